Source: an optimization exercise on an open RTL-to-GDS flow (aim: small area). Production flows keep margins and buffers that such runs may drop. Function was checked by simulation only, so behaviour that the tests miss may differ from the original. The runs stand in the order in which they began. Some may have run side by side, so a run need not build on the results above it, and the first need not be the original design. Some runs may be left out. An edit can pass the tests and still lose a function that they never use. No activity file was given, so power comes from the tool's default toggle rates.

==> flow/design.v <==
module mrfm_dsp
  (input clock,
   input reset,
   input enable,
   input serial_strobe,
   input [6:0] serial_addr,
   input [31:0] serial_data,
   input [11:0] rx_a_a,
   input [11:0] rx_b_a,
   output [15:0] adc_out,
   output [15:0] filt_out,
   output strobe_out);
   reg        k0nz, k1nz;
   reg [7:0]  rate_0, rate_1;
   reg [4:0]  shift;           
   wire       wr_decim = serial_strobe & (serial_addr == 7'd64);
   wire       wr_coeff = serial_strobe & (serial_addr == 7'd67);
   wire       wr_shift = serial_strobe & (serial_addr == 7'd68);
   wire       wr_k0    = serial_strobe & (serial_addr == 7'd75);
   wire       wr_k1    = serial_strobe & (serial_addr == 7'd76);
   always @(posedge clock)
     if (reset) begin
        k0nz <= 1'b0;
        k1nz <= 1'b0;
        rate_0 <= 8'd0;
        rate_1 <= 8'd0;
        shift <= 5'd0;
     end else begin
        if (wr_k0) k0nz <= |serial_data;
        if (wr_k1) k1nz <= |serial_data;
        if (wr_decim) begin
           rate_0 <= serial_data[7:0];
           rate_1 <= serial_data[15:8];
        end
        if (wr_shift)
          shift <= (serial_data[7:0] > 8'd22) ? 5'd0 : serial_data[4:0];
     end
   wire [16:0] sum_extend = (k0nz ? {rx_a_a[11], rx_a_a, 4'b0} : 17'd0)
                          + (k1nz ? {rx_b_a[11], rx_b_a, 4'b0} : 17'd0);
   wire        in_range = sum_extend[16] == sum_extend[15];
   reg [15:0]  adc0;
   always @(posedge clock)
     adc0 <= in_range ? sum_extend[15:0] : {sum_extend[16], {15{~sum_extend[16]}}};
   assign adc_out = adc0;
   reg [7:0]  cnt0, cnt1;
   wire       strobe_0 = (cnt0 == 8'd0) & enable;
   wire       strobe_1 = (cnt1 == 8'd0) & enable & strobe_0;
   assign strobe_out = strobe_1;
   always @(posedge clock)
     if (reset | ~enable)
       cnt0 <= 8'd0;
     else if (cnt0 == 8'd0)
       cnt0 <= rate_0;
     else
       cnt0 <= cnt0 - 8'd1;
   always @(posedge clock)
     if (reset | ~enable)
       cnt1 <= 8'd0;
     else if (strobe_0)
       if (cnt1 == 8'd0)
         cnt1 <= rate_1;
       else
         cnt1 <= cnt1 - 8'd1;
   reg [3:0]  phase;
   always @(posedge clock)
     if (reset | strobe_1)
       phase <= 4'd0;
     else if (phase != 4'd15)
       phase <= phase + 4'd1;
   reg [23:0] c1, c2, c3, c4, c5, c7, c8, c9, c10, c11;
   wire [23:0] cdata = reset ? 24'd0 : serial_data[23:0];
   wire [3:0]  caddr = serial_data[27:24];
   always @(posedge clock) begin
      if (reset | (wr_coeff & (caddr == 4'd1)))  c1  <= cdata;
      if (reset | (wr_coeff & (caddr == 4'd2)))  c2  <= cdata;
      if (reset | (wr_coeff & (caddr == 4'd3)))  c3  <= cdata;
      if (reset | (wr_coeff & (caddr == 4'd4)))  c4  <= cdata;
      if (reset | (wr_coeff & (caddr == 4'd5)))  c5  <= cdata;
      if (reset | (wr_coeff & (caddr == 4'd7)))  c7  <= cdata;
      if (reset | (wr_coeff & (caddr == 4'd8)))  c8  <= cdata;
      if (reset | (wr_coeff & (caddr == 4'd9)))  c9  <= cdata;
      if (reset | (wr_coeff & (caddr == 4'd10))) c10 <= cdata;
      if (reset | (wr_coeff & (caddr == 4'd11))) c11 <= cdata;
   end
   reg [23:0] cread;
   always @*
     case (phase)
       4'd0:  cread = c1;
       4'd1:  cread = c2;
       4'd2:  cread = c3;
       4'd3:  cread = c4;
       4'd4:  cread = c5;
       4'd6:  cread = c7;
       4'd7:  cread = c8;
       4'd8:  cread = c9;
       4'd9:  cread = c10;
       4'd10: cread = c11;
       default: cread = 24'd0;
     endcase
   reg [23:0] cq1, cq2;
   always @(posedge clock) begin
      cq1 <= cread;
      cq2 <= cq1;
   end
   reg [15:0] x1, x2;            
   reg [23:0] y1a, y1b;          
   reg [23:0] y2a, y2b;          
   reg [49:0] acc;
   wire [23:0] scaled;
   always @(posedge clock)
     if (reset) begin
        x1 <= 16'd0; x2 <= 16'd0;
     end else if (phase == 4'd0) begin
        x1 <= adc0; x2 <= x1;
     end
   always @(posedge clock)
     if (reset) begin
        y1a <= 24'd0; y1b <= 24'd0;
     end else if (phase == 4'd8) begin
        y1a <= scaled; y1b <= y1a;
     end
   always @(posedge clock)
     if (reset) begin
        y2a <= 24'd0; y2b <= 24'd0;
     end else if (phase == 4'd14) begin
        y2a <= scaled; y2b <= y2a;
     end
   assign filt_out = y2a[23:8];
   reg [23:0] opa;
   always @*
     case (phase)
       4'd0, 4'd1:        opa = {x2, 8'd0};
       4'd2:              opa = {x1, 8'd0};
       4'd3, 4'd8, 4'd9:  opa = y1b;
       4'd4, 4'd10:       opa = y1a;
       4'd11:             opa = y2b;
       4'd12:             opa = y2a;
       default:           opa = 24'd0;
     endcase
   wire [23:0] opb = phase[3] ? cq2 : cread;
   wire signed [23:0] sopa = opa;
   wire signed [23:0] sopb = opb;
   wire signed [46:0] product = sopa * sopb;
   wire        clear = (phase == 4'd0) | (phase == 4'd8);
   always @(posedge clock)
     acc <= (clear ? 50'd0 : acc) + {{3{product[46]}}, product};
   wire [21:0] below;            
   genvar      gi;
   generate
      for (gi = 0; gi < 22; gi = gi + 1) begin : g_therm
         assign below[gi] = (shift > gi);
      end
   endgenerate
   wire        neg = acc[49];
   wire        sticky = |(acc[21:0] & below);
   wire [25:0] diff = acc[48:23] ^ {26{neg}};
   wire        over = |(diff[21:0] & ~below) | |diff[25:22];
   wire [45:0] shifted = acc[45:0] >> shift;
   wire [23:0] rounded = shifted[23:0] + {23'd0, neg & sticky};
   assign scaled = over ? {neg, {23{~neg}}} : rounded;
endmodule  
==> flow/run.sh <==
#!/bin/bash
# synth_recipe.tcl (not shown) runs the flow's synth.tcl, then flattens the netlist and writes it again
# the make line also repeats each setting of config.mk as NAME=value (left out here)
make -C /OpenROAD-flow-scripts/flow DESIGN_CONFIG=/design/flow/config.mk WORK_HOME=/design/flow/orfs CLKGATE_MAP_FILE= SYNTH_SCRIPT=/design/flow/synth_recipe.tcl finish
==> flow/config.mk <==
export PLATFORM = sky130hd
export DESIGN_NAME = mrfm_dsp
export DESIGN_NICKNAME = mrfm_dsp
export VERILOG_FILES = /design/flow/design.v
export SDC_FILE = /design/flow/constraint.sdc
export NUM_CORES = 4
export LEC_CHECK = 0
export CAP_MARGIN = 20
export CORE_MARGIN = 2
export CORE_UTILIZATION = 40
export SLEW_MARGIN = 20
==> flow/constraint.sdc <==
create_clock -name core_clock -period 10.0 [get_ports {clock}]
set_input_delay 2.0000 -clock core_clock [delete_from_list [all_inputs] [get_ports {clock}]]
set_output_delay 2.0000 -clock core_clock [all_outputs]
set_load 0.01 [all_outputs]
==> results.toml, run 1 <==
[outcome]
status = "complete, but fails checks"
violations = "setup timing"

[min_path]
hold_depth = 0
min_path_type = "reg -> reg"

[synthesis]
synth-seq-cells = 516
yosysWarnings = 1
syn_nets = 5561
synth_cell_types = 90
yosysTopAreaCell = "fa_1"
ys.flop_type = "dfxtp_1"
synth_common_cells = "inv_1 (698), nand2_1 (627), fa_1 (601)"
syn_area_um2 = 46100
avgSynthCellArea_um2 = 9.82
seq_area_frac_synth = 0.276
synth_most_common_cell = "inv_1"
yosysTopAreaCellShare = 0.261
synth_area_leaders = "fa_1 (26%), edfxtp_1 (16%), dfxtp_1 (12%)"
synthArstFlopShare = 0
synth_edf_count = 240
synthCells = 4690

[clock_network]
ctsLongestPathBuffers = 3
postCtsHoldBufs = 0
htree_levels = 2
insertion_delay_ns = 0.66
clock_sinks = 516
numCtsBuffers = 51
clockRootBuffer = "clkbuf_16"
clkTransAtPathRegs_ns = 0.07
cts_tree = "yes"

[critical_path]
path_max_fanout = 9
reg2reg_depth = 42
required_ns = 10.58
cp-endpoint = "acc[38]$_DFF_P_"
crit_path_start_kind = "flip-flop"
max_stage_delay_ns = 0.52
cp_slowest_cell = "fa_1"
arrival_ns = 10.73
rr_startpoint = "phase[0]$_SDFFE_PP0P_"
startpoint = "phase[0]$_SDFFE_PP0P_"
endpoint_kind = "flip-flop"
reg2reg_to = "acc[38]$_DFF_P_"
worstSetupPathType = "reg -> reg"
r2r_setup_slack_ns = -0.15
path_common_cell = "fa_1"

[floorplan]
die_h_um = 343
ios = 100
core_um2 = 114000
row_count = 124
die_area_um2 = 118000
die_w_um = 343
initial_core_util = 0.403

[timing]
timing.hold.ws_ns = 0.309
final_hold_viol_count = 0
maxSlewViolCount = 0
finClkSkew_ns = 0.0546
fin_setup_tns_ns = -0.423
worst_slew_pin_slew_ns = 0.991
max_freq_mhz = 98.5
timing.final.crit_period_ns = 10.15
slew_headroom = 0.337
post-route-period-util = 1.02
final-setup-viol-count = 3
setup_slack_ns = -0.151
rsz0062_at_grt = "true"

[power_and_ir_drop]
clock_power_share = 0.191
power_density_nw_per_um2 = 190
switching_power_mw = 4.30
ir_worst_vdd_mv = 0.150
swShare = 0.403
power_leakage_nw = 24.9
comb_power_share = 0.552
seqPwrFrac = 0.258
p_int_mw = 6.38

[routing]
vias = 35748
wl_per_cell_um = 20.9
remaining_drc_errors = 0
viasPerCell = 5.31
antenna_left = 0
first_iter_violations = 2995
drt-total-wl_um = 141000
dr.pass1.iters = 6

[finish]
drive_gt1_frac = 0.201
areaGrowthSynthToFinish_pct = 22.1
final_area_um2 = 56200
largest_reg_flops = 50
fin_util = 0.492
regMostFlops = "acc"
nNetsFinal = 6053

[place]
hpwl_um = 109000
routabilityCongestion = 0.906
place_area_um2 = 52500
portBuffers = 99
place_ws_ns = -0.569

[flow_run]
cap_violations = 0

[global_route]
grt_pass1_wl_um = 218000
grt_pass1_vias = 36380
grt_use_total = 0.242
overflow = 0
antenna_found_initial = 3
grt_max_degree = 107
[layout by cell type, fill, tap and decap left out, types with 71 or more instances in the layout]
cell / count
nand2_1: 615
xnor2_1: 98
fa_1: 578
clkdlybuf4s50_1: 98
mux4_2: 71
and2_1: 105
dfxtp_1: 270
buf_4: 510
inv_1: 670
ha_1: 185
a21oi_1: 178
a22oi_1: 87
nor2_1: 295
edfxtp_1: 240
[power by group through the flow]
| stage | logic (mW) | clock network [mW] | registers, mW |
|---|---|---|---|
| 3_5_place_dp | 5.08 | 0 | 2.78 |
| 2_1_floorplan | 2.87 | 0 | 2.66 |
| 4_1_cts | 5.56 | 2.06 | 2.74 |
| 6_report | 5.89 | 2.04 | 2.75 |
| 3_3_place_gp | 5.10 | 0 | 2.77 |
| 5_1_grt | 6.33 | 2.14 | 2.77 |
[worst min path at each step]
stage                          from               to  slack, ns
floorplan            cq1[0]$_DFF_P_   cq2[0]$_DFF_P_       0.31
global placement    cq1[21]$_DFF_P_  cq2[21]$_DFF_P_       0.31
detailed placement  cq1[21]$_DFF_P_  cq2[21]$_DFF_P_       0.31
CTS                 cq1[21]$_DFF_P_  cq2[21]$_DFF_P_       0.31
global route        cq1[22]$_DFF_P_  cq2[22]$_DFF_P_       0.33
finish              cq1[21]$_DFF_P_  cq2[21]$_DFF_P_       0.31
[timing repair]
action                     4_1_cts  5_1_grt
buffers inserted                48       37
cloned                           3        1
setup endpoints to repair       17       20
pin swaps                       90      111
gates resized for setup        174      136
[layout make-up]
type / instances / area [µm²]
fill: 10352 / 58100
multi-input combinational: 3205 / 30600
sequential: 516 / 12700
timing repair buffer: 708 / 6520
inverter: 700 / 2630
tap: 1512 / 1890
clock buffer: 72 / 1550
clock inverter: 23 / 255
antenna: 1 / 2.50
[cell families (layout without fill, tap and decap cells)]
| logic type | Yosys count | count (layout) | synth area share |
|---|---|---|---|
| buffers and inverters | 969 | 1503 | 0.0825 |
| muxes | 154 | 154 | 0.0536 |
| other | 0 | 1 | 0 |
| AOI/OAI and AO/OA | 697 | 697 | 0.104 |
| DFF | 516 | 516 | 0.276 |
| and+or+nand+nor | 1402 | 1402 | 0.139 |
| adders and majority gates | 805 | 805 | 0.317 |
| xor gates and xnor gates | 147 | 147 | 0.0282 |
[through the flow]
step / instances / power [mW]
floorplan: 4690 / 5.53
global placement: 6556 / 7.87
detailed placement: 6556 / 7.86
CTS: 6701 / 10.4
global route: 6737 / 11.2
finish: 6737 / 10.7
[critical path: cells and delay by family (launching register included)]
kind,cells,cell delay [ns]
buffers and inverters,9,0.90
xor gates and xnor gates,2,0.30
AOI/OAI and AO/OA,15,3.16
muxes,1,0.33
and+or+nand+nor,5,0.97
DFF,1,0.39
adders and majority gates,10,4.09
[metal layers]
| metal | share of wire | vias to the layer above | GRT usage | routed length (µm) |
|---|---|---|---|---|
| met5 | 0.00023 | - | 0 | 32 |
| met4 | 0.030 | 4 | 0.0711 | 4200 |
| met3 | 0.085 | 198 | 0.0536 | 12000 |
| met2 | 0.45 | 1285 | 0.380 | 63800 |
| met1 | 0.43 | 17879 | 0.335 | 60600 |
| li1 | - | 16382 | - | - |
==> run 2, diff against run 1 <==
--- a/flow/design.v
+++ b/flow/design.v
@@ -1,2 +1,333 @@
+module mac_fa(input a, input b, input c, output s, output co);
+   assign s = a ^ b ^ c;
+   assign co = (a & b) | (a & c) | (b & c);
+endmodule
+module mac_ha(input a, input b, output s, output co);
+   assign s = a ^ b;
+   assign co = a & b;
+endmodule
+module mac(input [23:0] a, input [23:0] b, input [49:0] accin, output [49:0] sum);
+   wire [24:0] bb = {b, 1'b0};
+   wire [11:0] one, two, neg;
+   wire [24:0] pp [0:11];
+   genvar i, j;
+   generate for (i = 0; i < 12; i = i + 1) begin : g_enc
+      assign neg[i] = bb[2*i+2];
+      assign one[i] = bb[2*i+1] ^ bb[2*i];
+      assign two[i] = (bb[2*i+2] & ~bb[2*i+1] & ~bb[2*i]) | (~bb[2*i+2] & bb[2*i+1] & bb[2*i]);
+      assign pp[i][0] = (one[i] & a[0]) ^ neg[i];
+      for (j = 1; j < 24; j = j + 1) begin : g_pp
+         assign pp[i][j] = ((one[i] & a[j]) | (two[i] & a[j-1])) ^ neg[i];
+      end
+      assign pp[i][24] = ~(((one[i] & a[23]) | (two[i] & a[23])) ^ neg[i]);
+   end endgenerate
+   wire wrap = (a == 24'h800000) & (b == 24'h800000);
+   wire hs1, hc2; mac_ha u_hs1(.a(pp[0][22]), .b(pp[1][20]), .s(hs1), .co(hc2));
+   wire hs3, hc4; mac_ha u_hs3(.a(pp[0][23]), .b(pp[1][21]), .s(hs3), .co(hc4));
+   wire hs5, hc6; mac_ha u_hs5(.a(pp[0][24]), .b(pp[1][22]), .s(hs5), .co(hc6));
+   wire hs7, hc8; mac_ha u_hs7(.a(pp[0][14]), .b(pp[1][12]), .s(hs7), .co(hc8));
+   wire hs9, hc10; mac_ha u_hs9(.a(pp[0][15]), .b(pp[1][13]), .s(hs9), .co(hc10));
+   wire fs11, fc12; mac_fa u_fs11(.a(pp[0][16]), .b(pp[1][14]), .c(pp[2][12]), .s(fs11), .co(fc12));
+   wire hs13, hc14; mac_ha u_hs13(.a(pp[3][10]), .b(pp[4][8]), .s(hs13), .co(hc14));
+   wire fs15, fc16; mac_fa u_fs15(.a(pp[0][17]), .b(pp[1][15]), .c(pp[2][13]), .s(fs15), .co(fc16));
+   wire hs17, hc18; mac_ha u_hs17(.a(pp[3][11]), .b(pp[4][9]), .s(hs17), .co(hc18));
+   wire fs19, fc20; mac_fa u_fs19(.a(pp[0][18]), .b(pp[1][16]), .c(pp[2][14]), .s(fs19), .co(fc20));
+   wire fs21, fc22; mac_fa u_fs21(.a(pp[3][12]), .b(pp[4][10]), .c(pp[5][8]), .s(fs21), .co(fc22));
+   wire hs23, hc24; mac_ha u_hs23(.a(pp[6][6]), .b(pp[7][4]), .s(hs23), .co(hc24));
+   wire fs25, fc26; mac_fa u_fs25(.a(pp[0][19]), .b(pp[1][17]), .c(pp[2][15]), .s(fs25), .co(fc26));
+   wire fs27, fc28; mac_fa u_fs27(.a(pp[3][13]), .b(pp[4][11]), .c(pp[5][9]), .s(fs27), .co(fc28));
+   wire hs29, hc30; mac_ha u_hs29(.a(pp[6][7]), .b(pp[7][5]), .s(hs29), .co(hc30));
+   wire fs31, fc32; mac_fa u_fs31(.a(pp[0][20]), .b(pp[1][18]), .c(pp[2][16]), .s(fs31), .co(fc32));
+   wire fs33, fc34; mac_fa u_fs33(.a(pp[3][14]), .b(pp[4][12]), .c(pp[5][10]), .s(fs33), .co(fc34));
+   wire fs35, fc36; mac_fa u_fs35(.a(pp[6][8]), .b(pp[7][6]), .c(pp[8][4]), .s(fs35), .co(fc36));
+   wire hs37, hc38; mac_ha u_hs37(.a(pp[9][2]), .b(pp[10][0]), .s(hs37), .co(hc38));
+   wire fs39, fc40; mac_fa u_fs39(.a(pp[0][21]), .b(pp[1][19]), .c(pp[2][17]), .s(fs39), .co(fc40));
+   wire fs41, fc42; mac_fa u_fs41(.a(pp[3][15]), .b(pp[4][13]), .c(pp[5][11]), .s(fs41), .co(fc42));
+   wire fs43, fc44; mac_fa u_fs43(.a(pp[6][9]), .b(pp[7][7]), .c(pp[8][5]), .s(fs43), .co(fc44));
+   wire hs45, hc46; mac_ha u_hs45(.a(pp[9][3]), .b(pp[10][1]), .s(hs45), .co(hc46));
+   wire fs47, fc48; mac_fa u_fs47(.a(hs1), .b(pp[2][18]), .c(pp[3][16]), .s(fs47), .co(fc48));
+   wire fs49, fc50; mac_fa u_fs49(.a(pp[4][14]), .b(pp[5][12]), .c(pp[6][10]), .s(fs49), .co(fc50));
+   wire fs51, fc52; mac_fa u_fs51(.a(pp[7][8]), .b(pp[8][6]), .c(pp[9][4]), .s(fs51), .co(fc52));
+   wire fs53, fc54; mac_fa u_fs53(.a(pp[10][2]), .b(pp[11][0]), .c(neg[11]), .s(fs53), .co(fc54));
+   wire fs55, fc56; mac_fa u_fs55(.a(hc2), .b(hs3), .c(pp[2][19]), .s(fs55), .co(fc56));
+   wire fs57, fc58; mac_fa u_fs57(.a(pp[3][17]), .b(pp[4][15]), .c(pp[5][13]), .s(fs57), .co(fc58));
+   wire fs59, fc60; mac_fa u_fs59(.a(pp[6][11]), .b(pp[7][9]), .c(pp[8][7]), .s(fs59), .co(fc60));
+   wire fs61, fc62; mac_fa u_fs61(.a(pp[9][5]), .b(pp[10][3]), .c(pp[11][1]), .s(fs61), .co(fc62));
+   wire fs63, fc64; mac_fa u_fs63(.a(hc4), .b(hs5), .c(pp[2][20]), .s(fs63), .co(fc64));
+   wire fs65, fc66; mac_fa u_fs65(.a(pp[3][18]), .b(pp[4][16]), .c(pp[5][14]), .s(fs65), .co(fc66));
+   wire fs67, fc68; mac_fa u_fs67(.a(pp[6][12]), .b(pp[7][10]), .c(pp[8][8]), .s(fs67), .co(fc68));
+   wire fs69, fc70; mac_fa u_fs69(.a(pp[9][6]), .b(pp[10][4]), .c(pp[11][2]), .s(fs69), .co(fc70));
+   wire fs71, fc72; mac_fa u_fs71(.a(hc6), .b(pp[1][23]), .c(pp[2][21]), .s(fs71), .co(fc72));
+   wire fs73, fc74; mac_fa u_fs73(.a(pp[3][19]), .b(pp[4][17]), .c(pp[5][15]), .s(fs73), .co(fc74));
+   wire fs75, fc76; mac_fa u_fs75(.a(pp[6][13]), .b(pp[7][11]), .c(pp[8][9]), .s(fs75), .co(fc76));
+   wire fs77, fc78; mac_fa u_fs77(.a(pp[9][7]), .b(pp[10][5]), .c(pp[11][3]), .s(fs77), .co(fc78));
+   wire fs79, fc80; mac_fa u_fs79(.a(pp[1][24]), .b(pp[2][22]), .c(pp[3][20]), .s(fs79), .co(fc80));
+   wire fs81, fc82; mac_fa u_fs81(.a(pp[4][18]), .b(pp[5][16]), .c(pp[6][14]), .s(fs81), .co(fc82));
+   wire fs83, fc84; mac_fa u_fs83(.a(pp[7][12]), .b(pp[8][10]), .c(pp[9][8]), .s(fs83), .co(fc84));
+   wire hs85, hc86; mac_ha u_hs85(.a(pp[10][6]), .b(pp[11][4]), .s(hs85), .co(hc86));
+   wire fs87, fc88; mac_fa u_fs87(.a(pp[2][23]), .b(pp[3][21]), .c(pp[4][19]), .s(fs87), .co(fc88));
+   wire fs89, fc90; mac_fa u_fs89(.a(pp[5][17]), .b(pp[6][15]), .c(pp[7][13]), .s(fs89), .co(fc90));
+   wire fs91, fc92; mac_fa u_fs91(.a(pp[8][11]), .b(pp[9][9]), .c(pp[10][7]), .s(fs91), .co(fc92));
+   wire fs93, fc94; mac_fa u_fs93(.a(pp[2][24]), .b(pp[3][22]), .c(pp[4][20]), .s(fs93), .co(fc94));
+   wire fs95, fc96; mac_fa u_fs95(.a(pp[5][18]), .b(pp[6][16]), .c(pp[7][14]), .s(fs95), .co(fc96));
+   wire hs97, hc98; mac_ha u_hs97(.a(pp[8][12]), .b(pp[9][10]), .s(hs97), .co(hc98));
+   wire fs99, fc100; mac_fa u_fs99(.a(pp[3][23]), .b(pp[4][21]), .c(pp[5][19]), .s(fs99), .co(fc100));
+   wire fs101, fc102; mac_fa u_fs101(.a(pp[6][17]), .b(pp[7][15]), .c(pp[8][13]), .s(fs101), .co(fc102));
+   wire fs103, fc104; mac_fa u_fs103(.a(pp[3][24]), .b(pp[4][22]), .c(pp[5][20]), .s(fs103), .co(fc104));
+   wire hs105, hc106; mac_ha u_hs105(.a(pp[6][18]), .b(pp[7][16]), .s(hs105), .co(hc106));
+   wire fs107, fc108; mac_fa u_fs107(.a(pp[4][23]), .b(pp[5][21]), .c(pp[6][19]), .s(fs107), .co(fc108));
+   wire hs109, hc110; mac_ha u_hs109(.a(pp[4][24]), .b(pp[5][22]), .s(hs109), .co(hc110));
+   wire hs111, hc112; mac_ha u_hs111(.a(pp[0][8]), .b(pp[1][6]), .s(hs111), .co(hc112));
+   wire hs113, hc114; mac_ha u_hs113(.a(pp[0][9]), .b(pp[1][7]), .s(hs113), .co(hc114));
+   wire fs115, fc116; mac_fa u_fs115(.a(pp[0][10]), .b(pp[1][8]), .c(pp[2][6]), .s(fs115), .co(fc116));
+   wire hs117, hc118; mac_ha u_hs117(.a(pp[3][4]), .b(pp[4][2]), .s(hs117), .co(hc118));
+   wire fs119, fc120; mac_fa u_fs119(.a(pp[0][11]), .b(pp[1][9]), .c(pp[2][7]), .s(fs119), .co(fc120));
+   wire hs121, hc122; mac_ha u_hs121(.a(pp[3][5]), .b(pp[4][3]), .s(hs121), .co(hc122));
+   wire fs123, fc124; mac_fa u_fs123(.a(pp[0][12]), .b(pp[1][10]), .c(pp[2][8]), .s(fs123), .co(fc124));
+   wire fs125, fc126; mac_fa u_fs125(.a(pp[3][6]), .b(pp[4][4]), .c(pp[5][2]), .s(fs125), .co(fc126));
+   wire hs127, hc128; mac_ha u_hs127(.a(pp[6][0]), .b(neg[6]), .s(hs127), .co(hc128));
+   wire fs129, fc130; mac_fa u_fs129(.a(pp[0][13]), .b(pp[1][11]), .c(pp[2][9]), .s(fs129), .co(fc130));
+   wire fs131, fc132; mac_fa u_fs131(.a(pp[3][7]), .b(pp[4][5]), .c(pp[5][3]), .s(fs131), .co(fc132));
+   wire hs133, hc134; mac_ha u_hs133(.a(pp[6][1]), .b(accin[13]), .s(hs133), .co(hc134));
+   wire fs135, fc136; mac_fa u_fs135(.a(hs7), .b(pp[2][10]), .c(pp[3][8]), .s(fs135), .co(fc136));
+   wire fs137, fc138; mac_fa u_fs137(.a(pp[4][6]), .b(pp[5][4]), .c(pp[6][2]), .s(fs137), .co(fc138));
+   wire fs139, fc140; mac_fa u_fs139(.a(pp[7][0]), .b(neg[7]), .c(accin[14]), .s(fs139), .co(fc140));
+   wire fs141, fc142; mac_fa u_fs141(.a(hc8), .b(hs9), .c(pp[2][11]), .s(fs141), .co(fc142));
+   wire fs143, fc144; mac_fa u_fs143(.a(pp[3][9]), .b(pp[4][7]), .c(pp[5][5]), .s(fs143), .co(fc144));
+   wire fs145, fc146; mac_fa u_fs145(.a(pp[6][3]), .b(pp[7][1]), .c(accin[15]), .s(fs145), .co(fc146));
+   wire fs147, fc148; mac_fa u_fs147(.a(hc10), .b(fs11), .c(hs13), .s(fs147), .co(fc148));
+   wire fs149, fc150; mac_fa u_fs149(.a(pp[5][6]), .b(pp[6][4]), .c(pp[7][2]), .s(fs149), .co(fc150));
+   wire fs151, fc152; mac_fa u_fs151(.a(pp[8][0]), .b(neg[8]), .c(accin[16]), .s(fs151), .co(fc152));
+   wire fs153, fc154; mac_fa u_fs153(.a(fc12), .b(hc14), .c(fs15), .s(fs153), .co(fc154));
+   wire fs155, fc156; mac_fa u_fs155(.a(hs17), .b(pp[5][7]), .c(pp[6][5]), .s(fs155), .co(fc156));
+   wire fs157, fc158; mac_fa u_fs157(.a(pp[7][3]), .b(pp[8][1]), .c(accin[17]), .s(fs157), .co(fc158));
+   wire fs159, fc160; mac_fa u_fs159(.a(fc16), .b(hc18), .c(fs19), .s(fs159), .co(fc160));
+   wire fs161, fc162; mac_fa u_fs161(.a(fs21), .b(hs23), .c(pp[8][2]), .s(fs161), .co(fc162));
+   wire fs163, fc164; mac_fa u_fs163(.a(pp[9][0]), .b(neg[9]), .c(accin[18]), .s(fs163), .co(fc164));
+   wire fs165, fc166; mac_fa u_fs165(.a(fc20), .b(fc22), .c(hc24), .s(fs165), .co(fc166));
+   wire fs167, fc168; mac_fa u_fs167(.a(fs25), .b(fs27), .c(hs29), .s(fs167), .co(fc168));
+   wire fs169, fc170; mac_fa u_fs169(.a(pp[8][3]), .b(pp[9][1]), .c(accin[19]), .s(fs169), .co(fc170));
+   wire fs171, fc172; mac_fa u_fs171(.a(fc26), .b(fc28), .c(hc30), .s(fs171), .co(fc172));
+   wire fs173, fc174; mac_fa u_fs173(.a(fs31), .b(fs33), .c(fs35), .s(fs173), .co(fc174));
+   wire fs175, fc176; mac_fa u_fs175(.a(hs37), .b(neg[10]), .c(accin[20]), .s(fs175), .co(fc176));
+   wire fs177, fc178; mac_fa u_fs177(.a(fc32), .b(fc34), .c(fc36), .s(fs177), .co(fc178));
+   wire fs179, fc180; mac_fa u_fs179(.a(hc38), .b(fs39), .c(fs41), .s(fs179), .co(fc180));
+   wire fs181, fc182; mac_fa u_fs181(.a(fs43), .b(hs45), .c(accin[21]), .s(fs181), .co(fc182));
+   wire fs183, fc184; mac_fa u_fs183(.a(fc40), .b(fc42), .c(fc44), .s(fs183), .co(fc184));
+   wire fs185, fc186; mac_fa u_fs185(.a(hc46), .b(fs47), .c(fs49), .s(fs185), .co(fc186));
+   wire fs187, fc188; mac_fa u_fs187(.a(fs51), .b(fs53), .c(accin[22]), .s(fs187), .co(fc188));
+   wire fs189, fc190; mac_fa u_fs189(.a(fc48), .b(fc50), .c(fc52), .s(fs189), .co(fc190));
+   wire fs191, fc192; mac_fa u_fs191(.a(fc54), .b(fs55), .c(fs57), .s(fs191), .co(fc192));
+   wire fs193, fc194; mac_fa u_fs193(.a(fs59), .b(fs61), .c(accin[23]), .s(fs193), .co(fc194));
+   wire fs195, fc196; mac_fa u_fs195(.a(fc56), .b(fc58), .c(fc60), .s(fs195), .co(fc196));
+   wire fs197, fc198; mac_fa u_fs197(.a(fc62), .b(fs63), .c(fs65), .s(fs197), .co(fc198));
+   wire fs199, fc200; mac_fa u_fs199(.a(fs67), .b(fs69), .c(accin[24]), .s(fs199), .co(fc200));
+   wire fs201, fc202; mac_fa u_fs201(.a(fc64), .b(fc66), .c(fc68), .s(fs201), .co(fc202));
+   wire fs203, fc204; mac_fa u_fs203(.a(fc70), .b(fs71), .c(fs73), .s(fs203), .co(fc204));
+   wire fs205, fc206; mac_fa u_fs205(.a(fs75), .b(fs77), .c(accin[25]), .s(fs205), .co(fc206));
+   wire fs207, fc208; mac_fa u_fs207(.a(fc72), .b(fc74), .c(fc76), .s(fs207), .co(fc208));
+   wire fs209, fc210; mac_fa u_fs209(.a(fc78), .b(fs79), .c(fs81), .s(fs209), .co(fc210));
+   wire fs211, fc212; mac_fa u_fs211(.a(fs83), .b(hs85), .c(accin[26]), .s(fs211), .co(fc212));
+   wire fs213, fc214; mac_fa u_fs213(.a(fc80), .b(fc82), .c(fc84), .s(fs213), .co(fc214));
+   wire fs215, fc216; mac_fa u_fs215(.a(hc86), .b(fs87), .c(fs89), .s(fs215), .co(fc216));
+   wire fs217, fc218; mac_fa u_fs217(.a(fs91), .b(pp[11][5]), .c(accin[27]), .s(fs217), .co(fc218));
+   wire fs219, fc220; mac_fa u_fs219(.a(fc88), .b(fc90), .c(fc92), .s(fs219), .co(fc220));
+   wire fs221, fc222; mac_fa u_fs221(.a(fs93), .b(fs95), .c(hs97), .s(fs221), .co(fc222));
+   wire fs223, fc224; mac_fa u_fs223(.a(pp[10][8]), .b(pp[11][6]), .c(accin[28]), .s(fs223), .co(fc224));
+   wire fs225, fc226; mac_fa u_fs225(.a(fc94), .b(fc96), .c(hc98), .s(fs225), .co(fc226));
+   wire fs227, fc228; mac_fa u_fs227(.a(fs99), .b(fs101), .c(pp[9][11]), .s(fs227), .co(fc228));
+   wire fs229, fc230; mac_fa u_fs229(.a(pp[10][9]), .b(pp[11][7]), .c(accin[29]), .s(fs229), .co(fc230));
+   wire fs231, fc232; mac_fa u_fs231(.a(fc100), .b(fc102), .c(fs103), .s(fs231), .co(fc232));
+   wire fs233, fc234; mac_fa u_fs233(.a(hs105), .b(pp[8][14]), .c(pp[9][12]), .s(fs233), .co(fc234));
+   wire fs235, fc236; mac_fa u_fs235(.a(pp[10][10]), .b(pp[11][8]), .c(accin[30]), .s(fs235), .co(fc236));
+   wire fs237, fc238; mac_fa u_fs237(.a(fc104), .b(hc106), .c(fs107), .s(fs237), .co(fc238));
+   wire fs239, fc240; mac_fa u_fs239(.a(pp[7][17]), .b(pp[8][15]), .c(pp[9][13]), .s(fs239), .co(fc240));
+   wire fs241, fc242; mac_fa u_fs241(.a(pp[10][11]), .b(pp[11][9]), .c(accin[31]), .s(fs241), .co(fc242));
+   wire fs243, fc244; mac_fa u_fs243(.a(fc108), .b(hs109), .c(pp[6][20]), .s(fs243), .co(fc244));
+   wire fs245, fc246; mac_fa u_fs245(.a(pp[7][18]), .b(pp[8][16]), .c(pp[9][14]), .s(fs245), .co(fc246));
+   wire fs247, fc248; mac_fa u_fs247(.a(pp[10][12]), .b(pp[11][10]), .c(accin[32]), .s(fs247), .co(fc248));
+   wire fs249, fc250; mac_fa u_fs249(.a(hc110), .b(pp[5][23]), .c(pp[6][21]), .s(fs249), .co(fc250));
+   wire fs251, fc252; mac_fa u_fs251(.a(pp[7][19]), .b(pp[8][17]), .c(pp[9][15]), .s(fs251), .co(fc252));
+   wire fs253, fc254; mac_fa u_fs253(.a(pp[10][13]), .b(pp[11][11]), .c(accin[33]), .s(fs253), .co(fc254));
+   wire fs255, fc256; mac_fa u_fs255(.a(pp[5][24]), .b(pp[6][22]), .c(pp[7][20]), .s(fs255), .co(fc256));
+   wire fs257, fc258; mac_fa u_fs257(.a(pp[8][18]), .b(pp[9][16]), .c(pp[10][14]), .s(fs257), .co(fc258));
+   wire hs259, hc260; mac_ha u_hs259(.a(pp[11][12]), .b(accin[34]), .s(hs259), .co(hc260));
+   wire fs261, fc262; mac_fa u_fs261(.a(pp[6][23]), .b(pp[7][21]), .c(pp[8][19]), .s(fs261), .co(fc262));
+   wire fs263, fc264; mac_fa u_fs263(.a(pp[9][17]), .b(pp[10][15]), .c(pp[11][13]), .s(fs263), .co(fc264));
+   wire fs265, fc266; mac_fa u_fs265(.a(pp[6][24]), .b(pp[7][22]), .c(pp[8][20]), .s(fs265), .co(fc266));
+   wire hs267, hc268; mac_ha u_hs267(.a(pp[9][18]), .b(pp[10][16]), .s(hs267), .co(hc268));
+   wire fs269, fc270; mac_fa u_fs269(.a(pp[7][23]), .b(pp[8][21]), .c(pp[9][19]), .s(fs269), .co(fc270));
+   wire hs271, hc272; mac_ha u_hs271(.a(pp[7][24]), .b(pp[8][22]), .s(hs271), .co(hc272));
+   wire hs273, hc274; mac_ha u_hs273(.a(pp[0][4]), .b(pp[1][2]), .s(hs273), .co(hc274));
+   wire hs275, hc276; mac_ha u_hs275(.a(pp[0][5]), .b(pp[1][3]), .s(hs275), .co(hc276));
+   wire fs277, fc278; mac_fa u_fs277(.a(pp[0][6]), .b(pp[1][4]), .c(pp[2][2]), .s(fs277), .co(fc278));
+   wire hs279, hc280; mac_ha u_hs279(.a(pp[3][0]), .b(neg[3]), .s(hs279), .co(hc280));
+   wire fs281, fc282; mac_fa u_fs281(.a(pp[0][7]), .b(pp[1][5]), .c(pp[2][3]), .s(fs281), .co(fc282));
+   wire hs283, hc284; mac_ha u_hs283(.a(pp[3][1]), .b(accin[7]), .s(hs283), .co(hc284));
+   wire fs285, fc286; mac_fa u_fs285(.a(hs111), .b(pp[2][4]), .c(pp[3][2]), .s(fs285), .co(fc286));
+   wire fs287, fc288; mac_fa u_fs287(.a(pp[4][0]), .b(neg[4]), .c(accin[8]), .s(fs287), .co(fc288));
+   wire fs289, fc290; mac_fa u_fs289(.a(hc112), .b(hs113), .c(pp[2][5]), .s(fs289), .co(fc290));
+   wire fs291, fc292; mac_fa u_fs291(.a(pp[3][3]), .b(pp[4][1]), .c(accin[9]), .s(fs291), .co(fc292));
+   wire fs293, fc294; mac_fa u_fs293(.a(hc114), .b(fs115), .c(hs117), .s(fs293), .co(fc294));
+   wire fs295, fc296; mac_fa u_fs295(.a(pp[5][0]), .b(neg[5]), .c(accin[10]), .s(fs295), .co(fc296));
+   wire fs297, fc298; mac_fa u_fs297(.a(fc116), .b(hc118), .c(fs119), .s(fs297), .co(fc298));
+   wire fs299, fc300; mac_fa u_fs299(.a(hs121), .b(pp[5][1]), .c(accin[11]), .s(fs299), .co(fc300));
+   wire fs301, fc302; mac_fa u_fs301(.a(fc120), .b(hc122), .c(fs123), .s(fs301), .co(fc302));
+   wire fs303, fc304; mac_fa u_fs303(.a(fs125), .b(hs127), .c(accin[12]), .s(fs303), .co(fc304));
+   wire fs305, fc306; mac_fa u_fs305(.a(fc124), .b(fc126), .c(hc128), .s(fs305), .co(fc306));
+   wire fs307, fc308; mac_fa u_fs307(.a(fs129), .b(fs131), .c(hs133), .s(fs307), .co(fc308));
+   wire fs309, fc310; mac_fa u_fs309(.a(fc130), .b(fc132), .c(hc134), .s(fs309), .co(fc310));
+   wire fs311, fc312; mac_fa u_fs311(.a(fs135), .b(fs137), .c(fs139), .s(fs311), .co(fc312));
+   wire fs313, fc314; mac_fa u_fs313(.a(fc136), .b(fc138), .c(fc140), .s(fs313), .co(fc314));
+   wire fs315, fc316; mac_fa u_fs315(.a(fs141), .b(fs143), .c(fs145), .s(fs315), .co(fc316));
+   wire fs317, fc318; mac_fa u_fs317(.a(fc142), .b(fc144), .c(fc146), .s(fs317), .co(fc318));
+   wire fs319, fc320; mac_fa u_fs319(.a(fs147), .b(fs149), .c(fs151), .s(fs319), .co(fc320));
+   wire fs321, fc322; mac_fa u_fs321(.a(fc148), .b(fc150), .c(fc152), .s(fs321), .co(fc322));
+   wire fs323, fc324; mac_fa u_fs323(.a(fs153), .b(fs155), .c(fs157), .s(fs323), .co(fc324));
+   wire fs325, fc326; mac_fa u_fs325(.a(fc154), .b(fc156), .c(fc158), .s(fs325), .co(fc326));
+   wire fs327, fc328; mac_fa u_fs327(.a(fs159), .b(fs161), .c(fs163), .s(fs327), .co(fc328));
+   wire fs329, fc330; mac_fa u_fs329(.a(fc160), .b(fc162), .c(fc164), .s(fs329), .co(fc330));
+   wire fs331, fc332; mac_fa u_fs331(.a(fs165), .b(fs167), .c(fs169), .s(fs331), .co(fc332));
+   wire fs333, fc334; mac_fa u_fs333(.a(fc166), .b(fc168), .c(fc170), .s(fs333), .co(fc334));
+   wire fs335, fc336; mac_fa u_fs335(.a(fs171), .b(fs173), .c(fs175), .s(fs335), .co(fc336));
+   wire fs337, fc338; mac_fa u_fs337(.a(fc172), .b(fc174), .c(fc176), .s(fs337), .co(fc338));
+   wire fs339, fc340; mac_fa u_fs339(.a(fs177), .b(fs179), .c(fs181), .s(fs339), .co(fc340));
+   wire fs341, fc342; mac_fa u_fs341(.a(fc178), .b(fc180), .c(fc182), .s(fs341), .co(fc342));
+   wire fs343, fc344; mac_fa u_fs343(.a(fs183), .b(fs185), .c(fs187), .s(fs343), .co(fc344));
+   wire fs345, fc346; mac_fa u_fs345(.a(fc184), .b(fc186), .c(fc188), .s(fs345), .co(fc346));
+   wire fs347, fc348; mac_fa u_fs347(.a(fs189), .b(fs191), .c(fs193), .s(fs347), .co(fc348));
+   wire fs349, fc350; mac_fa u_fs349(.a(fc190), .b(fc192), .c(fc194), .s(fs349), .co(fc350));
+   wire fs351, fc352; mac_fa u_fs351(.a(fs195), .b(fs197), .c(fs199), .s(fs351), .co(fc352));
+   wire fs353, fc354; mac_fa u_fs353(.a(fc196), .b(fc198), .c(fc200), .s(fs353), .co(fc354));
+   wire fs355, fc356; mac_fa u_fs355(.a(fs201), .b(fs203), .c(fs205), .s(fs355), .co(fc356));
+   wire fs357, fc358; mac_fa u_fs357(.a(fc202), .b(fc204), .c(fc206), .s(fs357), .co(fc358));
+   wire fs359, fc360; mac_fa u_fs359(.a(fs207), .b(fs209), .c(fs211), .s(fs359), .co(fc360));
+   wire fs361, fc362; mac_fa u_fs361(.a(fc208), .b(fc210), .c(fc212), .s(fs361), .co(fc362));
+   wire fs363, fc364; mac_fa u_fs363(.a(fs213), .b(fs215), .c(fs217), .s(fs363), .co(fc364));
+   wire fs365, fc366; mac_fa u_fs365(.a(fc214), .b(fc216), .c(fc218), .s(fs365), .co(fc366));
+   wire fs367, fc368; mac_fa u_fs367(.a(fs219), .b(fs221), .c(fs223), .s(fs367), .co(fc368));
+   wire fs369, fc370; mac_fa u_fs369(.a(fc220), .b(fc222), .c(fc224), .s(fs369), .co(fc370));
+   wire fs371, fc372; mac_fa u_fs371(.a(fs225), .b(fs227), .c(fs229), .s(fs371), .co(fc372));
+   wire fs373, fc374; mac_fa u_fs373(.a(fc226), .b(fc228), .c(fc230), .s(fs373), .co(fc374));
+   wire fs375, fc376; mac_fa u_fs375(.a(fs231), .b(fs233), .c(fs235), .s(fs375), .co(fc376));
+   wire fs377, fc378; mac_fa u_fs377(.a(fc232), .b(fc234), .c(fc236), .s(fs377), .co(fc378));
+   wire fs379, fc380; mac_fa u_fs379(.a(fs237), .b(fs239), .c(fs241), .s(fs379), .co(fc380));
+   wire fs381, fc382; mac_fa u_fs381(.a(fc238), .b(fc240), .c(fc242), .s(fs381), .co(fc382));
+   wire fs383, fc384; mac_fa u_fs383(.a(fs243), .b(fs245), .c(fs247), .s(fs383), .co(fc384));
+   wire fs385, fc386; mac_fa u_fs385(.a(fc244), .b(fc246), .c(fc248), .s(fs385), .co(fc386));
+   wire fs387, fc388; mac_fa u_fs387(.a(fs249), .b(fs251), .c(fs253), .s(fs387), .co(fc388));
+   wire fs389, fc390; mac_fa u_fs389(.a(fc250), .b(fc252), .c(fc254), .s(fs389), .co(fc390));
+   wire fs391, fc392; mac_fa u_fs391(.a(fs255), .b(fs257), .c(hs259), .s(fs391), .co(fc392));
+   wire fs393, fc394; mac_fa u_fs393(.a(fc256), .b(fc258), .c(hc260), .s(fs393), .co(fc394));
+   wire fs395, fc396; mac_fa u_fs395(.a(fs261), .b(fs263), .c(accin[35]), .s(fs395), .co(fc396));
+   wire fs397, fc398; mac_fa u_fs397(.a(fc262), .b(fc264), .c(fs265), .s(fs397), .co(fc398));
+   wire fs399, fc400; mac_fa u_fs399(.a(hs267), .b(pp[11][14]), .c(accin[36]), .s(fs399), .co(fc400));
+   wire fs401, fc402; mac_fa u_fs401(.a(fc266), .b(hc268), .c(fs269), .s(fs401), .co(fc402));
+   wire fs403, fc404; mac_fa u_fs403(.a(pp[10][17]), .b(pp[11][15]), .c(accin[37]), .s(fs403), .co(fc404));
+   wire fs405, fc406; mac_fa u_fs405(.a(fc270), .b(hs271), .c(pp[9][20]), .s(fs405), .co(fc406));
+   wire fs407, fc408; mac_fa u_fs407(.a(pp[10][18]), .b(pp[11][16]), .c(accin[38]), .s(fs407), .co(fc408));
+   wire fs409, fc410; mac_fa u_fs409(.a(hc272), .b(pp[8][23]), .c(pp[9][21]), .s(fs409), .co(fc410));
+   wire fs411, fc412; mac_fa u_fs411(.a(pp[10][19]), .b(pp[11][17]), .c(accin[39]), .s(fs411), .co(fc412));
+   wire fs413, fc414; mac_fa u_fs413(.a(pp[8][24]), .b(pp[9][22]), .c(pp[10][20]), .s(fs413), .co(fc414));
+   wire hs415, hc416; mac_ha u_hs415(.a(pp[11][18]), .b(accin[40]), .s(hs415), .co(hc416));
+   wire fs417, fc418; mac_fa u_fs417(.a(pp[9][23]), .b(pp[10][21]), .c(pp[11][19]), .s(fs417), .co(fc418));
+   wire hs419, hc420; mac_ha u_hs419(.a(pp[9][24]), .b(pp[10][22]), .s(hs419), .co(hc420));
+   wire hs421, hc422; mac_ha u_hs421(.a(pp[0][2]), .b(pp[1][0]), .s(hs421), .co(hc422));
+   wire hs423, hc424; mac_ha u_hs423(.a(pp[0][3]), .b(pp[1][1]), .s(hs423), .co(hc424));
+   wire fs425, fc426; mac_fa u_fs425(.a(hs273), .b(pp[2][0]), .c(neg[2]), .s(fs425), .co(fc426));
+   wire fs427, fc428; mac_fa u_fs427(.a(hc274), .b(hs275), .c(pp[2][1]), .s(fs427), .co(fc428));
+   wire fs429, fc430; mac_fa u_fs429(.a(hc276), .b(fs277), .c(hs279), .s(fs429), .co(fc430));
+   wire fs431, fc432; mac_fa u_fs431(.a(fc278), .b(hc280), .c(fs281), .s(fs431), .co(fc432));
+   wire fs433, fc434; mac_fa u_fs433(.a(fc282), .b(hc284), .c(fs285), .s(fs433), .co(fc434));
+   wire fs435, fc436; mac_fa u_fs435(.a(fc286), .b(fc288), .c(fs289), .s(fs435), .co(fc436));
+   wire fs437, fc438; mac_fa u_fs437(.a(fc290), .b(fc292), .c(fs293), .s(fs437), .co(fc438));
+   wire fs439, fc440; mac_fa u_fs439(.a(fc294), .b(fc296), .c(fs297), .s(fs439), .co(fc440));
+   wire fs441, fc442; mac_fa u_fs441(.a(fc298), .b(fc300), .c(fs301), .s(fs441), .co(fc442));
+   wire fs443, fc444; mac_fa u_fs443(.a(fc302), .b(fc304), .c(fs305), .s(fs443), .co(fc444));
+   wire fs445, fc446; mac_fa u_fs445(.a(fc306), .b(fc308), .c(fs309), .s(fs445), .co(fc446));
+   wire fs447, fc448; mac_fa u_fs447(.a(fc310), .b(fc312), .c(fs313), .s(fs447), .co(fc448));
+   wire fs449, fc450; mac_fa u_fs449(.a(fc314), .b(fc316), .c(fs317), .s(fs449), .co(fc450));
+   wire fs451, fc452; mac_fa u_fs451(.a(fc318), .b(fc320), .c(fs321), .s(fs451), .co(fc452));
+   wire fs453, fc454; mac_fa u_fs453(.a(fc322), .b(fc324), .c(fs325), .s(fs453), .co(fc454));
+   wire fs455, fc456; mac_fa u_fs455(.a(fc326), .b(fc328), .c(fs329), .s(fs455), .co(fc456));
+   wire fs457, fc458; mac_fa u_fs457(.a(fc330), .b(fc332), .c(fs333), .s(fs457), .co(fc458));
+   wire fs459, fc460; mac_fa u_fs459(.a(fc334), .b(fc336), .c(fs337), .s(fs459), .co(fc460));
+   wire fs461, fc462; mac_fa u_fs461(.a(fc338), .b(fc340), .c(fs341), .s(fs461), .co(fc462));
+   wire fs463, fc464; mac_fa u_fs463(.a(fc342), .b(fc344), .c(fs345), .s(fs463), .co(fc464));
+   wire fs465, fc466; mac_fa u_fs465(.a(fc346), .b(fc348), .c(fs349), .s(fs465), .co(fc466));
+   wire fs467, fc468; mac_fa u_fs467(.a(fc350), .b(fc352), .c(fs353), .s(fs467), .co(fc468));
+   wire fs469, fc470; mac_fa u_fs469(.a(fc354), .b(fc356), .c(fs357), .s(fs469), .co(fc470));
+   wire fs471, fc472; mac_fa u_fs471(.a(fc358), .b(fc360), .c(fs361), .s(fs471), .co(fc472));
+   wire fs473, fc474; mac_fa u_fs473(.a(fc362), .b(fc364), .c(fs365), .s(fs473), .co(fc474));
+   wire fs475, fc476; mac_fa u_fs475(.a(fc366), .b(fc368), .c(fs369), .s(fs475), .co(fc476));
+   wire fs477, fc478; mac_fa u_fs477(.a(fc370), .b(fc372), .c(fs373), .s(fs477), .co(fc478));
+   wire fs479, fc480; mac_fa u_fs479(.a(fc374), .b(fc376), .c(fs377), .s(fs479), .co(fc480));
+   wire fs481, fc482; mac_fa u_fs481(.a(fc378), .b(fc380), .c(fs381), .s(fs481), .co(fc482));
+   wire fs483, fc484; mac_fa u_fs483(.a(fc382), .b(fc384), .c(fs385), .s(fs483), .co(fc484));
+   wire fs485, fc486; mac_fa u_fs485(.a(fc386), .b(fc388), .c(fs389), .s(fs485), .co(fc486));
+   wire fs487, fc488; mac_fa u_fs487(.a(fc390), .b(fc392), .c(fs393), .s(fs487), .co(fc488));
+   wire fs489, fc490; mac_fa u_fs489(.a(fc394), .b(fc396), .c(fs397), .s(fs489), .co(fc490));
+   wire fs491, fc492; mac_fa u_fs491(.a(fc398), .b(fc400), .c(fs401), .s(fs491), .co(fc492));
+   wire fs493, fc494; mac_fa u_fs493(.a(fc402), .b(fc404), .c(fs405), .s(fs493), .co(fc494));
+   wire fs495, fc496; mac_fa u_fs495(.a(fc406), .b(fc408), .c(fs409), .s(fs495), .co(fc496));
+   wire fs497, fc498; mac_fa u_fs497(.a(fc410), .b(fc412), .c(fs413), .s(fs497), .co(fc498));
+   wire fs499, fc500; mac_fa u_fs499(.a(fc414), .b(hc416), .c(fs417), .s(fs499), .co(fc500));
+   wire fs501, fc502; mac_fa u_fs501(.a(fc418), .b(hs419), .c(pp[11][20]), .s(fs501), .co(fc502));
+   wire fs503, fc504; mac_fa u_fs503(.a(hc420), .b(pp[10][23]), .c(pp[11][21]), .s(fs503), .co(fc504));
+   wire hs505, hc506; mac_ha u_hs505(.a(pp[10][24]), .b(pp[11][22]), .s(hs505), .co(hc506));
+   wire hs507, hc508; mac_ha u_hs507(.a(pp[0][0]), .b(neg[0]), .s(hs507), .co(hc508));
+   wire hs509, hc510; mac_ha u_hs509(.a(pp[0][1]), .b(accin[1]), .s(hs509), .co(hc510));
+   wire fs511, fc512; mac_fa u_fs511(.a(hs421), .b(neg[1]), .c(accin[2]), .s(fs511), .co(fc512));
+   wire fs513, fc514; mac_fa u_fs513(.a(hc422), .b(hs423), .c(accin[3]), .s(fs513), .co(fc514));
+   wire fs515, fc516; mac_fa u_fs515(.a(hc424), .b(fs425), .c(accin[4]), .s(fs515), .co(fc516));
+   wire fs517, fc518; mac_fa u_fs517(.a(fc426), .b(fs427), .c(accin[5]), .s(fs517), .co(fc518));
+   wire fs519, fc520; mac_fa u_fs519(.a(fc428), .b(fs429), .c(accin[6]), .s(fs519), .co(fc520));
+   wire fs521, fc522; mac_fa u_fs521(.a(fc430), .b(fs431), .c(hs283), .s(fs521), .co(fc522));
+   wire fs523, fc524; mac_fa u_fs523(.a(fc432), .b(fs433), .c(fs287), .s(fs523), .co(fc524));
+   wire fs525, fc526; mac_fa u_fs525(.a(fc434), .b(fs435), .c(fs291), .s(fs525), .co(fc526));
+   wire fs527, fc528; mac_fa u_fs527(.a(fc436), .b(fs437), .c(fs295), .s(fs527), .co(fc528));
+   wire fs529, fc530; mac_fa u_fs529(.a(fc438), .b(fs439), .c(fs299), .s(fs529), .co(fc530));
+   wire fs531, fc532; mac_fa u_fs531(.a(fc440), .b(fs441), .c(fs303), .s(fs531), .co(fc532));
+   wire fs533, fc534; mac_fa u_fs533(.a(fc442), .b(fs443), .c(fs307), .s(fs533), .co(fc534));
+   wire fs535, fc536; mac_fa u_fs535(.a(fc444), .b(fs445), .c(fs311), .s(fs535), .co(fc536));
+   wire fs537, fc538; mac_fa u_fs537(.a(fc446), .b(fs447), .c(fs315), .s(fs537), .co(fc538));
+   wire fs539, fc540; mac_fa u_fs539(.a(fc448), .b(fs449), .c(fs319), .s(fs539), .co(fc540));
+   wire fs541, fc542; mac_fa u_fs541(.a(fc450), .b(fs451), .c(fs323), .s(fs541), .co(fc542));
+   wire fs543, fc544; mac_fa u_fs543(.a(fc452), .b(fs453), .c(fs327), .s(fs543), .co(fc544));
+   wire fs545, fc546; mac_fa u_fs545(.a(fc454), .b(fs455), .c(fs331), .s(fs545), .co(fc546));
+   wire fs547, fc548; mac_fa u_fs547(.a(fc456), .b(fs457), .c(fs335), .s(fs547), .co(fc548));
+   wire fs549, fc550; mac_fa u_fs549(.a(fc458), .b(fs459), .c(fs339), .s(fs549), .co(fc550));
+   wire fs551, fc552; mac_fa u_fs551(.a(fc460), .b(fs461), .c(fs343), .s(fs551), .co(fc552));
+   wire fs553, fc554; mac_fa u_fs553(.a(fc462), .b(fs463), .c(fs347), .s(fs553), .co(fc554));
+   wire fs555, fc556; mac_fa u_fs555(.a(fc464), .b(fs465), .c(fs351), .s(fs555), .co(fc556));
+   wire fs557, fc558; mac_fa u_fs557(.a(fc466), .b(fs467), .c(fs355), .s(fs557), .co(fc558));
+   wire fs559, fc560; mac_fa u_fs559(.a(fc468), .b(fs469), .c(fs359), .s(fs559), .co(fc560));
+   wire fs561, fc562; mac_fa u_fs561(.a(fc470), .b(fs471), .c(fs363), .s(fs561), .co(fc562));
+   wire fs563, fc564; mac_fa u_fs563(.a(fc472), .b(fs473), .c(fs367), .s(fs563), .co(fc564));
+   wire fs565, fc566; mac_fa u_fs565(.a(fc474), .b(fs475), .c(fs371), .s(fs565), .co(fc566));
+   wire fs567, fc568; mac_fa u_fs567(.a(fc476), .b(fs477), .c(fs375), .s(fs567), .co(fc568));
+   wire fs569, fc570; mac_fa u_fs569(.a(fc478), .b(fs479), .c(fs379), .s(fs569), .co(fc570));
+   wire fs571, fc572; mac_fa u_fs571(.a(fc480), .b(fs481), .c(fs383), .s(fs571), .co(fc572));
+   wire fs573, fc574; mac_fa u_fs573(.a(fc482), .b(fs483), .c(fs387), .s(fs573), .co(fc574));
+   wire fs575, fc576; mac_fa u_fs575(.a(fc484), .b(fs485), .c(fs391), .s(fs575), .co(fc576));
+   wire fs577, fc578; mac_fa u_fs577(.a(fc486), .b(fs487), .c(fs395), .s(fs577), .co(fc578));
+   wire fs579, fc580; mac_fa u_fs579(.a(fc488), .b(fs489), .c(fs399), .s(fs579), .co(fc580));
+   wire fs581, fc582; mac_fa u_fs581(.a(fc490), .b(fs491), .c(fs403), .s(fs581), .co(fc582));
+   wire fs583, fc584; mac_fa u_fs583(.a(fc492), .b(fs493), .c(fs407), .s(fs583), .co(fc584));
+   wire fs585, fc586; mac_fa u_fs585(.a(fc494), .b(fs495), .c(fs411), .s(fs585), .co(fc586));
+   wire fs587, fc588; mac_fa u_fs587(.a(fc496), .b(fs497), .c(hs415), .s(fs587), .co(fc588));
+   wire fs589, fc590; mac_fa u_fs589(.a(fc498), .b(fs499), .c(accin[41]), .s(fs589), .co(fc590));
+   wire fs591, fc592; mac_fa u_fs591(.a(fc500), .b(fs501), .c(accin[42]), .s(fs591), .co(fc592));
+   wire fs593, fc594; mac_fa u_fs593(.a(fc502), .b(fs503), .c(accin[43]), .s(fs593), .co(fc594));
+   wire fs595, fc596; mac_fa u_fs595(.a(fc504), .b(hs505), .c(accin[44]), .s(fs595), .co(fc596));
+   wire fs597, fc598; mac_fa u_fs597(.a(hc506), .b(pp[11][23]), .c(accin[45]), .s(fs597), .co(fc598));
+   wire hs599, hc600; mac_ha u_hs599(.a(pp[11][24]), .b(accin[46]), .s(hs599), .co(hc600));
+   wire hs601, hc602; mac_ha u_hs601(.a(accin[47]), .b(wrap), .s(hs601), .co(hc602));
+   wire hs603, hc604; mac_ha u_hs603(.a(accin[48]), .b(wrap), .s(hs603), .co(hc604));
+   wire hs605, hc606; mac_ha u_hs605(.a(accin[49]), .b(wrap), .s(hs605), .co(hc606));
+   wire [49:0] ra = {hc604, hc602, hc600, fc598, fc596, fc594, fc592, fc590, fc588, fc586, fc584, fc582, fc580, fc578, fc576, fc574, fc572, fc570, fc568, fc566, fc564, fc562, fc560, fc558, fc556, fc554, fc552, fc550, fc548, fc546, fc544, fc542, fc540, fc538, fc536, fc534, fc532, fc530, fc528, fc526, fc524, fc522, fc520, fc518, fc516, fc514, fc512, hc510, hc508, hs507};
+   wire [49:0] rb = {hs605, hs603, hs601, hs599, fs597, fs595, fs593, fs591, fs589, fs587, fs585, fs583, fs581, fs579, fs577, fs575, fs573, fs571, fs569, fs567, fs565, fs563, fs561, fs559, fs557, fs555, fs553, fs551, fs549, fs547, fs545, fs543, fs541, fs539, fs537, fs535, fs533, fs531, fs529, fs527, fs525, fs523, fs521, fs519, fs517, fs515, fs513, fs511, hs509, accin[0]};
+   assign sum = ra + rb;
+endmodule
 module mrfm_dsp
   (input clock,
@@ -98,10 +429,8 @@
        default: cread = 24'd0;
      endcase
-   reg [23:0] cq1, cq2;
-   always @(posedge clock) begin
-      cq1 <= cread;
-      cq2 <= cq1;
-   end
-   reg [15:0] x1, x2;            
+   reg [23:0] cq;
+   always @(posedge clock)
+     cq <= cread;
+   reg [15:0] x0, x1, x2;        
    reg [23:0] y1a, y1b;          
    reg [23:0] y2a, y2b;          
@@ -109,20 +438,18 @@
    wire [23:0] scaled;
    always @(posedge clock)
-     if (reset) begin
-        x1 <= 16'd0; x2 <= 16'd0;
-     end else if (phase == 4'd0) begin
-        x1 <= adc0; x2 <= x1;
+     if (reset | (phase == 4'd0)) begin
+        x0 <= reset ? 16'd0 : adc0;
+        x1 <= reset ? 16'd0 : x0;
+        x2 <= reset ? 16'd0 : x1;
      end
    always @(posedge clock)
-     if (reset) begin
-        y1a <= 24'd0; y1b <= 24'd0;
-     end else if (phase == 4'd8) begin
-        y1a <= scaled; y1b <= y1a;
+     if (reset | (phase == 4'd7)) begin
+        y1a <= reset ? 24'd0 : scaled;
+        y1b <= reset ? 24'd0 : y1a;
      end
    always @(posedge clock)
-     if (reset) begin
-        y2a <= 24'd0; y2b <= 24'd0;
-     end else if (phase == 4'd14) begin
-        y2a <= scaled; y2b <= y2a;
+     if (reset | (phase == 4'd14)) begin
+        y2a <= reset ? 24'd0 : scaled;
+        y2b <= reset ? 24'd0 : y2a;
      end
    assign filt_out = y2a[23:8];
@@ -130,24 +457,27 @@
    always @*
      case (phase)
-       4'd0, 4'd1:        opa = {x2, 8'd0};
+       4'd1:              opa = {x2, 8'd0};
        4'd2:              opa = {x1, 8'd0};
-       4'd3, 4'd8, 4'd9:  opa = y1b;
-       4'd4, 4'd10:       opa = y1a;
-       4'd11:             opa = y2b;
-       4'd12:             opa = y2a;
+       4'd3:              opa = {x0, 8'd0};
+       4'd4, 4'd7, 4'd8:  opa = y1b;
+       4'd5, 4'd9:        opa = y1a;
+       4'd10:             opa = y2b;
+       4'd11:             opa = y2a;
        default:           opa = 24'd0;
      endcase
-   wire [23:0] opb = phase[3] ? cq2 : cread;
-   wire signed [23:0] sopa = opa;
-   wire signed [23:0] sopb = opb;
-   wire signed [46:0] product = sopa * sopb;
-   wire        clear = (phase == 4'd0) | (phase == 4'd8);
+   wire [49:0] sum;
+   wire [49:0] accin = (phase == 4'd1) ? 50'h2000002000000 :
+                       (phase == 4'd7) ? 50'h1aaaaad000000 : acc;
+   mac u_mac(.a(opa), .b(cq), .accin(accin), .sum(sum));
    always @(posedge clock)
-     acc <= (clear ? 50'd0 : acc) + {{3{product[46]}}, product};
+     acc <= sum;
+   wire [4:0]  shift_now = (wr_shift & (phase == 4'd7))
+                           ? ((serial_data[7:0] > 8'd22) ? 5'd0 : serial_data[4:0])
+                           : shift;
    wire [21:0] below;            
    genvar      gi;
    generate
       for (gi = 0; gi < 22; gi = gi + 1) begin : g_therm
-         assign below[gi] = (shift > gi);
+         assign below[gi] = (shift_now > gi);
       end
    endgenerate
@@ -156,5 +486,5 @@
    wire [25:0] diff = acc[48:23] ^ {26{neg}};
    wire        over = |(diff[21:0] & ~below) | |diff[25:22];
-   wire [45:0] shifted = acc[45:0] >> shift;
+   wire [45:0] shifted = acc[45:0] >> shift_now;
    wire [23:0] rounded = shifted[23:0] + {23'd0, neg & sticky};
    assign scaled = over ? {neg, {23{~neg}}} : rounded;
--- a/flow/config.mk
+++ b/flow/config.mk
@@ -6,4 +6,5 @@
 export NUM_CORES = 4
 export LEC_CHECK = 0
+export ABC_AREA = 1
 export CAP_MARGIN = 20
 export CORE_MARGIN = 2
==> results.toml, run 2 <==
[outcome]
status = "complete, no violations"

[clock_network]
cts_tree = "yes"
insertion_delay_ns = 0.68
htree_levels = 2
postCtsHoldBufs = 0
clock_sinks = 505
numCtsBuffers = 55
ctsResizeCount = 0
clkTransAtPathRegs_ns = 0.06
post_cts.repair.setup_buffers = 0
clockRootBuffer = "clkbuf_16"
ctsLongestPathBuffers = 3

[synthesis]
ys.flop_type = "edfxtp_1"
synth_most_common_cell = "inv_1"
synthAdderAreaFrac = 0.168
synth_edf_count = 375
seq_area_frac_synth = 0.355
muxShareOfSynthArea = 0.000256
synth_area_leaders = "edfxtp_1 (29%), fa_1 (13%), inv_1 (7.2%)"
synth_cell_types = 59
synthCells = 4562
synth-seq-cells = 505
synth-compound-area-share = 0.125
synthArstFlopShare = 0
syn_nets = 4997
yosysTopAreaCellShare = 0.288
synth_top_family_by_area = "adder cells"
syn_area_um2 = 39000
synth-xor-area-share = 0.0801
yosys.area_share.simple = 0.164
yosysWarnings = 2
yosysTopAreaCell = "edfxtp_1"
synth_common_cells = "inv_1 (751), nand2_1 (610), nand3_1 (389)"
avgSynthCellArea_um2 = 8.56

[place]
portBuffers = 99
routabilityCongestion = 0.961
hpwl_um = 92600

[global_route]
grt_use_total = 0.258
grt_pass1_vias = 31957
overflow = 0
grt_max_degree = 89
antenna_found_initial = 1
grt_pass1_wl_um = 196000

[timing]
maxSlewViolCount = 0
final-setup-viol-count = 0
post-route-period-util = 0.876
fin_setup_tns_ns = 0
worst_slew_pin_slew_ns = 1.22
timing.final.crit_period_ns = 8.76
max_freq_mhz = 114
finClkSkew_ns = 0.0351
slew_headroom = 0.186
final_hold_viol_count = 0
rsz0062_at_grt = "false"

[floorplan]
row_count = 114
die_area_um2 = 100000
core_um2 = 96700
initial_core_util = 0.404
die_h_um = 316
die_w_um = 316
ios = 100

[finish]
drive_gt1_frac = 0.0588
areaGrowthSynthToFinish_pct = 10.1
diodes = 0
nNetsFinal = 4960
layout_commonest_cell = "inv_1"
regMostFlops = "acc"
mostFrequentLayoutCells = "inv_1 (748), nand2_1 (607), nand3_1 (389)"
largest_reg_flops = 50

[critical_path]
r2r_setup_slack_ns = 1.24
path_buf_inv = 6
arrival_ns = 9.33
path_common_cell = "fa_1"
crit_path_start_kind = "flip-flop"
cp_top_family = "adder cells"
cp_slowest_cell = "a21oi_1"
worstSetupPathType = "reg -> reg"
max_stage_delay_ns = 0.57
path_max_fanout = 29
endpoint_kind = "flip-flop"
required_ns = 10.57

[min_path]
min_path_type = "reg -> reg"

[routing]
dr.pass1.iters = 8
vias = 32850
remaining_drc_errors = 0
drt-total-wl_um = 130000
first_iter_violations = 3662
viasPerCell = 5.62
wl_per_cell_um = 22.2
antenna_left = 0

[flow_run]
cap_violations = 0
## run 2: cell type report
| type | instances | area (µm²) |
|---|---|---|
| Clock buffer | 66 | 1510 |
| Multi-Input combinational cell | 2998 | 21000 |
| Clock inverter | 37 | 379 |
| Tap cell | 1276 | 1600 |
| Timing Repair Buffer | 190 | 1670 |
| Fill cell | 9596 | 53700 |
| Inverter | 775 | 2910 |
| Sequential cell | 505 | 13900 |
## run 2: final timing paths
kind,start,cells past startpoint,end
setup / recovery,phase[2]$_SDFFE_PP0P_,28,acc[48]$_DFF_P_
setup reg to reg,phase[2]$_SDFFE_PP0P_,28,acc[48]$_DFF_P_
hold / removal,cnt0[0]$_SDFF_PP0_,1,cnt0[0]$_SDFF_PP0_
hold reg to reg,cnt0[0]$_SDFF_PP0_,1,cnt0[0]$_SDFF_PP0_
## run 2: through the flow
step / cell area (µm²) / hold WS, ns / worst slack, ns / utilization / std cells
after global routing: 43000 / 0.462 / 0.775 / 0.444 / 5847
final: 43000 / 0.435 / 1.24 / 0.444 / 5847
after CTS: 43000 / 0.433 / 1.40 / 0.444 / 5847
after global placement: 41100 / 0.423 / 1.49 / 0.425 / 5744
after floorplan: 39000 / 0.405 / 2.73 / - / 4562
after detailed placement: 41100 / 0.424 / 1.39 / 0.425 / 5744
## run 2: layer usage
metal / track usage / vias to the layer above / part of all wire
met5: 0 / - / 0
met4: 0.105 / 0 / 0.046
met3: 0.0485 / 320 / 0.090
met2: 0.414 / 1612 / 0.46
met1: 0.343 / 15865 / 0.41
li1: - / 15053 / -
## run 2: worst reg2reg max path: cells and delay by family (launching register included)
| family | cells | cell delay, ns |
|---|---|---|
| compound gates | 8 | 2.27 |
| xor+xnor | 2 | 0.34 |
| fa+ha+maj | 7 | 3.14 |
| buf+inv | 6 | 1.35 |
| flops | 1 | 0.56 |
| simple gates | 5 | 1.01 |
## run 2: kinds of logic (layout without fill, tap and decap cells)
family / after synthesis / in the layout
fa+ha+maj: 368 / 368
mux: 1 / 1
simple gates: 1460 / 1460
xor+xnor: 357 / 357
flops: 505 / 505
compound gates: 812 / 812
buf+inv: 1059 / 1068
Power of run 2 is left out: the tool's default activity adds up to more than one toggle a clock period on the data nets, which glitch-free logic cannot reach.
==> run 3, diff against run 2 <==
--- a/flow/design.v
+++ b/flow/design.v
@@ -437,33 +437,40 @@
    reg [49:0] acc;
    wire [23:0] scaled;
+   reg         v1, v2;
    always @(posedge clock)
-     if (reset | (phase == 4'd0)) begin
-        x0 <= reset ? 16'd0 : adc0;
-        x1 <= reset ? 16'd0 : x0;
-        x2 <= reset ? 16'd0 : x1;
+     if (reset) begin
+        v1 <= 1'b0;
+        v2 <= 1'b0;
+     end else if (phase == 4'd14) begin
+        v1 <= 1'b1;
+        v2 <= v1;
      end
    always @(posedge clock)
-     if (reset | (phase == 4'd7)) begin
-        y1a <= reset ? 24'd0 : scaled;
-        y1b <= reset ? 24'd0 : y1a;
+     if (phase == 4'd0) begin
+        x0 <= adc0;
+        x1 <= x0;
+        x2 <= x1;
      end
    always @(posedge clock)
-     if (reset | (phase == 4'd14)) begin
-        y2a <= reset ? 24'd0 : scaled;
-        y2b <= reset ? 24'd0 : y2a;
+     if (phase == 4'd7) begin
+        y1a <= scaled;
+        y1b <= y1a;
      end
-   assign filt_out = y2a[23:8];
-   reg [23:0] opa;
-   always @*
-     case (phase)
-       4'd1:              opa = {x2, 8'd0};
-       4'd2:              opa = {x1, 8'd0};
-       4'd3:              opa = {x0, 8'd0};
-       4'd4, 4'd7, 4'd8:  opa = y1b;
-       4'd5, 4'd9:        opa = y1a;
-       4'd10:             opa = y2b;
-       4'd11:             opa = y2a;
-       default:           opa = 24'd0;
-     endcase
+   always @(posedge clock)
+     if (phase == 4'd14) begin
+        y2a <= scaled;
+        y2b <= y2a;
+     end
+   assign filt_out = y2a[23:8] & {16{v1}};
+   wire        s_x2  = (phase == 4'd1) & v2;
+   wire        s_x1  = (phase == 4'd2) & v1;
+   wire        s_x0  = (phase == 4'd3);
+   wire        s_y1b = ((phase == 4'd4) | (phase == 4'd7)) & v2 | (phase == 4'd8) & v1;
+   wire        s_y1a = (phase == 4'd5) & v1 | (phase == 4'd9);
+   wire        s_y2b = (phase == 4'd10) & v2;
+   wire        s_y2a = (phase == 4'd11) & v1;
+   wire [23:0] opa = ({24{s_x2}} & {x2, 8'd0}) | ({24{s_x1}} & {x1, 8'd0}) | ({24{s_x0}} & {x0, 8'd0})
+                   | ({24{s_y1b}} & y1b) | ({24{s_y1a}} & y1a)
+                   | ({24{s_y2b}} & y2b) | ({24{s_y2a}} & y2a);
    wire [49:0] sum;
    wire [49:0] accin = (phase == 4'd1) ? 50'h2000002000000 :
==> results.toml, run 3 <==
[outcome]
status = "complete, no violations"

[global_route]
grt_use_total = 0.266
grt-busiest-layer = "met2"
overflow = 0
use_met2 = 0.424
antenna_found_initial = 1
use_met1 = 0.362
grt_pass1_vias = 32242
grt_max_degree = 64
grt_pass1_wl_um = 201000
gr-usage-met3 = 0.0452

[finish]
nNetsFinal = 4910
layout_commonest_cell = "nand2_1"
largest_reg_flops = 50
areaGrowthSynthToFinish_pct = 10.7
drive_gt1_frac = 0.0560
mostFrequentLayoutCells = "nand2_1 (749), inv_1 (624), nand3_1 (434)"
fillCellCount = 9445
diodes = 0
regMostFlops = "acc"

[timing]
max_freq_mhz = 118
finClkSkew_ns = 0.0531
worst_slew_pin_slew_ns = 1.20
final_hold_viol_count = 0
maxSlewViolCount = 0
post-route-period-util = 0.846
final-setup-viol-count = 0
slew_headroom = 0.199
rsz0062_at_grt = "false"
fin_setup_tns_ns = 0
timing.final.crit_period_ns = 8.46

[clock_network]
htree_levels = 2
ctsLongestPathBuffers = 3
ctsResizeCount = 0
insertion_delay_ns = 0.65
clkTransAtPathRegs_ns = 0.06
post_cts.repair.setup_buffers = 0
postCtsHoldBufs = 0
clockRootBuffer = "clkbuf_16"
numCtsBuffers = 52
cts_tree = "yes"
clock_sinks = 507

[critical_path]
required_ns = 10.51
max_stage_delay_ns = 0.70
arrival_ns = 8.97
endpoint_kind = "flip-flop"
rr_startpoint = "phase[2]$_SDFFE_PP0P_"
crit_path_start_kind = "flip-flop"
path_common_cell = "nand2_1"
path_max_fanout = 25
startpoint = "phase[2]$_SDFFE_PP0P_"
cp_slowest_cell = "nor2_4"
worstSetupPathType = "reg -> reg"

[routing]
drt-total-wl_um = 133000
vias = 32969
viasPerCell = 5.69
remaining_drc_errors = 0
wl_per_cell_um = 22.9
first_iter_violations = 3869
antenna_left = 0
dr.pass1.iters = 7

[synthesis]
synth_common_cells = "nand2_1 (749), inv_1 (624), nand3_1 (434)"
synth-seq-cells = 507
synth_most_common_cell = "nand2_1"
synthArstFlopShare = 0
syn_area_um2 = 38700
syn_nets = 4917
avgSynthCellArea_um2 = 8.63
synth_edf_count = 375
synthCells = 4482
synth_area_leaders = "edfxtp_1 (29%), fa_1 (13%), xor2_1 (7.7%)"
seq_area_frac_synth = 0.359
synth_cell_types = 50
ys.flop_type = "edfxtp_1"
yosysTopAreaCellShare = 0.291
yosysTopAreaCell = "edfxtp_1"
yosysWarnings = 2

[place]
portBuffers = 99
hpwl_um = 96400
routabilityCongestion = 1.00

[floorplan]
core_um2 = 96300
die_h_um = 315
die_w_um = 315
die_area_um2 = 99200
ios = 100
initial_core_util = 0.402
row_count = 114

[min_path]
min_path_type = "reg -> reg"
hold_start = "adc0[4]$_DFF_P_"

[flow_run]
cap_violations = 0
==> run 3: cell count changes in the layout (fill, tap and decap cells not counted), moves of 8 or more <==
cell and delta:
nor2_1 -77, nand4_1 +21, a31oi_1 +8, xor2_1 +22, o211ai_1 -13, nor3_1 -11, a32o_1 +25, nand3_1 +45
inv_1 -124, a21oi_1 -8, o221ai_1 -8, nand2_1 +142, o21ai_0 -29, o22ai_1 -31
==> run 3: layer usage <==
layer	share of wire	vias to the layer above	wire length, µm
met5	0	-	0
met4	0.039	0	5240
met3	0.086	313	11400
met2	0.46	1574	60500
met1	0.42	16071	55800
li1	-	15011	-
==> run 3: cells by family after synthesis <==
kind of cell | synth area share
buf+inv | 0.0907
mux | 0.000259
xor+xnor | 0.0854
fa+ha+maj | 0.169
flops | 0.359
compound gates | 0.121
simple gates | 0.174
==> run 3: critical path: cells and delay by family, from the launching register on <==
family	cells	cell delay (ns)
AOI/OAI and AO/OA	6	1.28
xor gates and xnor gates	2	0.32
adders and majority gates	6	2.52
buffers and inverters	6	1.11
DFF	1	0.54
and+or+nand+nor	12	2.54
==> run 3: per-stage QoR <==
| stage | setup WS [ns] | hold WS [ns] | cell area, µm² | cells | util |
|---|---|---|---|---|---|
| after floorplan | 3.08 | 0.405 | 38700 | 4482 | - |
| after global placement | 1.69 | 0.422 | 41100 | 5697 | 0.427 |
| after detailed placement | 1.63 | 0.422 | 41100 | 5697 | 0.427 |
| after CTS | 1.59 | 0.436 | 42800 | 5795 | 0.445 |
| after global routing | 0.927 | 0.456 | 42800 | 5795 | 0.445 |
| final | 1.54 | 0.433 | 42800 | 5795 | 0.445 |
==> run 3: final cells by class <==
class / count / area, µm² / share of cell area
multi-input cells: 3066 / 21400 / 0.501
flip-flops and latches: 507 / 13900 / 0.325
inverters: 652 / 2450 / 0.0572
repair buffers: 196 / 1720 / 0.0402
well taps: 1276 / 1600 / 0.0373
clock buffers: 68 / 1430 / 0.0334
clock inverters: 30 / 272 / 0.00634
==> run 3: final timing paths <==
path | slack (ns) | end | depth (start not counted)
min | 0.43 | x0[4]$_DFFE_PN_ | 0
max reg2reg | 1.54 | acc[44]$_DFF_P_ | 32
min reg2reg | 0.43 | x0[4]$_DFFE_PN_ | 0
max | 1.54 | acc[44]$_DFF_P_ | 32
Power of run 3 is left out for the same reason.
==> run 4, diff against run 3 <==
--- a/flow/config.mk
+++ b/flow/config.mk
@@ -9,4 +9,5 @@
 export CAP_MARGIN = 20
 export CORE_MARGIN = 2
-export CORE_UTILIZATION = 40
+export CORE_UTILIZATION = 65
+export CTS_BUF_LIST = sky130_fd_sc_hd__clkbuf_4 sky130_fd_sc_hd__clkbuf_8
 export SLEW_MARGIN = 20
==> results.toml, run 4 <==
[global_route]
grt_max_degree = 75
overflow = 0
antenna_found_initial = 4
grt_pass1_vias = 32578
grt_pass1_wl_um = 190000
grt_use_total = 0.415

[floorplan]
core_um2 = 58900
initial_core_util = 0.657
row_count = 89
die_h_um = 248
die_area_um2 = 61500
ios = 100
die_w_um = 248

[timing]
max_freq_mhz = 119
post-route-period-util = 0.837
rsz0062_at_grt = "false"
finClkSkew_ns = 0.0706
maxSlewViolCount = 0
final-setup-viol-count = 0
timing.final.crit_period_ns = 8.37
worst_slew_pin_slew_ns = 1.27
slew_headroom = 0.153
final_hold_viol_count = 0
fin_setup_tns_ns = 0

[synthesis]
synth_cell_types = 50
synthCells = 4482
yosysWarnings = 2
ys.flop_type = "edfxtp_1"
synth_area_leaders = "edfxtp_1 (29%), fa_1 (13%), xor2_1 (7.7%)"
synthArstFlopShare = 0
avgSynthCellArea_um2 = 8.63
yosysTopAreaCell = "edfxtp_1"
synth-seq-cells = 507
syn_area_um2 = 38700
yosysTopAreaCellShare = 0.291
synth_edf_count = 375
syn_nets = 4917
synth_common_cells = "nand2_1 (749), inv_1 (624), nand3_1 (434)"
synth_most_common_cell = "nand2_1"
seq_area_frac_synth = 0.359

[critical_path]
path_max_fanout = 16
arrival_ns = 9.01
cp_top_family = "adder cells"
cp_slowest_cell = "ha_1"
reg2reg_to = "acc[42]$_DFF_P_"
endpoint_kind = "flip-flop"
crit_path_start_kind = "flip-flop"
max_stage_delay_ns = 0.67
rr_startpoint = "phase[1]$_SDFFE_PP0P_"
path_buf_inv = 7
reg2reg_depth = 34
path_common_cell = "nand2_1"
r2r_setup_slack_ns = 1.63
required_ns = 10.64
worstSetupPathType = "reg -> reg"

[clock_network]
clkTransAtPathRegs_ns = 0.06
clockRootBuffer = "clkbuf_8"
ctsLongestPathBuffers = 3
ctsResizeCount = 0
cts_tree = "yes"
clock_sinks = 507
post_cts.repair.setup_buffers = 0
insertion_delay_ns = 0.72
numCtsBuffers = 82
htree_levels = 3
postCtsHoldBufs = 0

[routing]
remaining_drc_errors = 0
vias = 33514
antenna_left = 0
drt-total-wl_um = 126000
wl_per_cell_um = 23.6
viasPerCell = 6.28
dr.pass1.iters = 8
first_iter_violations = 4116

[min_path]
hold_depth = 0
hold_start = "y2a[1]$_DFFE_PN_"
min_path_type = "reg -> reg"
min_to = "y2b[1]$_DFFE_PN_"

[finish]
nNetsFinal = 4931
layout_commonest_cell = "nand2_1"
fillCellCount = 4638
largest_reg_flops = 50
area.sequential_um2 = 13900
mostFrequentLayoutCells = "nand2_1 (749), inv_1 (624), nand3_1 (434)"
drive_gt1_frac = 0.0671
regMostFlops = "acc"
areaGrowthSynthToFinish_pct = 9.08
multi_input_area_um2 = 21400

[outcome]
status = "complete, no violations"

[place]
hpwl_um = 87700
routabilityCongestion = 1.05
portBuffers = 99

[flow_run]
cap_violations = 0
==> run 4: cell types whose count changed in the layout (fill, tap and decap cells not counted), moves of 9 or more <==
| cell | delta |
|---|---|
| clkbuf_8 | +84 |
| clkbuf_16 | -52 |
| clkbuf_4 | +30 |
| buf_4 | -10 |
| clkbuf_1 | -9 |
==> run 4: layout make-up <==
type | instances | share of cell area
well taps | 773 | 0.0229
multi-input cells | 3066 | 0.508
diodes | 2 | 0.000119
repair buffers | 187 | 0.0393
flip-flops and latches | 507 | 0.330
clock inverters | 29 | 0.00724
inverters | 652 | 0.0581
clock buffers | 121 | 0.0350
==> run 4: stage by stage <==
step	util	hold WS, ns	cells	instance area (µm²)	setup WS, ns
2_1_floorplan	-	0.405	4482	38700	3.08
3_3_place_gp	0.685	0.417	5184	40400	1.84
3_5_place_dp	0.686	0.417	5184	40400	1.73
4_1_cts	0.716	0.401	5334	42200	1.72
5_1_grt	0.716	0.440	5337	42200	1.17
6_report	0.716	0.403	5337	42200	1.63
==> run 4: how the worst max path moves through the flow <==
stage	cells past startpoint	slack [ns]	from	endpoint
after global placement	29	1.84	phase[3]$_SDFFE_PP0P_	acc[41]$_DFF_P_
after CTS	29	1.72	phase[3]$_SDFFE_PP0P_	acc[41]$_DFF_P_
after detailed placement	29	1.73	phase[3]$_SDFFE_PP0P_	acc[41]$_DFF_P_
final	34	1.63	phase[1]$_SDFFE_PP0P_	acc[42]$_DFF_P_
after floorplan	32	3.08	phase[1]$_SDFFE_PP0P_	acc[41]$_DFF_P_
after global routing	33	1.17	phase[1]$_SDFFE_PP0P_	acc[44]$_DFF_P_
==> run 4: kinds of logic after synthesis <==
family / count (synthesis) / share of synthesized area
AOI/OAI and AO/OA: 760 / 0.121
xor gates and xnor gates: 377 / 0.0854
adders and majority gates: 368 / 0.169
buffers and inverters: 909 / 0.0907
DFF: 507 / 0.359
muxes: 1 / 0.000259
and+or+nand+nor: 1560 / 0.174
==> run 4: routing by layer <==
| layer | wire [µm] | GRT usage | up-vias |
|---|---|---|---|
| li1 | - | - | 15077 |
| met1 | 47100 | 0.537 | 15730 |
| met4 | 7840 | 0.234 | 4 |
| met3 | 15400 | 0.117 | 485 |
| met5 | 24 | 0 | - |
| met2 | 55700 | 0.629 | 2218 |
Power of run 4 is left out for the same reason.
==> run 5, diff against run 4 <==
==> flow/design.v (replaced) <==
module mac_fa(input a, input b, input c, output s, output co);
   assign s = a ^ b ^ c;
   assign co = (a & b) | (a & c) | (b & c);
endmodule
module mac_ha(input a, input b, output s, output co);
   assign s = a ^ b;
   assign co = a & b;
endmodule
module mrfm_dsp
  (input clock,
   input reset,
   input enable,
   input serial_strobe,
   input [6:0] serial_addr,
   input [31:0] serial_data,
   input [11:0] rx_a_a,
   input [11:0] rx_b_a,
   output [15:0] adc_out,
   output [15:0] filt_out,
   output strobe_out);
   reg        k0nz, k1nz;
   reg [7:0]  rate_0, rate_1;
   reg [4:0]  shift;           
   wire       wr_decim = serial_strobe & (serial_addr == 7'd64);
   wire       wr_coeff = serial_strobe & (serial_addr == 7'd67);
   wire       wr_shift = serial_strobe & (serial_addr == 7'd68);
   wire       wr_k0    = serial_strobe & (serial_addr == 7'd75);
   wire       wr_k1    = serial_strobe & (serial_addr == 7'd76);
   always @(posedge clock)
     if (reset) begin
        k0nz <= 1'b0;
        k1nz <= 1'b0;
        rate_0 <= 8'd0;
        rate_1 <= 8'd0;
        shift <= 5'd0;
     end else begin
        if (wr_k0) k0nz <= |serial_data;
        if (wr_k1) k1nz <= |serial_data;
        if (wr_decim) begin
           rate_0 <= serial_data[7:0];
           rate_1 <= serial_data[15:8];
        end
        if (wr_shift)
          shift <= (serial_data[7:0] > 8'd22) ? 5'd0 : serial_data[4:0];
     end
   wire [12:0] sa = k0nz ? {rx_a_a[11], rx_a_a} : 13'd0;
   wire [12:0] sb = k1nz ? {rx_b_a[11], rx_b_a} : 13'd0;
   wire [12:0] ssum, scar;
   mac_ha u_sum0(.a(sa[0]), .b(sb[0]), .s(ssum[0]), .co(scar[0]));
   genvar      si;
   generate
      for (si = 1; si < 13; si = si + 1) begin : g_sum
         mac_fa u_sum(.a(sa[si]), .b(sb[si]), .c(scar[si-1]), .s(ssum[si]), .co(scar[si]));
      end
   endgenerate
   wire [16:0] sum_extend = {ssum, 4'b0};
   wire        in_range = sum_extend[16] == sum_extend[15];
   reg [15:0]  adc0;
   always @(posedge clock)
     adc0 <= in_range ? sum_extend[15:0] : {sum_extend[16], {15{~sum_extend[16]}}};
   assign adc_out = adc0;
   reg [7:0]  cnt0, cnt1;
   wire       strobe_0 = (cnt0 == 8'd0) & enable;
   wire       strobe_1 = (cnt1 == 8'd0) & enable & strobe_0;
   assign strobe_out = strobe_1;
   wire [7:0] dec0, dec1;
   wire [8:0] bor0, bor1;
   assign bor0[0] = 1'b1;
   assign bor1[0] = 1'b1;
   genvar     ci;
   generate
      for (ci = 0; ci < 8; ci = ci + 1) begin : g_dec
         assign dec0[ci] = cnt0[ci] ^ bor0[ci];
         assign dec1[ci] = cnt1[ci] ^ bor1[ci];
         assign bor0[ci+1] = bor0[ci] & ~cnt0[ci];
         assign bor1[ci+1] = bor1[ci] & ~cnt1[ci];
      end
   endgenerate
   always @(posedge clock)
     if (reset | ~enable)
       cnt0 <= 8'd0;
     else if (cnt0 == 8'd0)
       cnt0 <= rate_0;
     else
       cnt0 <= dec0;
   always @(posedge clock)
     if (reset | ~enable)
       cnt1 <= 8'd0;
     else if (strobe_0)
       if (cnt1 == 8'd0)
         cnt1 <= rate_1;
       else
         cnt1 <= dec1;
   reg [3:0]  phase;
   always @(posedge clock)
     if (reset | strobe_1)
       phase <= 4'd0;
     else if (phase != 4'd15)
       phase <= {phase[3] ^ (&phase[2:0]), phase[2] ^ (&phase[1:0]), phase[1] ^ phase[0], ~phase[0]};
   reg [23:0] c1, c2, c3, c4, c5, c7, c8, c9, c10, c11;
   wire [23:0] cdata = reset ? 24'd0 : serial_data[23:0];
   wire [3:0]  caddr = serial_data[27:24];
   always @(posedge clock) begin
      if (reset | (wr_coeff & (caddr == 4'd1)))  c1  <= cdata;
      if (reset | (wr_coeff & (caddr == 4'd2)))  c2  <= cdata;
      if (reset | (wr_coeff & (caddr == 4'd3)))  c3  <= cdata;
      if (reset | (wr_coeff & (caddr == 4'd4)))  c4  <= cdata;
      if (reset | (wr_coeff & (caddr == 4'd5)))  c5  <= cdata;
      if (reset | (wr_coeff & (caddr == 4'd7)))  c7  <= cdata;
      if (reset | (wr_coeff & (caddr == 4'd8)))  c8  <= cdata;
      if (reset | (wr_coeff & (caddr == 4'd9)))  c9  <= cdata;
      if (reset | (wr_coeff & (caddr == 4'd10))) c10 <= cdata;
      if (reset | (wr_coeff & (caddr == 4'd11))) c11 <= cdata;
   end
   reg [23:0] cread;
   always @*
     case (phase)
       4'd0:  cread = c1;
       4'd1:  cread = c2;
       4'd2:  cread = c3;
       4'd3:  cread = c4;
       4'd4:  cread = c5;
       4'd6:  cread = c7;
       4'd7:  cread = c8;
       4'd8:  cread = c9;
       4'd9:  cread = c10;
       4'd10: cread = c11;
       default: cread = 24'd0;
     endcase
   reg [23:0] cq;
   always @(posedge clock)
     cq <= cread;
   reg [15:0] x0, x1, x2;        
   reg [23:0] y1a, y1b;          
   reg [23:0] y2a, y2b;          
   reg [49:0] acc;
   wire [23:0] scaled;
   reg         v1, v2;
   always @(posedge clock)
     if (reset) begin
        v1 <= 1'b0;
        v2 <= 1'b0;
     end else if (phase == 4'd14) begin
        v1 <= 1'b1;
        v2 <= v1;
     end
   always @(posedge clock)
     if (phase == 4'd0) begin
        x0 <= adc0;
        x1 <= x0;
        x2 <= x1;
     end
   always @(posedge clock)
     if (phase == 4'd7) begin
        y1a <= scaled;
        y1b <= y1a;
     end
   always @(posedge clock)
     if (phase == 4'd14) begin
        y2a <= scaled;
        y2b <= y2a;
     end
   assign filt_out = y2a[23:8] & {16{v1}};
   wire        s_x2  = (phase == 4'd1) & v2;
   wire        s_x1  = (phase == 4'd2) & v1;
   wire        s_x0  = (phase == 4'd3);
   wire        s_y1b = ((phase == 4'd4) | (phase == 4'd7)) & v2 | (phase == 4'd8) & v1;
   wire        s_y1a = (phase == 4'd5) & v1 | (phase == 4'd9);
   wire        s_y2b = (phase == 4'd10) & v2;
   wire        s_y2a = (phase == 4'd11) & v1;
   wire [23:0] opa = ({24{s_x2}} & {x2, 8'd0}) | ({24{s_x1}} & {x1, 8'd0}) | ({24{s_x0}} & {x0, 8'd0})
                   | ({24{s_y1b}} & y1b) | ({24{s_y1a}} & y1a)
                   | ({24{s_y2b}} & y2b) | ({24{s_y2a}} & y2a);
   wire [49:0] sum;
   wire [49:0] accin = (phase == 4'd1) ? 50'h2000002000000 :
                       (phase == 4'd7) ? 50'h1aaaaad000000 : acc;
   wire [24:0] m_bb = {cq, 1'b0};
   wire [11:0] m_one, m_two, m_neg;
   wire [24:0] m_pp [0:11];
   genvar      m_i, m_j;
   generate for (m_i = 0; m_i < 12; m_i = m_i + 1) begin : g_booth
      assign m_neg[m_i] = m_bb[2*m_i+2];
      assign m_one[m_i] = m_bb[2*m_i+1] ^ m_bb[2*m_i];
      assign m_two[m_i] = (m_bb[2*m_i+2] & ~m_bb[2*m_i+1] & ~m_bb[2*m_i])
                        | (~m_bb[2*m_i+2] & m_bb[2*m_i+1] & m_bb[2*m_i]);
      assign m_pp[m_i][0] = (m_one[m_i] & opa[0]) ^ m_neg[m_i];
      for (m_j = 1; m_j < 24; m_j = m_j + 1) begin : g_pp
         assign m_pp[m_i][m_j] = ((m_one[m_i] & opa[m_j]) | (m_two[m_i] & opa[m_j-1])) ^ m_neg[m_i];
      end
      assign m_pp[m_i][24] = ~((m_one[m_i] | m_two[m_i]) & opa[23] ^ m_neg[m_i]);
   end endgenerate
   wire        m_wrap = (opa == 24'h800000) & (cq == 24'h800000);
   wire m_s1, m_c1; mac_ha m_h1(.a(m_pp[0][22]), .b(m_pp[1][20]), .s(m_s1), .co(m_c1));
   wire m_s2, m_c2; mac_ha m_h2(.a(m_pp[0][23]), .b(m_pp[1][21]), .s(m_s2), .co(m_c2));
   wire m_s3, m_c3; mac_ha m_h3(.a(m_pp[0][24]), .b(m_pp[1][22]), .s(m_s3), .co(m_c3));
   wire m_s4, m_c4; mac_ha m_h4(.a(m_pp[0][14]), .b(m_pp[1][12]), .s(m_s4), .co(m_c4));
   wire m_s5, m_c5; mac_ha m_h5(.a(m_pp[0][15]), .b(m_pp[1][13]), .s(m_s5), .co(m_c5));
   wire m_s6, m_c6; mac_fa m_f6(.a(m_pp[0][16]), .b(m_pp[1][14]), .c(m_pp[2][12]), .s(m_s6), .co(m_c6));
   wire m_s7, m_c7; mac_ha m_h7(.a(m_pp[3][10]), .b(m_pp[4][8]), .s(m_s7), .co(m_c7));
   wire m_s8, m_c8; mac_fa m_f8(.a(m_pp[0][17]), .b(m_pp[1][15]), .c(m_pp[2][13]), .s(m_s8), .co(m_c8));
   wire m_s9, m_c9; mac_ha m_h9(.a(m_pp[3][11]), .b(m_pp[4][9]), .s(m_s9), .co(m_c9));
   wire m_s10, m_c10; mac_fa m_f10(.a(m_pp[0][18]), .b(m_pp[1][16]), .c(m_pp[2][14]), .s(m_s10), .co(m_c10));
   wire m_s11, m_c11; mac_fa m_f11(.a(m_pp[3][12]), .b(m_pp[4][10]), .c(m_pp[5][8]), .s(m_s11), .co(m_c11));
   wire m_s12, m_c12; mac_ha m_h12(.a(m_pp[6][6]), .b(m_pp[7][4]), .s(m_s12), .co(m_c12));
   wire m_s13, m_c13; mac_fa m_f13(.a(m_pp[0][19]), .b(m_pp[1][17]), .c(m_pp[2][15]), .s(m_s13), .co(m_c13));
   wire m_s14, m_c14; mac_fa m_f14(.a(m_pp[3][13]), .b(m_pp[4][11]), .c(m_pp[5][9]), .s(m_s14), .co(m_c14));
   wire m_s15, m_c15; mac_ha m_h15(.a(m_pp[6][7]), .b(m_pp[7][5]), .s(m_s15), .co(m_c15));
   wire m_s16, m_c16; mac_fa m_f16(.a(m_pp[0][20]), .b(m_pp[1][18]), .c(m_pp[2][16]), .s(m_s16), .co(m_c16));
   wire m_s17, m_c17; mac_fa m_f17(.a(m_pp[3][14]), .b(m_pp[4][12]), .c(m_pp[5][10]), .s(m_s17), .co(m_c17));
   wire m_s18, m_c18; mac_fa m_f18(.a(m_pp[6][8]), .b(m_pp[7][6]), .c(m_pp[8][4]), .s(m_s18), .co(m_c18));
   wire m_s19, m_c19; mac_ha m_h19(.a(m_pp[9][2]), .b(m_pp[10][0]), .s(m_s19), .co(m_c19));
   wire m_s20, m_c20; mac_fa m_f20(.a(m_pp[0][21]), .b(m_pp[1][19]), .c(m_pp[2][17]), .s(m_s20), .co(m_c20));
   wire m_s21, m_c21; mac_fa m_f21(.a(m_pp[3][15]), .b(m_pp[4][13]), .c(m_pp[5][11]), .s(m_s21), .co(m_c21));
   wire m_s22, m_c22; mac_fa m_f22(.a(m_pp[6][9]), .b(m_pp[7][7]), .c(m_pp[8][5]), .s(m_s22), .co(m_c22));
   wire m_s23, m_c23; mac_ha m_h23(.a(m_pp[9][3]), .b(m_pp[10][1]), .s(m_s23), .co(m_c23));
   wire m_s24, m_c24; mac_fa m_f24(.a(m_s1), .b(m_pp[2][18]), .c(m_pp[3][16]), .s(m_s24), .co(m_c24));
   wire m_s25, m_c25; mac_fa m_f25(.a(m_pp[4][14]), .b(m_pp[5][12]), .c(m_pp[6][10]), .s(m_s25), .co(m_c25));
   wire m_s26, m_c26; mac_fa m_f26(.a(m_pp[7][8]), .b(m_pp[8][6]), .c(m_pp[9][4]), .s(m_s26), .co(m_c26));
   wire m_s27, m_c27; mac_fa m_f27(.a(m_pp[10][2]), .b(m_pp[11][0]), .c(m_neg[11]), .s(m_s27), .co(m_c27));
   wire m_s28, m_c28; mac_fa m_f28(.a(m_c1), .b(m_s2), .c(m_pp[2][19]), .s(m_s28), .co(m_c28));
   wire m_s29, m_c29; mac_fa m_f29(.a(m_pp[3][17]), .b(m_pp[4][15]), .c(m_pp[5][13]), .s(m_s29), .co(m_c29));
   wire m_s30, m_c30; mac_fa m_f30(.a(m_pp[6][11]), .b(m_pp[7][9]), .c(m_pp[8][7]), .s(m_s30), .co(m_c30));
   wire m_s31, m_c31; mac_fa m_f31(.a(m_pp[9][5]), .b(m_pp[10][3]), .c(m_pp[11][1]), .s(m_s31), .co(m_c31));
   wire m_s32, m_c32; mac_fa m_f32(.a(m_c2), .b(m_s3), .c(m_pp[2][20]), .s(m_s32), .co(m_c32));
   wire m_s33, m_c33; mac_fa m_f33(.a(m_pp[3][18]), .b(m_pp[4][16]), .c(m_pp[5][14]), .s(m_s33), .co(m_c33));
   wire m_s34, m_c34; mac_fa m_f34(.a(m_pp[6][12]), .b(m_pp[7][10]), .c(m_pp[8][8]), .s(m_s34), .co(m_c34));
   wire m_s35, m_c35; mac_fa m_f35(.a(m_pp[9][6]), .b(m_pp[10][4]), .c(m_pp[11][2]), .s(m_s35), .co(m_c35));
   wire m_s36, m_c36; mac_fa m_f36(.a(m_c3), .b(m_pp[1][23]), .c(m_pp[2][21]), .s(m_s36), .co(m_c36));
   wire m_s37, m_c37; mac_fa m_f37(.a(m_pp[3][19]), .b(m_pp[4][17]), .c(m_pp[5][15]), .s(m_s37), .co(m_c37));
   wire m_s38, m_c38; mac_fa m_f38(.a(m_pp[6][13]), .b(m_pp[7][11]), .c(m_pp[8][9]), .s(m_s38), .co(m_c38));
   wire m_s39, m_c39; mac_fa m_f39(.a(m_pp[9][7]), .b(m_pp[10][5]), .c(m_pp[11][3]), .s(m_s39), .co(m_c39));
   wire m_s40, m_c40; mac_fa m_f40(.a(m_pp[1][24]), .b(m_pp[2][22]), .c(m_pp[3][20]), .s(m_s40), .co(m_c40));
   wire m_s41, m_c41; mac_fa m_f41(.a(m_pp[4][18]), .b(m_pp[5][16]), .c(m_pp[6][14]), .s(m_s41), .co(m_c41));
   wire m_s42, m_c42; mac_fa m_f42(.a(m_pp[7][12]), .b(m_pp[8][10]), .c(m_pp[9][8]), .s(m_s42), .co(m_c42));
   wire m_s43, m_c43; mac_ha m_h43(.a(m_pp[10][6]), .b(m_pp[11][4]), .s(m_s43), .co(m_c43));
   wire m_s44, m_c44; mac_fa m_f44(.a(m_pp[2][23]), .b(m_pp[3][21]), .c(m_pp[4][19]), .s(m_s44), .co(m_c44));
   wire m_s45, m_c45; mac_fa m_f45(.a(m_pp[5][17]), .b(m_pp[6][15]), .c(m_pp[7][13]), .s(m_s45), .co(m_c45));
   wire m_s46, m_c46; mac_fa m_f46(.a(m_pp[8][11]), .b(m_pp[9][9]), .c(m_pp[10][7]), .s(m_s46), .co(m_c46));
   wire m_s47, m_c47; mac_fa m_f47(.a(m_pp[2][24]), .b(m_pp[3][22]), .c(m_pp[4][20]), .s(m_s47), .co(m_c47));
   wire m_s48, m_c48; mac_fa m_f48(.a(m_pp[5][18]), .b(m_pp[6][16]), .c(m_pp[7][14]), .s(m_s48), .co(m_c48));
   wire m_s49, m_c49; mac_ha m_h49(.a(m_pp[8][12]), .b(m_pp[9][10]), .s(m_s49), .co(m_c49));
   wire m_s50, m_c50; mac_fa m_f50(.a(m_pp[3][23]), .b(m_pp[4][21]), .c(m_pp[5][19]), .s(m_s50), .co(m_c50));
   wire m_s51, m_c51; mac_fa m_f51(.a(m_pp[6][17]), .b(m_pp[7][15]), .c(m_pp[8][13]), .s(m_s51), .co(m_c51));
   wire m_s52, m_c52; mac_fa m_f52(.a(m_pp[3][24]), .b(m_pp[4][22]), .c(m_pp[5][20]), .s(m_s52), .co(m_c52));
   wire m_s53, m_c53; mac_ha m_h53(.a(m_pp[6][18]), .b(m_pp[7][16]), .s(m_s53), .co(m_c53));
   wire m_s54, m_c54; mac_fa m_f54(.a(m_pp[4][23]), .b(m_pp[5][21]), .c(m_pp[6][19]), .s(m_s54), .co(m_c54));
   wire m_s55, m_c55; mac_ha m_h55(.a(m_pp[4][24]), .b(m_pp[5][22]), .s(m_s55), .co(m_c55));
   wire m_s56, m_c56; mac_ha m_h56(.a(m_pp[0][8]), .b(m_pp[1][6]), .s(m_s56), .co(m_c56));
   wire m_s57, m_c57; mac_ha m_h57(.a(m_pp[0][9]), .b(m_pp[1][7]), .s(m_s57), .co(m_c57));
   wire m_s58, m_c58; mac_fa m_f58(.a(m_pp[0][10]), .b(m_pp[1][8]), .c(m_pp[2][6]), .s(m_s58), .co(m_c58));
   wire m_s59, m_c59; mac_ha m_h59(.a(m_pp[3][4]), .b(m_pp[4][2]), .s(m_s59), .co(m_c59));
   wire m_s60, m_c60; mac_fa m_f60(.a(m_pp[0][11]), .b(m_pp[1][9]), .c(m_pp[2][7]), .s(m_s60), .co(m_c60));
   wire m_s61, m_c61; mac_ha m_h61(.a(m_pp[3][5]), .b(m_pp[4][3]), .s(m_s61), .co(m_c61));
   wire m_s62, m_c62; mac_fa m_f62(.a(m_pp[0][12]), .b(m_pp[1][10]), .c(m_pp[2][8]), .s(m_s62), .co(m_c62));
   wire m_s63, m_c63; mac_fa m_f63(.a(m_pp[3][6]), .b(m_pp[4][4]), .c(m_pp[5][2]), .s(m_s63), .co(m_c63));
   wire m_s64, m_c64; mac_ha m_h64(.a(m_pp[6][0]), .b(m_neg[6]), .s(m_s64), .co(m_c64));
   wire m_s65, m_c65; mac_fa m_f65(.a(m_pp[0][13]), .b(m_pp[1][11]), .c(m_pp[2][9]), .s(m_s65), .co(m_c65));
   wire m_s66, m_c66; mac_fa m_f66(.a(m_pp[3][7]), .b(m_pp[4][5]), .c(m_pp[5][3]), .s(m_s66), .co(m_c66));
   wire m_s67, m_c67; mac_ha m_h67(.a(m_pp[6][1]), .b(accin[13]), .s(m_s67), .co(m_c67));
   wire m_s68, m_c68; mac_fa m_f68(.a(m_s4), .b(m_pp[2][10]), .c(m_pp[3][8]), .s(m_s68), .co(m_c68));
   wire m_s69, m_c69; mac_fa m_f69(.a(m_pp[4][6]), .b(m_pp[5][4]), .c(m_pp[6][2]), .s(m_s69), .co(m_c69));
   wire m_s70, m_c70; mac_fa m_f70(.a(m_pp[7][0]), .b(m_neg[7]), .c(accin[14]), .s(m_s70), .co(m_c70));
   wire m_s71, m_c71; mac_fa m_f71(.a(m_c4), .b(m_s5), .c(m_pp[2][11]), .s(m_s71), .co(m_c71));
   wire m_s72, m_c72; mac_fa m_f72(.a(m_pp[3][9]), .b(m_pp[4][7]), .c(m_pp[5][5]), .s(m_s72), .co(m_c72));
   wire m_s73, m_c73; mac_fa m_f73(.a(m_pp[6][3]), .b(m_pp[7][1]), .c(accin[15]), .s(m_s73), .co(m_c73));
   wire m_s74, m_c74; mac_fa m_f74(.a(m_c5), .b(m_s6), .c(m_s7), .s(m_s74), .co(m_c74));
   wire m_s75, m_c75; mac_fa m_f75(.a(m_pp[5][6]), .b(m_pp[6][4]), .c(m_pp[7][2]), .s(m_s75), .co(m_c75));
   wire m_s76, m_c76; mac_fa m_f76(.a(m_pp[8][0]), .b(m_neg[8]), .c(accin[16]), .s(m_s76), .co(m_c76));
   wire m_s77, m_c77; mac_fa m_f77(.a(m_c6), .b(m_c7), .c(m_s8), .s(m_s77), .co(m_c77));
   wire m_s78, m_c78; mac_fa m_f78(.a(m_s9), .b(m_pp[5][7]), .c(m_pp[6][5]), .s(m_s78), .co(m_c78));
   wire m_s79, m_c79; mac_fa m_f79(.a(m_pp[7][3]), .b(m_pp[8][1]), .c(accin[17]), .s(m_s79), .co(m_c79));
   wire m_s80, m_c80; mac_fa m_f80(.a(m_c8), .b(m_c9), .c(m_s10), .s(m_s80), .co(m_c80));
   wire m_s81, m_c81; mac_fa m_f81(.a(m_s11), .b(m_s12), .c(m_pp[8][2]), .s(m_s81), .co(m_c81));
   wire m_s82, m_c82; mac_fa m_f82(.a(m_pp[9][0]), .b(m_neg[9]), .c(accin[18]), .s(m_s82), .co(m_c82));
   wire m_s83, m_c83; mac_fa m_f83(.a(m_c10), .b(m_c11), .c(m_c12), .s(m_s83), .co(m_c83));
   wire m_s84, m_c84; mac_fa m_f84(.a(m_s13), .b(m_s14), .c(m_s15), .s(m_s84), .co(m_c84));
   wire m_s85, m_c85; mac_fa m_f85(.a(m_pp[8][3]), .b(m_pp[9][1]), .c(accin[19]), .s(m_s85), .co(m_c85));
   wire m_s86, m_c86; mac_fa m_f86(.a(m_c13), .b(m_c14), .c(m_c15), .s(m_s86), .co(m_c86));
   wire m_s87, m_c87; mac_fa m_f87(.a(m_s16), .b(m_s17), .c(m_s18), .s(m_s87), .co(m_c87));
   wire m_s88, m_c88; mac_fa m_f88(.a(m_s19), .b(m_neg[10]), .c(accin[20]), .s(m_s88), .co(m_c88));
   wire m_s89, m_c89; mac_fa m_f89(.a(m_c16), .b(m_c17), .c(m_c18), .s(m_s89), .co(m_c89));
   wire m_s90, m_c90; mac_fa m_f90(.a(m_c19), .b(m_s20), .c(m_s21), .s(m_s90), .co(m_c90));
   wire m_s91, m_c91; mac_fa m_f91(.a(m_s22), .b(m_s23), .c(accin[21]), .s(m_s91), .co(m_c91));
   wire m_s92, m_c92; mac_fa m_f92(.a(m_c20), .b(m_c21), .c(m_c22), .s(m_s92), .co(m_c92));
   wire m_s93, m_c93; mac_fa m_f93(.a(m_c23), .b(m_s24), .c(m_s25), .s(m_s93), .co(m_c93));
   wire m_s94, m_c94; mac_fa m_f94(.a(m_s26), .b(m_s27), .c(accin[22]), .s(m_s94), .co(m_c94));
   wire m_s95, m_c95; mac_fa m_f95(.a(m_c24), .b(m_c25), .c(m_c26), .s(m_s95), .co(m_c95));
   wire m_s96, m_c96; mac_fa m_f96(.a(m_c27), .b(m_s28), .c(m_s29), .s(m_s96), .co(m_c96));
   wire m_s97, m_c97; mac_fa m_f97(.a(m_s30), .b(m_s31), .c(accin[23]), .s(m_s97), .co(m_c97));
   wire m_s98, m_c98; mac_fa m_f98(.a(m_c28), .b(m_c29), .c(m_c30), .s(m_s98), .co(m_c98));
   wire m_s99, m_c99; mac_fa m_f99(.a(m_c31), .b(m_s32), .c(m_s33), .s(m_s99), .co(m_c99));
   wire m_s100, m_c100; mac_fa m_f100(.a(m_s34), .b(m_s35), .c(accin[24]), .s(m_s100), .co(m_c100));
   wire m_s101, m_c101; mac_fa m_f101(.a(m_c32), .b(m_c33), .c(m_c34), .s(m_s101), .co(m_c101));
   wire m_s102, m_c102; mac_fa m_f102(.a(m_c35), .b(m_s36), .c(m_s37), .s(m_s102), .co(m_c102));
   wire m_s103, m_c103; mac_fa m_f103(.a(m_s38), .b(m_s39), .c(accin[25]), .s(m_s103), .co(m_c103));
   wire m_s104, m_c104; mac_fa m_f104(.a(m_c36), .b(m_c37), .c(m_c38), .s(m_s104), .co(m_c104));
   wire m_s105, m_c105; mac_fa m_f105(.a(m_c39), .b(m_s40), .c(m_s41), .s(m_s105), .co(m_c105));
   wire m_s106, m_c106; mac_fa m_f106(.a(m_s42), .b(m_s43), .c(accin[26]), .s(m_s106), .co(m_c106));
   wire m_s107, m_c107; mac_fa m_f107(.a(m_c40), .b(m_c41), .c(m_c42), .s(m_s107), .co(m_c107));
   wire m_s108, m_c108; mac_fa m_f108(.a(m_c43), .b(m_s44), .c(m_s45), .s(m_s108), .co(m_c108));
   wire m_s109, m_c109; mac_fa m_f109(.a(m_s46), .b(m_pp[11][5]), .c(accin[27]), .s(m_s109), .co(m_c109));
   wire m_s110, m_c110; mac_fa m_f110(.a(m_c44), .b(m_c45), .c(m_c46), .s(m_s110), .co(m_c110));
   wire m_s111, m_c111; mac_fa m_f111(.a(m_s47), .b(m_s48), .c(m_s49), .s(m_s111), .co(m_c111));
   wire m_s112, m_c112; mac_fa m_f112(.a(m_pp[10][8]), .b(m_pp[11][6]), .c(accin[28]), .s(m_s112), .co(m_c112));
   wire m_s113, m_c113; mac_fa m_f113(.a(m_c47), .b(m_c48), .c(m_c49), .s(m_s113), .co(m_c113));
   wire m_s114, m_c114; mac_fa m_f114(.a(m_s50), .b(m_s51), .c(m_pp[9][11]), .s(m_s114), .co(m_c114));
   wire m_s115, m_c115; mac_fa m_f115(.a(m_pp[10][9]), .b(m_pp[11][7]), .c(accin[29]), .s(m_s115), .co(m_c115));
   wire m_s116, m_c116; mac_fa m_f116(.a(m_c50), .b(m_c51), .c(m_s52), .s(m_s116), .co(m_c116));
   wire m_s117, m_c117; mac_fa m_f117(.a(m_s53), .b(m_pp[8][14]), .c(m_pp[9][12]), .s(m_s117), .co(m_c117));
   wire m_s118, m_c118; mac_fa m_f118(.a(m_pp[10][10]), .b(m_pp[11][8]), .c(accin[30]), .s(m_s118), .co(m_c118));
   wire m_s119, m_c119; mac_fa m_f119(.a(m_c52), .b(m_c53), .c(m_s54), .s(m_s119), .co(m_c119));
   wire m_s120, m_c120; mac_fa m_f120(.a(m_pp[7][17]), .b(m_pp[8][15]), .c(m_pp[9][13]), .s(m_s120), .co(m_c120));
   wire m_s121, m_c121; mac_fa m_f121(.a(m_pp[10][11]), .b(m_pp[11][9]), .c(accin[31]), .s(m_s121), .co(m_c121));
   wire m_s122, m_c122; mac_fa m_f122(.a(m_c54), .b(m_s55), .c(m_pp[6][20]), .s(m_s122), .co(m_c122));
   wire m_s123, m_c123; mac_fa m_f123(.a(m_pp[7][18]), .b(m_pp[8][16]), .c(m_pp[9][14]), .s(m_s123), .co(m_c123));
   wire m_s124, m_c124; mac_fa m_f124(.a(m_pp[10][12]), .b(m_pp[11][10]), .c(accin[32]), .s(m_s124), .co(m_c124));
   wire m_s125, m_c125; mac_fa m_f125(.a(m_c55), .b(m_pp[5][23]), .c(m_pp[6][21]), .s(m_s125), .co(m_c125));
   wire m_s126, m_c126; mac_fa m_f126(.a(m_pp[7][19]), .b(m_pp[8][17]), .c(m_pp[9][15]), .s(m_s126), .co(m_c126));
   wire m_s127, m_c127; mac_fa m_f127(.a(m_pp[10][13]), .b(m_pp[11][11]), .c(accin[33]), .s(m_s127), .co(m_c127));
   wire m_s128, m_c128; mac_fa m_f128(.a(m_pp[5][24]), .b(m_pp[6][22]), .c(m_pp[7][20]), .s(m_s128), .co(m_c128));
   wire m_s129, m_c129; mac_fa m_f129(.a(m_pp[8][18]), .b(m_pp[9][16]), .c(m_pp[10][14]), .s(m_s129), .co(m_c129));
   wire m_s130, m_c130; mac_ha m_h130(.a(m_pp[11][12]), .b(accin[34]), .s(m_s130), .co(m_c130));
   wire m_s131, m_c131; mac_fa m_f131(.a(m_pp[6][23]), .b(m_pp[7][21]), .c(m_pp[8][19]), .s(m_s131), .co(m_c131));
   wire m_s132, m_c132; mac_fa m_f132(.a(m_pp[9][17]), .b(m_pp[10][15]), .c(m_pp[11][13]), .s(m_s132), .co(m_c132));
   wire m_s133, m_c133; mac_fa m_f133(.a(m_pp[6][24]), .b(m_pp[7][22]), .c(m_pp[8][20]), .s(m_s133), .co(m_c133));
   wire m_s134, m_c134; mac_ha m_h134(.a(m_pp[9][18]), .b(m_pp[10][16]), .s(m_s134), .co(m_c134));
   wire m_s135, m_c135; mac_fa m_f135(.a(m_pp[7][23]), .b(m_pp[8][21]), .c(m_pp[9][19]), .s(m_s135), .co(m_c135));
   wire m_s136, m_c136; mac_ha m_h136(.a(m_pp[7][24]), .b(m_pp[8][22]), .s(m_s136), .co(m_c136));
   wire m_s137, m_c137; mac_ha m_h137(.a(m_pp[0][4]), .b(m_pp[1][2]), .s(m_s137), .co(m_c137));
   wire m_s138, m_c138; mac_ha m_h138(.a(m_pp[0][5]), .b(m_pp[1][3]), .s(m_s138), .co(m_c138));
   wire m_s139, m_c139; mac_fa m_f139(.a(m_pp[0][6]), .b(m_pp[1][4]), .c(m_pp[2][2]), .s(m_s139), .co(m_c139));
   wire m_s140, m_c140; mac_ha m_h140(.a(m_pp[3][0]), .b(m_neg[3]), .s(m_s140), .co(m_c140));
   wire m_s141, m_c141; mac_fa m_f141(.a(m_pp[0][7]), .b(m_pp[1][5]), .c(m_pp[2][3]), .s(m_s141), .co(m_c141));
   wire m_s142, m_c142; mac_ha m_h142(.a(m_pp[3][1]), .b(accin[7]), .s(m_s142), .co(m_c142));
   wire m_s143, m_c143; mac_fa m_f143(.a(m_s56), .b(m_pp[2][4]), .c(m_pp[3][2]), .s(m_s143), .co(m_c143));
   wire m_s144, m_c144; mac_fa m_f144(.a(m_pp[4][0]), .b(m_neg[4]), .c(accin[8]), .s(m_s144), .co(m_c144));
   wire m_s145, m_c145; mac_fa m_f145(.a(m_c56), .b(m_s57), .c(m_pp[2][5]), .s(m_s145), .co(m_c145));
   wire m_s146, m_c146; mac_fa m_f146(.a(m_pp[3][3]), .b(m_pp[4][1]), .c(accin[9]), .s(m_s146), .co(m_c146));
   wire m_s147, m_c147; mac_fa m_f147(.a(m_c57), .b(m_s58), .c(m_s59), .s(m_s147), .co(m_c147));
   wire m_s148, m_c148; mac_fa m_f148(.a(m_pp[5][0]), .b(m_neg[5]), .c(accin[10]), .s(m_s148), .co(m_c148));
   wire m_s149, m_c149; mac_fa m_f149(.a(m_c58), .b(m_c59), .c(m_s60), .s(m_s149), .co(m_c149));
   wire m_s150, m_c150; mac_fa m_f150(.a(m_s61), .b(m_pp[5][1]), .c(accin[11]), .s(m_s150), .co(m_c150));
   wire m_s151, m_c151; mac_fa m_f151(.a(m_c60), .b(m_c61), .c(m_s62), .s(m_s151), .co(m_c151));
   wire m_s152, m_c152; mac_fa m_f152(.a(m_s63), .b(m_s64), .c(accin[12]), .s(m_s152), .co(m_c152));
   wire m_s153, m_c153; mac_fa m_f153(.a(m_c62), .b(m_c63), .c(m_c64), .s(m_s153), .co(m_c153));
   wire m_s154, m_c154; mac_fa m_f154(.a(m_s65), .b(m_s66), .c(m_s67), .s(m_s154), .co(m_c154));
   wire m_s155, m_c155; mac_fa m_f155(.a(m_c65), .b(m_c66), .c(m_c67), .s(m_s155), .co(m_c155));
   wire m_s156, m_c156; mac_fa m_f156(.a(m_s68), .b(m_s69), .c(m_s70), .s(m_s156), .co(m_c156));
   wire m_s157, m_c157; mac_fa m_f157(.a(m_c68), .b(m_c69), .c(m_c70), .s(m_s157), .co(m_c157));
   wire m_s158, m_c158; mac_fa m_f158(.a(m_s71), .b(m_s72), .c(m_s73), .s(m_s158), .co(m_c158));
   wire m_s159, m_c159; mac_fa m_f159(.a(m_c71), .b(m_c72), .c(m_c73), .s(m_s159), .co(m_c159));
   wire m_s160, m_c160; mac_fa m_f160(.a(m_s74), .b(m_s75), .c(m_s76), .s(m_s160), .co(m_c160));
   wire m_s161, m_c161; mac_fa m_f161(.a(m_c74), .b(m_c75), .c(m_c76), .s(m_s161), .co(m_c161));
   wire m_s162, m_c162; mac_fa m_f162(.a(m_s77), .b(m_s78), .c(m_s79), .s(m_s162), .co(m_c162));
   wire m_s163, m_c163; mac_fa m_f163(.a(m_c77), .b(m_c78), .c(m_c79), .s(m_s163), .co(m_c163));
   wire m_s164, m_c164; mac_fa m_f164(.a(m_s80), .b(m_s81), .c(m_s82), .s(m_s164), .co(m_c164));
   wire m_s165, m_c165; mac_fa m_f165(.a(m_c80), .b(m_c81), .c(m_c82), .s(m_s165), .co(m_c165));
   wire m_s166, m_c166; mac_fa m_f166(.a(m_s83), .b(m_s84), .c(m_s85), .s(m_s166), .co(m_c166));
   wire m_s167, m_c167; mac_fa m_f167(.a(m_c83), .b(m_c84), .c(m_c85), .s(m_s167), .co(m_c167));
   wire m_s168, m_c168; mac_fa m_f168(.a(m_s86), .b(m_s87), .c(m_s88), .s(m_s168), .co(m_c168));
   wire m_s169, m_c169; mac_fa m_f169(.a(m_c86), .b(m_c87), .c(m_c88), .s(m_s169), .co(m_c169));
   wire m_s170, m_c170; mac_fa m_f170(.a(m_s89), .b(m_s90), .c(m_s91), .s(m_s170), .co(m_c170));
   wire m_s171, m_c171; mac_fa m_f171(.a(m_c89), .b(m_c90), .c(m_c91), .s(m_s171), .co(m_c171));
   wire m_s172, m_c172; mac_fa m_f172(.a(m_s92), .b(m_s93), .c(m_s94), .s(m_s172), .co(m_c172));
   wire m_s173, m_c173; mac_fa m_f173(.a(m_c92), .b(m_c93), .c(m_c94), .s(m_s173), .co(m_c173));
   wire m_s174, m_c174; mac_fa m_f174(.a(m_s95), .b(m_s96), .c(m_s97), .s(m_s174), .co(m_c174));
   wire m_s175, m_c175; mac_fa m_f175(.a(m_c95), .b(m_c96), .c(m_c97), .s(m_s175), .co(m_c175));
   wire m_s176, m_c176; mac_fa m_f176(.a(m_s98), .b(m_s99), .c(m_s100), .s(m_s176), .co(m_c176));
   wire m_s177, m_c177; mac_fa m_f177(.a(m_c98), .b(m_c99), .c(m_c100), .s(m_s177), .co(m_c177));
   wire m_s178, m_c178; mac_fa m_f178(.a(m_s101), .b(m_s102), .c(m_s103), .s(m_s178), .co(m_c178));
   wire m_s179, m_c179; mac_fa m_f179(.a(m_c101), .b(m_c102), .c(m_c103), .s(m_s179), .co(m_c179));
   wire m_s180, m_c180; mac_fa m_f180(.a(m_s104), .b(m_s105), .c(m_s106), .s(m_s180), .co(m_c180));
   wire m_s181, m_c181; mac_fa m_f181(.a(m_c104), .b(m_c105), .c(m_c106), .s(m_s181), .co(m_c181));
   wire m_s182, m_c182; mac_fa m_f182(.a(m_s107), .b(m_s108), .c(m_s109), .s(m_s182), .co(m_c182));
   wire m_s183, m_c183; mac_fa m_f183(.a(m_c107), .b(m_c108), .c(m_c109), .s(m_s183), .co(m_c183));
   wire m_s184, m_c184; mac_fa m_f184(.a(m_s110), .b(m_s111), .c(m_s112), .s(m_s184), .co(m_c184));
   wire m_s185, m_c185; mac_fa m_f185(.a(m_c110), .b(m_c111), .c(m_c112), .s(m_s185), .co(m_c185));
   wire m_s186, m_c186; mac_fa m_f186(.a(m_s113), .b(m_s114), .c(m_s115), .s(m_s186), .co(m_c186));
   wire m_s187, m_c187; mac_fa m_f187(.a(m_c113), .b(m_c114), .c(m_c115), .s(m_s187), .co(m_c187));
   wire m_s188, m_c188; mac_fa m_f188(.a(m_s116), .b(m_s117), .c(m_s118), .s(m_s188), .co(m_c188));
   wire m_s189, m_c189; mac_fa m_f189(.a(m_c116), .b(m_c117), .c(m_c118), .s(m_s189), .co(m_c189));
   wire m_s190, m_c190; mac_fa m_f190(.a(m_s119), .b(m_s120), .c(m_s121), .s(m_s190), .co(m_c190));
   wire m_s191, m_c191; mac_fa m_f191(.a(m_c119), .b(m_c120), .c(m_c121), .s(m_s191), .co(m_c191));
   wire m_s192, m_c192; mac_fa m_f192(.a(m_s122), .b(m_s123), .c(m_s124), .s(m_s192), .co(m_c192));
   wire m_s193, m_c193; mac_fa m_f193(.a(m_c122), .b(m_c123), .c(m_c124), .s(m_s193), .co(m_c193));
   wire m_s194, m_c194; mac_fa m_f194(.a(m_s125), .b(m_s126), .c(m_s127), .s(m_s194), .co(m_c194));
   wire m_s195, m_c195; mac_fa m_f195(.a(m_c125), .b(m_c126), .c(m_c127), .s(m_s195), .co(m_c195));
   wire m_s196, m_c196; mac_fa m_f196(.a(m_s128), .b(m_s129), .c(m_s130), .s(m_s196), .co(m_c196));
   wire m_s197, m_c197; mac_fa m_f197(.a(m_c128), .b(m_c129), .c(m_c130), .s(m_s197), .co(m_c197));
   wire m_s198, m_c198; mac_fa m_f198(.a(m_s131), .b(m_s132), .c(accin[35]), .s(m_s198), .co(m_c198));
   wire m_s199, m_c199; mac_fa m_f199(.a(m_c131), .b(m_c132), .c(m_s133), .s(m_s199), .co(m_c199));
   wire m_s200, m_c200; mac_fa m_f200(.a(m_s134), .b(m_pp[11][14]), .c(accin[36]), .s(m_s200), .co(m_c200));
   wire m_s201, m_c201; mac_fa m_f201(.a(m_c133), .b(m_c134), .c(m_s135), .s(m_s201), .co(m_c201));
   wire m_s202, m_c202; mac_fa m_f202(.a(m_pp[10][17]), .b(m_pp[11][15]), .c(accin[37]), .s(m_s202), .co(m_c202));
   wire m_s203, m_c203; mac_fa m_f203(.a(m_c135), .b(m_s136), .c(m_pp[9][20]), .s(m_s203), .co(m_c203));
   wire m_s204, m_c204; mac_fa m_f204(.a(m_pp[10][18]), .b(m_pp[11][16]), .c(accin[38]), .s(m_s204), .co(m_c204));
   wire m_s205, m_c205; mac_fa m_f205(.a(m_c136), .b(m_pp[8][23]), .c(m_pp[9][21]), .s(m_s205), .co(m_c205));
   wire m_s206, m_c206; mac_fa m_f206(.a(m_pp[10][19]), .b(m_pp[11][17]), .c(accin[39]), .s(m_s206), .co(m_c206));
   wire m_s207, m_c207; mac_fa m_f207(.a(m_pp[8][24]), .b(m_pp[9][22]), .c(m_pp[10][20]), .s(m_s207), .co(m_c207));
   wire m_s208, m_c208; mac_ha m_h208(.a(m_pp[11][18]), .b(accin[40]), .s(m_s208), .co(m_c208));
   wire m_s209, m_c209; mac_fa m_f209(.a(m_pp[9][23]), .b(m_pp[10][21]), .c(m_pp[11][19]), .s(m_s209), .co(m_c209));
   wire m_s210, m_c210; mac_ha m_h210(.a(m_pp[9][24]), .b(m_pp[10][22]), .s(m_s210), .co(m_c210));
   wire m_s211, m_c211; mac_ha m_h211(.a(m_pp[0][2]), .b(m_pp[1][0]), .s(m_s211), .co(m_c211));
   wire m_s212, m_c212; mac_ha m_h212(.a(m_pp[0][3]), .b(m_pp[1][1]), .s(m_s212), .co(m_c212));
   wire m_s213, m_c213; mac_fa m_f213(.a(m_s137), .b(m_pp[2][0]), .c(m_neg[2]), .s(m_s213), .co(m_c213));
   wire m_s214, m_c214; mac_fa m_f214(.a(m_c137), .b(m_s138), .c(m_pp[2][1]), .s(m_s214), .co(m_c214));
   wire m_s215, m_c215; mac_fa m_f215(.a(m_c138), .b(m_s139), .c(m_s140), .s(m_s215), .co(m_c215));
   wire m_s216, m_c216; mac_fa m_f216(.a(m_c139), .b(m_c140), .c(m_s141), .s(m_s216), .co(m_c216));
   wire m_s217, m_c217; mac_fa m_f217(.a(m_c141), .b(m_c142), .c(m_s143), .s(m_s217), .co(m_c217));
   wire m_s218, m_c218; mac_fa m_f218(.a(m_c143), .b(m_c144), .c(m_s145), .s(m_s218), .co(m_c218));
   wire m_s219, m_c219; mac_fa m_f219(.a(m_c145), .b(m_c146), .c(m_s147), .s(m_s219), .co(m_c219));
   wire m_s220, m_c220; mac_fa m_f220(.a(m_c147), .b(m_c148), .c(m_s149), .s(m_s220), .co(m_c220));
   wire m_s221, m_c221; mac_fa m_f221(.a(m_c149), .b(m_c150), .c(m_s151), .s(m_s221), .co(m_c221));
   wire m_s222, m_c222; mac_fa m_f222(.a(m_c151), .b(m_c152), .c(m_s153), .s(m_s222), .co(m_c222));
   wire m_s223, m_c223; mac_fa m_f223(.a(m_c153), .b(m_c154), .c(m_s155), .s(m_s223), .co(m_c223));
   wire m_s224, m_c224; mac_fa m_f224(.a(m_c155), .b(m_c156), .c(m_s157), .s(m_s224), .co(m_c224));
   wire m_s225, m_c225; mac_fa m_f225(.a(m_c157), .b(m_c158), .c(m_s159), .s(m_s225), .co(m_c225));
   wire m_s226, m_c226; mac_fa m_f226(.a(m_c159), .b(m_c160), .c(m_s161), .s(m_s226), .co(m_c226));
   wire m_s227, m_c227; mac_fa m_f227(.a(m_c161), .b(m_c162), .c(m_s163), .s(m_s227), .co(m_c227));
   wire m_s228, m_c228; mac_fa m_f228(.a(m_c163), .b(m_c164), .c(m_s165), .s(m_s228), .co(m_c228));
   wire m_s229, m_c229; mac_fa m_f229(.a(m_c165), .b(m_c166), .c(m_s167), .s(m_s229), .co(m_c229));
   wire m_s230, m_c230; mac_fa m_f230(.a(m_c167), .b(m_c168), .c(m_s169), .s(m_s230), .co(m_c230));
   wire m_s231, m_c231; mac_fa m_f231(.a(m_c169), .b(m_c170), .c(m_s171), .s(m_s231), .co(m_c231));
   wire m_s232, m_c232; mac_fa m_f232(.a(m_c171), .b(m_c172), .c(m_s173), .s(m_s232), .co(m_c232));
   wire m_s233, m_c233; mac_fa m_f233(.a(m_c173), .b(m_c174), .c(m_s175), .s(m_s233), .co(m_c233));
   wire m_s234, m_c234; mac_fa m_f234(.a(m_c175), .b(m_c176), .c(m_s177), .s(m_s234), .co(m_c234));
   wire m_s235, m_c235; mac_fa m_f235(.a(m_c177), .b(m_c178), .c(m_s179), .s(m_s235), .co(m_c235));
   wire m_s236, m_c236; mac_fa m_f236(.a(m_c179), .b(m_c180), .c(m_s181), .s(m_s236), .co(m_c236));
   wire m_s237, m_c237; mac_fa m_f237(.a(m_c181), .b(m_c182), .c(m_s183), .s(m_s237), .co(m_c237));
   wire m_s238, m_c238; mac_fa m_f238(.a(m_c183), .b(m_c184), .c(m_s185), .s(m_s238), .co(m_c238));
   wire m_s239, m_c239; mac_fa m_f239(.a(m_c185), .b(m_c186), .c(m_s187), .s(m_s239), .co(m_c239));
   wire m_s240, m_c240; mac_fa m_f240(.a(m_c187), .b(m_c188), .c(m_s189), .s(m_s240), .co(m_c240));
   wire m_s241, m_c241; mac_fa m_f241(.a(m_c189), .b(m_c190), .c(m_s191), .s(m_s241), .co(m_c241));
   wire m_s242, m_c242; mac_fa m_f242(.a(m_c191), .b(m_c192), .c(m_s193), .s(m_s242), .co(m_c242));
   wire m_s243, m_c243; mac_fa m_f243(.a(m_c193), .b(m_c194), .c(m_s195), .s(m_s243), .co(m_c243));
   wire m_s244, m_c244; mac_fa m_f244(.a(m_c195), .b(m_c196), .c(m_s197), .s(m_s244), .co(m_c244));
   wire m_s245, m_c245; mac_fa m_f245(.a(m_c197), .b(m_c198), .c(m_s199), .s(m_s245), .co(m_c245));
   wire m_s246, m_c246; mac_fa m_f246(.a(m_c199), .b(m_c200), .c(m_s201), .s(m_s246), .co(m_c246));
   wire m_s247, m_c247; mac_fa m_f247(.a(m_c201), .b(m_c202), .c(m_s203), .s(m_s247), .co(m_c247));
   wire m_s248, m_c248; mac_fa m_f248(.a(m_c203), .b(m_c204), .c(m_s205), .s(m_s248), .co(m_c248));
   wire m_s249, m_c249; mac_fa m_f249(.a(m_c205), .b(m_c206), .c(m_s207), .s(m_s249), .co(m_c249));
   wire m_s250, m_c250; mac_fa m_f250(.a(m_c207), .b(m_c208), .c(m_s209), .s(m_s250), .co(m_c250));
   wire m_s251, m_c251; mac_fa m_f251(.a(m_c209), .b(m_s210), .c(m_pp[11][20]), .s(m_s251), .co(m_c251));
   wire m_s252, m_c252; mac_fa m_f252(.a(m_c210), .b(m_pp[10][23]), .c(m_pp[11][21]), .s(m_s252), .co(m_c252));
   wire m_s253, m_c253; mac_ha m_h253(.a(m_pp[10][24]), .b(m_pp[11][22]), .s(m_s253), .co(m_c253));
   wire m_s254, m_c254; mac_ha m_h254(.a(m_pp[0][0]), .b(m_neg[0]), .s(m_s254), .co(m_c254));
   wire m_s255, m_c255; mac_ha m_h255(.a(m_pp[0][1]), .b(accin[1]), .s(m_s255), .co(m_c255));
   wire m_s256, m_c256; mac_fa m_f256(.a(m_s211), .b(m_neg[1]), .c(accin[2]), .s(m_s256), .co(m_c256));
   wire m_s257, m_c257; mac_fa m_f257(.a(m_c211), .b(m_s212), .c(accin[3]), .s(m_s257), .co(m_c257));
   wire m_s258, m_c258; mac_fa m_f258(.a(m_c212), .b(m_s213), .c(accin[4]), .s(m_s258), .co(m_c258));
   wire m_s259, m_c259; mac_fa m_f259(.a(m_c213), .b(m_s214), .c(accin[5]), .s(m_s259), .co(m_c259));
   wire m_s260, m_c260; mac_fa m_f260(.a(m_c214), .b(m_s215), .c(accin[6]), .s(m_s260), .co(m_c260));
   wire m_s261, m_c261; mac_fa m_f261(.a(m_c215), .b(m_s216), .c(m_s142), .s(m_s261), .co(m_c261));
   wire m_s262, m_c262; mac_fa m_f262(.a(m_c216), .b(m_s217), .c(m_s144), .s(m_s262), .co(m_c262));
   wire m_s263, m_c263; mac_fa m_f263(.a(m_c217), .b(m_s218), .c(m_s146), .s(m_s263), .co(m_c263));
   wire m_s264, m_c264; mac_fa m_f264(.a(m_c218), .b(m_s219), .c(m_s148), .s(m_s264), .co(m_c264));
   wire m_s265, m_c265; mac_fa m_f265(.a(m_c219), .b(m_s220), .c(m_s150), .s(m_s265), .co(m_c265));
   wire m_s266, m_c266; mac_fa m_f266(.a(m_c220), .b(m_s221), .c(m_s152), .s(m_s266), .co(m_c266));
   wire m_s267, m_c267; mac_fa m_f267(.a(m_c221), .b(m_s222), .c(m_s154), .s(m_s267), .co(m_c267));
   wire m_s268, m_c268; mac_fa m_f268(.a(m_c222), .b(m_s223), .c(m_s156), .s(m_s268), .co(m_c268));
   wire m_s269, m_c269; mac_fa m_f269(.a(m_c223), .b(m_s224), .c(m_s158), .s(m_s269), .co(m_c269));
   wire m_s270, m_c270; mac_fa m_f270(.a(m_c224), .b(m_s225), .c(m_s160), .s(m_s270), .co(m_c270));
   wire m_s271, m_c271; mac_fa m_f271(.a(m_c225), .b(m_s226), .c(m_s162), .s(m_s271), .co(m_c271));
   wire m_s272, m_c272; mac_fa m_f272(.a(m_c226), .b(m_s227), .c(m_s164), .s(m_s272), .co(m_c272));
   wire m_s273, m_c273; mac_fa m_f273(.a(m_c227), .b(m_s228), .c(m_s166), .s(m_s273), .co(m_c273));
   wire m_s274, m_c274; mac_fa m_f274(.a(m_c228), .b(m_s229), .c(m_s168), .s(m_s274), .co(m_c274));
   wire m_s275, m_c275; mac_fa m_f275(.a(m_c229), .b(m_s230), .c(m_s170), .s(m_s275), .co(m_c275));
   wire m_s276, m_c276; mac_fa m_f276(.a(m_c230), .b(m_s231), .c(m_s172), .s(m_s276), .co(m_c276));
   wire m_s277, m_c277; mac_fa m_f277(.a(m_c231), .b(m_s232), .c(m_s174), .s(m_s277), .co(m_c277));
   wire m_s278, m_c278; mac_fa m_f278(.a(m_c232), .b(m_s233), .c(m_s176), .s(m_s278), .co(m_c278));
   wire m_s279, m_c279; mac_fa m_f279(.a(m_c233), .b(m_s234), .c(m_s178), .s(m_s279), .co(m_c279));
   wire m_s280, m_c280; mac_fa m_f280(.a(m_c234), .b(m_s235), .c(m_s180), .s(m_s280), .co(m_c280));
   wire m_s281, m_c281; mac_fa m_f281(.a(m_c235), .b(m_s236), .c(m_s182), .s(m_s281), .co(m_c281));
   wire m_s282, m_c282; mac_fa m_f282(.a(m_c236), .b(m_s237), .c(m_s184), .s(m_s282), .co(m_c282));
   wire m_s283, m_c283; mac_fa m_f283(.a(m_c237), .b(m_s238), .c(m_s186), .s(m_s283), .co(m_c283));
   wire m_s284, m_c284; mac_fa m_f284(.a(m_c238), .b(m_s239), .c(m_s188), .s(m_s284), .co(m_c284));
   wire m_s285, m_c285; mac_fa m_f285(.a(m_c239), .b(m_s240), .c(m_s190), .s(m_s285), .co(m_c285));
   wire m_s286, m_c286; mac_fa m_f286(.a(m_c240), .b(m_s241), .c(m_s192), .s(m_s286), .co(m_c286));
   wire m_s287, m_c287; mac_fa m_f287(.a(m_c241), .b(m_s242), .c(m_s194), .s(m_s287), .co(m_c287));
   wire m_s288, m_c288; mac_fa m_f288(.a(m_c242), .b(m_s243), .c(m_s196), .s(m_s288), .co(m_c288));
   wire m_s289, m_c289; mac_fa m_f289(.a(m_c243), .b(m_s244), .c(m_s198), .s(m_s289), .co(m_c289));
   wire m_s290, m_c290; mac_fa m_f290(.a(m_c244), .b(m_s245), .c(m_s200), .s(m_s290), .co(m_c290));
   wire m_s291, m_c291; mac_fa m_f291(.a(m_c245), .b(m_s246), .c(m_s202), .s(m_s291), .co(m_c291));
   wire m_s292, m_c292; mac_fa m_f292(.a(m_c246), .b(m_s247), .c(m_s204), .s(m_s292), .co(m_c292));
   wire m_s293, m_c293; mac_fa m_f293(.a(m_c247), .b(m_s248), .c(m_s206), .s(m_s293), .co(m_c293));
   wire m_s294, m_c294; mac_fa m_f294(.a(m_c248), .b(m_s249), .c(m_s208), .s(m_s294), .co(m_c294));
   wire m_s295, m_c295; mac_fa m_f295(.a(m_c249), .b(m_s250), .c(accin[41]), .s(m_s295), .co(m_c295));
   wire m_s296, m_c296; mac_fa m_f296(.a(m_c250), .b(m_s251), .c(accin[42]), .s(m_s296), .co(m_c296));
   wire m_s297, m_c297; mac_fa m_f297(.a(m_c251), .b(m_s252), .c(accin[43]), .s(m_s297), .co(m_c297));
   wire m_s298, m_c298; mac_fa m_f298(.a(m_c252), .b(m_s253), .c(accin[44]), .s(m_s298), .co(m_c298));
   wire m_s299, m_c299; mac_fa m_f299(.a(m_c253), .b(m_pp[11][23]), .c(accin[45]), .s(m_s299), .co(m_c299));
   wire m_s300, m_c300; mac_ha m_h300(.a(m_pp[11][24]), .b(accin[46]), .s(m_s300), .co(m_c300));
   wire m_s301, m_c301; mac_ha m_h301(.a(accin[47]), .b(m_wrap), .s(m_s301), .co(m_c301));
   wire m_s302, m_c302; mac_ha m_h302(.a(accin[48]), .b(m_wrap), .s(m_s302), .co(m_c302));
   wire m_s303, m_c303; mac_ha m_h303(.a(accin[49]), .b(m_wrap), .s(m_s303), .co(m_c303));
   wire m_s304, m_c304; mac_ha m_h304(.a(m_s254), .b(accin[0]), .s(m_s304), .co(m_c304));
   wire m_s305, m_c305; mac_ha m_h305(.a(m_c254), .b(m_s255), .s(m_s305), .co(m_c305));
   wire m_s306, m_c306; mac_ha m_h306(.a(m_c255), .b(m_s256), .s(m_s306), .co(m_c306));
   wire m_s307, m_c307; mac_ha m_h307(.a(m_c256), .b(m_s257), .s(m_s307), .co(m_c307));
   wire m_s308, m_c308; mac_ha m_h308(.a(m_c257), .b(m_s258), .s(m_s308), .co(m_c308));
   wire m_s309, m_c309; mac_ha m_h309(.a(m_c258), .b(m_s259), .s(m_s309), .co(m_c309));
   wire m_s310, m_c310; mac_ha m_h310(.a(m_c259), .b(m_s260), .s(m_s310), .co(m_c310));
   wire m_s311, m_c311; mac_ha m_h311(.a(m_c260), .b(m_s261), .s(m_s311), .co(m_c311));
   wire m_s312, m_c312; mac_ha m_h312(.a(m_c261), .b(m_s262), .s(m_s312), .co(m_c312));
   wire m_s313, m_c313; mac_ha m_h313(.a(m_c262), .b(m_s263), .s(m_s313), .co(m_c313));
   wire m_s314, m_c314; mac_ha m_h314(.a(m_c263), .b(m_s264), .s(m_s314), .co(m_c314));
   wire m_s315, m_c315; mac_ha m_h315(.a(m_c264), .b(m_s265), .s(m_s315), .co(m_c315));
   wire m_s316, m_c316; mac_ha m_h316(.a(m_c265), .b(m_s266), .s(m_s316), .co(m_c316));
   wire m_s317, m_c317; mac_ha m_h317(.a(m_c266), .b(m_s267), .s(m_s317), .co(m_c317));
   wire m_s318, m_c318; mac_ha m_h318(.a(m_c267), .b(m_s268), .s(m_s318), .co(m_c318));
   wire m_s319, m_c319; mac_ha m_h319(.a(m_c268), .b(m_s269), .s(m_s319), .co(m_c319));
   wire m_s320, m_c320; mac_ha m_h320(.a(m_c269), .b(m_s270), .s(m_s320), .co(m_c320));
   wire m_s321, m_c321; mac_ha m_h321(.a(m_c270), .b(m_s271), .s(m_s321), .co(m_c321));
   wire m_s322, m_c322; mac_ha m_h322(.a(m_c271), .b(m_s272), .s(m_s322), .co(m_c322));
   wire m_s323, m_c323; mac_ha m_h323(.a(m_c272), .b(m_s273), .s(m_s323), .co(m_c323));
   wire m_s324, m_c324; mac_ha m_h324(.a(m_c273), .b(m_s274), .s(m_s324), .co(m_c324));
   wire m_s325, m_c325; mac_ha m_h325(.a(m_c274), .b(m_s275), .s(m_s325), .co(m_c325));
   wire m_s326, m_c326; mac_ha m_h326(.a(m_c275), .b(m_s276), .s(m_s326), .co(m_c326));
   wire m_s327, m_c327; mac_ha m_h327(.a(m_c276), .b(m_s277), .s(m_s327), .co(m_c327));
   wire m_s328, m_c328; mac_ha m_h328(.a(m_c277), .b(m_s278), .s(m_s328), .co(m_c328));
   wire m_s329, m_c329; mac_ha m_h329(.a(m_c278), .b(m_s279), .s(m_s329), .co(m_c329));
   wire m_s330, m_c330; mac_ha m_h330(.a(m_c279), .b(m_s280), .s(m_s330), .co(m_c330));
   wire m_s331, m_c331; mac_ha m_h331(.a(m_c280), .b(m_s281), .s(m_s331), .co(m_c331));
   wire m_s332, m_c332; mac_ha m_h332(.a(m_c281), .b(m_s282), .s(m_s332), .co(m_c332));
   wire m_s333, m_c333; mac_ha m_h333(.a(m_c282), .b(m_s283), .s(m_s333), .co(m_c333));
   wire m_s334, m_c334; mac_ha m_h334(.a(m_c283), .b(m_s284), .s(m_s334), .co(m_c334));
   wire m_s335, m_c335; mac_ha m_h335(.a(m_c284), .b(m_s285), .s(m_s335), .co(m_c335));
   wire m_s336, m_c336; mac_ha m_h336(.a(m_c285), .b(m_s286), .s(m_s336), .co(m_c336));
   wire m_s337, m_c337; mac_ha m_h337(.a(m_c286), .b(m_s287), .s(m_s337), .co(m_c337));
   wire m_s338, m_c338; mac_ha m_h338(.a(m_c287), .b(m_s288), .s(m_s338), .co(m_c338));
   wire m_s339, m_c339; mac_ha m_h339(.a(m_c288), .b(m_s289), .s(m_s339), .co(m_c339));
   wire m_s340, m_c340; mac_ha m_h340(.a(m_c289), .b(m_s290), .s(m_s340), .co(m_c340));
   wire m_s341, m_c341; mac_ha m_h341(.a(m_c290), .b(m_s291), .s(m_s341), .co(m_c341));
   wire m_s342, m_c342; mac_ha m_h342(.a(m_c291), .b(m_s292), .s(m_s342), .co(m_c342));
   wire m_s343, m_c343; mac_ha m_h343(.a(m_c292), .b(m_s293), .s(m_s343), .co(m_c343));
   wire m_s344, m_c344; mac_ha m_h344(.a(m_c293), .b(m_s294), .s(m_s344), .co(m_c344));
   wire m_s345, m_c345; mac_ha m_h345(.a(m_c294), .b(m_s295), .s(m_s345), .co(m_c345));
   wire m_s346, m_c346; mac_ha m_h346(.a(m_c295), .b(m_s296), .s(m_s346), .co(m_c346));
   wire m_s347, m_c347; mac_ha m_h347(.a(m_c296), .b(m_s297), .s(m_s347), .co(m_c347));
   wire m_s348, m_c348; mac_ha m_h348(.a(m_c297), .b(m_s298), .s(m_s348), .co(m_c348));
   wire m_s349, m_c349; mac_ha m_h349(.a(m_c298), .b(m_s299), .s(m_s349), .co(m_c349));
   wire m_s350, m_c350; mac_ha m_h350(.a(m_c299), .b(m_s300), .s(m_s350), .co(m_c350));
   wire m_s351, m_c351; mac_ha m_h351(.a(m_c300), .b(m_s301), .s(m_s351), .co(m_c351));
   wire m_s352, m_c352; mac_ha m_h352(.a(m_c301), .b(m_s302), .s(m_s352), .co(m_c352));
   wire m_s353, m_c353; mac_ha m_h353(.a(m_c302), .b(m_s303), .s(m_s353), .co(m_c353));
   wire m_g354 = m_c305 | m_s305 & m_c304;
   wire m_g355 = m_c307 | m_s307 & m_c306;
   wire m_p355 = m_s307 & m_s306;
   wire m_g356 = m_c309 | m_s309 & m_c308;
   wire m_p356 = m_s309 & m_s308;
   wire m_g357 = m_c311 | m_s311 & m_c310;
   wire m_p357 = m_s311 & m_s310;
   wire m_g358 = m_c313 | m_s313 & m_c312;
   wire m_p358 = m_s313 & m_s312;
   wire m_g359 = m_c315 | m_s315 & m_c314;
   wire m_p359 = m_s315 & m_s314;
   wire m_g360 = m_c317 | m_s317 & m_c316;
   wire m_p360 = m_s317 & m_s316;
   wire m_g361 = m_c319 | m_s319 & m_c318;
   wire m_p361 = m_s319 & m_s318;
   wire m_g362 = m_c321 | m_s321 & m_c320;
   wire m_p362 = m_s321 & m_s320;
   wire m_g363 = m_c323 | m_s323 & m_c322;
   wire m_p363 = m_s323 & m_s322;
   wire m_g364 = m_c325 | m_s325 & m_c324;
   wire m_p364 = m_s325 & m_s324;
   wire m_g365 = m_c327 | m_s327 & m_c326;
   wire m_p365 = m_s327 & m_s326;
   wire m_g366 = m_c329 | m_s329 & m_c328;
   wire m_p366 = m_s329 & m_s328;
   wire m_g367 = m_c331 | m_s331 & m_c330;
   wire m_p367 = m_s331 & m_s330;
   wire m_g368 = m_c333 | m_s333 & m_c332;
   wire m_p368 = m_s333 & m_s332;
   wire m_g369 = m_c335 | m_s335 & m_c334;
   wire m_p369 = m_s335 & m_s334;
   wire m_g370 = m_c337 | m_s337 & m_c336;
   wire m_p370 = m_s337 & m_s336;
   wire m_g371 = m_c339 | m_s339 & m_c338;
   wire m_p371 = m_s339 & m_s338;
   wire m_g372 = m_c341 | m_s341 & m_c340;
   wire m_p372 = m_s341 & m_s340;
   wire m_g373 = m_c343 | m_s343 & m_c342;
   wire m_p373 = m_s343 & m_s342;
   wire m_g374 = m_c345 | m_s345 & m_c344;
   wire m_p374 = m_s345 & m_s344;
   wire m_g375 = m_c347 | m_s347 & m_c346;
   wire m_p375 = m_s347 & m_s346;
   wire m_g376 = m_c349 | m_s349 & m_c348;
   wire m_p376 = m_s349 & m_s348;
   wire m_g377 = m_c351 | m_s351 & m_c350;
   wire m_p377 = m_s351 & m_s350;
   wire m_g378 = m_c353 | m_s353 & m_c352;
   wire m_p378 = m_s353 & m_s352;
   wire m_g379 = m_g355 | m_p355 & m_g354;
   wire m_g380 = m_g357 | m_p357 & m_g356;
   wire m_p380 = m_p357 & m_p356;
   wire m_g381 = m_g359 | m_p359 & m_g358;
   wire m_p381 = m_p359 & m_p358;
   wire m_g382 = m_g361 | m_p361 & m_g360;
   wire m_p382 = m_p361 & m_p360;
   wire m_g383 = m_g363 | m_p363 & m_g362;
   wire m_p383 = m_p363 & m_p362;
   wire m_g384 = m_g365 | m_p365 & m_g364;
   wire m_p384 = m_p365 & m_p364;
   wire m_g385 = m_g367 | m_p367 & m_g366;
   wire m_p385 = m_p367 & m_p366;
   wire m_g386 = m_g369 | m_p369 & m_g368;
   wire m_p386 = m_p369 & m_p368;
   wire m_g387 = m_g371 | m_p371 & m_g370;
   wire m_p387 = m_p371 & m_p370;
   wire m_g388 = m_g373 | m_p373 & m_g372;
   wire m_p388 = m_p373 & m_p372;
   wire m_g389 = m_g375 | m_p375 & m_g374;
   wire m_p389 = m_p375 & m_p374;
   wire m_g390 = m_g377 | m_p377 & m_g376;
   wire m_p390 = m_p377 & m_p376;
   wire m_g391 = m_g380 | m_p380 & m_g379;
   wire m_g392 = m_g382 | m_p382 & m_g381;
   wire m_p392 = m_p382 & m_p381;
   wire m_g393 = m_g384 | m_p384 & m_g383;
   wire m_p393 = m_p384 & m_p383;
   wire m_g394 = m_g386 | m_p386 & m_g385;
   wire m_p394 = m_p386 & m_p385;
   wire m_g395 = m_g388 | m_p388 & m_g387;
   wire m_p395 = m_p388 & m_p387;
   wire m_g396 = m_g390 | m_p390 & m_g389;
   wire m_p396 = m_p390 & m_p389;
   wire m_g397 = m_g392 | m_p392 & m_g391;
   wire m_g398 = m_g394 | m_p394 & m_g393;
   wire m_p398 = m_p394 & m_p393;
   wire m_g399 = m_g396 | m_p396 & m_g395;
   wire m_p399 = m_p396 & m_p395;
   wire m_g400 = m_g398 | m_p398 & m_g397;
   wire m_g401 = m_g399 | m_p399 & m_g400;
   wire m_g402 = m_g393 | m_p393 & m_g397;
   wire m_g403 = m_g395 | m_p395 & m_g400;
   wire m_g404 = m_g381 | m_p381 & m_g391;
   wire m_g405 = m_g383 | m_p383 & m_g397;
   wire m_g406 = m_g385 | m_p385 & m_g402;
   wire m_g407 = m_g387 | m_p387 & m_g400;
   wire m_g408 = m_g389 | m_p389 & m_g403;
   wire m_g409 = m_g356 | m_p356 & m_g379;
   wire m_g410 = m_g358 | m_p358 & m_g391;
   wire m_g411 = m_g360 | m_p360 & m_g404;
   wire m_g412 = m_g362 | m_p362 & m_g397;
   wire m_g413 = m_g364 | m_p364 & m_g405;
   wire m_g414 = m_g366 | m_p366 & m_g402;
   wire m_g415 = m_g368 | m_p368 & m_g406;
   wire m_g416 = m_g370 | m_p370 & m_g400;
   wire m_g417 = m_g372 | m_p372 & m_g407;
   wire m_g418 = m_g374 | m_p374 & m_g403;
   wire m_g419 = m_g376 | m_p376 & m_g408;
   wire m_g420 = m_g378 | m_p378 & m_g401;
   wire m_g421 = m_c306 | m_s306 & m_g354;
   wire m_g422 = m_c308 | m_s308 & m_g379;
   wire m_g423 = m_c310 | m_s310 & m_g409;
   wire m_g424 = m_c312 | m_s312 & m_g391;
   wire m_g425 = m_c314 | m_s314 & m_g410;
   wire m_g426 = m_c316 | m_s316 & m_g404;
   wire m_g427 = m_c318 | m_s318 & m_g411;
   wire m_g428 = m_c320 | m_s320 & m_g397;
   wire m_g429 = m_c322 | m_s322 & m_g412;
   wire m_g430 = m_c324 | m_s324 & m_g405;
   wire m_g431 = m_c326 | m_s326 & m_g413;
   wire m_g432 = m_c328 | m_s328 & m_g402;
   wire m_g433 = m_c330 | m_s330 & m_g414;
   wire m_g434 = m_c332 | m_s332 & m_g406;
   wire m_g435 = m_c334 | m_s334 & m_g415;
   wire m_g436 = m_c336 | m_s336 & m_g400;
   wire m_g437 = m_c338 | m_s338 & m_g416;
   wire m_g438 = m_c340 | m_s340 & m_g407;
   wire m_g439 = m_c342 | m_s342 & m_g417;
   wire m_g440 = m_c344 | m_s344 & m_g403;
   wire m_g441 = m_c346 | m_s346 & m_g418;
   wire m_g442 = m_c348 | m_s348 & m_g408;
   wire m_g443 = m_c350 | m_s350 & m_g419;
   wire m_g444 = m_c352 | m_s352 & m_g401;
   assign sum = {(m_s353 ^ m_g444), (m_s352 ^ m_g401), (m_s351 ^ m_g443), (m_s350 ^ m_g419), (m_s349 ^ m_g442), (m_s348 ^ m_g408), (m_s347 ^ m_g441), (m_s346 ^ m_g418), (m_s345 ^ m_g440), (m_s344 ^ m_g403), (m_s343 ^ m_g439), (m_s342 ^ m_g417), (m_s341 ^ m_g438), (m_s340 ^ m_g407), (m_s339 ^ m_g437), (m_s338 ^ m_g416), (m_s337 ^ m_g436), (m_s336 ^ m_g400), (m_s335 ^ m_g435), (m_s334 ^ m_g415), (m_s333 ^ m_g434), (m_s332 ^ m_g406), (m_s331 ^ m_g433), (m_s330 ^ m_g414), (m_s329 ^ m_g432), (m_s328 ^ m_g402), (m_s327 ^ m_g431), (m_s326 ^ m_g413), (m_s325 ^ m_g430), (m_s324 ^ m_g405), (m_s323 ^ m_g429), (m_s322 ^ m_g412), (m_s321 ^ m_g428), (m_s320 ^ m_g397), (m_s319 ^ m_g427), (m_s318 ^ m_g411), (m_s317 ^ m_g426), (m_s316 ^ m_g404), (m_s315 ^ m_g425), (m_s314 ^ m_g410), (m_s313 ^ m_g424), (m_s312 ^ m_g391), (m_s311 ^ m_g423), (m_s310 ^ m_g409), (m_s309 ^ m_g422), (m_s308 ^ m_g379), (m_s307 ^ m_g421), (m_s306 ^ m_g354), (m_s305 ^ m_c304), (m_s304)};
   always @(posedge clock)
     acc <= sum;
   wire [4:0]  shift_now = (wr_shift & (phase == 4'd7))
                           ? ((serial_data[7:0] > 8'd22) ? 5'd0 : serial_data[4:0])
                           : shift;
   wire [21:0] below;            
   genvar      gi;
   generate
      for (gi = 0; gi < 22; gi = gi + 1) begin : g_therm
         assign below[gi] = (shift_now > gi);
      end
   endgenerate
   wire        neg = acc[49];
   wire        sticky = |(acc[21:0] & below);
   wire [25:0] diff = acc[48:23] ^ {26{neg}};
   wire        over = |(diff[21:0] & ~below) | |diff[25:22];
   wire [45:0] shifted = acc[45:0] >> shift_now;
   wire [24:0] rcarry;
   assign rcarry[0] = neg & sticky;
   genvar      ri;
   generate
      for (ri = 0; ri < 24; ri = ri + 1) begin : g_round
         assign rcarry[ri+1] = rcarry[ri] & shifted[ri];
      end
   endgenerate
   wire [23:0] rounded = shifted[23:0] ^ rcarry[23:0];
   assign scaled = over ? {neg, {23{~neg}}} : rounded;
endmodule  
--- a/flow/config.mk
+++ b/flow/config.mk
@@ -9,5 +9,8 @@
 export CAP_MARGIN = 20
 export CORE_MARGIN = 2
-export CORE_UTILIZATION = 65
-export CTS_BUF_LIST = sky130_fd_sc_hd__clkbuf_4 sky130_fd_sc_hd__clkbuf_8
+export CORE_UTILIZATION = 50
+export CTS_CLUSTER_DIAMETER = 90
+export CTS_CLUSTER_SIZE = 22
 export SLEW_MARGIN = 20
+export SYNTH_HIERARCHICAL = 1
+export SYNTH_MINIMUM_KEEP_SIZE = 0
==> results.toml, run 5 <==
[global_route]
grt_pass1_vias = 28402
antenna_found_initial = 1
grt_pass1_wl_um = 177000
overflow = 0
grt_max_degree = 52
grt_use_total = 0.319

[synthesis]
synth_edf_count = 375
avgSynthCellArea_um2 = 9.86
synth_common_cells = "nand2_1 (652), edfxtp_1 (375), xor2_1 (315)"
syn_nets = 4104
syn_area_um2 = 35500
synth_area_leaders = "edfxtp_1 (32%), fa_1 (16%), xor2_1 (7.8%)"
synth_most_common_cell = "nand2_1"
yosysTopAreaCellShare = 0.317
ys.flop_type = "edfxtp_1"
synthArstFlopShare = 0
synth-seq-cells = 507
seq_area_frac_synth = 0.391
yosysWarnings = 7
synthCells = 3604
yosysTopAreaCell = "edfxtp_1"
synth_cell_types = 59

[finish]
largest_reg_flops = 50
mostFrequentLayoutCells = "nand2_1 (652), edfxtp_1 (375), xor2_1 (315)"
drive_gt1_frac = 0.0620
nNetsFinal = 4106
layout_commonest_cell = "nand2_1"
regMostFlops = "acc"
areaGrowthSynthToFinish_pct = 8.84

[routing]
antenna_left = 0
wl_per_cell_um = 25.8
dr.pass1.iters = 6
first_iter_violations = 2956
viasPerCell = 6.07
remaining_drc_errors = 0
vias = 27771
drt-total-wl_um = 118000

[timing]
final-setup-viol-count = 0
post-route-period-util = 0.910
fin_setup_tns_ns = 0
timing.final.crit_period_ns = 9.10
slew_headroom = 0.215
rsz0062_at_grt = "false"
final_hold_viol_count = 0
worst_slew_pin_slew_ns = 1.18
max_freq_mhz = 110
maxSlewViolCount = 0
finClkSkew_ns = 0.0349

[min_path]
min_path_type = "reg -> reg"
hold_start = "adc0[5]$_DFF_P_"
min_to = "x0[5]$_DFFE_PN_"
hold_depth = 0

[clock_network]
numCtsBuffers = 31
clock_sinks = 507
clkTransAtPathRegs_ns = 0.09
ctsLongestPathBuffers = 3
clockRootBuffer = "clkbuf_16"
htree_levels = 1
cts_tree = "yes"
ctsResizeCount = 0
postCtsHoldBufs = 0
post_cts.repair.setup_buffers = 0
insertion_delay_ns = 0.66

[floorplan]
ios = 100
die_h_um = 271
core_um2 = 70100
die_w_um = 271
initial_core_util = 0.507
row_count = 97
die_area_um2 = 73200

[critical_path]
reg2reg_to = "acc[49]$_DFF_P_"
reg2reg_depth = 35
rr_startpoint = "phase[0]$_SDFFE_PP0P_"
crit_path_start_kind = "input port"
required_ns = 10.41
arrival_ns = 9.51
path_max_fanout = 20
r2r_setup_slack_ns = 1.44
worstSetupPathType = "in -> reg"
cp_top_family = "adder cells"
path_buf_inv = 4
endpoint_kind = "flip-flop"
max_stage_delay_ns = 0.40
cp_slowest_cell = "clkdlybuf4s50_1"
path_common_cell = "ha_1"

[flow_run]
cap_violations = 0

[place]
routabilityCongestion = 0.967
portBuffers = 99
hpwl_um = 82900

[outcome]
status = "complete, no violations"
## run 5: changes by cell type in the layout (fill, tap and decap cells not counted), sizes merged, moves of 21 or more
| cell | before | now |
|---|---|---|
| a21oi | 143 | 87 |
| a32o | 25 | 0 |
| clkinv | 26 | 4 |
| a31oi | 26 | 4 |
| clkbuf | 121 | 48 |
| xor2 | 340 | 315 |
| nand3 | 437 | 114 |
| inv | 649 | 294 |
| nor2 | 260 | 202 |
| ha | 109 | 157 |
| nand2 | 751 | 658 |
| o21ai | 195 | 216 |
| a22o | 5 | 53 |
## run 5: cells by family after synthesis
| kind of cell | synth area share |
|---|---|
| buffers and inverters | 0.0583 |
| and+or+nand+nor | 0.125 |
| DFF | 0.391 |
| xor gates and xnor gates | 0.0840 |
| muxes | 0.00197 |
| adders and majority gates | 0.211 |
| AOI/OAI and AO/OA | 0.129 |
## run 5: how the worst max path moves through the flow
stage / end / cells past startpoint / start
after floorplan: y1a[23]$_DFFE_PP_ / 43 / serial_addr[5]
after global placement: y2a[23]$_DFFE_PN_ / 43 / serial_addr[5]
after detailed placement: y2a[23]$_DFFE_PN_ / 43 / serial_addr[5]
after CTS: y1a[23]$_DFFE_PP_ / 43 / serial_addr[5]
after global routing: y2a[23]$_DFFE_PN_ / 41 / serial_addr[5]
final: y1a[23]$_DFFE_PP_ / 43 / serial_addr[5]
## run 5: routing by layer
metal	vias to the layer above	GRT usage	part of all wire
li1	12384	-	-
met1	13763	0.431	0.41
met2	1361	0.516	0.46
met3	263	0.0454	0.079
met4	0	0.137	0.051
met5	-	0	0
## run 5: cell type report
cell class                      count  area [µm²]
Antenna cell                        1        2.50
Clock buffer                       48         840
Clock inverter                     10         141
Fill cell                        6254       31500
Inverter                          289        1090
Multi-Input combinational cell   2574       19700
Sequential cell                   507       13900
Tap cell                          940        1180
Timing Repair Buffer              203        1780
## run 5: per-module statistics from Yosys (local to each module, per instance)
module | times used | flip-flops and latches | area, µm² | cells inside
mrfm_dsp | 1 | 507 | 28900 | 3238
mac_ha | 90 | 0 | 12.5 | 1
mac_fa | 276 | 0 | 20.0 | 1
## run 5: per-stage QoR
stage                     hold WS [ns]   util  instance area, µm²  setup WS (ns)  instances
after floorplan                  0.426      -               35500           1.70       3604
after CTS                        0.448  0.551               38700          0.976       4570
after global placement           0.424  0.537               37700          0.314       4512
final                            0.446  0.551               38700          0.901       4572
after detailed placement         0.422  0.537               37700          0.303       4512
after global routing             0.458  0.551               38700          0.487       4572
Power of run 5 is left out for the same reason.
==> run 6, diff against run 5 <==
--- a/flow/config.mk
+++ b/flow/config.mk
@@ -7,10 +7,10 @@
 export LEC_CHECK = 0
 export ABC_AREA = 1
-export CAP_MARGIN = 20
+export CAP_MARGIN = 0
 export CORE_MARGIN = 2
 export CORE_UTILIZATION = 50
 export CTS_CLUSTER_DIAMETER = 90
 export CTS_CLUSTER_SIZE = 22
-export SLEW_MARGIN = 20
+export SLEW_MARGIN = 0
 export SYNTH_HIERARCHICAL = 1
 export SYNTH_MINIMUM_KEEP_SIZE = 0
==> results.toml, run 6 <==
[synthesis]
syn_area_um2 = 35500
synth-compound-area-share = 0.129
synth_common_cells = "nand2_1 (652), edfxtp_1 (375), xor2_1 (315)"
syn_nets = 4104
seq_area_frac_synth = 0.391
yosysTopAreaCell = "edfxtp_1"
synth_area_leaders = "edfxtp_1 (32%), fa_1 (16%), xor2_1 (7.8%)"
synth_cell_types = 59
avgSynthCellArea_um2 = 9.86
yosysWarnings = 7
synthCells = 3604
synth-xor-area-share = 0.0840
ys.flop_type = "edfxtp_1"
yosys.area_share.simple = 0.125
synth-seq-cells = 507
muxShareOfSynthArea = 0.00197
synth_edf_count = 375
synthAdderAreaFrac = 0.211
synth_most_common_cell = "nand2_1"
yosysTopAreaCellShare = 0.317
synth_top_family_by_area = "adder cells"
synthArstFlopShare = 0

[routing]
remaining_drc_errors = 0
vias = 27817
dr.pass1.iters = 6
wl_per_cell_um = 25.8
antenna_left = 0
drt-total-wl_um = 118000
viasPerCell = 6.09
first_iter_violations = 2910

[finish]
final_area_um2 = 38700
drive_gt1_frac = 0.0617
area.sequential_um2 = 13900
areaGrowthSynthToFinish_pct = 8.81
multi_input_area_um2 = 19700
regMostFlops = "acc"
fillCellCount = 6254
layout_commonest_cell = "nand2_1"
nNetsFinal = 4105
largest_reg_flops = 50
mostFrequentLayoutCells = "nand2_1 (652), edfxtp_1 (375), xor2_1 (315)"

[outcome]
status = "complete, no violations"

[global_route]
grt_pass1_wl_um = 177000
antenna_found_initial = 1
grt_max_degree = 52
grt_pass1_vias = 28402
grt_use_total = 0.319
overflow = 0

[critical_path]
rr_startpoint = "phase[0]$_SDFFE_PP0P_"
required_ns = 10.42
path_max_fanout = 20
reg2reg_to = "acc[47]$_DFF_P_"
reg2reg_depth = 35
r2r_setup_slack_ns = 1.43
worstSetupPathType = "in -> reg"
crit_path_start_kind = "input port"
arrival_ns = 9.54
path_common_cell = "ha_1"
cp_slowest_cell = "clkdlybuf4s50_1"
cp-endpoint = "y2a[23]$_DFFE_PN_"
startpoint = "serial_addr[5]"
max_stage_delay_ns = 0.40
endpoint_kind = "flip-flop"

[place]
routabilityCongestion = 0.967
hpwl_um = 82900
portBuffers = 99
place_area_um2 = 37700

[clock_network]
ctsResizeCount = 0
cts_tree = "yes"
insertion_delay_ns = 0.66
clkTransAtPathRegs_ns = 0.09
numCtsBuffers = 31
post_cts.repair.setup_buffers = 0
htree_levels = 1
postCtsHoldBufs = 0
ctsLongestPathBuffers = 3
clockRootBuffer = "clkbuf_16"
clock_sinks = 507

[floorplan]
die_area_um2 = 73200
row_count = 97
ios = 100
die_h_um = 271
die_w_um = 271
core_um2 = 70100
initial_core_util = 0.507

[flow_run]
cap_violations = 0

[timing]
rsz0062_at_grt = "false"
max_freq_mhz = 110
final_hold_viol_count = 0
worst_slew_pin_slew_ns = 1.24
finClkSkew_ns = 0.0305
final-setup-viol-count = 0
fin_setup_tns_ns = 0
slew_headroom = 0.177
maxSlewViolCount = 0
post-route-period-util = 0.913
timing.final.crit_period_ns = 9.13

[min_path]
min_path_type = "reg -> reg"
[run 6: cell count changes in the layout (fill, tap and decap cells not counted), sizes merged]
cell / previous run / this run
buf: 104 / 103
[run 6: layout make-up]
type | count | area share
Tap cell | 940 | 0.0304
Clock buffer | 48 | 0.0217
Multi-Input combinational cell | 2574 | 0.511
Antenna cell | 1 | 0.0000647
Sequential cell | 507 | 0.360
Clock inverter | 10 | 0.00366
Timing Repair Buffer | 202 | 0.0456
Inverter | 289 | 0.0281
[run 6: worst min-delay path by stage]
| stage | to | slack (ns) | start | cells after the start |
|---|---|---|---|---|
| after detailed placement | x0[5]$_DFFE_PN_ | 0.42 | adc0[5]$_DFF_P_ | 0 |
| final | x0[5]$_DFFE_PN_ | 0.44 | adc0[5]$_DFF_P_ | 0 |
| after global routing | x0[7]$_DFFE_PN_ | 0.46 | adc0[7]$_DFF_P_ | 0 |
| after floorplan | x1[10]$_DFFE_PN_ | 0.43 | x0[10]$_DFFE_PN_ | 0 |
| after CTS | x0[5]$_DFFE_PN_ | 0.45 | adc0[5]$_DFF_P_ | 0 |
| after global placement | x0[14]$_DFFE_PN_ | 0.42 | adc0[14]$_DFF_P_ | 0 |
[run 6: kinds of logic after synthesis]
family	after synthesis
buf+inv	523
mux	7
simple gates	1068
compound gates	725
flops	507
fa+ha+maj	433
xor+xnor	341
[run 6: critical path: cells and delay by family]
| family | cells | cell delay, ns |
|---|---|---|
| simple gates | 15 | 2.24 |
| compound gates | 1 | 0.06 |
| fa+ha+maj | 23 | 4.27 |
| buf+inv | 4 | 0.94 |
[run 6: per-module statistics from Yosys (local to each module, per instance)]
module | flip-flops and latches | times used
mac_ha | 0 | 90
mrfm_dsp | 507 | 1
mac_fa | 0 | 276
[run 6: metal layers]
layer,GRT usage,wire length [µm]
met3,0.0454,9270
met1,0.431,48000
met2,0.516,54600
met5,0,0
met4,0.137,6010
[run 6: through the flow]
stage	hold WS, ns	util	setup slack [ns]	cells
finish	0.444	0.551	0.874	4571
global route	0.458	0.551	0.487	4571
CTS	0.448	0.551	0.976	4570
detailed placement	0.422	0.537	0.303	4512
global placement	0.424	0.537	0.314	4512
floorplan	0.426	-	1.70	3604
Power of run 6 is left out for the same reason.
==> run 7, diff against run 6 <==
--- a/flow/config.mk
+++ b/flow/config.mk
@@ -7,10 +7,10 @@
 export LEC_CHECK = 0
 export ABC_AREA = 1
-export CAP_MARGIN = 0
+export CAP_MARGIN = 20
 export CORE_MARGIN = 2
 export CORE_UTILIZATION = 50
-export CTS_CLUSTER_DIAMETER = 90
-export CTS_CLUSTER_SIZE = 22
-export SLEW_MARGIN = 0
+export CTS_CLUSTER_DIAMETER = 100
+export CTS_CLUSTER_SIZE = 26
+export SLEW_MARGIN = 20
 export SYNTH_HIERARCHICAL = 1
 export SYNTH_MINIMUM_KEEP_SIZE = 0
==> results.toml, run 7 <==
[outcome]
status = "complete, no violations"

[critical_path]
path_common_cell = "ha_1"
worstSetupPathType = "in -> reg"
r2r_setup_slack_ns = 1.36
path_max_fanout = 20
required_ns = 10.37
arrival_ns = 9.50
cp_slowest_cell = "clkdlybuf4s50_1"
endpoint_kind = "flip-flop"
crit_path_start_kind = "input port"
max_stage_delay_ns = 0.40

[timing]
timing.final.crit_period_ns = 9.13
final_hold_viol_count = 0
finClkSkew_ns = 0.0640
slew_headroom = 0.175
worst_slew_pin_slew_ns = 1.24
maxSlewViolCount = 0
rsz0062_at_grt = "false"
post-route-period-util = 0.913
max_freq_mhz = 110
final-setup-viol-count = 0
fin_setup_tns_ns = 0

[global_route]
grt_max_degree = 52
antenna_found_initial = 1
overflow = 0
grt_pass1_vias = 28420
grt_pass1_wl_um = 177000
grt_use_total = 0.320

[clock_network]
clkTransAtPathRegs_ns = 0.10
numCtsBuffers = 28
clockRootBuffer = "clkbuf_16"
htree_levels = 1
cts_tree = "yes"
ctsLongestPathBuffers = 3
insertion_delay_ns = 0.66
post_cts.repair.setup_buffers = 0
ctsResizeCount = 0
clock_sinks = 507
postCtsHoldBufs = 0

[floorplan]
die_area_um2 = 73200
die_h_um = 271
row_count = 97
initial_core_util = 0.507
ios = 100
core_um2 = 70100
die_w_um = 271

[synthesis]
avgSynthCellArea_um2 = 9.86
yosysTopAreaCellShare = 0.317
synth_top_family_by_area = "adder cells"
synthAdderAreaFrac = 0.211
ys.flop_type = "edfxtp_1"
synth_common_cells = "nand2_1 (652), edfxtp_1 (375), xor2_1 (315)"
synth-seq-cells = 507
synth_cell_types = 59
yosys.area_share.simple = 0.125
synth_most_common_cell = "nand2_1"
synthArstFlopShare = 0
synth-compound-area-share = 0.129
yosysTopAreaCell = "edfxtp_1"
seq_area_frac_synth = 0.391
muxShareOfSynthArea = 0.00197
syn_area_um2 = 35500
synth_edf_count = 375
synthCells = 3604
syn_nets = 4104
synth_area_leaders = "edfxtp_1 (32%), fa_1 (16%), xor2_1 (7.8%)"
synth-xor-area-share = 0.0840
yosysWarnings = 7

[finish]
regMostFlops = "acc"
largest_reg_flops = 50
areaGrowthSynthToFinish_pct = 8.71
drive_gt1_frac = 0.0616
area.sequential_um2 = 13900
multi_input_area_um2 = 19700
nNetsFinal = 4103
fillCellCount = 6250
layout_commonest_cell = "nand2_1"
final_area_um2 = 38600
mostFrequentLayoutCells = "nand2_1 (652), edfxtp_1 (375), xor2_1 (315)"

[place]
hpwl_um = 82900
portBuffers = 99
place_area_um2 = 37700
routabilityCongestion = 0.967

[routing]
first_iter_violations = 2901
remaining_drc_errors = 0
vias = 27808
drt-total-wl_um = 118000
viasPerCell = 6.09
dr.pass1.iters = 6
antenna_left = 0
wl_per_cell_um = 25.8

[flow_run]
cap_violations = 0

[min_path]
min_path_type = "reg -> reg"
-- run 7: cell counts after synthesis --
No cell type changed its count.
-- run 7: through the flow --
step                hold slack (ns)   util  cells  setup WS [ns]
floorplan                     0.426      -   3604           1.70
global placement              0.424  0.537   4512          0.314
detailed placement            0.422  0.537   4512          0.303
CTS                           0.446  0.551   4562          0.922
global route                  0.463  0.551   4564          0.440
finish                        0.443  0.551   4564          0.871
-- run 7: cells by family (layout without fill, tap and decap cells) --
| group | after synthesis | in the layout |
|---|---|---|
| AND/OR/NAND/NOR | 1068 | 1068 |
| adder cells (fa/ha/maj) | 433 | 433 |
| AO/OA/AOI/OAI | 725 | 725 |
| XOR/XNOR | 341 | 341 |
| buffers and inverters | 523 | 542 |
| flip-flops | 507 | 507 |
| other | 0 | 1 |
| multiplexers | 7 | 7 |
-- run 7: worst max-delay path: cells and delay by family --
kind | cells | cell delay, ns
adder cells (fa/ha/maj) | 23 | 4.27
AND/OR/NAND/NOR | 15 | 2.22
buffers and inverters | 4 | 0.94
AO/OA/AOI/OAI | 1 | 0.06
-- run 7: final timing paths --
| check | start | to | depth (start not counted) |
|---|---|---|---|
| worst max-delay path | serial_addr[5] | y2a[23]$_DFFE_PN_ | 43 |
| worst min-delay path | adc0[5]$_DFF_P_ | x0[5]$_DFFE_PN_ | 0 |
| worst max register to register | phase[0]$_SDFFE_PP0P_ | acc[47]$_DFF_P_ | 35 |
| worst min register to register | adc0[5]$_DFF_P_ | x0[5]$_DFFE_PN_ | 0 |
-- run 7: area by class of cell --
cell class,instances,area share
sequential,507,0.360
inverter,289,0.0281
clock inverter,10,0.00483
multi-input combinational,2574,0.511
tap,940,0.0304
clock buffer,40,0.0194
antenna,1,0.0000648
timing repair buffer,203,0.0460
-- run 7: modules after synthesis, one instance, submodules excluded --
module | flops+latches | cells | copies in the design
mac_fa | 0 | 1 | 276
mrfm_dsp | 507 | 3238 | 1
mac_ha | 0 | 1 | 90
-- run 7: metal layers --
| layer | up-vias | wire length (µm) | track usage |
|---|---|---|---|
| li1 | 12355 | - | - |
| met1 | 13847 | 48300 | 0.433 |
| met2 | 1358 | 54600 | 0.515 |
| met3 | 248 | 8930 | 0.0442 |
| met4 | 0 | 5900 | 0.140 |
| met5 | - | 0 | 0 |
Power of run 7 is left out for the same reason.
==> run 8, diff against run 7 <==
--- a/flow/config.mk
+++ b/flow/config.mk
@@ -9,7 +9,8 @@
 export CAP_MARGIN = 20
 export CORE_MARGIN = 2
-export CORE_UTILIZATION = 50
-export CTS_CLUSTER_DIAMETER = 100
-export CTS_CLUSTER_SIZE = 26
+export CORE_UTILIZATION = 65
+export CTS_CLUSTER_DIAMETER = 90
+export CTS_CLUSTER_SIZE = 22
+export PLACE_DENSITY = 0.8
 export SLEW_MARGIN = 20
 export SYNTH_HIERARCHICAL = 1
==> results.toml, run 8 <==
[critical_path]
path_max_fanout = 20
crit_path_start_kind = "input port"
cp_slowest_cell = "clkdlybuf4s50_1"
required_ns = 10.39
reg2reg_depth = 36
rr_startpoint = "phase[0]$_SDFFE_PP0P_"
endpoint_kind = "flip-flop"
arrival_ns = 9.58
path_common_cell = "ha_1"
max_stage_delay_ns = 0.39
worstSetupPathType = "in -> reg"
r2r_setup_slack_ns = 0.98
reg2reg_to = "acc[47]$_DFF_P_"

[global_route]
grt_max_degree = 65
grt_pass1_vias = 28818
overflow = 0
antenna_found_initial = 0
grt_pass1_wl_um = 171000
grt_use_total = 0.400

[synthesis]
syn_area_um2 = 35500
ys.flop_type = "edfxtp_1"
synthAdderAreaFrac = 0.211
synth_most_common_cell = "nand2_1"
yosysTopAreaCell = "edfxtp_1"
synth_common_cells = "nand2_1 (652), edfxtp_1 (375), xor2_1 (315)"
yosys.area_share.simple = 0.125
synth-compound-area-share = 0.129
synthCells = 3604
synth-seq-cells = 507
avgSynthCellArea_um2 = 9.86
synth_edf_count = 375
synthArstFlopShare = 0
synth_area_leaders = "edfxtp_1 (32%), fa_1 (16%), xor2_1 (7.8%)"
yosysTopAreaCellShare = 0.317
syn_nets = 4104
muxShareOfSynthArea = 0.00197
synth-xor-area-share = 0.0840
yosysWarnings = 7
seq_area_frac_synth = 0.391
synth_cell_types = 59
synth_top_family_by_area = "adder cells"

[floorplan]
die_w_um = 238
row_count = 85
ios = 100
die_area_um2 = 56600
initial_core_util = 0.659
core_um2 = 53900
die_h_um = 238

[timing]
finClkSkew_ns = 0.0391
rsz0062_at_grt = "false"
post-route-period-util = 0.918
timing.final.crit_period_ns = 9.18
maxSlewViolCount = 0
final_hold_viol_count = 0
worst_slew_pin_slew_ns = 1.10
fin_setup_tns_ns = 0
slew_headroom = 0.267
final-setup-viol-count = 0
max_freq_mhz = 109

[place]
portBuffers = 99
routabilityCongestion = 1.01
hpwl_um = 80500

[clock_network]
postCtsHoldBufs = 0
clkTransAtPathRegs_ns = 0.09
cts_tree = "yes"
clock_sinks = 507
insertion_delay_ns = 0.65
ctsLongestPathBuffers = 3
numCtsBuffers = 30
htree_levels = 1
ctsResizeCount = 0
clockRootBuffer = "clkbuf_16"
post_cts.repair.setup_buffers = 0

[routing]
viasPerCell = 6.62
drt-total-wl_um = 113000
first_iter_violations = 3793
vias = 28615
antenna_left = 0
remaining_drc_errors = 0
dr.pass1.iters = 10
wl_per_cell_um = 26.2

[finish]
diodes = 0
fillCellCount = 3937
multi_input_area_um2 = 19700
largest_reg_flops = 50
regMostFlops = "acc"
drive_gt1_frac = 0.0588
mostFrequentLayoutCells = "nand2_1 (652), edfxtp_1 (375), xor2_1 (315)"
area.sequential_um2 = 13900
nNetsFinal = 4100
areaGrowthSynthToFinish_pct = 7.59
layout_commonest_cell = "nand2_1"

[min_path]
min_path_type = "reg -> reg"
hold_depth = 0
min_to = "x0[13]$_DFFE_PN_"
hold_start = "adc0[13]$_DFF_P_"

[flow_run]
cap_violations = 0

[outcome]
status = "complete, no violations"
run 8: stage by stage:
stage / instances / hold slack (ns) / area, µm² / util / worst slack, ns
global placement: 4264 / 0.418 / 37300 / 0.692 / 0.445
floorplan: 3604 / 0.426 / 35500 / - / 1.70
CTS: 4320 / 0.447 / 38200 / 0.709 / 0.942
global route: 4320 / 0.460 / 38200 / 0.709 / 0.387
finish: 4320 / 0.439 / 38200 / 0.709 / 0.816
detailed placement: 4264 / 0.429 / 37300 / 0.692 / 0.306
run 8: worst max path at each step:
stage / slack, ns / end / cells after the start / startpoint
CTS: 0.94 / y2a[23]$_DFFE_PN_ / 42 / serial_addr[5]
floorplan: 1.70 / y1a[23]$_DFFE_PP_ / 43 / serial_addr[5]
global route: 0.39 / y1a[23]$_DFFE_PP_ / 42 / serial_addr[5]
finish: 0.82 / y2a[23]$_DFFE_PN_ / 42 / serial_addr[5]
detailed placement: 0.31 / y1a[23]$_DFFE_PP_ / 42 / serial_addr[4]
global placement: 0.44 / y1a[23]$_DFFE_PP_ / 42 / serial_addr[5]
run 8: cell type report:
| cell class | instances | share of cell area |
|---|---|---|
| Clock buffer | 47 | 0.0213 |
| Clock inverter | 9 | 0.00340 |
| Inverter | 289 | 0.0284 |
| Multi-Input combinational cell | 2574 | 0.515 |
| Sequential cell | 507 | 0.364 |
| Tap cell | 696 | 0.0228 |
| Timing Repair Buffer | 198 | 0.0457 |
run 8: kinds of logic (layout without fill, tap and decap cells):
group,after synthesis,in the layout
mux,7,7
simple gates,1068,1068
compound gates,725,725
buf+inv,523,543
xor+xnor,341,341
flops,507,507
fa+ha+maj,433,433
run 8: critical path, delay by kind of cell:
| family | cells | cell delay (ns) |
|---|---|---|
| buffers and inverters | 5 | 1.10 |
| AOI/OAI and AO/OA | 2 | 0.48 |
| and+or+nand+nor | 12 | 1.63 |
| adders and majority gates | 23 | 4.36 |
run 8: per-layer routing:
| layer | vias up | global-route usage | share of wire |
|---|---|---|---|
| li1 | 12357 | - | - |
| met1 | 13723 | 0.525 | 0.37 |
| met2 | 2060 | 0.620 | 0.45 |
| met3 | 475 | 0.0836 | 0.11 |
| met4 | 0 | 0.237 | 0.070 |
| met5 | - | 0 | 0 |
run 8: per-module statistics from Yosys (local to each module, per instance):
| module | copies in the design | cells |
|---|---|---|
| mac_fa | 276 | 1 |
| mac_ha | 90 | 1 |
| mrfm_dsp | 1 | 3238 |
Power of run 8 is left out for the same reason.
==> run 9, diff against run 8 <==
--- a/flow/config.mk
+++ b/flow/config.mk
@@ -10,6 +10,6 @@
 export CORE_MARGIN = 2
 export CORE_UTILIZATION = 65
-export CTS_CLUSTER_DIAMETER = 90
-export CTS_CLUSTER_SIZE = 22
+export CTS_CLUSTER_DIAMETER = 100
+export CTS_CLUSTER_SIZE = 26
 export PLACE_DENSITY = 0.8
 export SLEW_MARGIN = 20
==> results.toml, run 9 <==
[floorplan]
ios = 100
die_h_um = 238
die_area_um2 = 56600
row_count = 85
core_um2 = 53900
die_w_um = 238
initial_core_util = 0.659

[finish]
mostFrequentLayoutCells = "nand2_1 (652), edfxtp_1 (375), xor2_1 (315)"
multi_input_area_um2 = 19700
layout_commonest_cell = "nand2_1"
area.sequential_um2 = 13900
regMostFlops = "acc"
diodes = 0
fillCellCount = 3944
nNetsFinal = 4098
largest_reg_flops = 50
areaGrowthSynthToFinish_pct = 7.68
drive_gt1_frac = 0.0588

[synthesis]
yosysWarnings = 7
synth_edf_count = 375
syn_area_um2 = 35500
syn_nets = 4104
yosysTopAreaCellShare = 0.317
seq_area_frac_synth = 0.391
synthArstFlopShare = 0
ys.flop_type = "edfxtp_1"
synth_common_cells = "nand2_1 (652), edfxtp_1 (375), xor2_1 (315)"
synthCells = 3604
synth_cell_types = 59
synth_most_common_cell = "nand2_1"
synth-seq-cells = 507
synth_area_leaders = "edfxtp_1 (32%), fa_1 (16%), xor2_1 (7.8%)"
yosysTopAreaCell = "edfxtp_1"
avgSynthCellArea_um2 = 9.86

[critical_path]
rr_startpoint = "phase[0]$_SDFFE_PP0P_"
endpoint_kind = "flip-flop"
worstSetupPathType = "reg -> reg"
path_max_fanout = 25
reg2reg_to = "acc[47]$_DFF_P_"
path_common_cell = "nand2_1"
max_stage_delay_ns = 0.79
reg2reg_depth = 36
r2r_setup_slack_ns = 0.79
cp_slowest_cell = "and2_1"
arrival_ns = 9.75
required_ns = 10.54
crit_path_start_kind = "flip-flop"

[routing]
first_iter_violations = 3833
remaining_drc_errors = 0
wl_per_cell_um = 26.3
antenna_left = 0
wl_met3_um = 12500
met2WireLength_um = 51500
vias = 28691
drt-total-wl_um = 114000
viasPerCell = 6.65
dr.pass1.iters = 8
routed.top_layer = "met4"
wl_met1_um = 42000

[clock_network]
clkTransAtPathRegs_ns = 0.10
clockRootBuffer = "clkbuf_16"
ctsLongestPathBuffers = 3
htree_levels = 1
numCtsBuffers = 28
insertion_delay_ns = 0.65
clock_sinks = 507
ctsResizeCount = 0
postCtsHoldBufs = 0
cts_tree = "yes"
post_cts.repair.setup_buffers = 0

[global_route]
grt_pass1_wl_um = 172000
grt_use_total = 0.403
grt_pass1_vias = 28970
overflow = 0
grt_max_degree = 65
antenna_found_initial = 0

[timing]
finClkSkew_ns = 0.0481
fin_setup_tns_ns = 0
rsz0062_at_grt = "false"
worst_slew_pin_slew_ns = 1.16
final-setup-viol-count = 0
final_hold_viol_count = 0
timing.final.crit_period_ns = 9.21
maxSlewViolCount = 0
post-route-period-util = 0.921
setup_slack_ns = 0.787
slew_headroom = 0.227
max_freq_mhz = 109

[min_path]
min_path_type = "reg -> reg"
hold_depth = 0
min_to = "x0[13]$_DFFE_PN_"
hold_start = "adc0[13]$_DFF_P_"

[place]
hpwl_um = 80500
portBuffers = 99
routabilityCongestion = 1.01
place_ws_ns = 0.306

[flow_run]
cap_violations = 0

[outcome]
status = "complete, no violations"
run 9: worst max path at each step:
stage                               start                end  slack [ns]  cells after the start
finish              phase[0]$_SDFFE_PP0P_    acc[47]$_DFF_P_        0.79                     36
global route               serial_addr[5]  y1a[23]$_DFFE_PP_        0.38                     42
CTS                        serial_addr[5]  y2a[23]$_DFFE_PN_        0.93                     42
detailed placement         serial_addr[4]  y1a[23]$_DFFE_PP_        0.31                     42
global placement           serial_addr[5]  y1a[23]$_DFFE_PP_        0.44                     42
floorplan                  serial_addr[5]  y1a[23]$_DFFE_PP_        1.70                     43
run 9: logic make-up after synthesis:
kind of cell | count (synthesis) | synth area share
and+or+nand+nor | 1068 | 0.125
AOI/OAI and AO/OA | 725 | 0.129
buffers and inverters | 523 | 0.0583
DFF | 507 | 0.391
adders and majority gates | 433 | 0.211
xor gates and xnor gates | 341 | 0.0840
muxes | 7 | 0.00197
run 9: per-module statistics from Yosys, one instance, submodules excluded:
| module | cells inside | cell area (µm²) |
|---|---|---|
| mac_fa | 1 | 20.0 |
| mac_ha | 1 | 12.5 |
| mrfm_dsp | 3238 | 28900 |
run 9: cell type report:
type | instances | area share
inverters | 289 | 0.0284
well taps | 696 | 0.0228
multi-input cells | 2574 | 0.514
clock inverters | 10 | 0.00526
clock buffers | 42 | 0.0202
flip-flops and latches | 507 | 0.363
repair buffers | 198 | 0.0456
run 9: metal layers:
metal,vias to the layer above,GRT usage
met2,2042,0.623
met1,13818,0.531
met4,0,0.236
li1,12365,-
met5,-,0
met3,466,0.0819
run 9: critical path: cells and delay by family, from the launching register on:
family | cells | cell delay, ns
AO/OA/AOI/OAI | 7 | 1.21
XOR/XNOR | 1 | 0.20
adder cells (fa/ha/maj) | 9 | 3.47
buffers and inverters | 6 | 1.34
flip-flops | 1 | 0.42
AND/OR/NAND/NOR | 13 | 2.41
run 9: through the flow:
stage	hold slack, ns	cells	util	area [µm²]
after floorplan	0.426	3604	-	35500
after global placement	0.418	4264	0.692	37300
after detailed placement	0.429	4264	0.692	37300
after CTS	0.449	4316	0.710	38300
after global routing	0.456	4316	0.710	38300
final	0.441	4316	0.710	38300
Power of run 9 is left out for the same reason.
==> run 10, diff against run 9 <==
--- a/flow/design.v
+++ b/flow/design.v
@@ -116,5 +116,4 @@
    always @*
      case (phase)
-       4'd0:  cread = c1;
        4'd1:  cread = c2;
        4'd2:  cread = c3;
@@ -131,5 +130,5 @@
    always @(posedge clock)
      cq <= cread;
-   reg [15:0] x0, x1, x2;        
+   reg [15:0] x1, x2;            
    reg [23:0] y1a, y1b;          
    reg [23:0] y2a, y2b;          
@@ -147,6 +146,5 @@
    always @(posedge clock)
      if (phase == 4'd0) begin
-        x0 <= adc0;
-        x1 <= x0;
+        x1 <= adc0;
         x2 <= x1;
      end
@@ -162,18 +160,17 @@
      end
    assign filt_out = y2a[23:8] & {16{v1}};
-   wire        s_x2  = (phase == 4'd1) & v2;
-   wire        s_x1  = (phase == 4'd2) & v1;
-   wire        s_x0  = (phase == 4'd3);
+   wire        s_x2  = (phase == 4'd0) & v2 | (phase == 4'd2) & v1;
+   wire        s_x1  = (phase == 4'd3);
    wire        s_y1b = ((phase == 4'd4) | (phase == 4'd7)) & v2 | (phase == 4'd8) & v1;
    wire        s_y1a = (phase == 4'd5) & v1 | (phase == 4'd9);
    wire        s_y2b = (phase == 4'd10) & v2;
    wire        s_y2a = (phase == 4'd11) & v1;
-   wire [23:0] opa = ({24{s_x2}} & {x2, 8'd0}) | ({24{s_x1}} & {x1, 8'd0}) | ({24{s_x0}} & {x0, 8'd0})
+   wire [23:0] opa = ({24{s_x2}} & {x2, 8'd0}) | ({24{s_x1}} & {x1, 8'd0})
                    | ({24{s_y1b}} & y1b) | ({24{s_y1a}} & y1a)
                    | ({24{s_y2b}} & y2b) | ({24{s_y2a}} & y2a);
+   wire [23:0] opb = (phase == 4'd0) ? c1 : cq;
    wire [49:0] sum;
-   wire [49:0] accin = (phase == 4'd1) ? 50'h2000002000000 :
-                       (phase == 4'd7) ? 50'h1aaaaad000000 : acc;
-   wire [24:0] m_bb = {cq, 1'b0};
+   wire [49:0] accin = ((phase == 4'd0) | (phase == 4'd7)) ? 50'h1aaaaad000000 : acc;
+   wire [24:0] m_bb = {opb, 1'b0};
    wire [11:0] m_one, m_two, m_neg;
    wire [24:0] m_pp [0:11];
@@ -190,5 +187,5 @@
       assign m_pp[m_i][24] = ~((m_one[m_i] | m_two[m_i]) & opa[23] ^ m_neg[m_i]);
    end endgenerate
-   wire        m_wrap = (opa == 24'h800000) & (cq == 24'h800000);
+   wire        m_wrap = (opa == 24'h800000) & (opb == 24'h800000);
    wire m_s1, m_c1; mac_ha m_h1(.a(m_pp[0][22]), .b(m_pp[1][20]), .s(m_s1), .co(m_c1));
    wire m_s2, m_c2; mac_ha m_h2(.a(m_pp[0][23]), .b(m_pp[1][21]), .s(m_s2), .co(m_c2));
--- a/flow/config.mk
+++ b/flow/config.mk
@@ -9,8 +9,7 @@
 export CAP_MARGIN = 20
 export CORE_MARGIN = 2
-export CORE_UTILIZATION = 65
+export CORE_UTILIZATION = 50
 export CTS_CLUSTER_DIAMETER = 100
 export CTS_CLUSTER_SIZE = 26
-export PLACE_DENSITY = 0.8
 export SLEW_MARGIN = 20
 export SYNTH_HIERARCHICAL = 1
==> results.toml, run 10 <==
[outcome]
status = "complete, no violations"

[clock_network]
clock_sinks = 494
cts_tree = "yes"
post_cts.repair.setup_buffers = 0
ctsResizeCount = 0
clockRootBuffer = "clkbuf_16"
htree_levels = 1
postCtsHoldBufs = 0
clkTransAtPathRegs_ns = 0.10
numCtsBuffers = 27
insertion_delay_ns = 0.63
ctsLongestPathBuffers = 3

[finish]
largest_reg_flops = 50
mostFrequentLayoutCells = "nand2_1 (595), edfxtp_1 (362), xor2_1 (305)"
fin_util = 0.547
regMostFlops = "acc"
layout_commonest_cell = "nand2_1"
nNetsFinal = 4079
areaGrowthSynthToFinish_pct = 8.64
drive_gt1_frac = 0.0731

[floorplan]
initial_core_util = 0.504
die_w_um = 269
ios = 100
row_count = 97
die_h_um = 269
die_area_um2 = 72400
core_um2 = 69800

[critical_path]
cp_top_family = "adder cells"
crit_path_start_kind = "flip-flop"
path_common_cell = "nand2_1"
max_stage_delay_ns = 0.93
reg2reg_depth = 33
path_max_fanout = 30
rr_startpoint = "phase[0]$_SDFFE_PP0P_"
r2r_setup_slack_ns = 0.83
cp_slowest_cell = "or2_1"
endpoint_kind = "flip-flop"
reg2reg_to = "acc[47]$_DFF_P_"
required_ns = 10.55
arrival_ns = 9.72
worstSetupPathType = "reg -> reg"
path_buf_inv = 5

[global_route]
overflow = 0
antenna_found_initial = 2
grt_pass1_vias = 28324
grt_pass1_wl_um = 174000
grt_max_degree = 52
grt_use_total = 0.315

[place]
hpwl_um = 82700
place_ws_ns = 0.262
routabilityCongestion = 0.926
portBuffers = 99

[synthesis]
yosysTopAreaCell = "edfxtp_1"
ys.flop_type = "edfxtp_1"
syn_area_um2 = 35100
synthArstFlopShare = 0
yosysWarnings = 7
synth_most_common_cell = "nand2_1"
yosysTopAreaCellShare = 0.309
synth_cell_types = 56
synthCells = 3588
avgSynthCellArea_um2 = 9.80
synth-seq-cells = 494
syn_nets = 4088
seq_area_frac_synth = 0.384
synth_common_cells = "nand2_1 (595), edfxtp_1 (362), xor2_1 (305)"
synth_edf_count = 362
synth_area_leaders = "edfxtp_1 (31%), fa_1 (16%), xor2_1 (7.6%)"

[flow_run]
cap_violations = 0

[timing]
fin_setup_tns_ns = 0
final-setup-viol-count = 0
rsz0062_at_grt = "false"
maxSlewViolCount = 0
finClkSkew_ns = 0.0261
slew_headroom = 0.195
worst_slew_pin_slew_ns = 1.20
final_hold_viol_count = 0
max_freq_mhz = 109
timing.final.crit_period_ns = 9.17
setup_slack_ns = 0.830
post-route-period-util = 0.917

[min_path]
min_to = "x1[10]$_DFFE_PP_"
hold_depth = 0
hold_start = "adc0[10]$_DFF_P_"
min_path_type = "reg -> reg"

[routing]
remaining_drc_errors = 0
antenna_left = 0
dr.pass1.iters = 7
viasPerCell = 6.04
wl_per_cell_um = 25.4
first_iter_violations = 2516
drt-total-wl_um = 115000
vias = 27437
[run 10: through the flow]
step                hold slack, ns  std cells  area, µm²
detailed placement           0.420       4490      37200
global placement             0.415       4490      37200
finish                       0.443       4541      38200
floorplan                    0.405       3588      35100
CTS                          0.441       4540      38200
global route                 0.456       4541      38200
[run 10: kinds of logic (layout without fill, tap and decap cells)]
group	count (synthesis)	after routing	synth area share
and+or+nand+nor	1092	1092	0.132
AOI/OAI and AO/OA	714	714	0.127
buffers and inverters	516	528	0.0588
DFF	494	494	0.384
adders and majority gates	433	433	0.213
xor gates and xnor gates	329	329	0.0820
muxes	10	10	0.00285
other	0	1	0
[run 10: layout make-up]
cell class              instances  area [µm²]
fillers                      6325       31600
multi-input cells            2578       19700
flip-flops and latches        494       13500
repair buffers                199        1770
well taps                     940        1180
inverters                     279        1050
clock buffers                  40         734
clock inverters                10         195
diodes                          1        2.50
[run 10: worst max-delay path by stage]
| stage | start | to | slack, ns | cells after the start |
|---|---|---|---|---|
| 3_3_place_gp | serial_addr[5] | y1a[23]$_DFFE_PN_ | 0.34 | 41 |
| 5_1_grt | phase[0]$_SDFFE_PP0P_ | acc[49]$_DFF_P_ | 0.28 | 33 |
| 6_report | phase[0]$_SDFFE_PP0P_ | acc[47]$_DFF_P_ | 0.83 | 33 |
| 4_1_cts | phase[0]$_SDFFE_PP0P_ | acc[47]$_DFF_P_ | 0.92 | 33 |
| 3_5_place_dp | serial_addr[5] | y1a[23]$_DFFE_PN_ | 0.26 | 41 |
| 2_1_floorplan | serial_addr[5] | y1a[23]$_DFFE_PN_ | 1.71 | 41 |
[run 10: metal layers]
metal	vias up	share of wire	global-route usage
li1	12291	-	-
met4	2	0.061	0.169
met2	1260	0.48	0.524
met1	13528	0.39	0.401
met3	356	0.068	0.0427
met5	-	0.00011	0
[run 10: worst register-to-register path: cells and delay by family (launching register included)]
| family | cells | cell delay [ns] |
|---|---|---|
| DFF | 1 | 0.35 |
| buffers and inverters | 5 | 1.18 |
| AOI/OAI and AO/OA | 5 | 1.26 |
| adders and majority gates | 8 | 3.14 |
| and+or+nand+nor | 13 | 2.78 |
| xor gates and xnor gates | 2 | 0.38 |
[run 10: modules after synthesis, one instance, submodules excluded]
module	cells inside	cell area (µm²)
mac_ha	1	12.5
mac_fa	1	20.0
mrfm_dsp	3222	28500
Power of run 10 is left out for the same reason.
==> run 11, diff against run 10 <==
--- a/flow/config.mk
+++ b/flow/config.mk
@@ -9,7 +9,8 @@
 export CAP_MARGIN = 20
 export CORE_MARGIN = 2
-export CORE_UTILIZATION = 50
-export CTS_CLUSTER_DIAMETER = 100
-export CTS_CLUSTER_SIZE = 26
+export CORE_UTILIZATION = 65
+export CTS_CLUSTER_DIAMETER = 90
+export CTS_CLUSTER_SIZE = 22
+export PLACE_DENSITY = 0.8
 export SLEW_MARGIN = 20
 export SYNTH_HIERARCHICAL = 1
==> results.toml, run 11 <==
[global_route]
use_met2 = 0.648
antenna_found_initial = 1
use_met1 = 0.490
gr-usage-met3 = 0.0991
overflow = 0
grt_pass1_wl_um = 171000
grt-busiest-layer = "met2"
grt_pass1_vias = 29101
grt_use_total = 0.402
grt_max_degree = 52

[floorplan]
die_area_um2 = 55900
ios = 100
die_h_um = 237
row_count = 85
die_w_um = 237
core_um2 = 53600
initial_core_util = 0.656

[critical_path]
arrival_ns = 9.51
r2r_setup_slack_ns = 1.21
endpoint_kind = "flip-flop"
path_max_fanout = 25
path_common_cell = "ha_1"
cp_slowest_cell = "clkdlybuf4s50_1"
reg2reg_to = "acc[47]$_DFF_P_"
worstSetupPathType = "in -> reg"
max_stage_delay_ns = 0.41
required_ns = 10.36
rr_startpoint = "phase[0]$_SDFFE_PP0P_"
reg2reg_depth = 32
crit_path_start_kind = "input port"

[timing]
rsz0062_at_grt = "false"
fin_setup_tns_ns = 0
timing.final.crit_period_ns = 9.15
final_hold_viol_count = 0
worst_slew_pin_slew_ns = 1.24
maxSlewViolCount = 0
final-setup-viol-count = 0
finClkSkew_ns = 0.0447
max_freq_mhz = 109
slew_headroom = 0.172
timing.hold.ws_ns = 0.440
post-route-period-util = 0.915

[clock_network]
clockRootBuffer = "clkbuf_16"
clkTransAtPathRegs_ns = 0.09
cts_tree = "yes"
numCtsBuffers = 29
insertion_delay_ns = 0.64
ctsResizeCount = 0
postCtsHoldBufs = 0
clock_sinks = 494
post_cts.repair.setup_buffers = 0
ctsLongestPathBuffers = 3
htree_levels = 1

[min_path]
hold_depth = 0
min_to = "x1[5]$_DFFE_PP_"
hold_start = "adc0[5]$_DFF_P_"
min_path_type = "reg -> reg"

[routing]
antenna_left = 0
wl_per_cell_um = 26.1
viasPerCell = 6.61
first_iter_violations = 3679
remaining_drc_errors = 0
drt-total-wl_um = 113000
vias = 28519
dr.pass1.iters = 7

[synthesis]
synth-seq-cells = 494
avgSynthCellArea_um2 = 9.80
synthArstFlopShare = 0
synth_most_common_cell = "nand2_1"
synth_edf_count = 362
synth_area_leaders = "edfxtp_1 (31%), fa_1 (16%), xor2_1 (7.6%)"
seq_area_frac_synth = 0.384
syn_area_um2 = 35100
yosysTopAreaCell = "edfxtp_1"
yosysTopAreaCellShare = 0.309
synth_common_cells = "nand2_1 (595), edfxtp_1 (362), xor2_1 (305)"
synth_cell_types = 56
yosysWarnings = 7
syn_nets = 4088
ys.flop_type = "edfxtp_1"
synthCells = 3588

[place]
place_area_um2 = 37000
portBuffers = 99
hpwl_um = 80900
dp.cells = 4261
routabilityCongestion = 1.01

[finish]
layout_commonest_cell = "nand2_1"
drive_gt1_frac = 0.0760
regMostFlops = "acc"
mostFrequentLayoutCells = "nand2_1 (593), edfxtp_1 (362), xor2_1 (305)"
final_area_um2 = 37900
areaGrowthSynthToFinish_pct = 7.96
fin_cells = 4316
largest_reg_flops = 50
nNetsFinal = 4096

[flow_run]
cap_violations = 0

[outcome]
status = "complete, no violations"
-- run 11: worst max-delay path by stage --
stage / start / end / slack [ns] / cells past startpoint
floorplan: serial_addr[5] / y1a[23]$_DFFE_PN_ / 1.71 / 41
global placement: serial_addr[5] / y1a[23]$_DFFE_PN_ / 0.46 / 42
detailed placement: serial_addr[5] / y1a[23]$_DFFE_PN_ / 0.32 / 43
CTS: serial_addr[5] / y1a[23]$_DFFE_PN_ / 0.96 / 43
global route: serial_addr[5] / y1a[23]$_DFFE_PN_ / 0.45 / 43
finish: serial_addr[5] / y1a[23]$_DFFE_PN_ / 0.85 / 43
-- run 11: cell families after synthesis --
kind of cell	after synthesis	share of synthesized area
buffers and inverters	516	0.0588
and+or+nand+nor	1092	0.132
AOI/OAI and AO/OA	714	0.127
muxes	10	0.00285
DFF	494	0.384
xor gates and xnor gates	329	0.0820
adders and majority gates	433	0.213
-- run 11: layer usage --
metal	vias up	wire length [µm]
met5	-	0
met4	0	8630
met3	531	12400
met2	2005	52300
met1	13645	39500
li1	12338	-
-- run 11: worst max-delay path: cells and delay by family --
kind                       cells  cell delay [ns]
AOI/OAI and AO/OA              3             0.42
adders and majority gates     23             4.34
buffers and inverters          2             0.65
and+or+nand+nor               15             2.07
-- run 11: Yosys stat by module, one instance, submodules excluded --
module | cell area [µm²] | times used | flops+latches
mac_fa | 20.0 | 276 | 0
mac_ha | 12.5 | 90 | 0
mrfm_dsp | 28500 | 1 | 494
-- run 11: area by class of cell --
cell class | count | area, µm²
multi-input cells | 2578 | 19700
flip-flops and latches | 494 | 13500
repair buffers | 214 | 1890
inverters | 279 | 1050
clock inverters | 7 | 95.1
fillers | 3966 | 15700
clock buffers | 47 | 793
diodes | 1 | 2.50
well taps | 696 | 871
-- run 11: metrics by stage --
| step | worst slack, ns | utilization |
|---|---|---|
| after detailed placement | 0.322 | 0.691 |
| final | 0.854 | 0.708 |
| after floorplan | 1.71 | - |
| after global placement | 0.459 | 0.691 |
| after global routing | 0.447 | 0.708 |
| after CTS | 0.956 | 0.708 |
Power of run 11 is left out for the same reason.

what the ideal ports hide:
Ports are ideal in the flow. The routed layouts listed here were re-timed in OpenROAD.
Step 1, drivers: a clkbuf_16 drives clock and a buf_2 each remaining input, both assumed.
Step 2 also shifts input and output timing later by t, the mid clock arrival at the registers, as if the neighbouring blocks saw the same clock.
a / b / c = no drivers / after step 1 / after step 2; a / b = the first two.
| run | t, ns | setup WS [ns] | worst data-port slew with drivers (ns) |
|---|---|---|---|
| run 1 | 0.690 | -0.151 / -0.151 / -0.151 | 0.06 |
| run 2 | 0.727 | 1.239 / 1.239 / 1.239 | 0.04 |
| run 3 | 0.697 | 1.536 / 1.536 / 1.536 | 0.06 |
| run 4 | 0.752 | 1.631 / 1.631 / 1.631 | 0.07 |
| run 5 | 0.701 | 0.901 / 0.935 / 0.235 | 0.08 |
| run 6 | 0.701 | 0.874 / 0.907 / 0.207 | 0.08 |
| run 7 | 0.695 | 0.871 / 0.908 / 0.214 | 0.08 |
| run 8 | 0.701 | 0.816 / 0.859 / 0.158 | 0.05 |
| run 9 | 0.698 | 0.787 / 0.787 / 0.150 | 0.06 |
| run 10 | 0.679 | 0.830 / 0.830 / 0.235 | 0.08 |
| run 11 | 0.676 | 0.854 / 0.888 / 0.212 | 0.08 |
The setup slack of run 6, which loses most, moves by +0.033 ns with the drivers and by -0.667 ns with both steps.
